Source: an optimization exercise on an open RTL-to-GDS flow (aim: small area and a short achievable clock period). Production flows keep margins and buffers that such runs may drop.
Where RTL was checked, it was by simulation tests only, not by an equivalence proof against the original.
Order is by start time. A run may have started before the one above it ended, and the first run may already hold edits.
The series may have gaps, and a smaller design here may also do less where the tests do not look.
No functional check of the RTL was part of runs 7 to 9, 15, 16, 21, 22 and 30.
The clock cells of runs 9 to 35 come from the design's own scripts or RTL, not from TritonCTS.
The clock input has no modelled driver; a real chip could not lean on it and would need a root buffer or a full tree.

===== flow/config.mk =====
export PLATFORM = sky130hd
export DESIGN_NAME = SPI_Wrapper
export DESIGN_NICKNAME = SPI_Wrapper
export VERILOG_FILES = /design/flow/design.v
export SDC_FILE = /design/flow/constraint.sdc
export NUM_CORES = 4
export LEC_CHECK = 0
export CAP_MARGIN = 40
export CORE_MARGIN = 2
export CORE_UTILIZATION = 40
export SETUP_SLACK_MARGIN = 0.4
export SLEW_MARGIN = 40

===== flow/constraint.sdc =====
create_clock -name core_clock -period 4.0 [get_ports {CLK}]
set_input_delay 0.8000 -clock core_clock [delete_from_list [all_inputs] [get_ports {CLK}]]
set_output_delay 0.8000 -clock core_clock [all_outputs]
set_load 0.01 [all_outputs]

===== flow/design.v =====
module SPI_SLAVE
#(
    parameter  in_RAM_width  = 10, 
    parameter  out_RAM_width = 8 
) 
(
    input  wire                     CLK,
    input  wire                     rst_n,
    input  wire                     MOSI,
    input  wire                     SS_n,
    input  wire [out_RAM_width-1:0] tx_data,
    input  wire                     tx_valid,
    output reg                      MISO,
    output reg  [in_RAM_width-1:0]  rx_data,
    output wire                     rx_valid
);
    localparam IDLE      = 3'b000;
    localparam CHK_CMD   = 3'b001;
    localparam WRITE     = 3'b010;
    localparam READ_ADDR = 3'b011;
    localparam READ_DATA = 3'b100;
    reg       read_flag;
    reg rx_rec_en;
    reg tx_ser_en;
    reg [3:0] ser_cnt;
    reg [2:0] CS;
    reg [2:0] NS;
    always @(posedge CLK , negedge rst_n) begin
        if (!rst_n) begin
            CS <= IDLE;
        end
        else begin
            CS <= NS;
        end
    end
    always @(*) begin
        case (CS)
        IDLE : begin
            if (!SS_n) begin
                NS = CHK_CMD;
            end
            else begin               
                NS = IDLE;
            end
        end
        CHK_CMD : begin
            if (!SS_n && !MOSI) begin
                NS = WRITE;
            end
            else if (!SS_n && MOSI && read_flag) begin                
                NS = READ_DATA;
            end
            else if (!SS_n && MOSI && !read_flag) begin
                NS = READ_ADDR;
            end
            else begin                
                NS = IDLE;
            end
        end
        WRITE : begin
            if(!SS_n) begin
                NS = WRITE;
            end
            else begin
                NS = IDLE;
            end
        end
        READ_ADDR : begin
            if (!SS_n) begin
                NS = READ_ADDR;
            end
            else begin               
                NS = IDLE;
            end
        end
        READ_DATA : begin
            if (!SS_n) begin
                NS = READ_DATA;
            end
            else begin               
                NS = IDLE;
            end
        end
        default : NS = IDLE;
        endcase
    end
    always @(posedge CLK,negedge rst_n) begin
        if (!rst_n) begin 
            read_flag     <= 1'b0;
        end
        else if (CS == READ_ADDR) begin   
            read_flag     <= 1'b1;
        end
        else if (CS == READ_DATA) begin
            read_flag     <= 1'b0;
        end
    end
    always @(*) begin
        rx_rec_en  = 1'b0;
        tx_ser_en  = 1'b0;
        if ((CS == WRITE || CS == READ_ADDR) || (CS == READ_DATA && !tx_valid)) begin
            rx_rec_en = 1'b1;
        end
        else if (CS == READ_DATA && tx_valid) begin
            tx_ser_en = 1'b1;
        end
        else begin 
            rx_rec_en  = 1'b0;
            tx_ser_en  = 1'b0;
        end
    end
    always @(posedge CLK , negedge rst_n) begin
        if (!rst_n) begin
            rx_data       <= 10'b0;
            ser_cnt       <= 4'b0;
            MISO          <= 1'b0;
        end
        else if (rx_rec_en && ser_cnt != 10) begin
            rx_data       <= {rx_data[8:0],MOSI};
            ser_cnt       <= ser_cnt + 1'b1;
        end
        else if (tx_ser_en && ser_cnt != 4'd8) begin
            MISO          <= tx_data[7-ser_cnt];
            ser_cnt       <= ser_cnt + 1'b1;
        end
        else begin
            ser_cnt       <= 4'b0;
        end
    end
    assign rx_valid = (ser_cnt == 4'd10)? 1'b1:1'b0;
endmodule
module RAM
#(
    parameter IN_WIDTH  = 10,
    parameter OUT_WIDTH = 8,
    parameter MEM_DEPTH = 256,
    parameter ADDR_SIZE = 8
) 
(
    input  wire                CLK,
    input  wire                rst_n,
    input  wire [IN_WIDTH-1:0] din,
    input  wire                rx_valid,
    output reg                 tx_valid,
    output reg [OUT_WIDTH-1:0] dout
);
integer i;
reg [ADDR_SIZE-1:0] RAM [MEM_DEPTH-1:0];
reg [ADDR_SIZE-1:0] address;
always @(posedge CLK , negedge rst_n) begin
    if (!rst_n) begin 
        address  <= 8'b0;
        dout     <= 8'b0;
        tx_valid <= 0;
    end
    else if (rx_valid) begin
        case (din[9:8]) 
            2'b00: begin address      <= din[7:0];     tx_valid <= 0; end
            2'b01: begin RAM[address] <= din[7:0];     tx_valid <= 0; end
            2'b10: begin address      <= din[7:0];     tx_valid <= 0; end
            2'b11: begin dout         <= RAM[address]; tx_valid <= 1; end
        endcase
    end
end
endmodule
module SPI_Wrapper 
#(
    parameter  in_RAM_width  = 10, 
    parameter  out_RAM_width = 8 
) 
(
    input  wire CLK,
    input  wire rst_n,
    input  wire SS_n,
    input  wire MOSI,
    output wire MISO
);
    wire [in_RAM_width-1:0]  rx_data;
    wire [out_RAM_width-1:0] tx_data;
    wire                     rx_valid;
    wire                     tx_valid;
    SPI_SLAVE SLAVE (
        .CLK(CLK),
        .rst_n(rst_n),
        .SS_n(SS_n),
        .MOSI(MOSI),
        .MISO(MISO),
        .rx_data(rx_data),
        .tx_data(tx_data),
        .rx_valid(rx_valid),
        .tx_valid(tx_valid)
    );
    RAM RAM (
        .CLK(CLK),
        .rst_n(rst_n),
        .din(rx_data),
        .dout(tx_data),
        .rx_valid(rx_valid),
        .tx_valid(tx_valid)
    );
endmodule

===== flow/run.sh =====
#!/bin/bash
# synth_recipe.tcl (not shown) runs the flow's synth.tcl, then flattens the netlist and writes it again
# the make line also repeats each setting of config.mk as NAME=value (left out here)
make -C /OpenROAD-flow-scripts/flow DESIGN_CONFIG=/design/flow/config.mk WORK_HOME=/design/flow/orfs CLKGATE_MAP_FILE= SYNTH_SCRIPT=/design/flow/synth_recipe.tcl finish

==> impl_metrics.yaml, run 1 <==
outcome:
  status: "complete, no violations"
global_route:
  grtUsageTotal: 0.429
  grt_use_met2: 0.596
  grt_start_max_net_pins: 135
  use_met3: 0.170
  grt_pass1_wl_um: 562000
  antenna_found_initial: 52
  busiest_layer: "met2"
  use_met1: 0.544
  grt_pass1_vias: 54300
  grt_overflow_total: 0
sta:
  worstMarginPinSlew_ns: 1.04
  finalSetupViolCount: 0
  finalCriticalPeriod_ns: 3.71
  whs_ns: 0.472
  setup_tns_ns: 0
  finClkSkew_ns: 0.0643
  rsz0062_at_grt: "true"
  timing.final.hold_violations: 0
  slew_viol_final: 0
  fmax_mhz: 269
  fin_crit_sh: 0.928
  max_slew_margin: 0.305
worst_setup_path:
  end_kind: "flip-flop"
  arrival_ns: 4.48
  crit_chain: "buf_6 > and4b_4 > buf_12 > nand3_1 > nand4_1 > or4_4 > or4_4 > nor3_2 > a21oi_1"
  slowest_delay_ns: 0.68
  r2r_slack_ns: 0.29
  cp_top_family: "simple AND/OR/NAND/NOR gates"
  critPathSlowestCell: "or4_4"
  cp_max_fo: 18
  r2r_start: "RAM.address[7]"
  reg2reg_to: "RAM.dout[5]"
  reg2reg_depth: 9
  crit_path_frequent_cell: "or4_4"
  crit_buf_inv: 2
  path_class: "reg2reg"
  worstPathRequired_ns: 4.76
  critPathLaunchType: "flip-flop"
synth:
  synthAdderAreaFrac: 0.000473
  synthFlopType: "edfxtp_1"
  synth_compound_area_frac: 0.0922
  synth_nets: 4979
  ys_ff_latch: 2084
  ys_seq_area_frac: 0.787
  yosys.area_share.simple: 0.0958
  syn_area_per_cell_um2: 16.0
  yosys.area.top_type: "edfxtp_1"
  async_flop_share: 0.0173
  synth_warnings: 3
  syn_area_um2: 79300
  synth_edf_count: 2048
  synthMuxAreaShare: 0.00339
  ys_types: 57
  synth_top_family_by_area: "simple AND/OR/NAND/NOR gates"
  synth_xor_area_frac: 0.000221
  synthCells: 4972
  yosys-top-cells-count: "edfxtp_1, nand3_1, a22oi_1, nor2_1, clkbuf_1"
  synth_top_area_frac: 0.775
  yosysMostFrequentCell: "edfxtp_1"
  synthTopCellsByArea: "edfxtp_1, a22oi_1, nand3_1"
clock_network:
  numClockSinks: 2084
  cts.clk_slew.worst_paths_ns: 0.06
  htree_num_levels: 4
  root_buffer: "clkbuf_16"
  cts_tree: "built"
  clk_latency_ns: 0.92
  cts_inserted_buffers: 218
  max-clock-path-buffers: 3
routing:
  initialDrtViolationCount: 11900
  antenna_left: 0
  routed_wl_um: 441000
  firstDrtPassIters: 8
  drc: 0
  vias: 60000
  avgViaCountPerCell: 6.98
  avgRoutedWirePerCell_um: 51.3
floorplanning:
  io_pins: 5
  die_y_um: 449
  std_cell_rows: 163
  die_w_um: 449
  dieArea_um2: 202000
  fp.coreArea_um2: 197000
  start_util: 0.402
finish:
  finalNonFillerCells: 8600
  area_growth_pct: 23.6
  drive_gt1_frac: 0.246
  fin_nets: 5734
worst_hold_path:
  hp-class: "in2async"
placed_design:
  io_buffers: 4
  gp_congestion: 1.04
  hpwl_um: 310000
  placed_cells: 8111
run:
  cap_violations: 0
## placed cells by master (no fill, tap or decap), types with 18 or more instances in the layout
cell type and instances:
nand3_1 597, buf_4 806, mux2_2 19, a32oi_1 102
clkinvlp_4 18, o22ai_1 139, clkinv_2 48, or4_1 20
dfrtp_1 23, nand2_1 99, nor2_1 252, nor3_1 76
diode_2 40, nor3_2 41, edfxtp_1 2048, a22o_1 29
clkinv_1 40, nand4_1 172, a22oi_1 496, bufinv_16 30
a21oi_1 124, clkbuf_1 36, nor4_1 54, buf_12 116
clkbuf_16 219
## worst max-delay path by stage
stage	from	end	slack, ns	depth (start not counted)
floorplan	RAM.address[7]	RAM.RAM[45][0]	0.92	7
CTS	RAM.address[3]	RAM.dout[1]	0.38	11
finish	RAM.address[7]	RAM.dout[5]	0.29	9
global route	RAM.address[3]	RAM.dout[0]	0.35	11
detailed placement	RAM.address[3]	RAM.dout[0]	-0.15	11
global placement	RAM.address[3]	RAM.dout[0]	-0.57	11
## worst min-delay path, cell delays in order
cell	delay, ns
dlygate4sd3_1	0.53
buf_2	0.17
buf_4	0.26
## area by class of cell
cell class / instances / area, µm²
fillers: 16800 / 99100
flip-flops and latches: 2084 / 62400
multi-input cells: 2480 / 16200
repair buffers: 939 / 8570
clock buffers: 256 / 5620
well taps: 2640 / 3300
clock inverters: 157 / 1830
diodes: 40 / 100
inverters: 4 / 15.0
## per-layer routing
layer	wire [µm]	up-vias
met2	181000	5887
met1	155000	30700
met4	39300	32
met5	218	-
li1	-	22000
met3	65400	1396
## per-stage QoR
stage	worst slack (ns)	instance area [µm²]	util
finish	0.289	98100	0.497
global route	0.353	98000	0.497
CTS	0.380	97500	0.495
detailed placement	-0.154	89800	0.456
global placement	-0.568	89700	0.455
floorplan	0.918	79300	-
## kinds of logic (layout without fill, tap and decap cells)
logic type / after synthesis / in the layout
flops: 2084 / 2084
compound gates: 1004 / 1004
simple gates: 1449 / 1449
fa+ha+maj: 3 / 3
other cells: 0 / 40
buf+inv: 408 / 1356
mux: 22 / 22
xor+xnor: 2 / 2
## flip-flops by register name, indices dropped and copies added (netlist names)
register	count
SLAVE.CS	3
SLAVE.read_flag	1
RAM.RAM	2048
RAM.dout	8
SLAVE.ser_cnt	4
RAM.address	8
SLAVE.rx_data	10
SLAVE.MISO	1
RAM.tx_valid	1
## timing repair
item / CTS / global route
endpoints found under the hold margin: 15 / 0
setup buffers: 9 / 23
endpoints found under the setup margin: 8 / 7
pin swaps: 6 / 13
gates resized for setup: 28 / 38
hold buffers: 1 / 0
Power of run 1 is not shown: the default activity estimate is doubtful for this run.
==> run 2, diff against run 1 <==
==> flow/design.v (replaced) <==
module SPI_SLAVE (
    input  wire       CLK,
    input  wire       rst_n,
    input  wire       MOSI,
    input  wire       SS_n,
    input  wire       tx_valid,
    input  wire       tx_bit,      
    output wire [2:0] tx_idx,
    output reg        MISO,
    output reg  [9:0] rx_data,
    output wire       rx_valid
);
    localparam IDLE      = 3'b000;
    localparam CHK_CMD   = 3'b001;
    localparam WRITE     = 3'b010;
    localparam READ_ADDR = 3'b011;
    localparam READ_DATA = 3'b100;
    reg       read_flag;
    reg [3:0] ser_cnt;
    reg [2:0] CS;
    reg [2:0] NS;
    always @(posedge CLK, negedge rst_n) begin
        if (!rst_n) CS <= IDLE;
        else        CS <= NS;
    end
    always @(*) begin
        case (CS)
        IDLE      : NS = SS_n ? IDLE : CHK_CMD;
        CHK_CMD   : NS = SS_n ? IDLE : (!MOSI ? WRITE : (read_flag ? READ_DATA : READ_ADDR));
        WRITE     : NS = SS_n ? IDLE : WRITE;
        READ_ADDR : NS = SS_n ? IDLE : READ_ADDR;
        READ_DATA : NS = SS_n ? IDLE : READ_DATA;
        default   : NS = IDLE;
        endcase
    end
    always @(posedge CLK, negedge rst_n) begin
        if (!rst_n)                read_flag <= 1'b0;
        else if (CS == READ_ADDR)  read_flag <= 1'b1;
        else if (CS == READ_DATA)  read_flag <= 1'b0;
    end
    wire rx_rec_en = (CS == WRITE) || (CS == READ_ADDR) || (CS == READ_DATA && !tx_valid);
    wire tx_ser_en = (CS == READ_DATA) && tx_valid;
    always @(posedge CLK)
        rx_data <= {rx_data[8:0], MOSI};
    always @(posedge CLK, negedge rst_n) begin
        if (!rst_n) begin
            ser_cnt <= 4'b0;
            MISO    <= 1'b0;
        end
        else if (rx_rec_en && ser_cnt != 4'd10) begin
            ser_cnt <= ser_cnt + 1'b1;
        end
        else if (tx_ser_en && ser_cnt != 4'd8) begin
            MISO    <= tx_bit;
            ser_cnt <= ser_cnt + 1'b1;
        end
        else begin
            ser_cnt <= 4'b0;
        end
    end
    assign tx_idx   = ~ser_cnt[2:0];
    assign rx_valid = (ser_cnt == 4'd10);
endmodule
module RAM (
    input  wire       CLK,
    input  wire       rst_n,
    input  wire [9:0] din,
    input  wire       rx_valid,
    input  wire [2:0] tx_idx,
    output reg        tx_valid,
    output wire       tx_bit
);
    integer r, p;
    reg [2:0] ph;
    always @(posedge CLK)
        case (ph)
        3'd0: ph <= 3'd1;
        3'd1: ph <= 3'd2;
        3'd2: ph <= 3'd3;
        3'd3: ph <= 3'd4;
        3'd4: ph <= 3'd5;
        3'd5: ph <= 3'd6;
        3'd6: ph <= 3'd7;
        3'd7: ph <= 3'd0;
        default: ph <= 3'd0;
        endcase
    reg [7:0] address;
    reg       zflag;
    always @(posedge CLK)
        if (rx_valid && !din[8]) address <= din[7:0];
    always @(posedge CLK, negedge rst_n) begin
        if (!rst_n) begin
            zflag    <= 1'b1;
            tx_valid <= 1'b0;
        end
        else if (rx_valid) begin
            if (!din[8]) zflag <= 1'b0;
            tx_valid <= din[9] & din[8];
        end
    end
    wire [7:0] raddr = zflag ? 8'd0 : address;
    reg [7:0] wdata;
    reg       wact;
    reg [2:0] wcnt;
    reg       wz;
    wire      wload = rx_valid && din[9:8] == 2'b01;
    always @(posedge CLK) begin
        if (wload) begin
            wdata <= din[7:0];
            wact  <= 1'b1;
            wcnt  <= 3'd0;
            wz    <= zflag;
        end
        else begin
            if (wcnt == 3'd7) wact <= 1'b0;
            wcnt <= wcnt + 1'b1;
        end
    end
    wire [7:0] waddr = wz ? 8'd0 : address;
    wire       wbit  = wdata[~ph];
    reg [2047:0] mem;
    always @(posedge CLK)
        for (r = 0; r < 256; r = r + 1) begin
            for (p = 1; p < 8; p = p + 1)
                mem[8*r+p] <= mem[8*r+p-1];
            mem[8*r] <= (wact && waddr == r) ? wbit : mem[8*r+7];
        end
    reg [15:0] m1;
    always @(posedge CLK)
        for (r = 0; r < 16; r = r + 1)
            m1[r] <= mem[8*(16*r + raddr[3:0])];
    reg [7:0] S;
    always @(posedge CLK)
        S <= {S[6:2], m1[raddr[7:4]], S[0], S[7]};
    assign tx_bit = S[ph + tx_idx];
endmodule
module SPI_Wrapper (
    input  wire CLK,
    input  wire rst_n,
    input  wire SS_n,
    input  wire MOSI,
    output wire MISO
);
    wire [9:0] rx_data;
    wire [2:0] tx_idx;
    wire       rx_valid;
    wire       tx_valid;
    wire       tx_bit;
    SPI_SLAVE SLAVE (
        .CLK(CLK),
        .rst_n(rst_n),
        .SS_n(SS_n),
        .MOSI(MOSI),
        .tx_valid(tx_valid),
        .tx_bit(tx_bit),
        .tx_idx(tx_idx),
        .MISO(MISO),
        .rx_data(rx_data),
        .rx_valid(rx_valid)
    );
    RAM RAM (
        .CLK(CLK),
        .rst_n(rst_n),
        .din(rx_data),
        .rx_valid(rx_valid),
        .tx_idx(tx_idx),
        .tx_valid(tx_valid),
        .tx_bit(tx_bit)
    );
endmodule
==> run 2 against run 1 <==
  * Sequential cell count increased by 33
  * Cell count decreased by 41%
  * First-iteration DRC count decreased by 88%
  * Clock-buffer cell count increased by 11
  * Critical endpoint is now RAM.m1[14]
==> impl_metrics.yaml, run 2 <==
routing:
  avgViaCountPerCell: 4.47
  routed_wl_um: 87000
  avgRoutedWirePerCell_um: 17.2
  vias: 22600
  firstDrtPassIters: 7
  antenna_left: 0
  initialDrtViolationCount: 1385
  drc: 0
global_route:
  grtUsageTotal: 0.138
  grt_overflow_total: 0
  grt_pass1_wl_um: 133000
  grt_start_max_net_pins: 73
  grt_pass1_vias: 21700
  antenna_found_initial: 1
finish:
  drive_gt1_frac: 0.134
  diodes: 0
  largestRegisters: "RAM.mem (2048), RAM.m1 (16), SLAVE.rx_data (10)"
  nFillCells: 10500
  layout.cells.most_common: "dfxtp_1"
  largest_register_ffs: 2048
  mostFrequentLayoutCells: "dfxtp_1, a21oi_1, a31oi_1"
  area_growth_pct: 17.3
  top_register: "RAM.mem"
  fin_nets: 3298
worst_setup_path:
  end_kind: "flip-flop"
  worstPathRequired_ns: 4.59
  path_class: "reg2reg"
  arrival_ns: 3.61
  cp_max_fo: 28
  critPathLaunchType: "flip-flop"
synth:
  yosys-top-cells-count: "dfxtp_1, a21oi_1, a31oi_1, clkbuf_1, buf_2"
  syn_area_um2: 49500
  synthTopCellsByArea: "dfxtp_1, a31oi_1, a21oi_1"
  ys_seq_area_frac: 0.861
  synthAdderAreaFrac: 0.00293
  synthCells: 3199
  synth_nets: 3214
  synthFlopType: "dfxtp_1"
  synth_top_area_frac: 0.845
  synthMuxAreaShare: 0.0291
  synth_top_family_by_area: "compound AO/OA/AOI/OAI gates"
  synth_xor_area_frac: 0.000708
  ys_types: 51
  yosys.area.top_type: "dfxtp_1"
  async_flop_share: 0.00520
  syn_area_per_cell_um2: 15.5
  synth_edf_count: 17
  synth_warnings: 2
  yosys.area_share.simple: 0.0160
  synth_compound_area_frac: 0.0753
  ys_ff_latch: 2117
  yosysMostFrequentCell: "dfxtp_1"
clock_network:
  numClockSinks: 2117
  max-clock-path-buffers: 3
  htree_num_levels: 4
  cts.clk_slew.worst_paths_ns: 0.06
  cts_resized: 0
  clk_latency_ns: 0.76
  root_buffer: "clkbuf_16"
  cts_setup_buffers: 0
  cts_inserted_buffers: 188
  postCtsHoldBufs: 0
  cts_tree: "built"
sta:
  finalSetupViolCount: 0
  worstMarginPinSlew_ns: 0.853
  fin_crit_sh: 0.755
  finClkSkew_ns: 0.0378
  fmax_mhz: 331
  max_slew_margin: 0.432
  slew_viol_final: 0
  setup_tns_ns: 0
  timing.final.hold_violations: 0
  rsz0062_at_grt: "false"
  finalCriticalPeriod_ns: 3.02
floorplanning:
  die_w_um: 356
  std_cell_rows: 129
  io_pins: 5
  die_y_um: 356
  dieArea_um2: 127000
  start_util: 0.401
  fp.coreArea_um2: 123000
worst_hold_path:
  hp-class: "reg2reg"
placed_design:
  gp_congestion: 0.758
  hpwl_um: 50100
  io_buffers: 4
run:
  cap_violations: 0
outcome:
  status: "complete, no violations"
[run 2: layer usage]
metal  vias to the layer above  global-route usage  wire length (µm)  part of all wire
li1                      11100                   -                 -                 -
met1                     11000               0.202             43700              0.50
met2                       466               0.204             37100              0.43
met3                       163              0.0288              4170             0.048
met4                         0              0.0476              2080             0.024
met5                         -                   0                 0                 0
[run 2: cells by family after synthesis]
| group | after synthesis |
|---|---|
| AND/OR/NAND/NOR | 135 |
| flip-flops | 2117 |
| multiplexers | 111 |
| adder cells (fa/ha/maj) | 11 |
| buffers and inverters | 177 |
| XOR/XNOR | 4 |
| AO/OA/AOI/OAI | 644 |
[run 2: stage by stage]
step                      worst slack, ns  hold WS, ns  instances  cell area (µm²)  utilization
after floorplan                      1.86        0.310       3199            49500            -
after global placement               1.01        0.310       4728            51500        0.418
after detailed placement            0.954        0.312       4729            51500        0.418
after CTS                           0.936        0.291       5067            58000        0.471
after global routing                0.935        0.305       5068            58100        0.471
final                               0.980        0.294       5068            58100        0.471
[run 2: final cells by class]
| class | count | area, µm² | share of cell area |
|---|---|---|---|
| inverters | 10 | 37.5 | 0.000646 |
| clock inverters | 71 | 987 | 0.0170 |
| flip-flops and latches | 2117 | 42600 | 0.734 |
| multi-input cells | 905 | 6310 | 0.109 |
| clock buffers | 267 | 5520 | 0.0950 |
| well taps | 1637 | 2050 | 0.0353 |
| repair buffers | 61 | 571 | 0.00982 |
[run 2: final timing paths]
kind                                    start         endpoint  slack (ns)  cells past startpoint
worst max-delay path                RAM.zflag       RAM.m1[14]        0.98                      4
worst min-delay path            RAM.mem[1877]    RAM.mem[1878]        0.29                      0
worst max register to register      RAM.zflag       RAM.m1[14]        0.98                      4
worst min register to register  RAM.mem[1877]    RAM.mem[1878]        0.29                      0
max in group asynchronous               rst_n  SLAVE.read_flag        3.17                      1
min in group asynchronous               rst_n      SLAVE.CS[0]        0.43                      1
[run 2: critical path, cell delays in order, from the launching register on]
cell and delay (ns):
dfstp_2 0.95, nand2b_2 0.67, mux2_2 0.41, o21ai_0 0.62, a31oi_1 0.18
Power of run 2 is not shown: the default activity estimate is doubtful for this run.
==> run 3, diff against run 2 <==
--- a/flow/config.mk
+++ b/flow/config.mk
@@ -8,5 +8,5 @@
 export CAP_MARGIN = 40
 export CORE_MARGIN = 2
 export CORE_UTILIZATION = 40
-export SETUP_SLACK_MARGIN = 0.4
+export SETUP_SLACK_MARGIN = 2.0
 export SLEW_MARGIN = 40
==> run 3 against run 2 <==
  * Still clean on timing, DRC and antenna
  * Critical path depth grew 2
  * First-iteration DRC count grew 19%
  * Non-clock buffer count grew 113
  * Global-route usage grew 0.96 points
  * Highest routed layer unchanged
  * Sequential cell count is the same
  * Wire length grew 14%
  * Via count grew 4.5%
  * Cell area grew 3.6%
  * Register-to-register slack gained 0.93 ns
  * Synthesized area is the same
  * Synthesized cell count is the same
  * Utilization grew 1.7 points
==> impl_metrics.yaml, run 3 <==
outcome:
  status: "complete, no violations"
clock_network:
  cts_inserted_buffers: 184
  max-clock-path-buffers: 3
  cts_tree: "built"
  root_buffer: "clkbuf_16"
  postCtsHoldBufs: 0
  clk_latency_ns: 0.78
  cts.clk_slew.worst_paths_ns: 0.07
  htree_num_levels: 4
  numClockSinks: 2117
sta:
  fin_crit_sh: 0.522
  finalSetupViolCount: 0
  finalCriticalPeriod_ns: 2.09
  timing.final.hold_violations: 0
  max_slew_margin: 0.564
  setup_tns_ns: 0
  worstMarginPinSlew_ns: 0.654
  slew_viol_final: 0
  rsz0062_at_grt: "true"
  fmax_mhz: 479
  finClkSkew_ns: 0.0335
global_route:
  grt_start_max_net_pins: 39
  grt_pass1_vias: 22300
  grt_overflow_total: 0
  grtUsageTotal: 0.148
  antenna_found_initial: 1
  grt_pass1_wl_um: 140000
synth:
  ys_seq_area_frac: 0.861
  synthFlopType: "dfxtp_1"
  yosysMostFrequentCell: "dfxtp_1"
  yosys-top-cells-count: "dfxtp_1, a21oi_1, a31oi_1, clkbuf_1, buf_2"
  synthCells: 3199
  synthTopCellsByArea: "dfxtp_1, a31oi_1, a21oi_1"
  syn_area_um2: 49500
  ys_types: 51
  async_flop_share: 0.00520
  ys_ff_latch: 2117
  synth_nets: 3214
  yosys.area.top_type: "dfxtp_1"
  synth_warnings: 2
  synth_top_area_frac: 0.845
  synth_edf_count: 17
  syn_area_per_cell_um2: 15.5
floorplanning:
  dieArea_um2: 127000
  std_cell_rows: 129
  fp.coreArea_um2: 123000
  die_y_um: 356
  die_w_um: 356
  io_pins: 5
  start_util: 0.401
finish:
  layout.cells.most_common: "dfxtp_1"
  largest_register_ffs: 2048
  fin_nets: 3410
  largestRegisters: "RAM.mem (2048), RAM.m1 (16), SLAVE.rx_data (10)"
  finalNonFillerCells: 5189
  area_growth_pct: 21.6
  mostFrequentLayoutCells: "dfxtp_1, a21oi_1, a31oi_1"
  top_register: "RAM.mem"
  nFillCells: 10300
  fin_util: 0.488
  drive_gt1_frac: 0.177
placed_design:
  gp_congestion: 0.747
  hpwl_um: 48500
  io_buffers: 4
  placed_cells: 4726
worst_setup_path:
  worstPathRequired_ns: 4.62
  cp_max_fo: 6
  path_class: "reg2reg"
  critPathLaunchType: "flip-flop"
  end_kind: "flip-flop"
  arrival_ns: 2.71
routing:
  firstDrtPassIters: 7
  antenna_left: 0
  initialDrtViolationCount: 1650
  avgViaCountPerCell: 4.56
  avgRoutedWirePerCell_um: 19.1
  vias: 23700
  routed_wl_um: 99000
  drc: 0
run:
  cap_violations: 0
worst_hold_path:
  hp-class: "reg2reg"
[run 3: cell counts after synthesis]
No cell type changed its count.
[run 3: critical path, cell delays in order (launching register included)]
cell and delay (ns):
dfstp_2 0.57, and2b_4 0.23, buf_12 0.15, buf_12 0.12, mux4_2 0.45, a221oi_4 0.35, a31oi_1 0.07
[run 3: through the flow]
| step | instance area [µm²] | hold slack [ns] | worst slack, ns |
|---|---|---|---|
| global route | 60200 | 0.307 | 1.84 |
| floorplan | 49500 | 0.310 | 2.10 |
| global placement | 51500 | 0.309 | 0.879 |
| finish | 60200 | 0.303 | 1.91 |
| detailed placement | 51500 | 0.312 | 1.08 |
| CTS | 59300 | 0.304 | 1.85 |
[run 3: metal layers]
| layer | vias to the layer above | track usage | wire, µm |
|---|---|---|---|
| met1 | 11600 | 0.212 | 48100 |
| met3 | 176 | 0.0322 | 5140 |
| li1 | 11400 | - | - |
| met5 | - | 0 | 0 |
| met2 | 579 | 0.221 | 43000 |
| met4 | 0 | 0.0527 | 2720 |
[run 3: kinds of logic after synthesis]
logic type,share of synthesized area
xor+xnor,0.000708
mux,0.0291
compound gates,0.0753
buf+inv,0.0153
simple gates,0.0160
fa+ha+maj,0.00293
flops,0.861
[run 3: path summary, 6_finish.rpt]
path | startpoint | to | slack, ns | cells after the start
max reg2reg | RAM.zflag | RAM.m1[9] | 1.91 | 6
min reg2reg | RAM.mem[1570] | RAM.mem[1571] | 0.30 | 0
min | RAM.mem[1570] | RAM.mem[1571] | 0.30 | 0
max | RAM.zflag | RAM.m1[9] | 1.91 | 6
min in group asynchronous | rst_n | SLAVE.MISO | 0.40 | 1
max in group asynchronous | rst_n | RAM.zflag | 3.22 | 1
[run 3: area by class of cell]
type	count	area, µm²	area share
repair buffers	174	2410	0.0400
inverters	10	37.5	0.000624
flip-flops and latches	2117	42600	0.708
clock buffers	262	5430	0.0901
multi-input cells	908	6730	0.112
well taps	1637	2050	0.0340
diodes	2	5.00	0.0000831
clock inverters	79	935	0.0155
[run 3: timing repair]
action                                  4_1_cts  5_1_grt
cloned                                       16       16
endpoints found under the setup margin      283      225
pin swaps                                    18       19
gates resized for setup                     102       64
setup buffers                                66       22
Power of run 3 is not shown: the default activity estimate is doubtful for this run.
==> run 4, diff against run 3 <==
--- a/flow/config.mk
+++ b/flow/config.mk
@@ -8,5 +8,8 @@
 export CAP_MARGIN = 40
 export CORE_MARGIN = 2
 export CORE_UTILIZATION = 40
-export SETUP_SLACK_MARGIN = 2.0
+export CTS_BUF_LIST = sky130_fd_sc_hd__clkbuf_8
+export CTS_CLUSTER_DIAMETER = 60
+export CTS_CLUSTER_SIZE = 20
+export SETUP_SLACK_MARGIN = 0.4
 export SLEW_MARGIN = 40
==> run 4 against run 3 <==
  * Non-clock buffer count shrank 113
  * Critical path depth shrank 2
  * Critical endpoint is now RAM.m1[14]
  * Highest routed layer unchanged
  * Sequential share of layout area grew 8.8 points
  * Largest cell class unchanged
  * Clock-buffer cell count shrank 140
  * First-iteration DRC count shrank 18%
  * Cell area shrank 11%
==> impl_metrics.yaml, run 4 <==
floorplanning:
  die_w_um: 356
  dieArea_um2: 127000
  die_y_um: 356
  start_util: 0.401
  fp.coreArea_um2: 123000
  std_cell_rows: 129
  io_pins: 5
synth:
  synth_xor_area_frac: 0.000708
  synth_compound_area_frac: 0.0753
  syn_area_um2: 49500
  syn_area_per_cell_um2: 15.5
  synthAdderAreaFrac: 0.00293
  synthCells: 3199
  yosys.area_share.simple: 0.0160
  synthFlopType: "dfxtp_1"
  yosysMostFrequentCell: "dfxtp_1"
  yosys.area.top_type: "dfxtp_1"
  ys_ff_latch: 2117
  ys_types: 51
  synth_top_area_frac: 0.845
  yosys-top-cells-count: "dfxtp_1, a21oi_1, a31oi_1, clkbuf_1, buf_2"
  synth_warnings: 2
  synth_edf_count: 17
  synthMuxAreaShare: 0.0291
  async_flop_share: 0.00520
  synth_top_family_by_area: "compound AO/OA/AOI/OAI gates"
  synthTopCellsByArea: "dfxtp_1, a31oi_1, a21oi_1"
  synth_nets: 3214
  ys_seq_area_frac: 0.861
routing:
  avgRoutedWirePerCell_um: 17.3
  avgViaCountPerCell: 4.48
  vias: 21800
  routed_wl_um: 84400
  antenna_left: 0
  initialDrtViolationCount: 1353
  drc: 0
  firstDrtPassIters: 5
placed_design:
  placed_cells: 4729
  hpwl_um: 50100
  dp_slack_ns: 0.954
  gp_congestion: 0.758
  io_buffers: 4
sta:
  fin_crit_sh: 0.757
  finalCriticalPeriod_ns: 3.03
  rsz0062_at_grt: "false"
  fmax_mhz: 330
  finClkSkew_ns: 0.0371
  timing.final.hold_violations: 0
  worstMarginPinSlew_ns: 0.845
  setup_ws_ns: 0.972
  finalSetupViolCount: 0
  whs_ns: 0.310
  setup_tns_ns: 0
  max_slew_margin: 0.437
  slew_viol_final: 0
worst_hold_path:
  min_to: "RAM.mem[1700]"
  holdPathStages: 0
  hp-class: "reg2reg"
  min_from: "RAM.mem[1699]"
worst_setup_path:
  critPathLaunchType: "flip-flop"
  crit_start: "RAM.zflag"
  crit_chain: "nand2b_2 > mux2_2 > o21ai_0 > a31oi_1"
  reg2reg_depth: 4
  r2r_start: "RAM.zflag"
  arrival_ns: 3.69
  slowest_delay_ns: 0.99
  critPathSlowestCell: "dfstp_2"
  cp_top_family: "flip-flops"
  r2r_slack_ns: 0.97
  cp_max_fo: 28
  path_class: "reg2reg"
  reg2reg_to: "RAM.m1[14]"
  end_kind: "flip-flop"
  crit_buf_inv: 0
  worstPathRequired_ns: 4.66
clock_network:
  clk_latency_ns: 0.82
  htree_num_levels: 3
  postCtsHoldBufs: 0
  cts.clk_slew.worst_paths_ns: 0.12
  cts_setup_buffers: 0
  root_buffer: "clkbuf_8"
  cts_resized: 0
  numClockSinks: 2117
  cts_tree: "built"
  cts_inserted_buffers: 120
  max-clock-path-buffers: 3
finish:
  top_register: "RAM.mem"
  drive_gt1_frac: 0.0923
  finalNonFillerCells: 4877
  largest_register_ffs: 2048
  largestRegisters: "RAM.mem (2048), RAM.m1 (16), SLAVE.rx_data (10)"
  area_growth_pct: 8.08
  mostFrequentLayoutCells: "dfxtp_1, a21oi_1, a31oi_1"
  layout.cells.most_common: "dfxtp_1"
  fin_nets: 3230
global_route:
  grt_start_max_net_pins: 73
  grt_overflow_total: 0
  antenna_found_initial: 1
  grt_pass1_vias: 20700
  grtUsageTotal: 0.133
  grt_pass1_wl_um: 128000
outcome:
  status: "complete, no violations"
run:
  cap_violations: 0
[run 4: cell counts after synthesis]
No cell type changed its count.
[run 4: through the flow]
stage / utilization / area, µm²
4_1_cts: 0.434 / 53500
5_1_grt: 0.434 / 53500
3_3_place_gp: 0.418 / 51500
3_5_place_dp: 0.418 / 51500
2_1_floorplan: - / 49500
6_report: 0.434 / 53500
[run 4: cells by family after synthesis]
group / Yosys count
AND/OR/NAND/NOR: 135
XOR/XNOR: 4
multiplexers: 111
buffers and inverters: 177
flip-flops: 2117
AO/OA/AOI/OAI: 644
adder cells (fa/ha/maj): 11
[run 4: final cells by class]
type | count | area (µm²)
Antenna cell | 1 | 2.50
Clock buffer | 122 | 1680
Clock inverter | 24 | 253
Fill cell | 11000 | 69800
Inverter | 10 | 37.5
Multi-Input combinational cell | 905 | 6310
Sequential cell | 2117 | 42600
Tap cell | 1637 | 2050
Timing Repair Buffer | 61 | 571
[run 4: how the worst max path moves through the flow]
stage	cells after the start	end	slack (ns)
3_3_place_gp	4	RAM.m1[7]	1.01
3_5_place_dp	4	RAM.m1[14]	0.95
6_report	4	RAM.m1[14]	0.97
2_1_floorplan	4	RAM.wdata[0]	1.86
4_1_cts	4	RAM.m1[14]	0.93
5_1_grt	4	RAM.m1[14]	0.90
[run 4: layer usage]
layer  GRT usage  part of all wire  up-vias
met5           0                 0        -
met4      0.0408             0.024        0
met3      0.0220             0.039      143
met2       0.198              0.42      386
met1       0.199              0.51    10500
li1            -                 -    10800
[run 4: worst register-to-register path, delay by kind of cell, from the launching register on]
family             cells  cell delay [ns]
AOI/OAI and AO/OA      2             0.80
muxes                  1             0.42
and+or+nand+nor        1             0.69
DFF                    1             0.99
Power of run 4 is not shown: the default activity estimate is doubtful for this run.
==> run 5, diff against run 4 <==
--- a/flow/config.mk
+++ b/flow/config.mk
@@ -8,8 +8,8 @@
 export CAP_MARGIN = 40
 export CORE_MARGIN = 2
 export CORE_UTILIZATION = 40
-export CTS_BUF_LIST = sky130_fd_sc_hd__clkbuf_8
-export CTS_CLUSTER_DIAMETER = 60
-export CTS_CLUSTER_SIZE = 20
+export CTS_BUF_LIST = sky130_fd_sc_hd__clkbuf_16
+export CTS_CLUSTER_DIAMETER = 80
+export CTS_CLUSTER_SIZE = 30
 export SETUP_SLACK_MARGIN = 0.4
 export SLEW_MARGIN = 40
==> run 5 against run 4 <==
  * Still clean on timing, DRC and antenna
  * Critical path depth did not move
  * Sequential share of layout area fell by 0.43 points
  * Clock-buffer cell count fell by 39
  * Critical path type unchanged
==> impl_metrics.yaml, run 5 <==
global_route:
  grt_overflow_total: 0
  grt_pass1_wl_um: 127000
  grtUsageTotal: 0.133
  grt_pass1_vias: 20400
  antenna_found_initial: 1
  grt_start_max_net_pins: 73
routing:
  avgViaCountPerCell: 4.48
  drc: 0
  initialDrtViolationCount: 1473
  firstDrtPassIters: 5
  routed_wl_um: 83800
  antenna_left: 0
  avgRoutedWirePerCell_um: 17.3
  vias: 21700
sta:
  slew_viol_final: 0
  setup_tns_ns: 0
  fmax_mhz: 331
  rsz0062_at_grt: "false"
  worstMarginPinSlew_ns: 0.851
  fin_crit_sh: 0.755
  finalSetupViolCount: 0
  timing.final.hold_violations: 0
  finalCriticalPeriod_ns: 3.02
  finClkSkew_ns: 0.0298
  max_slew_margin: 0.433
worst_hold_path:
  min_from: "RAM.mem[893]"
  holdPathStages: 0
  hp-class: "reg2reg"
  min_to: "RAM.mem[894]"
clock_network:
  numClockSinks: 2117
  postCtsHoldBufs: 0
  max-clock-path-buffers: 3
  root_buffer: "clkbuf_16"
  cts_resized: 0
  htree_num_levels: 3
  cts_tree: "built"
  cts.clk_slew.worst_paths_ns: 0.11
  cts_inserted_buffers: 81
  clk_latency_ns: 0.70
  cts_setup_buffers: 0
worst_setup_path:
  crit_chain: "nand2b_2 > mux2_2 > o21ai_0 > a31oi_1"
  cp_max_fo: 28
  path_class: "reg2reg"
  reg2reg_to: "RAM.m1[14]"
  end_kind: "flip-flop"
  r2r_slack_ns: 0.98
  slowest_delay_ns: 0.99
  r2r_start: "RAM.zflag"
  critPathLaunchType: "flip-flop"
  reg2reg_depth: 4
  cp_top_family: "flip-flops"
  crit_buf_inv: 0
  critPathSlowestCell: "dfstp_2"
  worstPathRequired_ns: 4.53
  arrival_ns: 3.55
synth:
  synthAdderAreaFrac: 0.00293
  synth_compound_area_frac: 0.0753
  synth_xor_area_frac: 0.000708
  synth_top_area_frac: 0.845
  ys_seq_area_frac: 0.861
  syn_area_um2: 49500
  syn_area_per_cell_um2: 15.5
  synth_edf_count: 17
  synthTopCellsByArea: "dfxtp_1, a31oi_1, a21oi_1"
  ys_types: 51
  yosys-top-cells-count: "dfxtp_1, a21oi_1, a31oi_1, clkbuf_1, buf_2"
  synth_warnings: 2
  synthCells: 3199
  yosys.area.top_type: "dfxtp_1"
  synthFlopType: "dfxtp_1"
  synth_nets: 3214
  async_flop_share: 0.00520
  yosysMostFrequentCell: "dfxtp_1"
  synthMuxAreaShare: 0.0291
  synth_top_family_by_area: "compound AO/OA/AOI/OAI gates"
  yosys.area_share.simple: 0.0160
  ys_ff_latch: 2117
finish:
  multi_input_area_um2: 6310
  fin_nets: 3191
  layout.cells.most_common: "dfxtp_1"
  largest_register_ffs: 2048
  nFillCells: 10900
  regArea_um2: 42600
  largestRegisters: "RAM.mem (2048), RAM.m1 (16), SLAVE.rx_data (10)"
  top_register: "RAM.mem"
  diodes: 0
  area_growth_pct: 8.67
  drive_gt1_frac: 0.0783
  mostFrequentLayoutCells: "dfxtp_1, a21oi_1, a31oi_1"
floorplanning:
  dieArea_um2: 127000
  die_w_um: 356
  fp.coreArea_um2: 123000
  io_pins: 5
  die_y_um: 356
  start_util: 0.401
  std_cell_rows: 129
placed_design:
  gp_congestion: 0.758
  hpwl_um: 50100
  io_buffers: 4
run:
  cap_violations: 0
outcome:
  status: "complete, no violations"
==> run 5: cell types whose count changed in the layout (fill, tap and decap cells not counted), moves of 2 or more <==
cell | before | now
clkbuf_8 | 122 | 0
clkinvlp_4 | 3 | 1
clkinv_8 | 3 | 5
inv_6 | 4 | 1
clkinv_2 | 3 | 1
bufinv_16 | 2 | 0
clkbuf_16 | 0 | 83
inv_8 | 3 | 1
==> run 5: final cells by class <==
type,instances,share of cell area
sequential,2117,0.792
multi-input combinational,905,0.117
clock buffer,83,0.0386
tap,1637,0.0381
timing repair buffer,61,0.0106
clock inverter,16,0.00279
inverter,10,0.000698
==> run 5: worst max-delay path by stage <==
stage / endpoint / slack, ns / cells past startpoint / start
after global placement: RAM.m1[7] / 1.01 / 4 / RAM.zflag
after detailed placement: RAM.m1[14] / 0.95 / 4 / RAM.zflag
after CTS: RAM.m1[14] / 0.93 / 4 / RAM.zflag
final: RAM.m1[14] / 0.98 / 4 / RAM.zflag
after global routing: RAM.m1[14] / 0.93 / 4 / RAM.zflag
after floorplan: RAM.wdata[0] / 1.86 / 4 / SLAVE.ser_cnt[0]
==> run 5: kinds of logic (layout without fill, tap and decap cells) <==
family	Yosys count	count (layout)
fa+ha+maj	11	11
buf+inv	177	170
flops	2117	2117
xor+xnor	4	4
mux	111	111
simple gates	135	135
compound gates	644	644
==> run 5: through the flow <==
stage	instance area [µm²]	hold WS, ns	utilization	std cells	setup WS, ns
2_1_floorplan	49500	0.310	-	3199	1.86
3_3_place_gp	51500	0.310	0.418	4728	1.01
3_5_place_dp	51500	0.312	0.418	4729	0.954
4_1_cts	53800	0.310	0.436	4828	0.934
5_1_grt	53800	0.319	0.436	4829	0.935
6_report	53800	0.307	0.436	4829	0.981
==> run 5: per-layer routing <==
| layer | global-route usage | part of all wire | up-vias |
|---|---|---|---|
| met5 | 0 | 0.00011 | - |
| met4 | 0.0455 | 0.029 | 2 |
| met3 | 0.0205 | 0.041 | 131 |
| met2 | 0.194 | 0.42 | 382 |
| met1 | 0.199 | 0.51 | 10400 |
| li1 | - | - | 10700 |
Power of run 5 is not shown: the default activity estimate is doubtful for this run.
==> run 6, diff against run 5 <==
--- a/flow/config.mk
+++ b/flow/config.mk
@@ -11,5 +11,5 @@
 export CTS_BUF_LIST = sky130_fd_sc_hd__clkbuf_16
 export CTS_CLUSTER_DIAMETER = 80
 export CTS_CLUSTER_SIZE = 30
-export SETUP_SLACK_MARGIN = 0.4
+export SETUP_SLACK_MARGIN = 2.0
 export SLEW_MARGIN = 40
==> run 6 against run 5 <==
  * Cell area is 3.5% higher
  * Synthesized area stayed put
  * Utilization is 1.5 points higher
  * Register-to-register slack better by 0.92 ns
  * Via count is 3.1% higher
  * Wire length is 10% higher
  * Critical path depth is 1 higher
  * Sequential share of layout area is 2.7 points lower
  * Worst setup slack better by 0.92 ns
  * Die area stayed put
  * Critical endpoint is now RAM.m1[11]
  * Highest routed layer unchanged
==> impl_metrics.yaml, run 6 <==
routing:
  routed_wl_um: 92500
  vias: 22300
  avgViaCountPerCell: 4.54
  firstDrtPassIters: 5
  initialDrtViolationCount: 1606
  avgRoutedWirePerCell_um: 18.8
  drc: 0
  antenna_left: 0
finish:
  drive_gt1_frac: 0.119
  fin_nets: 3280
  diodes: 0
  largestRegisters: "RAM.mem (2048), RAM.m1 (16), SLAVE.rx_data (10)"
  layout.cells.most_common: "dfxtp_1"
  largest_register_ffs: 2048
  area_growth_pct: 12.5
  mostFrequentLayoutCells: "dfxtp_1, a31oi_1, a21oi_1"
  top_register: "RAM.mem"
synth:
  synth_edf_count: 17
  synth_nets: 3214
  ys_ff_latch: 2117
  yosys-top-cells-count: "dfxtp_1, a21oi_1, a31oi_1, clkbuf_1, buf_2"
  synth_top_area_frac: 0.845
  yosys.area.top_type: "dfxtp_1"
  yosysMostFrequentCell: "dfxtp_1"
  synthCells: 3199
  synthFlopType: "dfxtp_1"
  syn_area_per_cell_um2: 15.5
  synthTopCellsByArea: "dfxtp_1, a31oi_1, a21oi_1"
  ys_seq_area_frac: 0.861
  syn_area_um2: 49500
  async_flop_share: 0.00520
  synth_warnings: 2
  ys_types: 51
clock_network:
  numClockSinks: 2117
  htree_num_levels: 3
  cts_inserted_buffers: 81
  clk_latency_ns: 0.68
  max-clock-path-buffers: 3
  cts.clk_slew.worst_paths_ns: 0.11
  cts_tree: "built"
  postCtsHoldBufs: 0
  root_buffer: "clkbuf_16"
global_route:
  grt_overflow_total: 0
  antenna_found_initial: 2
  grtUsageTotal: 0.140
  busiest_layer: "met2"
  grt_start_max_net_pins: 40
  use_met1: 0.203
  use_met3: 0.0262
  grt_pass1_vias: 20900
  grt_pass1_wl_um: 133000
  grt_use_met2: 0.211
sta:
  rsz0062_at_grt: "true"
  finClkSkew_ns: 0.0258
  fin_crit_sh: 0.524
  setup_tns_ns: 0
  finalCriticalPeriod_ns: 2.10
  whs_ns: 0.324
  finalSetupViolCount: 0
  slew_viol_final: 0
  max_slew_margin: 0.560
  worstMarginPinSlew_ns: 0.660
  fmax_mhz: 477
  timing.final.hold_violations: 0
placed_design:
  hpwl_um: 48500
  gp_congestion: 0.747
  io_buffers: 4
worst_setup_path:
  reg2reg_to: "RAM.m1[11]"
  r2r_slack_ns: 1.90
  cp_max_fo: 6
  worstPathRequired_ns: 4.52
  r2r_start: "RAM.zflag"
  critPathLaunchType: "flip-flop"
  reg2reg_depth: 5
  arrival_ns: 2.61
  path_class: "reg2reg"
  end_kind: "flip-flop"
run:
  cap_violations: 0
outcome:
  status: "complete, no violations"
floorplanning:
  io_pins: 5
  fp.coreArea_um2: 123000
  std_cell_rows: 129
  die_y_um: 356
  start_util: 0.401
  die_w_um: 356
  dieArea_um2: 127000
worst_hold_path:
  hp-class: "reg2reg"
  min_from: "RAM.mem[261]"
  min_to: "RAM.mem[262]"
  holdPathStages: 0
run 6: metal layers:
layer | share of wire | wire length [µm]
met1 | 0.50 | 45800
met2 | 0.43 | 39400
met3 | 0.047 | 4380
met4 | 0.031 | 2910
met5 | 0.00015 | 14
run 6: critical path, cell delays in order (launching register included):
cell	delay (ns)
dfstp_2	0.59
and2b_4	0.23
buf_12	0.15
mux4_2	0.47
a221oi_4	0.40
a31oi_1	0.09
run 6: repair_timing:
item / 4_1_cts / 5_1_grt
cloned: 13 / 8
setup buffers: 61 / 11
endpoints found under the hold margin: 0 / 0
endpoints found under the setup margin: 283 / 226
gates resized for setup: 95 / 74
pin swaps: 22 / 14
run 6: kinds of logic (layout without fill, tap and decap cells):
logic type / Yosys count / in the layout / share of synthesized area
compound gates: 644 / 644 / 0.0753
xor+xnor: 4 / 4 / 0.000708
fa+ha+maj: 11 / 11 / 0.00293
buf+inv: 177 / 256 / 0.0153
flops: 2117 / 2117 / 0.861
mux: 111 / 111 / 0.0291
simple gates: 135 / 137 / 0.0160
run 6: worst max path at each step:
stage	from	end	depth (start not counted)
2_1_floorplan	RAM.zflag	RAM.m1[12]	6
3_3_place_gp	RAM.zflag	RAM.m1[7]	5
3_5_place_dp	RAM.zflag	RAM.m1[1]	6
4_1_cts	RAM.zflag	RAM.m1[9]	6
5_1_grt	RAM.zflag	RAM.m1[9]	6
6_report	RAM.zflag	RAM.m1[11]	5
run 6: cell type report:
type | count | area [µm²]
fill | 10800 | 67600
sequential | 2117 | 42600
multi-input combinational | 907 | 6680
clock buffer | 85 | 2130
timing repair buffer | 148 | 2070
tap | 1637 | 2050
clock inverter | 13 | 100
inverter | 10 | 37.5
run 6: through the flow:
| stage | cell area, µm² | instances | worst slack, ns | util |
|---|---|---|---|---|
| floorplan | 49500 | 3199 | 2.10 | - |
| global placement | 51500 | 4723 | 0.879 | 0.417 |
| detailed placement | 51500 | 4726 | 1.08 | 0.418 |
| CTS | 55100 | 4898 | 1.92 | 0.446 |
| global route | 55700 | 4917 | 1.86 | 0.451 |
| finish | 55700 | 4917 | 1.90 | 0.451 |
Power of run 6 is not shown: the default activity estimate is doubtful for this run.
==> run 7, diff against run 6 <==
--- a/flow/design.v
+++ b/flow/design.v
@@ -85,39 +85,36 @@
         default: ph <= 3'd0;
         endcase
     reg [7:0] address;
-    reg       zflag;
-    always @(posedge CLK)
-        if (rx_valid && !din[8]) address <= din[7:0];
     always @(posedge CLK, negedge rst_n) begin
         if (!rst_n) begin
-            zflag    <= 1'b1;
+            address  <= 8'b0;
             tx_valid <= 1'b0;
         end
         else if (rx_valid) begin
-            if (!din[8]) zflag <= 1'b0;
+            if (!din[8]) address <= din[7:0];
             tx_valid <= din[9] & din[8];
         end
     end
-    wire [7:0] raddr = zflag ? 8'd0 : address;
     reg [7:0] wdata;
+    reg [7:0] waddr;
     reg       wact;
     reg [2:0] wcnt;
-    reg       wz;
+    reg       wbit;
     wire      wload = rx_valid && din[9:8] == 2'b01;
     always @(posedge CLK) begin
         if (wload) begin
             wdata <= din[7:0];
+            waddr <= address;
             wact  <= 1'b1;
             wcnt  <= 3'd0;
-            wz    <= zflag;
         end
         else begin
             if (wcnt == 3'd7) wact <= 1'b0;
             wcnt <= wcnt + 1'b1;
         end
     end
-    wire [7:0] waddr = wz ? 8'd0 : address;
-    wire       wbit  = wdata[~ph];
+    always @(posedge CLK)
+        wbit <= wload ? din[~(ph + 3'd1)] : wdata[~(ph + 3'd1)];
     reg [2047:0] mem;
     always @(posedge CLK)
         for (r = 0; r < 256; r = r + 1) begin
@@ -128,10 +125,10 @@
     reg [15:0] m1;
     always @(posedge CLK)
         for (r = 0; r < 16; r = r + 1)
-            m1[r] <= mem[8*(16*r + raddr[3:0])];
+            m1[r] <= mem[8*(16*r + address[3:0])];
     reg [7:0] S;
     always @(posedge CLK)
-        S <= {S[6:2], m1[raddr[7:4]], S[0], S[7]};
+        S <= {S[6:2], m1[address[7:4]], S[0], S[7]};
     assign tx_bit = S[ph + tx_idx];
 endmodule
 module SPI_Wrapper (
==> run 7 against run 6 <==
  * Still clean
  * Global-route usage shrank 1.6 points
  * Cell area shrank 0.34%
  * Clock skew is 0.0098 ns higher
  * First-iteration DRC count down 26%
  * Worst setup slack improved by 0.024 ns
  * Hold slack got worse by 0.27 ns
==> impl_metrics.yaml, run 7 <==
outcome:
  status: "complete, no violations"
synth:
  yosysMostFrequentCell: "dfxtp_1"
  ys_types: 45
  yosys-top-cells-count: "dfxtp_1, mux2_2, nor2_1, mux4_2, nand2_1"
  synth_nets: 2979
  synth_warnings: 2
  ys_seq_area_frac: 0.854
  ys_ff_latch: 2124
  yosys.area.top_type: "dfxtp_1"
  synthTopCellsByArea: "dfxtp_1, mux2_2, mux4_2"
  synth_edf_count: 16
  syn_area_um2: 50100
  syn_area_per_cell_um2: 16.9
  synthCells: 2964
  synthFlopType: "dfxtp_1"
  async_flop_share: 0.00847
  synth_top_area_frac: 0.836
routing:
  initialDrtViolationCount: 1188
  drc: 0
  vias: 19600
  firstDrtPassIters: 4
  routed_wl_um: 80100
  antenna_left: 0
  avgRoutedWirePerCell_um: 17.1
  avgViaCountPerCell: 4.17
sta:
  finClkSkew_ns: 0.0356
  finalCriticalPeriod_ns: 2.07
  fmax_mhz: 483
  setup_tns_ns: 0
  finalSetupViolCount: 0
  max_slew_margin: 0.539
  timing.final.hold_violations: 0
  rsz0062_at_grt: "true"
  worstMarginPinSlew_ns: 0.691
  whs_ns: 0.0504
  fin_crit_sh: 0.518
  slew_viol_final: 0
global_route:
  antenna_found_initial: 1
  grt_use_met2: 0.186
  grt_start_max_net_pins: 84
  use_met1: 0.187
  grt_pass1_wl_um: 120000
  grt_overflow_total: 0
  use_met3: 0.0205
  grtUsageTotal: 0.125
  grt_pass1_vias: 18800
  busiest_layer: "met1"
floorplanning:
  die_y_um: 358
  std_cell_rows: 129
  dieArea_um2: 128000
  io_pins: 5
  fp.coreArea_um2: 124000
  start_util: 0.404
  die_w_um: 358
clock_network:
  numClockSinks: 2124
  root_buffer: "clkbuf_16"
  postCtsHoldBufs: 0
  cts.clk_slew.worst_paths_ns: 0.11
  cts_tree: "built"
  htree_num_levels: 3
  cts_inserted_buffers: 82
  max-clock-path-buffers: 3
  clk_latency_ns: 0.69
placed_design:
  gp_congestion: 0.716
  dpl_cell_area_um2: 52000
  io_buffers: 4
  hpwl_um: 46000
finish:
  mostFrequentLayoutCells: "dfxtp_1, mux2_2, nor2_1"
  drive_gt1_frac: 0.194
  area_growth_pct: 10.8
  fin_nets: 3054
  nFillCells: 10700
  largestRegisters: "RAM.mem (2048), RAM.m1 (16), SLAVE.rx_data (10)"
  regArea_um2: 42800
  multi_input_area_um2: 7270
  top_register: "RAM.mem"
  layout.cells.most_common: "dfxtp_1"
  largest_register_ffs: 2048
  design_area_um2: 55500
worst_setup_path:
  reg2reg_depth: 4
  cp_max_fo: 5
  r2r_slack_ns: 1.93
  critPathLaunchType: "flip-flop"
  path_class: "reg2reg"
  worstPathRequired_ns: 4.54
  arrival_ns: 2.62
  end_kind: "flip-flop"
  endpoint: "RAM.m1[5]"
  crit_start: "RAM.address[0]"
  r2r_start: "RAM.address[0]"
  reg2reg_to: "RAM.m1[5]"
worst_hold_path:
  hp-class: "in2async"
run:
  cap_violations: 0
-- run 7: cell count changes after synthesis, sizes merged, moves of 18 or more --
cell,previous run,this run
a21oi,291,2
mux2,34,265
o21ai,35,3
mux2i,54,8
mux4,23,90
a31oi,289,1
clkbuf,91,53
nand3b,20,2
nand2,20,88
buf,76,36
nand2b,25,5
nor2,35,216
-- run 7: stage by stage --
step,utilization,instances,setup WS [ns]
2_1_floorplan,-,2964,1.76
3_3_place_gp,0.419,4534,1.29
3_5_place_dp,0.420,4536,1.41
4_1_cts,0.444,4679,1.90
5_1_grt,0.448,4696,1.89
6_report,0.448,4697,1.93
-- run 7: how the worst min path moves through the flow --
stage                              from               end  slack [ns]  depth (start not counted)
after floorplan           RAM.mem[1001]     RAM.mem[1002]        0.31                          0
after global placement    RAM.mem[1346]     RAM.mem[1347]        0.31                          0
after detailed placement  RAM.mem[1746]     RAM.mem[1747]        0.31                          0
after CTS                         rst_n    RAM.address[1]        0.02                          1
after global routing              rst_n  SLAVE.ser_cnt[2]        0.05                          1
final                             rst_n    RAM.address[6]        0.05                          1
-- run 7: timing repair --
action                     4_1_cts  5_1_grt
cloned                           2        4
resized for setup               66       39
pin swaps                        6        6
setup endpoints to repair      283      210
setup buffers                   37       13
-- run 7: cell families (layout without fill, tap and decap cells) --
group,Yosys count,in the layout,synth area share
compound gates,12,12,0.00157
xor+xnor,5,5,0.000875
fa+ha+maj,11,11,0.00290
buf+inv,98,193,0.00875
flops,2124,2124,0.854
mux,363,363,0.102
other cells,0,1,0
simple gates,351,351,0.0297
-- run 7: final cells by class --
cell class / count / share of cell area
Antenna cell: 1 / 0.0000451
Clock buffer: 89 / 0.0401
Clock inverter: 15 / 0.00246
Inverter: 9 / 0.000609
Multi-Input combinational cell: 742 / 0.131
Sequential cell: 2124 / 0.771
Tap cell: 1637 / 0.0369
Timing Repair Buffer: 80 / 0.0176
-- run 7: critical path: stages (launching register included) --
cell and delay (ns):
dfrtp_4 0.53, buf_12 0.16, buf_12 0.13, mux4_2 0.59
mux4_2 0.51
-- run 7: per-layer routing --
layer	wire (µm)	vias up
li1	-	9687
met1	41200	9592
met2	34200	202
met3	2970	105
met4	1710	0
met5	0	-
Power of run 7 is not shown: the default activity estimate is doubtful for this run.
==> run 8, diff against run 7 <==
--- a/flow/design.v
+++ b/flow/design.v
@@ -4,8 +4,9 @@
     input  wire       MOSI,
     input  wire       SS_n,
     input  wire       tx_valid,
+    input  wire [2:0] ph,          
     input  wire       tx_bit,      
-    output wire [2:0] tx_idx,
+    output reg  [2:0] tx_pos,
     output reg        MISO,
     output reg  [9:0] rx_data,
     output wire       rx_valid
@@ -40,6 +41,9 @@
     end
     wire rx_rec_en = (CS == WRITE) || (CS == READ_ADDR) || (CS == READ_DATA && !tx_valid);
     wire tx_ser_en = (CS == READ_DATA) && tx_valid;
+    wire tx_shift  = tx_ser_en && ser_cnt != 4'd8;
+    wire cnt_inc   = (rx_rec_en && ser_cnt != 4'd10) || tx_shift;
+    wire [3:0] cnt_next = cnt_inc ? ser_cnt + 1'b1 : 4'd0;
     always @(posedge CLK)
         rx_data <= {rx_data[8:0], MOSI};
     always @(posedge CLK, negedge rst_n) begin
@@ -47,18 +51,13 @@
             ser_cnt <= 4'b0;
             MISO    <= 1'b0;
         end
-        else if (rx_rec_en && ser_cnt != 4'd10) begin
-            ser_cnt <= ser_cnt + 1'b1;
-        end
-        else if (tx_ser_en && ser_cnt != 4'd8) begin
-            MISO    <= tx_bit;
-            ser_cnt <= ser_cnt + 1'b1;
-        end
         else begin
-            ser_cnt <= 4'b0;
+            ser_cnt <= cnt_next;
+            if (tx_shift) MISO <= tx_bit;
         end
     end
-    assign tx_idx   = ~ser_cnt[2:0];
+    always @(posedge CLK)
+        tx_pos <= ph + 3'd1 + ~cnt_next[2:0];
     assign rx_valid = (ser_cnt == 4'd10);
 endmodule
 module RAM (
@@ -66,12 +65,12 @@
     input  wire       rst_n,
     input  wire [9:0] din,
     input  wire       rx_valid,
-    input  wire [2:0] tx_idx,
+    input  wire [2:0] tx_pos,
+    output reg  [2:0] ph,
     output reg        tx_valid,
     output wire       tx_bit
 );
-    integer r, p;
-    reg [2:0] ph;
+    integer r, p, j;
     always @(posedge CLK)
         case (ph)
         3'd0: ph <= 3'd1;
@@ -84,32 +83,37 @@
         3'd7: ph <= 3'd0;
         default: ph <= 3'd0;
         endcase
-    reg [7:0] address;
+    reg [7:0]  address;
+    reg [15:0] asel;
     always @(posedge CLK, negedge rst_n) begin
         if (!rst_n) begin
             address  <= 8'b0;
+            asel     <= 16'b1;
             tx_valid <= 1'b0;
         end
         else if (rx_valid) begin
-            if (!din[8]) address <= din[7:0];
+            if (!din[8]) begin
+                address <= din[7:0];
+                asel    <= 16'b1 << din[3:0];
+            end
             tx_valid <= din[9] & din[8];
         end
     end
-    reg [7:0] wdata;
-    reg [7:0] waddr;
-    reg       wact;
-    reg [2:0] wcnt;
-    reg       wbit;
-    wire      wload = rx_valid && din[9:8] == 2'b01;
+    reg [7:0]  wdata;
+    reg [15:0] whi;
+    reg [3:0]  wlo;
+    reg [2:0]  wcnt;
+    reg        wbit;
+    wire       wload = rx_valid && din[9:8] == 2'b01;
     always @(posedge CLK) begin
         if (wload) begin
             wdata <= din[7:0];
-            waddr <= address;
-            wact  <= 1'b1;
+            whi   <= 16'b1 << address[7:4];
+            wlo   <= address[3:0];
             wcnt  <= 3'd0;
         end
         else begin
-            if (wcnt == 3'd7) wact <= 1'b0;
+            if (wcnt == 3'd7) whi <= 16'b0;
             wcnt <= wcnt + 1'b1;
         end
     end
@@ -120,16 +124,25 @@
         for (r = 0; r < 256; r = r + 1) begin
             for (p = 1; p < 8; p = p + 1)
                 mem[8*r+p] <= mem[8*r+p-1];
-            mem[8*r] <= (wact && waddr == r) ? wbit : mem[8*r+7];
+            mem[8*r] <= (whi[r/16] && wlo == r%16) ? wbit : mem[8*r+7];
         end
     reg [15:0] m1;
-    always @(posedge CLK)
-        for (r = 0; r < 16; r = r + 1)
-            m1[r] <= mem[8*(16*r + address[3:0])];
+    reg [3:0]  m2;
+    reg        b;
+    always @(posedge CLK) begin
+        for (r = 0; r < 16; r = r + 1) begin
+            b = 1'b0;
+            for (j = 0; j < 16; j = j + 1)
+                b = b | (asel[j] & mem[8*(16*r + j)]);
+            m1[r] <= b;
+        end
+        for (r = 0; r < 4; r = r + 1)
+            m2[r] <= m1[4*r + address[5:4]];
+    end
     reg [7:0] S;
     always @(posedge CLK)
-        S <= {S[6:2], m1[address[7:4]], S[0], S[7]};
-    assign tx_bit = S[ph + tx_idx];
+        S <= {S[6:3], m2[address[7:6]], S[1:0], S[7]};
+    assign tx_bit = S[tx_pos];
 endmodule
 module SPI_Wrapper (
     input  wire CLK,
@@ -139,7 +152,8 @@
     output wire MISO
 );
     wire [9:0] rx_data;
-    wire [2:0] tx_idx;
+    wire [2:0] tx_pos;
+    wire [2:0] ph;
     wire       rx_valid;
     wire       tx_valid;
     wire       tx_bit;
@@ -149,8 +163,9 @@
         .SS_n(SS_n),
         .MOSI(MOSI),
         .tx_valid(tx_valid),
+        .ph(ph),
         .tx_bit(tx_bit),
-        .tx_idx(tx_idx),
+        .tx_pos(tx_pos),
         .MISO(MISO),
         .rx_data(rx_data),
         .rx_valid(rx_valid)
@@ -160,7 +175,8 @@
         .rst_n(rst_n),
         .din(rx_data),
         .rx_valid(rx_valid),
-        .tx_idx(tx_idx),
+        .tx_pos(tx_pos),
+        .ph(ph),
         .tx_valid(tx_valid),
         .tx_bit(tx_bit)
     );
--- a/flow/config.mk
+++ b/flow/config.mk
@@ -11,5 +11,5 @@
 export CTS_BUF_LIST = sky130_fd_sc_hd__clkbuf_16
 export CTS_CLUSTER_DIAMETER = 80
 export CTS_CLUSTER_SIZE = 30
-export SETUP_SLACK_MARGIN = 2.0
+export SETUP_SLACK_MARGIN = 2.3
 export SLEW_MARGIN = 40
==> run 8 against run 7 <==
  * Sequential share of layout area fell by 4.7 points
  * Synthesized cell count rose by 5.4%
  * First-iteration DRC count rose by 7.5%
  * Cell count rose by 6.0%
  * Worst setup slack got worse by 0.21 ns
  * Global-route usage rose by 2.3 points
  * Die area rose by 1.7%
  * Clock skew rose by 0.0016 ns
  * Cell area rose by 8.8%
  * Maximum frequency fell by 9.4%
  * Largest cell class unchanged
==> impl_metrics.yaml, run 8 <==
outcome:
  status: "complete, no violations"
clock_network:
  cts.clk_slew.worst_paths_ns: 0.11
  cts_tree: "built"
  cts_inserted_buffers: 82
  htree_num_levels: 3
  root_buffer: "clkbuf_16"
  numClockSinks: 2158
  max-clock-path-buffers: 3
  clk_latency_ns: 0.69
worst_setup_path:
  end_kind: "flip-flop"
  endpoint: "SLAVE.tx_pos[2]"
  critPathLaunchType: "flip-flop"
  path_class: "reg2reg"
  worstPathRequired_ns: 4.58
  cp_max_fo: 2
  r2r_start: "SLAVE.ser_cnt[0]"
  arrival_ns: 2.87
  reg2reg_to: "SLAVE.tx_pos[2]"
  reg2reg_depth: 11
  r2r_slack_ns: 1.71
  crit_start: "SLAVE.ser_cnt[0]"
synth:
  yosys-top-cells-count: "dfxtp_1, nand2_1, mux2_2, clkbuf_1"
  synth_xor_area_frac: 0.000860
  synthMuxAreaShare: 0.0656
  synth_compound_area_frac: 0.0270
  synthAdderAreaFrac: 0.00236
  yosys.area_share.simple: 0.0347
  synthCells: 3123
  synth_top_family_by_area: "multiplexers"
  yosysMostFrequentCell: "dfxtp_1"
  ys_ff_latch: 2158
  syn_area_um2: 50900
  syn_area_per_cell_um2: 16.3
  synth_edf_count: 28
  synthTopCellsByArea: "dfxtp_1, mux2_2, nand2_1"
  yosys.area.top_type: "dfxtp_1"
  synth_warnings: 2
  synth_nets: 3136
  ys_types: 53
  ys_seq_area_frac: 0.857
  async_flop_share: 0.0158
  synth_top_area_frac: 0.824
  synthFlopType: "dfxtp_1"
finish:
  fin_util: 0.480
  fin_nets: 3325
  top_register: "RAM.mem"
  nFillCells: 10600
  drive_gt1_frac: 0.274
  finalNonFillerCells: 4979
  mostFrequentLayoutCells: "dfxtp_1, nand2_4, mux2_4"
  largest_register_ffs: 2048
  area_growth_pct: 18.6
  layout.cells.most_common: "dfxtp_1"
routing:
  initialDrtViolationCount: 1277
  vias: 22100
  avgViaCountPerCell: 4.43
  routed_wl_um: 99600
  avgRoutedWirePerCell_um: 20.0
  firstDrtPassIters: 5
  drc: 0
  antenna_left: 0
floorplanning:
  dieArea_um2: 130000
  io_pins: 5
  die_y_um: 361
  std_cell_rows: 130
  die_w_um: 361
  start_util: 0.404
  fp.coreArea_um2: 126000
global_route:
  antenna_found_initial: 2
  grt_pass1_vias: 21200
  grt_overflow_total: 0
  grt_start_max_net_pins: 87
  grt_pass1_wl_um: 142000
  grtUsageTotal: 0.147
run:
  cap_violations: 0
placed_design:
  placed_cells: 4700
  io_buffers: 4
  gp_congestion: 0.723
  hpwl_um: 54500
worst_hold_path:
  holdPathStages: 0
  hp-class: "reg2reg"
sta:
  finClkSkew_ns: 0.0371
  slew_viol_final: 0
  setup_tns_ns: 0
  fmax_mhz: 437
  fin_crit_sh: 0.572
  finalCriticalPeriod_ns: 2.29
  worstMarginPinSlew_ns: 0.861
  rsz0062_at_grt: "true"
  timing.final.hold_violations: 0
  max_slew_margin: 0.426
  finalSetupViolCount: 0
run 8: cell count changes in the layout (fill, tap and decap cells not counted), sizes merged, moves of 64 or more:
cell,before,now
a221oi,0,64
a22o,0,64
buf,74,217
mux4,90,7
nand2,88,285
nor2,216,28
run 8: how the worst min path moves through the flow:
| stage | from | end |
|---|---|---|
| floorplan | RAM.mem[1001] | RAM.mem[1002] |
| global placement | RAM.mem[1260] | RAM.mem[1261] |
| detailed placement | RAM.mem[1526] | RAM.mem[1527] |
| CTS | RAM.mem[942] | RAM.mem[943] |
| global route | RAM.mem[900] | RAM.mem[901] |
| finish | RAM.mem[942] | RAM.mem[943] |
run 8: critical path: stages (launching register included):
cell and delay [ns]:
dfrtp_1 0.41, inv_2 0.09, ha_2 0.18, mux2i_1 0.07, o311ai_1 0.26, o21a_1 0.21, or2_4 0.15, ha_4 0.12
inv_2 0.03, fa_2 0.34, xor2_1 0.17, xnor2_1 0.15
run 8: cell type report:
| cell class | count | area, µm² | area share |
|---|---|---|---|
| clock inverters | 16 | 103 | 0.00170 |
| inverters | 11 | 45.0 | 0.000746 |
| clock buffers | 84 | 2100 | 0.0348 |
| multi-input cells | 833 | 9220 | 0.153 |
| flip-flops and latches | 2158 | 43700 | 0.724 |
| well taps | 1650 | 2060 | 0.0342 |
| repair buffers | 226 | 3140 | 0.0521 |
| diodes | 1 | 2.50 | 0.0000414 |
run 8: kinds of logic (layout without fill, tap and decap cells):
logic type | Yosys count | count (layout)
other | 0 | 1
XOR/XNOR | 5 | 5
AND/OR/NAND/NOR | 377 | 378
flip-flops | 2158 | 2158
multiplexers | 277 | 277
adder cells (fa/ha/maj) | 9 | 9
AO/OA/AOI/OAI | 164 | 164
buffers and inverters | 133 | 337
run 8: repair_timing:
item / in CTS / in global routing
cloned: 9 / 7
hold buffers: 0 / 0
pin swaps: 49 / 129
resized for setup: 322 / 434
buffers inserted: 119 / 34
setup endpoints to repair: 346 / 333
run 8: layer usage:
layer / wire length, µm / vias to the layer above / global-route usage
met4: 2250 / 0 / 0.0398
li1: - / 10500 / -
met5: 0 / - / 0
met1: 49000 / 11000 / 0.217
met3: 3520 / 135 / 0.0194
met2: 44800 / 355 / 0.228
run 8: through the flow:
stage	instance area [µm²]	hold slack, ns	worst slack, ns
2_1_floorplan	51200	0.310	1.80
3_3_place_gp	52900	0.309	1.44
3_5_place_dp	53200	0.312	1.46
4_1_cts	58000	0.309	1.69
5_1_grt	60400	0.321	1.62
6_report	60400	0.312	1.71
Power of run 8 is not shown: the default activity estimate is doubtful for this run.
==> run 9, diff against run 8 <==
==> flow/flow/run.sh (new file) <==
#!/bin/bash
# The standard layout, with the clock tree built by flow/cts_hook.tcl.
set -euo pipefail
W=$(pwd)
bash standard.sh PRE_CTS_TCL="$W/flow/cts_hook.tcl" finish > "$W/orfs_make.log" 2>&1
==> flow/flow/cts_hook.tcl (new file) <==
# Runs before ORFS's CTS step: builds a two-level clock tree (the clock port
# drives 4 clkbuf_16, each driving a quarter of the leaf buffers, each leaf
# driving a compact cluster of flip-flops), then stands in for
# clock_tree_synthesis so the rest of cts.tcl (legalisation, repair) runs as usual.
source [file join [file dirname [info script]] mytree.tcl]
set ::mytree_leafn 30
set ::mytree_nmid 4
set ::mytree_leaf_cell sky130_fd_sc_hd__clkbuf_16
mytree_build
proc clock_tree_synthesis {args} {
  puts "clock_tree_synthesis: tree built by cts_hook.tcl"
  set_propagated_clock [all_clocks]
}
==> flow/flow/mytree.tcl (new file) <==
# Two-level clock tree: the clock port drives NMID mid buffers, each driving
# leaf buffers; each leaf buffer drives a compact cluster of about LEAFN flops.
proc mytree_build {} {
  set block [ord::get_db_block]
  set db [ord::get_db]
  set lib_master [$db findMaster sky130_fd_sc_hd__clkbuf_16]
  set leaf_master [$db findMaster $::mytree_leaf_cell]
  set clknet [$block findNet CLK]
  set pts {}
  foreach it [$clknet getITerms] {
    set inst [$it getInst]
    set bb [$inst getBBox]
    set x [expr {([$bb xMin] + [$bb xMax]) / 2}]
    set y [expr {([$bb yMin] + [$bb yMax]) / 2}]
    lappend pts [list $x $y $it]
  }
  set n [llength $pts]
  set k [expr {int(ceil(double($n) / $::mytree_leafn))}]
  set bands [expr {max(1, int(round(sqrt($k))))}]
  set pts [lsort -integer -index 1 $pts]
  # split into bands with a whole number of clusters each
  set clusters {}
  set start 0
  for {set b 0} {$b < $bands} {incr b} {
    set kb [expr {($k * ($b + 1)) / $bands - ($k * $b) / $bands}]
    set cnt [expr {(($n * (($k * ($b + 1)) / $bands)) / $k) - $start}]
    if {$b == $bands - 1} { set cnt [expr {$n - $start}] }
    set band [lsort -integer -index 0 [lrange $pts $start [expr {$start + $cnt - 1}]]]
    set start [expr {$start + $cnt}]
    set bn [llength $band]
    set s 0
    for {set c 0} {$c < $kb} {incr c} {
      set e [expr {($bn * ($c + 1)) / $kb}]
      lappend clusters [lrange $band $s [expr {$e - 1}]]
      set s $e
    }
  }
  # leaf buffers
  set leaves {}
  set i 0
  foreach cl $clusters {
    set sx 0; set sy 0
    foreach p $cl { set sx [expr {$sx + [lindex $p 0]}]; set sy [expr {$sy + [lindex $p 1]}] }
    set cx [expr {$sx / [llength $cl]}]; set cy [expr {$sy / [llength $cl]}]
    set inst [odb::dbInst_create $block $leaf_master "ctsleaf_$i"]
    $inst setLocation $cx $cy
    $inst setPlacementStatus PLACED
    set net [odb::dbNet_create $block "clknet_leaf_$i"]
    $net setSigType CLOCK
    [$inst findITerm X] connect $net
    foreach p $cl {
      set it [lindex $p 2]
      $it disconnect
      $it connect $net
    }
    lappend leaves [list $cx $cy $inst]
    incr i
  }
  # mid buffers: split leaves into NMID groups (by x halves then y halves)
  set groups [list $leaves]
  set axis 0
  while {[llength $groups] < $::mytree_nmid} {
    set ng {}
    foreach g $groups {
      set g [lsort -integer -index $axis $g]
      set h [expr {[llength $g] / 2}]
      lappend ng [lrange $g 0 [expr {$h - 1}]] [lrange $g $h end]
    }
    set groups $ng
    set axis [expr {1 - $axis}]
  }
  set j 0
  foreach g $groups {
    set sx 0; set sy 0
    foreach p $g { set sx [expr {$sx + [lindex $p 0]}]; set sy [expr {$sy + [lindex $p 1]}] }
    set cx [expr {$sx / [llength $g]}]; set cy [expr {$sy / [llength $g]}]
    set inst [odb::dbInst_create $block $lib_master "ctsmid_$j"]
    $inst setLocation $cx $cy
    $inst setPlacementStatus PLACED
    set net [odb::dbNet_create $block "clknet_mid_$j"]
    $net setSigType CLOCK
    [$inst findITerm X] connect $net
    foreach p $g { [[lindex $p 2] findITerm A] connect $net }
    [$inst findITerm A] connect $clknet
    incr j
  }
  $clknet setSigType CLOCK
  puts "mytree: $n sinks, [llength $clusters] leaves, $j mids"
}
==> flow/standard.sh (new file) <==
#!/bin/bash
# synth_recipe.tcl (not shown) runs the flow's synth.tcl, then flattens the netlist and writes it again
# the make line also repeats each setting of config.mk as NAME=value (left out here)
make -C /OpenROAD-flow-scripts/flow DESIGN_CONFIG=/design/flow/config.mk WORK_HOME=/design/flow/orfs CLKGATE_MAP_FILE= SYNTH_SCRIPT=/design/flow/synth_recipe.tcl "${@:-finish}"
--- a/flow/config.mk
+++ b/flow/config.mk
@@ -8,8 +8,5 @@
 export CAP_MARGIN = 40
 export CORE_MARGIN = 2
 export CORE_UTILIZATION = 40
-export CTS_BUF_LIST = sky130_fd_sc_hd__clkbuf_16
-export CTS_CLUSTER_DIAMETER = 80
-export CTS_CLUSTER_SIZE = 30
 export SETUP_SLACK_MARGIN = 2.3
 export SLEW_MARGIN = 40
removed: flow/run.sh
==> run 9 against run 8 <==
  * Sequential cell count unchanged
  * Critical endpoint unchanged
  * Die area unchanged
  * Global-route usage decreased by 0.77 points
  * Register-to-register slack about the same
  * Cell count decreased by 0.10%
  * Highest routed layer unchanged
  * Worst setup slack improved by 0.0098 ns
==> impl_metrics.yaml, run 9 <==
outcome:
  status: "complete, no violations"
global_route:
  grt_start_max_net_pins: 87
  grt_overflow_total: 0
  grt_pass1_vias: 20600
  antenna_found_initial: 3
  grt_pass1_wl_um: 136000
  grtUsageTotal: 0.140
placed_design:
  gp_congestion: 0.723
  io_buffers: 4
  hpwl_um: 54500
sta:
  finClkSkew_ns: 0.0286
  max_slew_margin: 0.443
  finalSetupViolCount: 0
  finalCriticalPeriod_ns: 2.28
  rsz0062_at_grt: "true"
  worstMarginPinSlew_ns: 0.836
  timing.final.hold_violations: 0
  setup_tns_ns: 0
  slew_viol_final: 0
  fmax_mhz: 439
  whs_ns: 0.320
  fin_crit_sh: 0.569
finish:
  top_register: "RAM.mem"
  layout.cells.most_common: "dfxtp_1"
  fin_util: 0.473
  fin_nets: 3338
  drive_gt1_frac: 0.258
  area_growth_pct: 16.9
  largest_register_ffs: 2048
  mostFrequentLayoutCells: "dfxtp_1, mux2_4, nand2_4"
worst_hold_path:
  holdPathStages: 0
  min_to: "RAM.mem[846]"
  min_from: "RAM.mem[845]"
  hp-class: "reg2reg"
worst_setup_path:
  r2r_start: "SLAVE.ser_cnt[0]"
  reg2reg_depth: 11
  critPathSlowestCell: "dfrtp_1"
  crit_chain: "inv_2 > ha_2 > mux2i_1 > o311ai_1 > o21a_1 > or2_4 > ha_4 > inv_2 > fa_2 > xor2_1 > xnor2_1"
  arrival_ns: 2.70
  cp_max_fo: 2
  end_kind: "flip-flop"
  worstPathRequired_ns: 4.42
  slowest_delay_ns: 0.41
  r2r_slack_ns: 1.72
  crit_path_frequent_cell: "inv_2"
  reg2reg_to: "SLAVE.tx_pos[2]"
  path_class: "reg2reg"
  critPathLaunchType: "flip-flop"
routing:
  antenna_left: 0
  initialDrtViolationCount: 1344
  avgRoutedWirePerCell_um: 19.6
  firstDrtPassIters: 5
  drc: 0
  vias: 21800
  routed_wl_um: 97700
  avgViaCountPerCell: 4.39
synth:
  yosys-top-cells-count: "dfxtp_1, nand2_1, mux2_2, clkbuf_1"
  synthMuxAreaShare: 0.0656
  syn_area_um2: 50900
  synth_nets: 3136
  ys_seq_area_frac: 0.857
  ys_types: 53
  synthCells: 3123
  syn_area_per_cell_um2: 16.3
  synthAdderAreaFrac: 0.00236
  synth_xor_area_frac: 0.000860
  synth_compound_area_frac: 0.0270
  synth_edf_count: 28
  yosysMostFrequentCell: "dfxtp_1"
  synth_warnings: 2
  yosys.area_share.simple: 0.0347
  async_flop_share: 0.0158
  synth_top_area_frac: 0.824
  synthFlopType: "dfxtp_1"
  synthTopCellsByArea: "dfxtp_1, mux2_2, nand2_1"
  ys_ff_latch: 2158
  synth_top_family_by_area: "multiplexers"
  yosys.area.top_type: "dfxtp_1"
clock_network:
  clk_latency_ns: 0.54
  postCtsHoldBufs: 0
  cts.clk_slew.worst_paths_ns: 0.11
floorplanning:
  std_cell_rows: 130
  dieArea_um2: 130000
  io_pins: 5
  die_w_um: 361
  start_util: 0.404
  die_y_um: 361
  fp.coreArea_um2: 126000
run:
  cap_violations: 0
[run 9: cell types whose count changed in the layout (fill, tap and decap cells not counted), sizes merged]
cell    previous run  this run
clkinv             4         0
clkbuf            90        84
inv               22        10
buf              217       234
[run 9: what timing repair did]
item | CTS | global route
gates cloned | 3 | 13
endpoints found under the setup margin | 346 | 285
endpoints found under the hold margin | 0 | 0
resized for setup | 138 | 443
buffers inserted | 93 | 87
pin swaps | 22 | 114
[run 9: final cells by class]
cell class,instances,area (µm²)
sequential,2158,43700
tap,1650,2060
inverter,11,45.0
antenna,1,2.50
timing repair buffer,245,3220
fill,10600,66400
multi-input combinational,833,8590
buffer,76,1900
[run 9: cell families after synthesis]
| family | count (synthesis) |
|---|---|
| xor gates and xnor gates | 5 |
| adders and majority gates | 9 |
| AOI/OAI and AO/OA | 164 |
| DFF | 2158 |
| and+or+nand+nor | 377 |
| buffers and inverters | 133 |
| muxes | 277 |
[run 9: worst max path at each step]
stage                                start              end  slack (ns)  cells past startpoint
after floorplan           SLAVE.ser_cnt[0]  SLAVE.tx_pos[2]        1.80                     11
after global placement          RAM.wlo[0]    RAM.mem[1168]        1.44                      5
after detailed placement        RAM.wlo[1]    RAM.mem[1800]        1.46                      5
after CTS                 SLAVE.ser_cnt[1]  SLAVE.tx_pos[2]        1.71                     11
after global routing      SLAVE.ser_cnt[0]  SLAVE.tx_pos[2]        1.63                     11
final                     SLAVE.ser_cnt[0]  SLAVE.tx_pos[2]        1.72                     11
[run 9: critical path: cells and delay by family, from the launching register on]
kind | cells | cell delay [ns]
AND/OR/NAND/NOR | 1 | 0.15
AO/OA/AOI/OAI | 2 | 0.47
flip-flops | 1 | 0.41
XOR/XNOR | 2 | 0.32
multiplexers | 1 | 0.07
adder cells (fa/ha/maj) | 3 | 0.64
buffers and inverters | 2 | 0.12
[run 9: metal layers]
metal | up-vias | track usage | part of all wire
met4 | 0 | 0.0336 | 0.029
met2 | 351 | 0.216 | 0.44
met5 | - | 0 | 0
met1 | 10800 | 0.208 | 0.50
met3 | 146 | 0.0175 | 0.036
li1 | 10500 | - | -
[run 9: metrics by stage]
step	area [µm²]	std cells	setup WS, ns
after floorplan	51200	3123	1.80
after global placement	52900	4687	1.44
after detailed placement	53200	4700	1.46
after CTS	56600	4872	1.71
after global routing	59500	4973	1.63
final	59500	4974	1.72
Power of run 9 is not shown: the default activity estimate is doubtful for this run.
==> run 10, diff against run 9 <==
--- a/flow/design.v
+++ b/flow/design.v
@@ -9,7 +9,7 @@
     output reg  [2:0] tx_pos,
     output reg        MISO,
     output reg  [9:0] rx_data,
-    output wire       rx_valid
+    output reg        rx_valid
 );
     localparam IDLE      = 3'b000;
     localparam CHK_CMD   = 3'b001;
@@ -48,17 +48,18 @@
         rx_data <= {rx_data[8:0], MOSI};
     always @(posedge CLK, negedge rst_n) begin
         if (!rst_n) begin
-            ser_cnt <= 4'b0;
-            MISO    <= 1'b0;
+            ser_cnt  <= 4'b0;
+            rx_valid <= 1'b0;
+            MISO     <= 1'b0;
         end
         else begin
-            ser_cnt <= cnt_next;
+            ser_cnt  <= cnt_next;
+            rx_valid <= cnt_inc && ser_cnt == 4'd9;
             if (tx_shift) MISO <= tx_bit;
         end
     end
     always @(posedge CLK)
-        tx_pos <= ph + 3'd1 + ~cnt_next[2:0];
-    assign rx_valid = (ser_cnt == 4'd10);
+        tx_pos <= cnt_inc ? tx_pos : ph;
 endmodule
 module RAM (
     input  wire       CLK,
@@ -101,15 +102,16 @@
     end
     reg [7:0]  wdata;
     reg [15:0] whi;
-    reg [3:0]  wlo;
+    reg [15:0] wlo;
     reg [2:0]  wcnt;
+    reg [2:0]  wpos;
     reg        wbit;
     wire       wload = rx_valid && din[9:8] == 2'b01;
     always @(posedge CLK) begin
         if (wload) begin
             wdata <= din[7:0];
             whi   <= 16'b1 << address[7:4];
-            wlo   <= address[3:0];
+            wlo   <= asel;
             wcnt  <= 3'd0;
         end
         else begin
@@ -117,14 +119,16 @@
             wcnt <= wcnt + 1'b1;
         end
     end
-    always @(posedge CLK)
-        wbit <= wload ? din[~(ph + 3'd1)] : wdata[~(ph + 3'd1)];
+    always @(posedge CLK) begin
+        wpos <= ~(ph + 3'd2);
+        wbit <= wload ? din[wpos] : wdata[wpos];
+    end
     reg [2047:0] mem;
     always @(posedge CLK)
         for (r = 0; r < 256; r = r + 1) begin
             for (p = 1; p < 8; p = p + 1)
                 mem[8*r+p] <= mem[8*r+p-1];
-            mem[8*r] <= (whi[r/16] && wlo == r%16) ? wbit : mem[8*r+7];
+            mem[8*r] <= (whi[r/16] && wlo[r%16]) ? wbit : mem[8*r+7];
         end
     reg [15:0] m1;
     reg [3:0]  m2;
--- a/flow/config.mk
+++ b/flow/config.mk
@@ -8,5 +8,5 @@
 export CAP_MARGIN = 40
 export CORE_MARGIN = 2
 export CORE_UTILIZATION = 40
-export SETUP_SLACK_MARGIN = 2.3
+export SETUP_SLACK_MARGIN = 2.6
 export SLEW_MARGIN = 40
==> run 10 against run 9 <==
  * Still clean on timing, DRC and antenna
  * Wire length fell by 5.8%
  * Critical path depth fell by 10
  * Synthesized cell count down 0.86%
  * Largest cell class unchanged
  * Highest routed layer unchanged
==> impl_metrics.yaml, run 10 <==
synth:
  synth_top_area_frac: 0.827
  yosys-top-cells-count: "dfxtp_1, nand2_1, mux2_2, clkbuf_1, a22o_1"
  syn_area_um2: 50700
  synth_warnings: 2
  synth_edf_count: 43
  ys_types: 46
  ys_ff_latch: 2169
  yosysMostFrequentCell: "dfxtp_1"
  synthCells: 3096
  synthTopCellsByArea: "dfxtp_1, mux2_2, edfxtp_1"
  syn_area_per_cell_um2: 16.4
  synthFlopType: "dfxtp_1"
  yosys.area.top_type: "dfxtp_1"
  ys_seq_area_frac: 0.868
  async_flop_share: 0.0143
  synth_nets: 3108
global_route:
  grt_pass1_vias: 20100
  antenna_found_initial: 2
  grt_overflow_total: 0
  grt_pass1_wl_um: 134000
  grt_start_max_net_pins: 157
  grtUsageTotal: 0.137
worst_hold_path:
  hp-class: "in2async"
sta:
  setup_tns_ns: 0
  finClkSkew_ns: 0.0405
  rsz0062_at_grt: "true"
  fin_crit_sh: 0.474
  max_slew_margin: 0.564
  timing.final.hold_violations: 0
  fmax_mhz: 528
  finalSetupViolCount: 0
  worstMarginPinSlew_ns: 0.654
  finalCriticalPeriod_ns: 1.89
  slew_viol_final: 0
floorplanning:
  die_w_um: 360
  fp.coreArea_um2: 126000
  dieArea_um2: 130000
  die_y_um: 360
  io_pins: 5
  start_util: 0.403
  std_cell_rows: 130
worst_setup_path:
  cp_top_family: "flip-flops"
  worstPathRequired_ns: 3.20
  end_kind: "output port"
  crit_chain: "buf_2"
  critPathLaunchType: "flip-flop"
  crit_buf_inv: 1
  arrival_ns: 1.09
  path_class: "reg2out"
  critPathSlowestCell: "dfrtp_1"
  slowest_delay_ns: 0.41
  cp_max_fo: 2
routing:
  drc: 0
  vias: 20800
  routed_wl_um: 92000
  avgRoutedWirePerCell_um: 19.0
  antenna_left: 0
  initialDrtViolationCount: 1404
  firstDrtPassIters: 5
  avgViaCountPerCell: 4.31
placed_design:
  gp_congestion: 0.734
  hpwl_um: 52100
  dpl_cell_area_um2: 52600
  io_buffers: 4
clock_network:
  clk_latency_ns: 0.54
  postCtsHoldBufs: 0
  cts.clk_slew.worst_paths_ns: 0.11
run:
  cap_violations: 0
finish:
  design_area_um2: 56400
  nFillCells: 10900
  fin_nets: 3195
  largest_register_ffs: 2048
  drive_gt1_frac: 0.177
  area_growth_pct: 11.1
  layout.cells.most_common: "dfxtp_1"
  mostFrequentLayoutCells: "dfxtp_1, nand2_1, mux2_2"
  top_register: "RAM.mem"
outcome:
  status: "complete, no violations"
[run 10: changes by cell type after synthesis, moves of 11 or more]
cell,before,now
mux2_2,194,240
mux2_4,40,0
buf_2,12,48
edfxtp_1,28,43
buf_4,15,1
a22o_1,64,75
[run 10: worst paths after layout]
check                            startpoint  depth (start not counted)         endpoint  slack [ns]
setup reg to reg           SLAVE.ser_cnt[1]                          5  SLAVE.tx_pos[1]        2.45
hold / removal                        rst_n                          1     RAM.asel[13]        0.20
min in group core_clock        RAM.mem[484]                          0     RAM.mem[485]        0.31
setup / recovery                 SLAVE.MISO                          1             MISO        2.11
max in group asynchronous             rst_n                          1     RAM.asel[14]        3.45
hold reg to reg                RAM.mem[484]                          0     RAM.mem[485]        0.31
[run 10: metal layers]
metal / share of wire / vias to the layer above / routed length (µm) / track usage
met2: 0.45 / 254 / 41300 / 0.221
li1: - / 10200 / - / -
met3: 0.031 / 110 / 2860 / 0.0116
met4: 0.020 / 0 / 1810 / 0.0238
met1: 0.50 / 10300 / 46100 / 0.204
met5: 0 / - / 0 / 0
[run 10: what timing repair did]
| item | CTS | global route |
|---|---|---|
| endpoints found under the hold margin | 0 | 0 |
| gates cloned | 2 | 1 |
| endpoints found under the setup margin | 297 | 128 |
| setup buffers | 92 | 8 |
| gates resized for setup | 110 | 37 |
| pin swaps | 20 | 13 |
[run 10: cells by family (layout without fill, tap and decap cells)]
family,Yosys count,count (layout),synth area share
AOI/OAI and AO/OA,156,156,0.0267
DFF,2169,2169,0.868
muxes,277,277,0.0634
other,0,1,0
adders and majority gates,8,8,0.00197
xor gates and xnor gates,3,3,0.000518
buffers and inverters,142,227,0.0119
and+or+nand+nor,341,341,0.0279
[run 10: worst register-to-register path: stages, from the launching register on]
cell	delay, ns
dfrtp_1	0.44
inv_2	0.09
ha_4	0.12
mux2i_1	0.06
o311ai_1	0.23
o21a_2	0.30
[run 10: cell type report]
cell class                 instances  area (µm²)  share of cell area
timing repair inverter             1        7.51            0.000133
antenna                            1        2.50           0.0000444
sequential                      2169       44100               0.781
inverter                           9        37.5            0.000666
buffer                            77        1930              0.0342
multi-input combinational        785        6550               0.116
timing repair buffer             140        1730              0.0306
tap                             1650        2060              0.0366
[run 10: through the flow]
step | setup slack [ns] | instances | hold slack, ns | util
6_report | 2.11 | 4832 | 0.196 | 0.448
5_1_grt | 2.05 | 4831 | 0.210 | 0.448
4_1_cts | 2.07 | 4822 | 0.311 | 0.446
3_5_place_dp | 1.85 | 4651 | 0.312 | 0.418
3_3_place_gp | 1.91 | 4646 | 0.310 | 0.418
2_1_floorplan | 2.38 | 3096 | 0.310 | -
Power of run 10 is not shown: the default activity estimate is doubtful for this run.
==> run 11, diff against run 10 <==
--- a/flow/config.mk
+++ b/flow/config.mk
@@ -5,8 +5,9 @@
 export SDC_FILE = /design/flow/constraint.sdc
 export NUM_CORES = 4
 export LEC_CHECK = 0
+export ABC_AREA = 1
 export CAP_MARGIN = 40
 export CORE_MARGIN = 2
 export CORE_UTILIZATION = 40
-export SETUP_SLACK_MARGIN = 2.6
+export SETUP_SLACK_MARGIN = 2.3
 export SLEW_MARGIN = 40
==> run 11 against run 10 <==
  * First-iteration DRC count increased by 32%
  * Cell count rose by 4.2%
  * Register-to-register slack worse by 0.08 ns
  * Wire length fell by 2.3%
  * Global-route usage decreased by 0.20 points
  * Die area is 1.0% lower
  * Cell area shrank 3.8%
  * Sequential cell count unchanged
  * Sequential share of layout area is 3.0 points higher
  * Clock skew down 0.017 ns
  * Synthesized cell count is 9.9% higher
  * Via count grew 9.1%
==> impl_metrics.yaml, run 11 <==
global_route:
  grt_use_met2: 0.203
  use_met1: 0.212
  antenna_found_initial: 0
  grt_start_max_net_pins: 123
  grt_pass1_wl_um: 132000
  busiest_layer: "met1"
  use_met3: 0.0140
  grt_pass1_vias: 20700
  grt_overflow_total: 0
  grtUsageTotal: 0.135
placed_design:
  hpwl_um: 53800
  io_buffers: 4
  gp_congestion: 0.795
  dp_slack_ns: 2.11
  placed_cells: 4940
  dpl_cell_area_um2: 52100
synth:
  ys_types: 37
  ys_seq_area_frac: 0.877
  synth_top_area_frac: 0.836
  synthCells: 3403
  synth_warnings: 2
  syn_area_um2: 50200
  yosys-top-cells-count: "dfxtp_1, nand2_1, a21oi_1, a31oi_1, clkbuf_1"
  syn_area_per_cell_um2: 14.7
  async_flop_share: 0.0143
  synth_edf_count: 43
  yosys.area.top_type: "dfxtp_1"
  synthFlopType: "dfxtp_1"
  ys_ff_latch: 2169
  yosysMostFrequentCell: "dfxtp_1"
  synth_nets: 3415
  synthTopCellsByArea: "dfxtp_1, a31oi_1, a21oi_1"
worst_setup_path:
  critPathSlowestCell: "dfrtp_1"
  cp_top_family: "flip-flops"
  cp_max_fo: 2
  r2r_start: "RAM.asel[14]"
  reg2reg_to: "RAM.m1[7]"
  end_kind: "output port"
  slowest_delay_ns: 0.40
  path_class: "reg2out"
  crit_chain: "buf_2"
  worstPathRequired_ns: 3.20
  critPathLaunchType: "flip-flop"
  reg2reg_depth: 4
  cp.depth: 1
  r2r_slack_ns: 2.37
  arrival_ns: 1.07
  crit_buf_inv: 1
sta:
  fin_crit_sh: 0.468
  rsz0062_at_grt: "true"
  finClkSkew_ns: 0.0239
  timing.final.hold_violations: 0
  worstMarginPinSlew_ns: 0.786
  setup_tns_ns: 0
  finalCriticalPeriod_ns: 1.87
  setup_ws_ns: 2.13
  finalSetupViolCount: 0
  fmax_mhz: 534
  max_slew_margin: 0.476
  slew_viol_final: 0
floorplanning:
  std_cell_rows: 129
  dieArea_um2: 128000
  die_y_um: 358
  io_pins: 5
  die_w_um: 358
  start_util: 0.404
  fp.coreArea_um2: 124000
worst_hold_path:
  holdPathStages: 0
  hp-class: "reg2reg"
  min_to: "RAM.mem[843]"
  min_from: "RAM.mem[842]"
finish:
  layout.cells.most_common: "dfxtp_1"
  top_register: "RAM.mem"
  mostFrequentLayoutCells: "dfxtp_1, nand2_1, a21oi_1"
  design_area_um2: 54200
  drive_gt1_frac: 0.0509
  largest_register_ffs: 2048
  area_growth_pct: 8.01
  finalNonFillerCells: 5033
  diodes: 0
  fin_nets: 3410
routing:
  vias: 22700
  avgRoutedWirePerCell_um: 17.9
  firstDrtPassIters: 5
  initialDrtViolationCount: 1850
  drc: 0
  avgViaCountPerCell: 4.52
  antenna_left: 0
  routed_wl_um: 89900
clock_network:
  clk_latency_ns: 0.53
  cts.clk_slew.worst_paths_ns: 0.10
outcome:
  status: "complete, no violations"
run:
  cap_violations: 0
==> run 11: cell count changes after synthesis, moves of 20 or more <==
cell / before / now
inv_1: 9 / 38
mux2_1: 20 / 0
nand4_1: 17 / 41
a22o_1: 75 / 16
a221oi_1: 64 / 8
a31oi_1: 0 / 257
mux2_2: 240 / 0
nand3_1: 4 / 52
clkbuf_1: 83 / 112
a21oi_1: 2 / 264
o21ai_0: 6 / 27
==> run 11: through the flow <==
stage | util | hold slack, ns
after floorplan | - | 0.310
after global placement | 0.419 | 0.310
after detailed placement | 0.420 | 0.312
after CTS | 0.436 | 0.317
after global routing | 0.437 | 0.325
final | 0.437 | 0.315
==> run 11: worst max-delay path by stage <==
stage                   startpoint          to  slack (ns)
floorplan           SLAVE.rx_valid  RAM.whi[0]        2.49
global placement    SLAVE.rx_valid  RAM.whi[9]        2.15
detailed placement  SLAVE.rx_valid  RAM.whi[9]        2.11
CTS                     SLAVE.MISO        MISO        2.09
global route            SLAVE.MISO        MISO        2.07
finish                  SLAVE.MISO        MISO        2.13
==> run 11: final cells by class <==
type,instances,area (µm²)
Tap cell,1637,2050
Timing Repair inverter,1,8.76
Multi-Input combinational cell,1034,5390
Timing Repair Buffer,75,638
Sequential cell,2169,44000
Buffer,77,1930
Fill cell,11000,69900
Inverter,40,176
==> run 11: metal layers <==
layer / vias up / wire length [µm]
met5: - / 0
met4: 0 / 1950
met3: 119 / 4570
met2: 487 / 37600
met1: 10900 / 45800
li1: 11200 / -
==> run 11: logic make-up after synthesis <==
group / after synthesis / synth area share
compound gates: 583 / 0.0668
xor+xnor: 3 / 0.000524
fa+ha+maj: 8 / 0.00199
buf+inv: 201 / 0.0164
flops: 2169 / 0.877
mux: 1 / 0.000199
simple gates: 438 / 0.0373
==> run 11: repair_timing <==
action                     in CTS  in global routing
cloned                          1                  1
setup endpoints to repair     185                147
resized for setup              12                  4
hold buffers                    0                  0
pin swaps                       1                  1
buffers inserted                3                 11
Power of run 11 is not shown: the default activity estimate is doubtful for this run.
==> run 12, diff against run 11 <==
--- a/flow/config.mk
+++ b/flow/config.mk
@@ -5,7 +5,6 @@
 export SDC_FILE = /design/flow/constraint.sdc
 export NUM_CORES = 4
 export LEC_CHECK = 0
-export ABC_AREA = 1
 export CAP_MARGIN = 40
 export CORE_MARGIN = 2
 export CORE_UTILIZATION = 40
==> run 12 against run 11 <==
  * Via count decreased by 9.9%
  * Worst setup slack gained 0.023 ns
  * Synthesized area rose by 1.1%
  * Hold slack improved by 0.0011 ns
  * Critical endpoint unchanged
==> impl_metrics.yaml, run 12 <==
worst_setup_path:
  critPathLaunchType: "flip-flop"
  crit_chain: "buf_6"
  r2r_start: "RAM.whi[6]"
  crit_buf_inv: 1
  end_kind: "output port"
  slowest_delay_ns: 0.40
  cp_top_family: "flip-flops"
  cp_max_fo: 2
  critPathSlowestCell: "dfrtp_1"
  arrival_ns: 1.05
  reg2reg_to: "RAM.mem[816]"
  r2r_slack_ns: 2.31
  path_class: "reg2out"
  worstPathRequired_ns: 3.20
  reg2reg_depth: 2
finish:
  top_register: "RAM.mem"
  finalNonFillerCells: 4751
  diodes: 0
  drive_gt1_frac: 0.135
  layout.cells.most_common: "dfxtp_1"
  mostFrequentLayoutCells: "dfxtp_1, nand2_1, mux2_2"
  area_growth_pct: 7.99
  fin_nets: 3115
  largest_register_ffs: 2048
sta:
  whs_ns: 0.316
  timing.final.hold_violations: 0
  rsz0062_at_grt: "true"
  fmax_mhz: 540
  finClkSkew_ns: 0.0322
  worstMarginPinSlew_ns: 0.980
  finalCriticalPeriod_ns: 1.85
  fin_crit_sh: 0.463
  finalSetupViolCount: 0
  setup_tns_ns: 0
  max_slew_margin: 0.347
  slew_viol_final: 0
floorplanning:
  dieArea_um2: 130000
  fp.coreArea_um2: 126000
  die_w_um: 360
  die_y_um: 360
  std_cell_rows: 130
  start_util: 0.403
  io_pins: 5
global_route:
  grt_overflow_total: 0
  grtUsageTotal: 0.133
  grt_start_max_net_pins: 161
  busiest_layer: "met2"
  use_met1: 0.201
  grt_use_met2: 0.207
  use_met3: 0.0154
  grt_pass1_vias: 19900
  antenna_found_initial: 2
  grt_pass1_wl_um: 131000
placed_design:
  placed_cells: 4650
  io_buffers: 4
  hpwl_um: 51700
  gp_congestion: 0.740
worst_hold_path:
  min_from: "RAM.mem[630]"
  holdPathStages: 0
  hp-class: "reg2reg"
  min_to: "RAM.mem[631]"
routing:
  drc: 0
  firstDrtPassIters: 5
  avgViaCountPerCell: 4.31
  vias: 20500
  initialDrtViolationCount: 1429
  routed_wl_um: 88500
  avgRoutedWirePerCell_um: 18.6
  antenna_left: 0
synth:
  synthFlopType: "dfxtp_1"
  syn_area_per_cell_um2: 16.4
  synth_top_area_frac: 0.827
  yosys-top-cells-count: "dfxtp_1, nand2_1, mux2_2, clkbuf_1, a22o_1"
  synth_nets: 3108
  synth_warnings: 2
  synthCells: 3096
  yosysMostFrequentCell: "dfxtp_1"
  ys_seq_area_frac: 0.868
  synthTopCellsByArea: "dfxtp_1, mux2_2, edfxtp_1"
  ys_ff_latch: 2169
  async_flop_share: 0.0143
  yosys.area.top_type: "dfxtp_1"
  synth_edf_count: 43
  ys_types: 46
  syn_area_um2: 50700
clock_network:
  postCtsHoldBufs: 0
  cts.clk_slew.worst_paths_ns: 0.10
  clk_latency_ns: 0.53
run:
  cap_violations: 0
outcome:
  status: "complete, no violations"
==> run 12: per-layer routing <==
metal / vias up / part of all wire
li1: 10000 / -
met1: 10100 / 0.51
met2: 251 / 0.43
met3: 113 / 0.033
met4: 0 / 0.022
met5: - / 0
==> run 12: through the flow <==
step	utilization	setup WS [ns]	instance area (µm²)
after floorplan	-	2.32	50700
after global placement	0.418	1.94	52500
after detailed placement	0.418	1.88	52600
after CTS	0.435	2.11	54700
after global routing	0.436	2.09	54800
final	0.436	2.15	54800
==> run 12: cells by family (layout without fill, tap and decap cells) <==
group,after synthesis,in the layout,share of synthesized area
mux,277,277,0.0634
compound gates,156,156,0.0267
fa+ha+maj,8,8,0.00197
xor+xnor,3,3,0.000518
flops,2169,2169,0.868
buf+inv,142,147,0.0119
simple gates,341,341,0.0279
==> run 12: cell type report <==
| type | instances | area, µm² |
|---|---|---|
| fill | 11000 | 71000 |
| sequential | 2169 | 44100 |
| multi-input combinational | 785 | 6180 |
| tap | 1650 | 2060 |
| buffer | 77 | 1930 |
| timing repair buffer | 60 | 513 |
| inverter | 9 | 37.5 |
| timing repair inverter | 1 | 7.51 |
==> run 12: how the worst max path moves through the flow <==
stage,from,to,cells past startpoint
final,SLAVE.MISO,MISO,1
after global routing,SLAVE.MISO,MISO,1
after CTS,SLAVE.MISO,MISO,1
after detailed placement,SLAVE.rx_valid,RAM.wbit,4
after global placement,SLAVE.rx_valid,RAM.wbit,4
after floorplan,SLAVE.rx_valid,RAM.wbit,5
==> run 12: what timing repair did <==
item	in CTS	in global routing
cloned	1	0
pin swaps	0	3
resized for setup	20	15
buffers inserted	18	5
setup endpoints to repair	137	14
Power of run 12 is not shown: the default activity estimate is doubtful for this run.
==> run 13, diff against run 12 <==
--- a/flow/flow/cts_hook.tcl
+++ b/flow/flow/cts_hook.tcl
@@ -5,7 +5,7 @@
 source [file join [file dirname [info script]] mytree.tcl]
 set ::mytree_leafn 30
 set ::mytree_nmid 4
-set ::mytree_leaf_cell sky130_fd_sc_hd__clkbuf_16
+set ::mytree_leaf_cell sky130_fd_sc_hd__buf_16
 mytree_build
 proc clock_tree_synthesis {args} {
   puts "clock_tree_synthesis: tree built by cts_hook.tcl"
--- a/flow/flow/mytree.tcl
+++ b/flow/flow/mytree.tcl
@@ -3,7 +3,7 @@
 proc mytree_build {} {
   set block [ord::get_db_block]
   set db [ord::get_db]
-  set lib_master [$db findMaster sky130_fd_sc_hd__clkbuf_16]
+  set lib_master [$db findMaster $::mytree_leaf_cell]
   set leaf_master [$db findMaster $::mytree_leaf_cell]
   set clknet [$block findNet CLK]
   set pts {}
==> run 13 against run 12 <==
  * Clock skew rose by 0.00065 ns
  * Global-route usage barely moved
  * Die area unchanged
  * Utilization is 0.17 points higher
  * Sequential cell count unchanged
  * Wire length hardly changed
  * Cell count about the same
==> impl_metrics.yaml, run 13 <==
finish:
  top_register: "RAM.mem"
  diodes: 0
  area_growth_pct: 8.41
  fin_nets: 3116
  largest_register_ffs: 2048
  mostFrequentLayoutCells: "dfxtp_1, nand2_1, mux2_2"
  drive_gt1_frac: 0.135
  layout.cells.most_common: "dfxtp_1"
worst_hold_path:
  min_from: "RAM.mem[630]"
  hp-class: "reg2reg"
worst_setup_path:
  r2r_start: "RAM.asel[2]"
  end_kind: "output port"
  cp_top_family: "flip-flops"
  path_class: "reg2out"
  arrival_ns: 1.08
  crit_chain: "buf_6"
  crit_start: "SLAVE.MISO"
  worstPathRequired_ns: 3.20
  crit_buf_inv: 1
  cp_max_fo: 2
  slowest_delay_ns: 0.40
  critPathSlowestCell: "dfrtp_1"
  critPathLaunchType: "flip-flop"
clock_network:
  clk_latency_ns: 0.56
  cts.clk_slew.worst_paths_ns: 0.11
floorplanning:
  dieArea_um2: 130000
  die_w_um: 360
  std_cell_rows: 130
  fp.coreArea_um2: 126000
  start_util: 0.403
  die_y_um: 360
  io_pins: 5
synth:
  synthCells: 3096
  syn_area_um2: 50700
  synth_warnings: 2
  ys_seq_area_frac: 0.868
  synth_nets: 3108
  yosysMostFrequentCell: "dfxtp_1"
  syn_area_per_cell_um2: 16.4
  synthFlopType: "dfxtp_1"
  synthTopCellsByArea: "dfxtp_1, mux2_2, edfxtp_1"
  async_flop_share: 0.0143
  yosys-top-cells-count: "dfxtp_1, nand2_1, mux2_2, clkbuf_1, a22o_1"
  ys_ff_latch: 2169
  ys_types: 46
  synth_top_area_frac: 0.827
  yosys.area.top_type: "dfxtp_1"
  synth_edf_count: 43
sta:
  setup_tns_ns: 0
  max_slew_margin: 0.362
  worstMarginPinSlew_ns: 0.957
  rsz0062_at_grt: "true"
  finalCriticalPeriod_ns: 1.88
  slew_viol_final: 0
  fin_crit_sh: 0.469
  fmax_mhz: 533
  timing.final.hold_violations: 0
  finClkSkew_ns: 0.0329
  finalSetupViolCount: 0
routing:
  drc: 0
  firstDrtPassIters: 5
  avgRoutedWirePerCell_um: 18.6
  antenna_left: 0
  routed_wl_um: 88500
  avgViaCountPerCell: 4.32
  initialDrtViolationCount: 1333
  vias: 20500
outcome:
  status: "complete, no violations"
global_route:
  grt_start_max_net_pins: 161
  grt_pass1_vias: 19900
  grt_overflow_total: 0
  antenna_found_initial: 2
  grtUsageTotal: 0.133
  grt_pass1_wl_um: 131000
placed_design:
  io_buffers: 4
  hpwl_um: 51700
  gp_congestion: 0.740
run:
  cap_violations: 0
[run 13: cell counts after synthesis]
No cell type changed its count.
[run 13: logic make-up after synthesis]
| family | count (synthesis) | share of synthesized area |
|---|---|---|
| and+or+nand+nor | 341 | 0.0279 |
| muxes | 277 | 0.0634 |
| buffers and inverters | 142 | 0.0119 |
| DFF | 2169 | 0.868 |
| adders and majority gates | 8 | 0.00197 |
| xor gates and xnor gates | 3 | 0.000518 |
| AOI/OAI and AO/OA | 156 | 0.0267 |
[run 13: area by class of cell]
type | instances | area (µm²)
sequential | 2169 | 44100
buffer | 77 | 2120
inverter | 9 | 37.5
multi-input combinational | 785 | 6180
fill | 11000 | 70700
tap | 1650 | 2060
timing repair buffer | 61 | 533
timing repair inverter | 1 | 7.51
[run 13: path summary, 6_finish.rpt]
kind | end | slack, ns | depth (start not counted)
max in group asynchronous | RAM.asel[7] | 3.01 | 2
max reg2reg | RAM.m1[0] | 2.35 | 3
min reg2reg | RAM.mem[631] | 0.31 | 0
min in group asynchronous | SLAVE.read_flag | 0.64 | 2
min | RAM.mem[631] | 0.31 | 0
max | MISO | 2.12 | 1
[run 13: what timing repair did]
| action | 4_1_cts | 5_1_grt |
|---|---|---|
| cloned | 1 | 0 |
| setup endpoints to repair | 138 | 21 |
| resized for setup | 20 | 14 |
| hold buffers | 0 | 0 |
| buffers inserted | 18 | 6 |
| pin swaps | 0 | 3 |
[run 13: worst register-to-register path: stages (launching register included)]
cell	delay [ns]
dfrtp_2	0.62
buf_4	0.34
a221oi_1	0.42
nand4_1	0.13
[run 13: per-stage QoR]
step	instance area, µm²	hold slack [ns]	setup slack (ns)	utilization	cells
after floorplan	50700	0.310	2.32	-	3096
after detailed placement	52600	0.312	1.88	0.418	4650
final	55000	0.310	2.12	0.437	4752
after global placement	52500	0.310	1.94	0.418	4645
after global routing	55000	0.325	2.07	0.437	4752
after CTS	54900	0.314	2.09	0.436	4746
[run 13: per-layer routing]
metal | track usage | vias up | routed length (µm)
li1 | - | 10100 | -
met3 | 0.0140 | 121 | 3170
met1 | 0.202 | 10100 | 45200
met4 | 0.0271 | 0 | 2000
met2 | 0.206 | 282 | 38200
met5 | 0 | - | 0
Power of run 13 is not shown: the default activity estimate is doubtful for this run.
==> run 14, diff against run 13 <==
--- a/flow/flow/cts_hook.tcl
+++ b/flow/flow/cts_hook.tcl
@@ -5,7 +5,7 @@
 source [file join [file dirname [info script]] mytree.tcl]
 set ::mytree_leafn 30
 set ::mytree_nmid 4
-set ::mytree_leaf_cell sky130_fd_sc_hd__buf_16
+set ::mytree_leaf_cell sky130_fd_sc_hd__clkbuf_16
 mytree_build
 proc clock_tree_synthesis {args} {
   puts "clock_tree_synthesis: tree built by cts_hook.tcl"
--- a/flow/flow/mytree.tcl
+++ b/flow/flow/mytree.tcl
@@ -3,7 +3,7 @@
 proc mytree_build {} {
   set block [ord::get_db_block]
   set db [ord::get_db]
-  set lib_master [$db findMaster $::mytree_leaf_cell]
+  set lib_master [$db findMaster sky130_fd_sc_hd__clkbuf_16]
   set leaf_master [$db findMaster $::mytree_leaf_cell]
   set clknet [$block findNet CLK]
   set pts {}
--- a/flow/config.mk
+++ b/flow/config.mk
@@ -5,8 +5,9 @@
 export SDC_FILE = /design/flow/constraint.sdc
 export NUM_CORES = 4
 export LEC_CHECK = 0
+export ABC_AREA = 1
 export CAP_MARGIN = 40
 export CORE_MARGIN = 2
 export CORE_UTILIZATION = 40
-export SETUP_SLACK_MARGIN = 2.3
+export SETUP_SLACK_MARGIN = 2.15
 export SLEW_MARGIN = 40
==> run 14 against run 13 <==
  * Synthesized cell count up 9.9%
  * Synthesized area is 1.1% lower
  * Utilization down 0.18 points
  * Critical path depth unchanged
  * Clock skew is 0.0035 ns lower
  * Die area shrank 1.0%
  * Cell count up 5.6%
  * Worst setup slack improved by 0.00094 ns
  * Hold slack better by 0.0035 ns
  * Sequential cell count unchanged
  * Via count rose by 9.9%
  * Sequential share of layout area up 1.3 points
  * Largest cell class unchanged
==> impl_metrics.yaml, run 14 <==
outcome:
  status: "complete, no violations"
synth:
  syn_area_per_cell_um2: 14.7
  yosysMostFrequentCell: "dfxtp_1"
  synthTopCellsByArea: "dfxtp_1, a31oi_1, a21oi_1"
  synth_compound_area_frac: 0.0668
  async_flop_share: 0.0143
  synthMuxAreaShare: 0.000199
  synth_nets: 3415
  synthFlopType: "dfxtp_1"
  yosys.area_share.simple: 0.0373
  synth_xor_area_frac: 0.000523
  ys_types: 37
  yosys-top-cells-count: "dfxtp_1, nand2_1, a21oi_1, a31oi_1, clkbuf_1"
  ys_seq_area_frac: 0.877
  synthAdderAreaFrac: 0.00199
  synth_top_area_frac: 0.836
  yosys.area.top_type: "dfxtp_1"
  syn_area_um2: 50200
  synthCells: 3403
  synth_top_family_by_area: "compound AO/OA/AOI/OAI gates"
  synth_edf_count: 43
  synth_warnings: 2
  ys_ff_latch: 2169
worst_setup_path:
  cp_top_family: "flip-flops"
  worstPathRequired_ns: 3.20
  slowest_delay_ns: 0.40
  arrival_ns: 1.07
  end_kind: "output port"
  crit_buf_inv: 1
  critPathSlowestCell: "dfrtp_1"
  crit_chain: "buf_2"
  critPathLaunchType: "flip-flop"
  path_class: "reg2out"
  cp_max_fo: 2
  r2r_slack_ns: 2.22
sta:
  finClkSkew_ns: 0.0294
  max_slew_margin: 0.426
  slew_viol_final: 0
  setup_ws_ns: 2.13
  fmax_mhz: 534
  rsz0062_at_grt: "true"
  timing.final.hold_violations: 0
  setup_tns_ns: 0
  fin_crit_sh: 0.469
  finalCriticalPeriod_ns: 1.87
  finalSetupViolCount: 0
  worstMarginPinSlew_ns: 0.862
global_route:
  grt_pass1_wl_um: 132000
  grt_start_max_net_pins: 123
  antenna_found_initial: 1
  grt_overflow_total: 0
  grtUsageTotal: 0.135
  grt_pass1_vias: 20700
routing:
  routed_wl_um: 89000
  initialDrtViolationCount: 1920
  avgRoutedWirePerCell_um: 17.7
  antenna_left: 0
  drc: 0
  avgViaCountPerCell: 4.49
  vias: 22600
  firstDrtPassIters: 5
finish:
  nFillCells: 11000
  multi_input_area_um2: 5380
  regArea_um2: 44000
  area_growth_pct: 7.70
  mostFrequentLayoutCells: "dfxtp_1, nand2_1, a21oi_1"
  fin_nets: 3396
  top_register: "RAM.mem"
  finalNonFillerCells: 5020
  layout.cells.most_common: "dfxtp_1"
  largest_register_ffs: 2048
  drive_gt1_frac: 0.0455
clock_network:
  cts.clk_slew.worst_paths_ns: 0.10
  clk_latency_ns: 0.53
floorplanning:
  start_util: 0.404
  die_w_um: 358
  io_pins: 5
  fp.coreArea_um2: 124000
  die_y_um: 358
  dieArea_um2: 128000
  std_cell_rows: 129
worst_hold_path:
  hp-class: "reg2reg"
placed_design:
  dp_slack_ns: 2.11
  placed_cells: 4940
  gp_congestion: 0.795
  io_buffers: 4
  hpwl_um: 53800
run:
  cap_violations: 0
run 14: cell count changes after synthesis, moves of 20 or more:
| cell | delta |
|---|---|
| a21oi_1 | +262 |
| nand3_1 | +48 |
| o21ai_0 | +21 |
| a22o_1 | -59 |
| inv_1 | +29 |
| nand4_1 | +24 |
| mux2_2 | -240 |
| a221oi_1 | -56 |
| clkbuf_1 | +29 |
| a31oi_1 | +257 |
| mux2_1 | -20 |
run 14: kinds of logic after synthesis:
kind of cell               after synthesis
xor gates and xnor gates                 3
buffers and inverters                  201
adders and majority gates                8
DFF                                   2169
and+or+nand+nor                        438
AOI/OAI and AO/OA                      583
muxes                                    1
run 14: final timing paths:
kind,start,endpoint,cells past startpoint
setup / recovery,SLAVE.MISO,MISO,1
hold / removal,RAM.mem[842],RAM.mem[843],0
setup reg to reg,RAM.asel[1],RAM.m1[13],3
hold reg to reg,RAM.mem[842],RAM.mem[843],0
max in group asynchronous,rst_n,RAM.asel[13],2
min in group asynchronous,rst_n,SLAVE.CS[1],2
run 14: cell type report:
class / count / area share
buffer: 77 / 0.0356
multi-input combinational: 1034 / 0.0994
inverter: 40 / 0.00301
antenna: 1 / 0.0000463
timing repair buffer: 62 / 0.00970
tap: 1637 / 0.0379
sequential: 2169 / 0.814
run 14: metrics by stage:
step | area [µm²] | hold slack (ns) | utilization
2_1_floorplan | 50200 | 0.310 | -
3_3_place_gp | 52000 | 0.310 | 0.419
3_5_place_dp | 52100 | 0.312 | 0.420
4_1_cts | 54000 | 0.317 | 0.435
5_1_grt | 54100 | 0.325 | 0.435
6_report | 54100 | 0.314 | 0.436
run 14: timing repair:
item | 4_1_cts | 5_1_grt
endpoints found under the setup margin | 23 | 18
buffers inserted | 0 | 1
pin swaps | 1 | 0
resized for setup | 5 | 1
hold buffers | 0 | 0
cloned | 1 | 0
run 14: per-layer routing:
layer | track usage | share of wire | vias to the layer above
met5 | 0 | 0 | -
met4 | 0.0261 | 0.022 | 0
met3 | 0.0144 | 0.048 | 121
met2 | 0.203 | 0.42 | 500
met1 | 0.211 | 0.51 | 10800
li1 | - | - | 11200
Power of run 14 is not shown: the default activity estimate is doubtful for this run.
==> run 15, diff against run 14 <==
--- a/flow/design.v
+++ b/flow/design.v
@@ -84,41 +84,38 @@
         3'd7: ph <= 3'd0;
         default: ph <= 3'd0;
         endcase
-    reg [7:0]  address;
-    reg [15:0] asel;
+    reg [7:0] address;
     always @(posedge CLK, negedge rst_n) begin
         if (!rst_n) begin
             address  <= 8'b0;
-            asel     <= 16'b1;
             tx_valid <= 1'b0;
         end
         else if (rx_valid) begin
-            if (!din[8]) begin
-                address <= din[7:0];
-                asel    <= 16'b1 << din[3:0];
-            end
+            if (!din[8]) address <= din[7:0];
             tx_valid <= din[9] & din[8];
         end
     end
-    reg [7:0]  wdata;
-    reg [15:0] whi;
-    reg [15:0] wlo;
-    reg [2:0]  wcnt;
-    reg [2:0]  wpos;
-    reg        wbit;
-    wire       wload = rx_valid && din[9:8] == 2'b01;
+    reg [7:0] wdata;
+    reg [7:0] waddr;
+    reg       wact;
+    reg [2:0] wcnt;
+    reg [2:0] wpos;
+    reg       wbit;
+    wire      wload = rx_valid && din[9:8] == 2'b01;
     always @(posedge CLK) begin
         if (wload) begin
             wdata <= din[7:0];
-            whi   <= 16'b1 << address[7:4];
-            wlo   <= asel;
+            waddr <= address;
+            wact  <= 1'b1;
             wcnt  <= 3'd0;
         end
         else begin
-            if (wcnt == 3'd7) whi <= 16'b0;
+            if (wcnt == 3'd7) wact <= 1'b0;
             wcnt <= wcnt + 1'b1;
         end
     end
+    wire [15:0] whi = wact ? 16'b1 << waddr[7:4] : 16'b0;
+    wire [15:0] wlo = 16'b1 << waddr[3:0];
     always @(posedge CLK) begin
         wpos <= ~(ph + 3'd2);
         wbit <= wload ? din[wpos] : wdata[wpos];
@@ -130,22 +127,19 @@
                 mem[8*r+p] <= mem[8*r+p-1];
             mem[8*r] <= (whi[r/16] && wlo[r%16]) ? wbit : mem[8*r+7];
         end
-    reg [15:0] m1;
-    reg [3:0]  m2;
-    reg        b;
-    always @(posedge CLK) begin
+    wire [15:0] asel = 16'b1 << address[3:0];
+    reg  [15:0] m1;
+    reg         b;
+    always @(posedge CLK)
         for (r = 0; r < 16; r = r + 1) begin
             b = 1'b0;
             for (j = 0; j < 16; j = j + 1)
                 b = b | (asel[j] & mem[8*(16*r + j)]);
             m1[r] <= b;
         end
-        for (r = 0; r < 4; r = r + 1)
-            m2[r] <= m1[4*r + address[5:4]];
-    end
     reg [7:0] S;
     always @(posedge CLK)
-        S <= {S[6:3], m2[address[7:6]], S[1:0], S[7]};
+        S <= {S[6:2], m1[address[7:4]], S[0], S[7]};
     assign tx_bit = S[tx_pos];
 endmodule
 module SPI_Wrapper (
==> run 15 against run 14 <==
  * Still clean on timing, DRC and antenna
  * Critical path depth unchanged
  * Wire length increased by 3.1%
  * Register-to-register slack got worse by 0.05 ns
  * Clock skew is 0.0097 ns lower
  * Global-route usage grew 0.25 points
  * Critical path type unchanged
  * Critical endpoint unchanged
  * Largest cell class unchanged
==> impl_metrics.yaml, run 15 <==
routing:
  drc: 0
  avgRoutedWirePerCell_um: 17.8
  vias: 23800
  antenna_left: 0
  routed_wl_um: 91700
  initialDrtViolationCount: 1771
  firstDrtPassIters: 5
  avgViaCountPerCell: 4.61
worst_setup_path:
  crit_chain: "buf_2"
  r2r_start: "RAM.address[0]"
  reg2reg_to: "RAM.m1[5]"
  reg2reg_depth: 9
  arrival_ns: 1.06
  path_class: "reg2out"
  crit_buf_inv: 1
  critPathSlowestCell: "dfrtp_1"
  end_kind: "output port"
  critPathLaunchType: "flip-flop"
  slowest_delay_ns: 0.41
  cp_max_fo: 2
  r2r_slack_ns: 2.17
  worstPathRequired_ns: 3.20
  cp_top_family: "flip-flops"
synth:
  yosys.area.top_type: "dfxtp_1"
  ys_seq_area_frac: 0.860
  syn_area_per_cell_um2: 14.2
  synth_edf_count: 19
  synth_top_area_frac: 0.839
  synth_nets: 3521
  syn_area_um2: 50000
  ys_types: 29
  yosys-top-cells-count: "dfxtp_1, a21oi_1, a31oi_1, nand4_1, nand2_1"
  synthFlopType: "dfxtp_1"
  synth_warnings: 2
  yosysMostFrequentCell: "dfxtp_1"
  ys_ff_latch: 2131
  async_flop_share: 0.00892
  synthCells: 3507
  synthTopCellsByArea: "dfxtp_1, a31oi_1, a21oi_1"
outcome:
  status: "complete, no violations"
sta:
  finalSetupViolCount: 0
  fin_crit_sh: 0.464
  setup_tns_ns: 0
  slew_viol_final: 0
  timing.final.hold_violations: 0
  finalCriticalPeriod_ns: 1.86
  max_slew_margin: 0.354
  worstMarginPinSlew_ns: 0.969
  rsz0062_at_grt: "true"
  finClkSkew_ns: 0.0197
  fmax_mhz: 539
floorplanning:
  die_w_um: 357
  io_pins: 5
  die_y_um: 357
  start_util: 0.404
  std_cell_rows: 129
  fp.coreArea_um2: 124000
  dieArea_um2: 128000
finish:
  diodes: 0
  regArea_um2: 43000
  fin_util: 0.444
  layout.cells.most_common: "dfxtp_1"
  nFillCells: 10900
  largestRegisters: "RAM.mem (2048), RAM.m1 (16), SLAVE.rx_data (10)"
  drive_gt1_frac: 0.0755
  multi_input_area_um2: 6170
  fin_nets: 3538
  largest_register_ffs: 2048
  mostFrequentLayoutCells: "dfxtp_1, a21oi_1, a31oi_1"
  area_growth_pct: 10.1
  top_register: "RAM.mem"
placed_design:
  hpwl_um: 53500
  gp_congestion: 0.765
  io_buffers: 4
global_route:
  grtUsageTotal: 0.138
  grt_pass1_wl_um: 137000
  grt_pass1_vias: 22400
  antenna_found_initial: 1
  grt_start_max_net_pins: 148
  grt_overflow_total: 0
clock_network:
  clk_latency_ns: 0.52
  postCtsHoldBufs: 0
  cts.clk_slew.worst_paths_ns: 0.11
worst_hold_path:
  hp-class: "in2async"
run:
  cap_violations: 0
[run 15: cell count changes in the layout (fill, tap and decap cells not counted), sizes merged, moves of 16 or more]
| cell | previous run | this run |
|---|---|---|
| nand4 | 41 | 185 |
| nor3 | 24 | 3 |
| nand2 | 274 | 152 |
| buf | 59 | 108 |
| inv | 40 | 90 |
| a22o | 16 | 0 |
| nor2 | 44 | 126 |
| edfxtp | 43 | 19 |
[run 15: worst max-delay path by stage]
stage                         startpoint   endpoint  slack [ns]  cells after the start
after global placement    RAM.address[3]  RAM.m1[0]        1.28                      7
after global routing          SLAVE.MISO       MISO        2.11                      1
after detailed placement  RAM.address[3]  RAM.m1[0]        1.24                      7
after CTS                 RAM.address[2]  RAM.m1[0]        2.11                      9
final                         SLAVE.MISO       MISO        2.14                      1
after floorplan           SLAVE.rx_valid   RAM.wbit        2.28                      8
[run 15: final cells by class]
class / instances / share of cell area
sequential: 2131 / 0.781
multi-input combinational: 1106 / 0.112
inverter: 93 / 0.00739
buffer: 76 / 0.0346
timing repair buffer: 116 / 0.0276
tap: 1637 / 0.0372
[run 15: kinds of logic after synthesis]
logic type,synth area share
flip-flops,0.860
AND/OR/NAND/NOR,0.0516
AO/OA/AOI/OAI,0.0632
buffers and inverters,0.0225
XOR/XNOR,0.000526
adder cells (fa/ha/maj),0.00250
[run 15: stage by stage]
| step | hold WS [ns] | setup WS (ns) | instance area, µm² | cells |
|---|---|---|---|---|
| floorplan | 0.310 | 2.28 | 50000 | 3507 |
| global placement | 0.309 | 1.28 | 51700 | 5001 |
| detailed placement | 0.312 | 1.24 | 52000 | 5016 |
| CTS | 0.235 | 2.11 | 54600 | 5140 |
| global route | 0.239 | 2.11 | 55000 | 5159 |
| finish | 0.241 | 2.14 | 55000 | 5159 |
[run 15: layer usage]
metal	track usage	wire length, µm	share of wire
met1	0.213	46600	0.51
met2	0.207	38700	0.42
met3	0.0170	4670	0.051
met4	0.0263	1700	0.019
met5	0	0	0
[run 15: what timing repair did]
item                       in CTS  in global routing
gates cloned                    3                  6
setup endpoints to repair     155                121
pin swaps                      17                 12
setup buffers                  45                 13
gates resized for setup        51                 51
Power of run 15 is not shown: the default activity estimate is doubtful for this run.
==> run 16, diff against run 15 <==
--- a/flow/config.mk
+++ b/flow/config.mk
@@ -5,7 +5,6 @@
 export SDC_FILE = /design/flow/constraint.sdc
 export NUM_CORES = 4
 export LEC_CHECK = 0
-export ABC_AREA = 1
 export CAP_MARGIN = 40
 export CORE_MARGIN = 2
 export CORE_UTILIZATION = 40
==> run 16 against run 15 <==
  * Worst setup slack lost 0.13 ns
  * Still clean on timing, DRC and antenna
  * Via count down 6.0%
  * Critical path depth grew 6
  * Global-route usage grew 0.26 points
  * Hold slack got worse by 0.017 ns
  * Cell area increased by 5.5%
  * Cell count fell by 2.8%
  * Maximum frequency down 6.6%
  * Wire length rose by 6.3%
  * Register-to-register slack worse by 0.16 ns
  * Die area increased by 1.4%
==> impl_metrics.yaml, run 16 <==
global_route:
  grtUsageTotal: 0.140
  grt_start_max_net_pins: 97
  grt_pass1_vias: 21100
  grt_pass1_wl_um: 138000
  antenna_found_initial: 2
  grt_overflow_total: 0
worst_setup_path:
  worstPathRequired_ns: 4.41
  arrival_ns: 2.40
  crit_start: "RAM.waddr[7]"
  cp_max_fo: 8
  end_kind: "flip-flop"
  critPathLaunchType: "flip-flop"
  path_class: "reg2reg"
  r2r_start: "RAM.waddr[7]"
sta:
  finalCriticalPeriod_ns: 1.99
  rsz0062_at_grt: "true"
  finalSetupViolCount: 0
  worstMarginPinSlew_ns: 0.759
  finClkSkew_ns: 0.0237
  max_slew_margin: 0.493
  fmax_mhz: 503
  whs_ns: 0.223
  setup_tns_ns: 0
  timing.final.hold_violations: 0
  slew_viol_final: 0
  fin_crit_sh: 0.497
routing:
  initialDrtViolationCount: 1653
  avgViaCountPerCell: 4.46
  firstDrtPassIters: 5
  antenna_left: 0
  drc: 0
  routed_wl_um: 97400
  vias: 22400
  avgRoutedWirePerCell_um: 19.4
synth:
  ys_types: 66
  syn_area_um2: 50600
  synth_warnings: 2
  synthCells: 3195
  synth_nets: 3209
  ys_ff_latch: 2131
  ys_seq_area_frac: 0.848
  yosys-top-cells-count: "dfxtp_1, mux2_2, nor2_1, nand2_1, clkbuf_1"
  yosys.area.top_type: "dfxtp_1"
  syn_area_per_cell_um2: 15.9
  synth_top_area_frac: 0.827
  yosysMostFrequentCell: "dfxtp_1"
  synthFlopType: "dfxtp_1"
  synth_edf_count: 19
  async_flop_share: 0.00892
  synthTopCellsByArea: "dfxtp_1, mux2_2, nor2_1"
placed_design:
  hpwl_um: 56000
  io_buffers: 4
  gp_congestion: 0.778
outcome:
  status: "complete, no violations"
finish:
  drive_gt1_frac: 0.234
  largest_register_ffs: 2048
  top_register: "RAM.mem"
  nFillCells: 10700
  mostFrequentLayoutCells: "dfxtp_1, mux2_2, nand2_1"
  fin_nets: 3381
  largestRegisters: "RAM.mem (2048), RAM.m1 (16), SLAVE.rx_data (10)"
  layout.cells.most_common: "dfxtp_1"
  area_growth_pct: 14.6
run:
  cap_violations: 0
floorplanning:
  dieArea_um2: 129000
  die_w_um: 360
  std_cell_rows: 130
  fp.coreArea_um2: 126000
  start_util: 0.403
  die_y_um: 360
  io_pins: 5
clock_network:
  cts.clk_slew.worst_paths_ns: 0.11
  clk_latency_ns: 0.53
  postCtsHoldBufs: 0
worst_hold_path:
  hp-class: "in2async"
-- run 16: layout make-up --
| type | instances | area [µm²] | share of cell area |
|---|---|---|---|
| antenna | 1 | 2.50 | 0.0000431 |
| timing repair buffer | 190 | 2250 | 0.0387 |
| sequential | 2131 | 43000 | 0.740 |
| tap | 1650 | 2060 | 0.0356 |
| inverter | 16 | 77.6 | 0.00134 |
| multi-input combinational | 952 | 8780 | 0.151 |
| buffer | 76 | 1900 | 0.0328 |
-- run 16: path summary, 6_finish.rpt --
check / end / slack (ns) / cells past startpoint
max reg2reg: RAM.mem[560] / 2.01 / 7
max in group asynchronous: RAM.address[2] / 3.41 / 1
min: SLAVE.MISO / 0.22 / 1
min in group core_clock: RAM.mem[1213] / 0.32 / 0
max: RAM.mem[560] / 2.01 / 7
min reg2reg: RAM.mem[1213] / 0.32 / 0
-- run 16: worst max-delay path: stages, from the launching register on --
cell	delay, ns
edfxtp_1	0.48
or3b_4	0.43
buf_12	0.15
nor2b_4	0.13
buf_12	0.14
buf_12	0.15
nand2_1	0.07
mux2_1	0.30
-- run 16: repair_timing --
action	4_1_cts	5_1_grt
gates resized for setup	204	234
setup endpoints to repair	275	293
pin swaps	21	66
setup buffers	101	46
gates cloned	6	10
-- run 16: through the flow --
| step | area, µm² | setup slack, ns | utilization | instances |
|---|---|---|---|---|
| after detailed placement | 52700 | 1.21 | 0.419 | 4776 |
| final | 58000 | 2.01 | 0.462 | 5016 |
| after global routing | 58000 | 1.95 | 0.462 | 5015 |
| after floorplan | 50600 | 2.17 | - | 3195 |
| after global placement | 52500 | 1.20 | 0.418 | 4769 |
| after CTS | 56500 | 2.01 | 0.450 | 4959 |
-- run 16: cell families (layout without fill, tap and decap cells) --
family,Yosys count,in the layout,share of synthesized area
simple gates,459,466,0.0411
flops,2131,2131,0.848
buf+inv,119,282,0.0103
other cells,0,1,0
xor+xnor,3,3,0.000519
mux,326,326,0.0754
compound gates,147,147,0.0222
fa+ha+maj,10,10,0.00247
-- run 16: layer usage --
metal / share of wire / up-vias / track usage / wire length [µm]
li1: - / 10700 / - / -
met1: 0.49 / 10900 / 0.211 / 47400
met2: 0.43 / 527 / 0.219 / 42100
met3: 0.053 / 170 / 0.0150 / 5180
met4: 0.028 / 4 / 0.0292 / 2750
met5: 0.00023 / - / 0 / 22
Power of run 16 is not shown: the default activity estimate is doubtful for this run.
==> run 17, diff against run 16 <==
==> flow/design.v: back to that of run 10 <==
--- a/flow/config.mk
+++ b/flow/config.mk
@@ -5,8 +5,10 @@
 export SDC_FILE = /design/flow/constraint.sdc
 export NUM_CORES = 4
 export LEC_CHECK = 0
+export ABC_AREA = 1
 export CAP_MARGIN = 40
 export CORE_MARGIN = 2
-export CORE_UTILIZATION = 40
-export SETUP_SLACK_MARGIN = 2.15
+export CORE_UTILIZATION = 65
+export PLACE_DENSITY = 0.75
+export SETUP_SLACK_MARGIN = 2.2
 export SLEW_MARGIN = 40
==> run 17 against run 16 <==
  * Sequential share of layout area is 8.5 points higher
  * Cell count is 12% lower
  * Critical path depth is 6 lower
  * Wire length is 3.1% lower
  * Maximum frequency is 6.5% higher
  * Cell area is 8.1% lower
  * Critical endpoint is now MISO
  * Global-route usage is 9.3 points higher
  * Worst setup slack better by 0.12 ns
  * Sequential cell count is 38 higher
  * Register-to-register slack better by 0.19 ns
  * Still clean on timing, DRC and antenna
==> impl_metrics.yaml, run 17 <==
placed_design:
  gp_congestion: 0.820
  io_buffers: 4
  dpl_cell_area_um2: 51400
  dp_slack_ns: 2.15
  hpwl_um: 57100
sta:
  finalSetupViolCount: 0
  setup_tns_ns: 0
  setup_ws_ns: 2.13
  slew_viol_final: 0
  finalCriticalPeriod_ns: 1.87
  timing.final.hold_violations: 0
  finClkSkew_ns: 0.0331
  rsz0062_at_grt: "true"
  fmax_mhz: 536
  max_slew_margin: 0.383
  worstMarginPinSlew_ns: 0.926
  fin_crit_sh: 0.466
  whs_ns: 0.310
floorplanning:
  die_w_um: 282
  start_util: 0.659
  dieArea_um2: 79500
  fp.coreArea_um2: 76200
  std_cell_rows: 101
  die_y_um: 282
  io_pins: 5
synth:
  synth_top_area_frac: 0.836
  synth_nets: 3415
  ys_types: 37
  synthTopCellsByArea: "dfxtp_1, a31oi_1, a21oi_1"
  synthFlopType: "dfxtp_1"
  synth_warnings: 2
  syn_area_um2: 50200
  yosys.area.top_type: "dfxtp_1"
  synth_edf_count: 43
  async_flop_share: 0.0143
  yosys-top-cells-count: "dfxtp_1, nand2_1, a21oi_1, a31oi_1, clkbuf_1"
  yosysMostFrequentCell: "dfxtp_1"
  ys_seq_area_frac: 0.877
  synthCells: 3403
  ys_ff_latch: 2169
  syn_area_per_cell_um2: 14.7
global_route:
  grt_use_met2: 0.374
  antenna_found_initial: 1
  busiest_layer: "met2"
  grt_start_max_net_pins: 153
  grt_pass1_vias: 23300
  use_met1: 0.343
  grt_pass1_wl_um: 140000
  use_met3: 0.0205
  grtUsageTotal: 0.234
  grt_overflow_total: 0
worst_setup_path:
  reg2reg_to: "RAM.mem[1632]"
  crit_chain: "buf_2"
  arrival_ns: 1.07
  r2r_start: "RAM.wlo[12]"
  reg2reg_depth: 3
  slowest_delay_ns: 0.40
  path_class: "reg2out"
  end_kind: "output port"
  r2r_slack_ns: 2.20
  worstPathRequired_ns: 3.20
  critPathSlowestCell: "dfrtp_1"
  cp_top_family: "flip-flops"
  cp_max_fo: 2
  critPathLaunchType: "flip-flop"
  crit_buf_inv: 1
routing:
  avgViaCountPerCell: 5.39
  routed_wl_um: 94400
  avgRoutedWirePerCell_um: 21.4
  initialDrtViolationCount: 2168
  drc: 0
  vias: 23800
  firstDrtPassIters: 6
  antenna_left: 0
run:
  cap_violations: 0
clock_network:
  postCtsHoldBufs: 0
  clk_latency_ns: 0.52
  cts.clk_slew.worst_paths_ns: 0.11
finish:
  diodes: 0
  fin_nets: 3397
  area_growth_pct: 6.21
  top_register: "RAM.mem"
  mostFrequentLayoutCells: "dfxtp_1, nand2_1, a21oi_1"
  drive_gt1_frac: 0.0449
  layout.cells.most_common: "dfxtp_1"
  design_area_um2: 53300
  largest_register_ffs: 2048
worst_hold_path:
  holdPathStages: 0
  min_to: "RAM.mem[1715]"
  hp-class: "reg2reg"
  min_from: "RAM.mem[1714]"
outcome:
  status: "complete, no violations"
run 17: cell types whose count changed after synthesis, moves of 17 or more:
| cell | before | now |
|---|---|---|
| mux2i_1 | 33 | 1 |
| mux2_2 | 262 | 0 |
| a31oi_1 | 4 | 257 |
| a21oi_1 | 15 | 264 |
| mux4_2 | 17 | 0 |
| clkbuf_1 | 52 | 112 |
| nand4_1 | 5 | 41 |
| nand2_1 | 151 | 272 |
| inv_1 | 16 | 38 |
| nor2_1 | 177 | 40 |
| nand3_1 | 22 | 52 |
| nor2b_1 | 18 | 0 |
| edfxtp_1 | 19 | 43 |
run 17: area by class of cell:
class / instances / area (µm²)
plain buffers: 77 / 1930
fillers: 4823 / 22900
inverters: 40 / 176
multi-input cells: 1033 / 5370
flip-flops and latches: 2169 / 44000
well taps: 1030 / 1290
repair buffers: 63 / 531
repair inverters: 1 / 8.76
run 17: metrics by stage:
step           utilization  instances
2_1_floorplan            -       3403
3_3_place_gp         0.672       4324
3_5_place_dp         0.674       4334
4_1_cts              0.699       4412
5_1_grt              0.700       4413
6_report             0.700       4413
run 17: per-layer routing:
layer	routed length, µm	share of wire	vias up
li1	-	-	11200
met1	42600	0.45	11700
met2	43300	0.46	788
met3	5370	0.057	176
met4	3180	0.034	0
met5	0	0	-
run 17: kinds of logic after synthesis:
logic type | synth area share
multiplexers | 0.000199
buffers and inverters | 0.0164
AO/OA/AOI/OAI | 0.0668
XOR/XNOR | 0.000524
flip-flops | 0.877
AND/OR/NAND/NOR | 0.0373
adder cells (fa/ha/maj) | 0.00199
run 17: repair_timing:
action / CTS / global route
pin swaps: 1 / 0
gates resized for setup: 5 / 1
gates cloned: 0 / 1
endpoints found under the setup margin: 18 / 4
setup buffers: 1 / 0
run 17: how the worst max path moves through the flow:
| stage | from | to | slack [ns] | cells after the start |
|---|---|---|---|---|
| final | SLAVE.MISO | MISO | 2.13 | 1 |
| after global routing | SLAVE.MISO | MISO | 2.09 | 1 |
| after CTS | SLAVE.MISO | MISO | 2.11 | 1 |
| after detailed placement | RAM.asel[1] | RAM.m1[6] | 2.15 | 4 |
| after global placement | SLAVE.rx_valid | RAM.whi[12] | 1.88 | 3 |
| after floorplan | SLAVE.rx_valid | RAM.whi[0] | 2.49 | 4 |
run 17: worst reg2reg max path: stages, from the launching register on:
cell	delay [ns]
edfxtp_1	0.86
buf_4	0.53
a21oi_1	0.18
a31oi_1	0.16
Power of run 17 is not shown: the default activity estimate is doubtful for this run.
==> run 18, diff against run 17 <==
--- a/flow/config.mk
+++ b/flow/config.mk
@@ -5,7 +5,6 @@
 export SDC_FILE = /design/flow/constraint.sdc
 export NUM_CORES = 4
 export LEC_CHECK = 0
-export ABC_AREA = 1
 export CAP_MARGIN = 40
 export CORE_MARGIN = 2
 export CORE_UTILIZATION = 65
==> run 18 against run 17 <==
  * Highest routed layer is now met5
  * Maximum frequency is 0.38% higher
  * Critical endpoint unchanged
  * Clock skew is 0.0070 ns lower
  * Sequential share of layout area is 0.62 points lower
  * Global-route usage is 1.4 points lower
  * First-iteration DRC count is 32% lower
  * Via count is 12% lower
==> impl_metrics.yaml, run 18 <==
clock_network:
  clk_latency_ns: 0.53
  cts.clk_slew.worst_paths_ns: 0.10
finish:
  layout.cells.most_common: "dfxtp_1"
  finalNonFillerCells: 4117
  nFillCells: 5003
  design_area_um2: 53700
  area_growth_pct: 5.95
  drive_gt1_frac: 0.126
  diodes: 0
  fin_nets: 3091
  top_register: "RAM.mem"
  mostFrequentLayoutCells: "dfxtp_1, nand2_1, mux2_2"
  largest_register_ffs: 2048
worst_hold_path:
  holdPathStages: 0
  min_from: "RAM.mem[481]"
  hp-class: "reg2reg"
  min_to: "RAM.mem[482]"
sta:
  max_slew_margin: 0.374
  fmax_mhz: 538
  timing.final.hold_violations: 0
  fin_crit_sh: 0.465
  rsz0062_at_grt: "true"
  setup_tns_ns: 0
  finClkSkew_ns: 0.0261
  worstMarginPinSlew_ns: 0.939
  whs_ns: 0.317
  finalSetupViolCount: 0
  finalCriticalPeriod_ns: 1.86
  slew_viol_final: 0
worst_setup_path:
  cp_top_family: "flip-flops"
  critPathSlowestCell: "dfrtp_1"
  r2r_slack_ns: 2.22
  reg2reg_to: "RAM.m1[13]"
  worstPathRequired_ns: 3.20
  arrival_ns: 1.06
  end_kind: "output port"
  crit_buf_inv: 1
  path_class: "reg2out"
  reg2reg_depth: 3
  crit_chain: "buf_2"
  cp_max_fo: 2
  critPathLaunchType: "flip-flop"
  cp.depth: 1
  r2r_start: "RAM.asel[14]"
  slowest_delay_ns: 0.39
floorplanning:
  fp.coreArea_um2: 77300
  die_y_um: 283
  start_util: 0.656
  io_pins: 5
  die_w_um: 283
  dieArea_um2: 80300
  std_cell_rows: 102
synth:
  synth_warnings: 2
  ys_seq_area_frac: 0.868
  yosys-top-cells-count: "dfxtp_1, nand2_1, mux2_2, clkbuf_1, a22o_1"
  syn_area_per_cell_um2: 16.4
  synthFlopType: "dfxtp_1"
  synth_top_area_frac: 0.827
  yosys.area.top_type: "dfxtp_1"
  async_flop_share: 0.0143
  syn_area_um2: 50700
  synth_nets: 3108
  ys_types: 46
  synthCells: 3096
  ys_ff_latch: 2169
  yosysMostFrequentCell: "dfxtp_1"
  synthTopCellsByArea: "dfxtp_1, mux2_2, edfxtp_1"
  synth_edf_count: 43
routing:
  antenna_left: 0
  routed_wl_um: 90400
  firstDrtPassIters: 5
  drc: 0
  avgRoutedWirePerCell_um: 22.0
  avgViaCountPerCell: 5.10
  vias: 21000
  initialDrtViolationCount: 1479
global_route:
  antenna_found_initial: 1
  grt_start_max_net_pins: 109
  grt_pass1_wl_um: 133000
  grt_overflow_total: 0
  grt_pass1_vias: 21200
  grtUsageTotal: 0.220
outcome:
  status: "complete, no violations"
placed_design:
  gp_congestion: 0.791
  io_buffers: 4
  dpl_cell_area_um2: 51800
  hpwl_um: 52000
  placed_cells: 4037
run:
  cap_violations: 0
[run 18: worst max-delay path by stage]
stage                startpoint  slack (ns)          end
2_1_floorplan  SLAVE.rx_data[9]        2.23   RAM.whi[3]
3_3_place_gp   SLAVE.rx_data[9]        1.87   RAM.whi[3]
3_5_place_dp               MOSI        2.00  SLAVE.CS[2]
4_1_cts              SLAVE.MISO        2.11         MISO
5_1_grt              SLAVE.MISO        2.09         MISO
6_report             SLAVE.MISO        2.14         MISO
[run 18: cell families (layout without fill, tap and decap cells)]
group / count (synthesis) / after routing / synth area share
muxes: 277 / 277 / 0.0634
and+or+nand+nor: 341 / 341 / 0.0279
DFF: 2169 / 2169 / 0.868
AOI/OAI and AO/OA: 156 / 156 / 0.0267
xor gates and xnor gates: 3 / 3 / 0.000518
adders and majority gates: 8 / 8 / 0.00197
buffers and inverters: 142 / 123 / 0.0119
[run 18: what timing repair did]
action | CTS | global route
setup buffers | 2 | 0
resized for setup | 9 | 3
hold buffers | 0 | 0
setup endpoints to repair | 28 | 22
[run 18: area by class of cell]
cell class	instances	area, µm²	area share
plain buffers	77	1930	0.0359
inverters	9	38.8	0.000722
multi-input cells	785	6120	0.114
flip-flops and latches	2169	44000	0.819
well taps	1040	1300	0.0242
repair buffers	37	322	0.00598
[run 18: stage by stage]
stage | worst slack (ns) | util
floorplan | 2.23 | -
global placement | 1.87 | 0.669
detailed placement | 2.00 | 0.670
CTS | 2.11 | 0.695
global route | 2.09 | 0.695
finish | 2.14 | 0.695
[run 18: metal layers]
layer	share of wire	global-route usage
met5	0.00014	0
met1	0.47	0.321
met4	0.033	0.0586
met3	0.046	0.0213
met2	0.45	0.356
Power of run 18 is not shown: the default activity estimate is doubtful for this run.
==> run 19, diff against run 18 <==
--- a/flow/flow/cts_hook.tcl
+++ b/flow/flow/cts_hook.tcl
@@ -3,9 +3,9 @@
 # driving a compact cluster of flip-flops), then stands in for
 # clock_tree_synthesis so the rest of cts.tcl (legalisation, repair) runs as usual.
 source [file join [file dirname [info script]] mytree.tcl]
-set ::mytree_leafn 30
+set ::mytree_leafn 16
 set ::mytree_nmid 4
-set ::mytree_leaf_cell sky130_fd_sc_hd__clkbuf_16
+set ::mytree_leaf_cell sky130_fd_sc_hd__clkbuf_8
 mytree_build
 proc clock_tree_synthesis {args} {
   puts "clock_tree_synthesis: tree built by cts_hook.tcl"
--- a/flow/config.mk
+++ b/flow/config.mk
@@ -5,6 +5,7 @@
 export SDC_FILE = /design/flow/constraint.sdc
 export NUM_CORES = 4
 export LEC_CHECK = 0
+export ABC_AREA = 1
 export CAP_MARGIN = 40
 export CORE_MARGIN = 2
 export CORE_UTILIZATION = 65
==> run 19 against run 18 <==
  * Cell count is 8.8% higher
  * Via count is 14% higher
  * Hold slack worse by 0.020 ns
  * Highest routed layer is now met4
  * Cell area fell by 0.72%
  * Sequential cell count unchanged
  * Sequential share of layout area is 0.54 points higher
  * Synthesized area down 1.1%
  * Critical path depth is the same
  * Still clean
==> impl_metrics.yaml, run 19 <==
outcome:
  status: "complete, no violations"
clock_network:
  cts.clk_slew.worst_paths_ns: 0.10
  clk_latency_ns: 0.56
synth:
  ys_ff_latch: 2169
  synth_edf_count: 43
  synthCells: 3403
  yosysMostFrequentCell: "dfxtp_1"
  async_flop_share: 0.0143
  ys_types: 37
  yosys.area.top_type: "dfxtp_1"
  synth_warnings: 2
  synthFlopType: "dfxtp_1"
  syn_area_um2: 50200
  syn_area_per_cell_um2: 14.7
  yosys-top-cells-count: "dfxtp_1, nand2_1, a21oi_1, a31oi_1, clkbuf_1"
  ys_seq_area_frac: 0.877
  synthTopCellsByArea: "dfxtp_1, a31oi_1, a21oi_1"
  synth_nets: 3415
  synth_top_area_frac: 0.836
sta:
  finalCriticalPeriod_ns: 1.90
  max_slew_margin: 0.454
  slew_viol_final: 0
  setup_tns_ns: 0
  finalSetupViolCount: 0
  worstMarginPinSlew_ns: 0.818
  rsz0062_at_grt: "true"
  finClkSkew_ns: 0.0448
  fin_crit_sh: 0.476
  timing.final.hold_violations: 0
  fmax_mhz: 525
placed_design:
  io_buffers: 4
  hpwl_um: 57100
  dpl_cell_area_um2: 51400
  gp_congestion: 0.820
worst_hold_path:
  hp-class: "reg2reg"
worst_setup_path:
  cp_max_fo: 2
  crit_chain: "buf_2"
  arrival_ns: 1.10
  critPathLaunchType: "flip-flop"
  end_kind: "output port"
  crit_buf_inv: 1
  cp_top_family: "flip-flops"
  r2r_slack_ns: 2.24
  slowest_delay_ns: 0.40
  critPathSlowestCell: "dfrtp_1"
  path_class: "reg2out"
  worstPathRequired_ns: 3.20
floorplanning:
  fp.coreArea_um2: 76200
  die_w_um: 282
  std_cell_rows: 101
  die_y_um: 282
  dieArea_um2: 79500
  io_pins: 5
  start_util: 0.659
finish:
  design_area_um2: 53400
  top_register: "RAM.mem"
  diodes: 0
  fin_nets: 3462
  area_growth_pct: 6.31
  fin_util: 0.700
  largest_register_ffs: 2048
  drive_gt1_frac: 0.0632
  layout.cells.most_common: "dfxtp_1"
  mostFrequentLayoutCells: "dfxtp_1, nand2_1, a21oi_1"
routing:
  avgRoutedWirePerCell_um: 20.6
  initialDrtViolationCount: 2036
  drc: 0
  routed_wl_um: 92400
  antenna_left: 0
  vias: 23900
  avgViaCountPerCell: 5.33
  firstDrtPassIters: 5
global_route:
  grt_overflow_total: 0
  grt_start_max_net_pins: 153
  grtUsageTotal: 0.233
  grt_pass1_vias: 23800
  antenna_found_initial: 0
  grt_pass1_wl_um: 140000
run:
  cap_violations: 0
==> run 19: cell count changes after synthesis, moves of 21 or more <==
cell and delta:
clkbuf_1 +29, mux2_2 -240, a31oi_1 +257, o21ai_0 +21, a221oi_1 -56, a22o_1 -59, nand3_1 +48, nand4_1 +24
a21oi_1 +262, inv_1 +29
==> run 19: path summary, 6_finish.rpt <==
kind                              startpoint           end  cells after the start
worst max-delay path              SLAVE.MISO          MISO                      1
worst min-delay path            RAM.mem[326]  RAM.mem[327]                      0
worst max register to register  RAM.asel[10]    RAM.m1[14]                      5
worst min register to register  RAM.mem[326]  RAM.mem[327]                      0
max in group asynchronous              rst_n   RAM.asel[0]                      2
min in group asynchronous              rst_n   SLAVE.CS[1]                      2
==> run 19: cells by family (layout without fill, tap and decap cells) <==
kind of cell	after synthesis	after routing	share of synthesized area
AO/OA/AOI/OAI	583	583	0.0668
flip-flops	2169	2169	0.877
XOR/XNOR	3	3	0.000524
adder cells (fa/ha/maj)	8	8	0.00199
multiplexers	1	1	0.000199
buffers and inverters	201	246	0.0164
AND/OR/NAND/NOR	438	438	0.0373
==> run 19: worst reg2reg max path, stage by stage, from the launching register on <==
cell	delay, ns
dfrtp_1	0.57
buf_4	0.33
nand2_1	0.09
nand4_1	0.07
nor2_1	0.41
nand3_1	0.13
==> run 19: final cells by class <==
class                   instances  area (µm²)
repair buffers                 66         557
fillers                      4865       22800
well taps                    1030        1290
plain buffers                 140        1970
inverters                      40         163
flip-flops and latches       2169       44000
multi-input cells            1033        5370
==> run 19: routing by layer <==
layer,wire (µm),vias up,global-route usage,part of all wire
met1,41700,11600,0.340,0.45
li1,-,11300,-,-
met4,3000,0,0.0768,0.032
met5,0,-,0,0
met3,5990,193,0.0260,0.065
met2,41600,838,0.367,0.45
==> run 19: stage by stage <==
stage	setup slack [ns]	hold WS, ns	instances
2_1_floorplan	2.49	0.310	3403
3_3_place_gp	1.88	0.310	4324
3_5_place_dp	2.15	0.312	4334
4_1_cts	2.07	0.308	4475
5_1_grt	2.05	0.316	4478
6_report	2.10	0.297	4478
==> run 19: what timing repair did <==
action / 4_1_cts / 5_1_grt
pin swaps: 1 / 0
hold endpoints to repair: 0 / 0
hold buffers: 0 / 0
setup endpoints to repair: 18 / 5
gates resized for setup: 5 / 1
buffers inserted: 1 / 2
Power of run 19 is not shown: the default activity estimate is doubtful for this run.
==> run 20, diff against run 19 <==
--- a/flow/flow/cts_hook.tcl
+++ b/flow/flow/cts_hook.tcl
@@ -3,9 +3,9 @@
 # driving a compact cluster of flip-flops), then stands in for
 # clock_tree_synthesis so the rest of cts.tcl (legalisation, repair) runs as usual.
 source [file join [file dirname [info script]] mytree.tcl]
-set ::mytree_leafn 16
+set ::mytree_leafn 24
 set ::mytree_nmid 4
-set ::mytree_leaf_cell sky130_fd_sc_hd__clkbuf_8
+set ::mytree_leaf_cell sky130_fd_sc_hd__clkbuf_16
 mytree_build
 proc clock_tree_synthesis {args} {
   puts "clock_tree_synthesis: tree built by cts_hook.tcl"
==> run 20 against run 19 <==
  * Global-route usage up 0.13 points
  * Worst setup slack better by 0.020 ns
  * First-iteration DRC count shrank 8.1%
  * Sequential cell count unchanged
  * Hold slack improved by 0.022 ns
  * Cell count down 1.0%
  * Synthesized area unchanged
  * Largest cell class unchanged
==> impl_metrics.yaml, run 20 <==
synth:
  ys_types: 37
  synthMuxAreaShare: 0.000199
  synth_top_area_frac: 0.836
  synth_edf_count: 43
  synthAdderAreaFrac: 0.00199
  yosysMostFrequentCell: "dfxtp_1"
  synth_compound_area_frac: 0.0668
  synth_top_family_by_area: "compound AO/OA/AOI/OAI gates"
  synth_nets: 3415
  async_flop_share: 0.0143
  synthFlopType: "dfxtp_1"
  synthCells: 3403
  syn_area_per_cell_um2: 14.7
  ys_ff_latch: 2169
  synth_xor_area_frac: 0.000523
  ys_seq_area_frac: 0.877
  yosys.area_share.simple: 0.0373
  yosys.area.top_type: "dfxtp_1"
  syn_area_um2: 50200
  synth_warnings: 2
  synthTopCellsByArea: "dfxtp_1, a31oi_1, a21oi_1"
  yosys-top-cells-count: "dfxtp_1, nand2_1, a21oi_1, a31oi_1, clkbuf_1"
floorplanning:
  dieArea_um2: 79500
  fp.coreArea_um2: 76200
  start_util: 0.659
  std_cell_rows: 101
  io_pins: 5
  die_y_um: 282
  die_w_um: 282
sta:
  finalCriticalPeriod_ns: 1.88
  setup_tns_ns: 0
  finClkSkew_ns: 0.0155
  timing.final.hold_violations: 0
  fin_crit_sh: 0.471
  fmax_mhz: 531
  finalSetupViolCount: 0
  max_slew_margin: 0.449
  rsz0062_at_grt: "true"
  slew_viol_final: 0
  worstMarginPinSlew_ns: 0.826
worst_setup_path:
  worstPathRequired_ns: 3.20
  end_kind: "output port"
  path_class: "reg2out"
  critPathLaunchType: "flip-flop"
  cp_max_fo: 2
  cp_top_family: "flip-flops"
  r2r_slack_ns: 2.27
  r2r_start: "RAM.wlo[1]"
  crit_buf_inv: 1
  crit_chain: "buf_2"
  arrival_ns: 1.08
  slowest_delay_ns: 0.40
  critPathSlowestCell: "dfrtp_1"
  crit_start: "SLAVE.MISO"
global_route:
  grt_overflow_total: 0
  grt_pass1_wl_um: 141000
  grt_start_max_net_pins: 153
  grtUsageTotal: 0.234
  grt_pass1_vias: 23400
  antenna_found_initial: 1
routing:
  vias: 23800
  avgViaCountPerCell: 5.37
  routed_wl_um: 93400
  drc: 0
  initialDrtViolationCount: 1871
  avgRoutedWirePerCell_um: 21.1
  antenna_left: 0
  firstDrtPassIters: 5
finish:
  fin_nets: 3417
  layout.cells.most_common: "dfxtp_1"
  diodes: 0
  largest_register_ffs: 2048
  area_growth_pct: 7.11
  mostFrequentLayoutCells: "dfxtp_1, nand2_1, a21oi_1"
  top_register: "RAM.mem"
  drive_gt1_frac: 0.0505
  nFillCells: 4782
clock_network:
  postCtsHoldBufs: 0
  clk_latency_ns: 0.55
  cts.clk_slew.worst_paths_ns: 0.09
placed_design:
  hpwl_um: 57100
  io_buffers: 4
  gp_congestion: 0.820
worst_hold_path:
  hp-class: "reg2reg"
  min_from: "RAM.mem[1814]"
run:
  cap_violations: 0
outcome:
  status: "complete, no violations"
## run 20: cells by family (layout without fill, tap and decap cells)
group	after synthesis	in the layout
flip-flops	2169	2169
AO/OA/AOI/OAI	583	583
AND/OR/NAND/NOR	438	438
buffers and inverters	201	201
adder cells (fa/ha/maj)	8	8
XOR/XNOR	3	3
multiplexers	1	1
## run 20: timing repair
item	in CTS	in global routing
gates resized for setup	5	0
pin swaps	1	0
endpoints found under the setup margin	11	3
buffers inserted	1	2
## run 20: final cells by class
type	count	area (µm²)	area share
multi-input combinational	1033	5370	0.0998
sequential	2169	44000	0.819
tap	1030	1290	0.0240
buffer	95	2380	0.0442
inverter	40	163	0.00303
timing repair buffer	66	557	0.0104
## run 20: metal layers
metal,GRT usage,vias up,wire length [µm]
met3,0.0269,187,5560
met5,0,-,0
met1,0.342,11700,42300
met2,0.367,775,42100
li1,-,11200,-
met4,0.0792,0,3490
## run 20: per-stage QoR
stage	utilization	instances	hold WS (ns)	setup slack [ns]	instance area, µm²
floorplan	-	3403	0.310	2.49	50200
global placement	0.672	4324	0.310	1.88	51200
detailed placement	0.674	4334	0.312	2.15	51400
CTS	0.705	4430	0.316	2.09	53700
global route	0.706	4433	0.321	2.06	53800
finish	0.706	4433	0.318	2.12	53800
## run 20: final timing paths
kind | end | cells after the start
worst max-delay path | MISO | 1
worst min-delay path | RAM.mem[1815] | 0
worst max register to register | RAM.mem[776] | 3
worst min register to register | RAM.mem[1815] | 0
max in group asynchronous | RAM.asel[1] | 2
min in group asynchronous | SLAVE.ser_cnt[0] | 2
Power of run 20 is not shown: the default activity estimate is doubtful for this run.
==> run 21, diff against run 20 <==
--- a/flow/design.v
+++ b/flow/design.v
@@ -84,25 +84,29 @@
         3'd7: ph <= 3'd0;
         default: ph <= 3'd0;
         endcase
-    reg [7:0]  address;
+    reg [7:4]  address;
     reg [15:0] asel;
+    reg        zflag;
+    always @(posedge CLK)
+        if (rx_valid && !din[8]) begin
+            address <= din[7:4];
+            asel    <= 16'b1 << din[3:0];
+        end
     always @(posedge CLK, negedge rst_n) begin
         if (!rst_n) begin
-            address  <= 8'b0;
-            asel     <= 16'b1;
+            zflag    <= 1'b1;
             tx_valid <= 1'b0;
         end
         else if (rx_valid) begin
-            if (!din[8]) begin
-                address <= din[7:0];
-                asel    <= 16'b1 << din[3:0];
-            end
+            if (!din[8]) zflag <= 1'b0;
             tx_valid <= din[9] & din[8];
         end
     end
+    wire [15:0] rsel = zflag ? 16'b1 : asel;
+    wire [7:4]  rhi  = zflag ? 4'b0 : address;
     reg [7:0]  wdata;
     reg [15:0] whi;
-    reg [15:0] wlo;
+    reg        wz;
     reg [2:0]  wcnt;
     reg [2:0]  wpos;
     reg        wbit;
@@ -110,8 +114,8 @@
     always @(posedge CLK) begin
         if (wload) begin
             wdata <= din[7:0];
-            whi   <= 16'b1 << address[7:4];
-            wlo   <= asel;
+            whi   <= 16'b1 << rhi;
+            wz    <= zflag;
             wcnt  <= 3'd0;
         end
         else begin
@@ -119,6 +123,7 @@
             wcnt <= wcnt + 1'b1;
         end
     end
+    wire [15:0] wlo = wz ? 16'b1 : asel;
     always @(posedge CLK) begin
         wpos <= ~(ph + 3'd2);
         wbit <= wload ? din[wpos] : wdata[wpos];
@@ -137,15 +142,15 @@
         for (r = 0; r < 16; r = r + 1) begin
             b = 1'b0;
             for (j = 0; j < 16; j = j + 1)
-                b = b | (asel[j] & mem[8*(16*r + j)]);
+                b = b | (rsel[j] & mem[8*(16*r + j)]);
             m1[r] <= b;
         end
         for (r = 0; r < 4; r = r + 1)
-            m2[r] <= m1[4*r + address[5:4]];
+            m2[r] <= m1[4*r + rhi[5:4]];
     end
     reg [7:0] S;
     always @(posedge CLK)
-        S <= {S[6:3], m2[address[7:6]], S[1:0], S[7]};
+        S <= {S[6:3], m2[rhi[7:6]], S[1:0], S[7]};
     assign tx_bit = S[tx_pos];
 endmodule
 module SPI_Wrapper (
--- a/flow/flow/cts_hook.tcl
+++ b/flow/flow/cts_hook.tcl
@@ -3,7 +3,7 @@
 # driving a compact cluster of flip-flops), then stands in for
 # clock_tree_synthesis so the rest of cts.tcl (legalisation, repair) runs as usual.
 source [file join [file dirname [info script]] mytree.tcl]
-set ::mytree_leafn 24
+set ::mytree_leafn 30
 set ::mytree_nmid 4
 set ::mytree_leaf_cell sky130_fd_sc_hd__clkbuf_16
 mytree_build
==> flow/config.mk (replaced) <==
export PLATFORM = sky130hd
export DESIGN_NAME = SPI_Wrapper
export DESIGN_NICKNAME = SPI_Wrapper
export VERILOG_FILES = /design/flow/design.v
export SDC_FILE = /design/flow/constraint.sdc
export NUM_CORES = 4
export LEC_CHECK = 0
export CAP_MARGIN = 40
export CORE_MARGIN = 2
export CORE_UTILIZATION = 40
export SETUP_SLACK_MARGIN = 2.3
export SLEW_MARGIN = 40
==> run 21 against run 20 <==
  * Still clean on timing, DRC and antenna
  * Critical path depth is the same
  * Wire length decreased by 1.9%
  * Maximum frequency increased by 1.5%
  * Sequential cell count down 14
  * First-iteration DRC count decreased by 19%
  * Hold slack better by 0.0062 ns
  * Clock skew grew 0.012 ns
  * Sequential share of layout area down 3.2 points
  * Register-to-register slack worse by 0.08 ns
  * Critical path type unchanged
==> impl_metrics.yaml, run 21 <==
worst_setup_path:
  worstPathRequired_ns: 3.20
  cp_max_fo: 2
  crit_buf_inv: 1
  r2r_start: "RAM.wz"
  crit_chain: "buf_2"
  arrival_ns: 1.06
  slowest_delay_ns: 0.40
  reg2reg_depth: 6
  end_kind: "output port"
  critPathSlowestCell: "dfrtp_1"
  path_class: "reg2out"
  reg2reg_to: "RAM.mem[1488]"
  critPathLaunchType: "flip-flop"
  cp_top_family: "flip-flops"
  r2r_slack_ns: 2.19
global_route:
  grt_overflow_total: 0
  use_met1: 0.198
  grt_pass1_vias: 20000
  grt_use_met2: 0.211
  grtUsageTotal: 0.132
  busiest_layer: "met2"
  use_met3: 0.0111
  grt_start_max_net_pins: 96
  grt_pass1_wl_um: 130000
  antenna_found_initial: 3
worst_hold_path:
  min_to: "RAM.mem[78]"
  holdPathStages: 0
  min_from: "RAM.mem[77]"
  hp-class: "reg2reg"
finish:
  fin_nets: 3227
  diodes: 0
  top_register: "RAM.mem"
  mostFrequentLayoutCells: "dfxtp_1, nand2_1, mux2_2"
  layout.cells.most_common: "dfxtp_1"
  nFillCells: 11000
  drive_gt1_frac: 0.144
  finalNonFillerCells: 4863
  fin_util: 0.443
  largest_register_ffs: 2048
  area_growth_pct: 9.77
floorplanning:
  die_y_um: 360
  die_w_um: 360
  dieArea_um2: 129000
  fp.coreArea_um2: 126000
  io_pins: 5
  start_util: 0.403
  std_cell_rows: 130
sta:
  finClkSkew_ns: 0.0271
  fmax_mhz: 539
  worstMarginPinSlew_ns: 0.937
  finalSetupViolCount: 0
  rsz0062_at_grt: "true"
  fin_crit_sh: 0.464
  setup_tns_ns: 0
  max_slew_margin: 0.376
  slew_viol_final: 0
  timing.final.hold_violations: 0
  finalCriticalPeriod_ns: 1.86
  whs_ns: 0.325
clock_network:
  postCtsHoldBufs: 0
  clk_latency_ns: 0.53
  cts.clk_slew.worst_paths_ns: 0.11
synth:
  ys_seq_area_frac: 0.863
  yosys.area.top_type: "dfxtp_1"
  synthFlopType: "dfxtp_1"
  async_flop_share: 0.00557
  synth_nets: 3160
  syn_area_per_cell_um2: 16.1
  synth_edf_count: 48
  synthTopCellsByArea: "dfxtp_1, mux2_2, edfxtp_1"
  ys_ff_latch: 2155
  synthCells: 3148
  ys_types: 46
  synth_top_area_frac: 0.829
  synth_warnings: 2
  yosys-top-cells-count: "dfxtp_1, nand2_1, mux2_2, a22oi_1, clkbuf_1"
  yosysMostFrequentCell: "dfxtp_1"
  syn_area_um2: 50600
routing:
  routed_wl_um: 91600
  initialDrtViolationCount: 1523
  antenna_left: 0
  vias: 21300
  drc: 0
  avgViaCountPerCell: 4.37
  firstDrtPassIters: 5
  avgRoutedWirePerCell_um: 18.8
run:
  cap_violations: 0
placed_design:
  hpwl_um: 54800
  placed_cells: 4723
  gp_congestion: 0.775
  io_buffers: 4
outcome:
  status: "complete, no violations"
## run 21: metal layers
layer,part of all wire,vias up,routed length [µm]
li1,-,10300,-
met1,0.49,10500,45200
met2,0.44,389,40700
met3,0.042,113,3850
met4,0.021,4,1910
met5,0.00027,-,25
## run 21: worst max path at each step
stage	depth (start not counted)	slack, ns	to	from
floorplan	6	2.48	RAM.mem[0]	RAM.wz
global placement	3	1.58	RAM.mem[680]	RAM.wz
detailed placement	4	1.60	RAM.mem[160]	RAM.wz
CTS	1	2.10	MISO	SLAVE.MISO
global route	1	2.09	MISO	SLAVE.MISO
finish	1	2.14	MISO	SLAVE.MISO
## run 21: timing repair
action                                  CTS  global route
pin swaps                                 5            15
setup buffers                            36            21
gates resized for setup                  51            70
endpoints found under the setup margin  288           101
cloned                                    0             7
## run 21: cell families after synthesis
family,share of synthesized area
AO/OA/AOI/OAI,0.0215
adder cells (fa/ha/maj),0.00198
XOR/XNOR,0.000519
buffers and inverters,0.0151
flip-flops,0.863
multiplexers,0.0628
AND/OR/NAND/NOR,0.0351
## run 21: per-stage QoR
step	area, µm²	setup WS (ns)
3_3_place_gp	52300	1.58
2_1_floorplan	50600	2.48
5_1_grt	55600	2.09
3_5_place_dp	52500	1.60
4_1_cts	55000	2.10
6_report	55600	2.14
## run 21: cell type report
cell class,count,area (µm²),share of cell area
Buffer,76,1900,0.0342
Inverter,10,37.5,0.000675
Multi-Input combinational cell,855,6430,0.116
Sequential cell,2155,43700,0.786
Tap cell,1650,2060,0.0372
Timing Repair Buffer,117,1450,0.0261
Power of run 21 is not shown: the default activity estimate is doubtful for this run.
==> run 22, diff against run 21 <==
--- a/flow/config.mk
+++ b/flow/config.mk
@@ -5,8 +5,10 @@
 export SDC_FILE = /design/flow/constraint.sdc
 export NUM_CORES = 4
 export LEC_CHECK = 0
+export ABC_AREA = 1
 export CAP_MARGIN = 40
 export CORE_MARGIN = 2
-export CORE_UTILIZATION = 40
-export SETUP_SLACK_MARGIN = 2.3
+export CORE_UTILIZATION = 65
+export PLACE_DENSITY = 0.75
+export SETUP_SLACK_MARGIN = 2.2
 export SLEW_MARGIN = 40
==> run 22 against run 21 <==
  * Via count up 12%
  * Clock skew up 0.0084 ns
  * Wire length down 0.67%
  * Die area down 39%
  * Utilization up 27 points
  * Cell area down 2.5%
  * Hold slack worse by 0.0026 ns
==> impl_metrics.yaml, run 22 <==
worst_hold_path:
  min_from: "RAM.mem[1794]"
  hp-class: "reg2reg"
  min_to: "RAM.mem[1795]"
  holdPathStages: 0
synth:
  async_flop_share: 0.00557
  synth_warnings: 2
  yosysMostFrequentCell: "dfxtp_1"
  yosys-top-cells-count: "dfxtp_1, nand2_1, o21ai_0, nor2_1, clkbuf_1"
  ys_ff_latch: 2155
  syn_area_um2: 50300
  synthCells: 3635
  synthTopCellsByArea: "dfxtp_1, nand2_1, edfxtp_1"
  synth_edf_count: 48
  synth_top_area_frac: 0.834
  synth_nets: 3647
  synthFlopType: "dfxtp_1"
  ys_seq_area_frac: 0.869
  ys_types: 36
  yosys.area.top_type: "dfxtp_1"
  syn_area_per_cell_um2: 13.8
finish:
  fin_nets: 3707
  mostFrequentLayoutCells: "dfxtp_1, nand2_1, o21ai_0"
  design_area_um2: 54200
  regArea_um2: 43700
  finalNonFillerCells: 4723
  multi_input_area_um2: 6010
  largest_register_ffs: 2048
  drive_gt1_frac: 0.0585
  diodes: 0
  area_growth_pct: 7.81
  nFillCells: 4821
  layout.cells.most_common: "dfxtp_1"
  top_register: "RAM.mem"
worst_setup_path:
  cp_max_fo: 5
  crit_chain: "buf_12 > nor2_4 > buf_12 > nand2_2 > nand4_1 > nor2_2 > nand2_1"
  end_kind: "flip-flop"
  critPathSlowestCell: "dfstp_4"
  worstPathRequired_ns: 4.40
  critPathLaunchType: "flip-flop"
  arrival_ns: 2.29
  reg2reg_to: "RAM.m1[14]"
  slowest_delay_ns: 0.67
  crit_path_frequent_cell: "buf_12"
  r2r_start: "RAM.zflag"
  cp_top_family: "simple AND/OR/NAND/NOR gates"
  crit_buf_inv: 2
  r2r_slack_ns: 2.12
  path_class: "reg2reg"
  reg2reg_depth: 7
floorplanning:
  start_util: 0.660
  fp.coreArea_um2: 76200
  io_pins: 5
  dieArea_um2: 79600
  die_w_um: 282
  std_cell_rows: 101
  die_y_um: 282
routing:
  routed_wl_um: 91000
  initialDrtViolationCount: 2318
  vias: 23800
  antenna_left: 0
  firstDrtPassIters: 6
  avgViaCountPerCell: 5.04
  drc: 0
  avgRoutedWirePerCell_um: 19.3
sta:
  setup_tns_ns: 0
  timing.final.hold_violations: 0
  finalSetupViolCount: 0
  max_slew_margin: 0.418
  fmax_mhz: 531
  worstMarginPinSlew_ns: 0.872
  finalCriticalPeriod_ns: 1.88
  slew_viol_final: 0
  setup_ws_ns: 2.12
  fin_crit_sh: 0.471
  rsz0062_at_grt: "true"
  finClkSkew_ns: 0.0355
placed_design:
  dpl_cell_area_um2: 51500
  hpwl_um: 54900
  dp_slack_ns: 1.51
  placed_cells: 4602
  gp_congestion: 0.827
  io_buffers: 4
global_route:
  grtUsageTotal: 0.227
  grt_pass1_wl_um: 136000
  grt_overflow_total: 0
  grt_pass1_vias: 22700
  antenna_found_initial: 0
  grt_start_max_net_pins: 93
clock_network:
  clk_latency_ns: 0.53
  postCtsHoldBufs: 0
  cts.clk_slew.worst_paths_ns: 0.12
outcome:
  status: "complete, no violations"
run:
  cap_violations: 0
[run 22: what timing repair did]
action / CTS / global route
pin swaps: 18 / 31
cloned: 1 / 3
resized for setup: 36 / 38
setup endpoints to repair: 207 / 35
setup buffers: 36 / 3
[run 22: per-layer routing]
| layer | part of all wire | track usage |
|---|---|---|
| met2 | 0.44 | 0.352 |
| met1 | 0.47 | 0.346 |
| met3 | 0.059 | 0.0239 |
| met4 | 0.029 | 0.0565 |
| met5 | 0 | 0 |
[run 22: worst max path at each step]
stage / start / end / slack (ns) / cells past startpoint
after floorplan: SLAVE.rx_valid / RAM.address[4] / 2.31 / 2
after global placement: RAM.zflag / RAM.m1[14] / 1.62 / 7
after detailed placement: RAM.zflag / RAM.m1[6] / 1.51 / 7
after CTS: SLAVE.MISO / MISO / 2.11 / 1
after global routing: SLAVE.MISO / MISO / 2.09 / 1
final: RAM.zflag / RAM.m1[14] / 2.12 / 7
[run 22: logic make-up after synthesis]
group	after synthesis	synth area share
buf+inv	162	0.0144
xor+xnor	3	0.000523
simple gates	1011	0.0837
compound gates	296	0.0304
fa+ha+maj	8	0.00199
flops	2155	0.869
[run 22: final cells by class]
cell class,instances,share of cell area
Timing Repair Buffer,80,0.0194
Multi-Input combinational cell,1319,0.111
Sequential cell,2155,0.806
Tap cell,1030,0.0238
Buffer,76,0.0351
Inverter,63,0.00478
[run 22: per-stage QoR]
step                      hold WS, ns   util
after detailed placement        0.312  0.675
after floorplan                 0.310      -
final                           0.322  0.711
after CTS                       0.328  0.708
after global placement          0.309  0.672
after global routing            0.334  0.711
Power of run 22 is not shown: the default activity estimate is doubtful for this run.
==> run 23, diff against run 22 <==
--- a/flow/design.v
+++ b/flow/design.v
@@ -84,29 +84,25 @@
         3'd7: ph <= 3'd0;
         default: ph <= 3'd0;
         endcase
-    reg [7:4]  address;
+    reg [7:0]  address;
     reg [15:0] asel;
-    reg        zflag;
-    always @(posedge CLK)
-        if (rx_valid && !din[8]) begin
-            address <= din[7:4];
-            asel    <= 16'b1 << din[3:0];
-        end
     always @(posedge CLK, negedge rst_n) begin
         if (!rst_n) begin
-            zflag    <= 1'b1;
+            address  <= 8'b0;
+            asel     <= 16'b1;
             tx_valid <= 1'b0;
         end
         else if (rx_valid) begin
-            if (!din[8]) zflag <= 1'b0;
+            if (!din[8]) begin
+                address <= din[7:0];
+                asel    <= 16'b1 << din[3:0];
+            end
             tx_valid <= din[9] & din[8];
         end
     end
-    wire [15:0] rsel = zflag ? 16'b1 : asel;
-    wire [7:4]  rhi  = zflag ? 4'b0 : address;
     reg [7:0]  wdata;
     reg [15:0] whi;
-    reg        wz;
+    reg [15:0] wlo;
     reg [2:0]  wcnt;
     reg [2:0]  wpos;
     reg        wbit;
@@ -114,8 +110,8 @@
     always @(posedge CLK) begin
         if (wload) begin
             wdata <= din[7:0];
-            whi   <= 16'b1 << rhi;
-            wz    <= zflag;
+            whi   <= 16'b1 << address[7:4];
+            wlo   <= asel;
             wcnt  <= 3'd0;
         end
         else begin
@@ -123,7 +119,6 @@
             wcnt <= wcnt + 1'b1;
         end
     end
-    wire [15:0] wlo = wz ? 16'b1 : asel;
     always @(posedge CLK) begin
         wpos <= ~(ph + 3'd2);
         wbit <= wload ? din[wpos] : wdata[wpos];
@@ -142,15 +137,15 @@
         for (r = 0; r < 16; r = r + 1) begin
             b = 1'b0;
             for (j = 0; j < 16; j = j + 1)
-                b = b | (rsel[j] & mem[8*(16*r + j)]);
+                b = b | (asel[j] & mem[8*(16*r + j)]);
             m1[r] <= b;
         end
         for (r = 0; r < 4; r = r + 1)
-            m2[r] <= m1[4*r + rhi[5:4]];
+            m2[r] <= m1[4*r + address[5:4]];
     end
     reg [7:0] S;
     always @(posedge CLK)
-        S <= {S[6:3], m2[rhi[7:6]], S[1:0], S[7]};
+        S <= {S[6:3], m2[address[7:6]], S[1:0], S[7]};
     assign tx_bit = S[tx_pos];
 endmodule
 module SPI_Wrapper (
--- a/flow/config.mk
+++ b/flow/config.mk
@@ -10,5 +10,5 @@
 export CORE_MARGIN = 2
 export CORE_UTILIZATION = 65
 export PLACE_DENSITY = 0.75
-export SETUP_SLACK_MARGIN = 2.2
+export SETUP_SLACK_MARGIN = 2.0
 export SLEW_MARGIN = 40
==> run 23 against run 22 <==
  * Synthesized area fell by 0.14%
  * Register-to-register slack improved by 0.02 ns
  * Maximum frequency increased by 1.2%
  * Sequential cell count is 14 higher
  * Via count is 0.24% lower
  * Cell count shrank 6.6%
  * Synthesized cell count is 6.4% lower
  * Utilization down 1.2 points
==> impl_metrics.yaml, run 23 <==
synth:
  synth_nets: 3415
  syn_area_per_cell_um2: 14.7
  synthFlopType: "dfxtp_1"
  async_flop_share: 0.0143
  yosys.area.top_type: "dfxtp_1"
  synthCells: 3403
  ys_seq_area_frac: 0.877
  yosysMostFrequentCell: "dfxtp_1"
  synth_top_area_frac: 0.836
  ys_ff_latch: 2169
  synth_edf_count: 43
  synthTopCellsByArea: "dfxtp_1, a31oi_1, a21oi_1"
  yosys-top-cells-count: "dfxtp_1, nand2_1, a21oi_1, a31oi_1, clkbuf_1"
  synth_warnings: 2
  ys_types: 37
  syn_area_um2: 50200
routing:
  avgViaCountPerCell: 5.39
  avgRoutedWirePerCell_um: 21.2
  vias: 23800
  antenna_left: 0
  drc: 0
  routed_wl_um: 93600
  firstDrtPassIters: 5
  initialDrtViolationCount: 2081
finish:
  largest_register_ffs: 2048
  top_register: "RAM.mem"
  drive_gt1_frac: 0.0441
  regArea_um2: 44000
  mostFrequentLayoutCells: "dfxtp_1, nand2_1, a21oi_1"
  diodes: 0
  fin_nets: 3395
  multi_input_area_um2: 5360
  area_growth_pct: 6.14
  nFillCells: 4826
  layout.cells.most_common: "dfxtp_1"
floorplanning:
  start_util: 0.659
  std_cell_rows: 101
  die_w_um: 282
  fp.coreArea_um2: 76200
  io_pins: 5
  die_y_um: 282
  dieArea_um2: 79500
placed_design:
  hpwl_um: 57100
  io_buffers: 4
  dp_slack_ns: 2.15
  gp_congestion: 0.820
sta:
  fmax_mhz: 537
  max_slew_margin: 0.413
  finalSetupViolCount: 0
  finClkSkew_ns: 0.0304
  timing.final.hold_violations: 0
  slew_viol_final: 0
  rsz0062_at_grt: "false"
  finalCriticalPeriod_ns: 1.86
  setup_tns_ns: 0
  worstMarginPinSlew_ns: 0.880
  setup_ws_ns: 2.14
  fin_crit_sh: 0.466
worst_setup_path:
  crit_path_frequent_cell: "nand2_1"
  critPathLaunchType: "flip-flop"
  arrival_ns: 2.22
  crit_chain: "nand2_1 > nand2_1 > a221oi_1 > nand3_1"
  r2r_start: "RAM.asel[1]"
  slowest_delay_ns: 0.71
  cp_max_fo: 18
  end_kind: "flip-flop"
  path_class: "reg2reg"
  critPathSlowestCell: "dfrtp_2"
  worstPathRequired_ns: 4.36
  crit_buf_inv: 0
  crit_start: "RAM.asel[1]"
  cp_top_family: "flip-flops"
clock_network:
  clk_latency_ns: 0.52
  cts.clk_slew.worst_paths_ns: 0.11
  cts_setup_buffers: 0
  cts_resized: 2
  postCtsHoldBufs: 0
global_route:
  antenna_found_initial: 1
  grt_pass1_wl_um: 140000
  grtUsageTotal: 0.234
  grt_pass1_vias: 23200
  grt_overflow_total: 0
  grt_start_max_net_pins: 153
outcome:
  status: "complete, no violations"
worst_hold_path:
  min_from: "RAM.mem[1714]"
  hp-class: "reg2reg"
run:
  cap_violations: 0
run 23: worst paths after layout:
kind | cells after the start | slack [ns] | to
setup / recovery | 4 | 2.14 | RAM.m1[6]
hold / removal | 0 | 0.31 | RAM.mem[1715]
setup reg to reg | 4 | 2.14 | RAM.m1[6]
hold reg to reg | 0 | 0.31 | RAM.mem[1715]
max in group asynchronous | 2 | 2.98 | RAM.asel[0]
min in group asynchronous | 2 | 0.67 | SLAVE.read_flag
run 23: final cells by class:
| class | instances | area share |
|---|---|---|
| plain buffers | 77 | 0.0362 |
| inverters | 40 | 0.00305 |
| multi-input cells | 1033 | 0.101 |
| flip-flops and latches | 2169 | 0.826 |
| well taps | 1030 | 0.0242 |
| repair buffers | 62 | 0.00982 |
run 23: kinds of logic (layout without fill, tap and decap cells):
| kind of cell | after synthesis | count (layout) | synth area share |
|---|---|---|---|
| AOI/OAI and AO/OA | 583 | 583 | 0.0668 |
| buffers and inverters | 201 | 179 | 0.0164 |
| adders and majority gates | 8 | 8 | 0.00199 |
| and+or+nand+nor | 438 | 438 | 0.0373 |
| DFF | 2169 | 2169 | 0.877 |
| muxes | 1 | 1 | 0.000199 |
| xor gates and xnor gates | 3 | 3 | 0.000524 |
run 23: metrics by stage:
stage          hold slack, ns  instances  utilization  cell area (µm²)
2_1_floorplan           0.310       3403            -            50200
3_3_place_gp            0.310       4324        0.672            51200
3_5_place_dp            0.312       4334        0.674            51400
4_1_cts                 0.314       4411        0.699            53300
5_1_grt                 0.332       4411        0.699            53300
6_report                0.309       4411        0.699            53300
run 23: routing by layer:
layer  share of wire  GRT usage  vias up
li1                -          -    11200
met1            0.45      0.343    11700
met2            0.46      0.374      766
met3           0.057     0.0205      179
met4           0.034     0.0719        0
met5               0          0        -
Power of run 23 is not shown: the default activity estimate is doubtful for this run.
==> run 24, diff against run 23 <==
==> flow/flow/cts_hook.tcl (replaced) <==
# Runs before ORFS's CTS step: builds a two-level clock tree (the clock port
# drives 4 buf_16, each driving a quarter of the leaf buffers, each leaf
# buffer a buf_12 driving a compact cluster of flip-flops), then stands in for
# clock_tree_synthesis so the rest of cts.tcl (legalisation, repair) runs as usual.
source [file join [file dirname [info script]] mytree.tcl]
set ::mytree_leafn 30
set ::mytree_nmid 4
set ::mytree_leaf_cell sky130_fd_sc_hd__buf_12
set ::mytree_mid_cell sky130_fd_sc_hd__buf_16
mytree_build
proc clock_tree_synthesis {args} {
  puts "clock_tree_synthesis: tree built by cts_hook.tcl"
  set_propagated_clock [all_clocks]
}
--- a/flow/flow/mytree.tcl
+++ b/flow/flow/mytree.tcl
@@ -3,7 +3,7 @@
 proc mytree_build {} {
   set block [ord::get_db_block]
   set db [ord::get_db]
-  set lib_master [$db findMaster sky130_fd_sc_hd__clkbuf_16]
+  set lib_master [$db findMaster $::mytree_mid_cell]
   set leaf_master [$db findMaster $::mytree_leaf_cell]
   set clknet [$block findNet CLK]
   set pts {}
--- a/flow/config.mk
+++ b/flow/config.mk
@@ -10,5 +10,5 @@
 export CORE_MARGIN = 2
 export CORE_UTILIZATION = 65
 export PLACE_DENSITY = 0.75
-export SETUP_SLACK_MARGIN = 2.0
+export SETUP_SLACK_MARGIN = 2.2
 export SLEW_MARGIN = 40
==> run 24 against run 23 <==
  * Still clean
  * Synthesized area unchanged
  * Die area stayed put
  * Register-to-register slack improved by 0.07 ns
  * Worst setup slack improved by 0.038 ns
  * Wire length down 0.16%
  * Cell area is 0.62% lower
  * Clock skew decreased by 0.0046 ns
  * Utilization down 0.43 points
==> impl_metrics.yaml, run 24 <==
outcome:
  status: "complete, no violations"
sta:
  finalSetupViolCount: 0
  rsz0062_at_grt: "true"
  max_slew_margin: 0.452
  fmax_mhz: 548
  fin_crit_sh: 0.456
  timing.final.hold_violations: 0
  finalCriticalPeriod_ns: 1.82
  finClkSkew_ns: 0.0258
  setup_tns_ns: 0
  slew_viol_final: 0
  worstMarginPinSlew_ns: 0.822
worst_setup_path:
  critPathSlowestCell: "dfrtp_1"
  arrival_ns: 1.02
  crit_buf_inv: 1
  cp_top_family: "flip-flops"
  crit_chain: "buf_2"
  end_kind: "output port"
  path_class: "reg2out"
  worstPathRequired_ns: 3.20
  slowest_delay_ns: 0.41
  critPathLaunchType: "flip-flop"
  cp_max_fo: 2
finish:
  area_growth_pct: 5.48
  finalNonFillerCells: 4413
  nFillCells: 4896
  drive_gt1_frac: 0.0449
  diodes: 0
  mostFrequentLayoutCells: "dfxtp_1, nand2_1, a21oi_1"
  largest_register_ffs: 2048
  top_register: "RAM.mem"
  layout.cells.most_common: "dfxtp_1"
  fin_nets: 3397
synth:
  ys_seq_area_frac: 0.877
  synthTopCellsByArea: "dfxtp_1, a31oi_1, a21oi_1"
  async_flop_share: 0.0143
  syn_area_per_cell_um2: 14.7
  ys_ff_latch: 2169
  synth_edf_count: 43
  yosysMostFrequentCell: "dfxtp_1"
  synthFlopType: "dfxtp_1"
  synth_warnings: 2
  synth_nets: 3415
  yosys.area.top_type: "dfxtp_1"
  synthCells: 3403
  yosys-top-cells-count: "dfxtp_1, nand2_1, a21oi_1, a31oi_1, clkbuf_1"
  ys_types: 37
  synth_top_area_frac: 0.836
  syn_area_um2: 50200
placed_design:
  hpwl_um: 57100
  placed_cells: 4334
  gp_congestion: 0.820
  io_buffers: 4
routing:
  avgViaCountPerCell: 5.38
  firstDrtPassIters: 5
  drc: 0
  vias: 23700
  antenna_left: 0
  avgRoutedWirePerCell_um: 21.2
  routed_wl_um: 93500
  initialDrtViolationCount: 2103
floorplanning:
  dieArea_um2: 79500
  std_cell_rows: 101
  die_y_um: 282
  die_w_um: 282
  fp.coreArea_um2: 76200
  start_util: 0.659
  io_pins: 5
global_route:
  grt_start_max_net_pins: 153
  busiest_layer: "met2"
  antenna_found_initial: 0
  grt_pass1_vias: 23100
  grtUsageTotal: 0.234
  grt_use_met2: 0.372
  use_met3: 0.0252
  grt_overflow_total: 0
  grt_pass1_wl_um: 140000
  use_met1: 0.341
worst_hold_path:
  hp-class: "reg2reg"
clock_network:
  clk_latency_ns: 0.48
  cts.clk_slew.worst_paths_ns: 0.11
run:
  cap_violations: 0
## run 24: area by class of cell
| type | instances | area, µm² | share of cell area |
|---|---|---|---|
| plain buffers | 77 | 1570 | 0.0297 |
| inverters | 40 | 163 | 0.00307 |
| multi-input cells | 1033 | 5370 | 0.101 |
| flip-flops and latches | 2169 | 44000 | 0.831 |
| well taps | 1030 | 1290 | 0.0243 |
| repair buffers | 64 | 542 | 0.0102 |
## run 24: cells by family (layout without fill, tap and decap cells)
family | Yosys count | in the layout | share of synthesized area
flip-flops | 2169 | 2169 | 0.877
adder cells (fa/ha/maj) | 8 | 8 | 0.00199
buffers and inverters | 201 | 181 | 0.0164
AND/OR/NAND/NOR | 438 | 438 | 0.0373
AO/OA/AOI/OAI | 583 | 583 | 0.0668
multiplexers | 1 | 1 | 0.000199
XOR/XNOR | 3 | 3 | 0.000524
## run 24: repair_timing
item                                    4_1_cts  5_1_grt
endpoints found under the setup margin       18        1
setup buffers                                 1        0
pin swaps                                     1        0
gates cloned                                  0        0
hold buffers                                  0        0
resized for setup                             5        0
hold endpoints to repair                      0        0
## run 24: path summary, 6_finish.rpt
check                              startpoint            end  slack, ns  cells after the start
max in group asynchronous               rst_n    RAM.asel[0]       2.93                      2
min in group asynchronous               rst_n    SLAVE.CS[1]       0.72                      2
worst min register to register  RAM.mem[1714]  RAM.mem[1715]       0.32                      0
worst max register to register    RAM.wlo[12]  RAM.mem[1632]       2.21                      3
worst min-delay path            RAM.mem[1714]  RAM.mem[1715]       0.32                      0
worst max-delay path               SLAVE.MISO           MISO       2.18                      1
## run 24: metal layers
metal / vias up / wire (µm)
met5: - / 0
met4: 0 / 3170
met3: 186 / 5650
met2: 782 / 42600
met1: 11600 / 42100
li1: 11200 / -
## run 24: stage by stage
step / utilization / area (µm²) / setup WS (ns) / hold slack [ns]
after global placement: 0.672 / 51200 / 1.88 / 0.310
after global routing: 0.695 / 52900 / 2.13 / 0.337
after floorplan: - / 50200 / 2.49 / 0.310
after CTS: 0.695 / 52900 / 2.15 / 0.321
final: 0.695 / 52900 / 2.18 / 0.319
after detailed placement: 0.674 / 51400 / 2.15 / 0.312
Power of run 24 is not shown: the default activity estimate is doubtful for this run.
==> run 25, diff against run 24 <==
==> flow/config.mk (replaced) <==
export PLATFORM = sky130hd
export DESIGN_NAME = SPI_Wrapper
export DESIGN_NICKNAME = SPI_Wrapper
export VERILOG_FILES = /design/flow/design.v
export SDC_FILE = /design/flow/constraint.sdc
export NUM_CORES = 4
export LEC_CHECK = 0
export CAP_MARGIN = 40
export CORE_MARGIN = 2
export CORE_UTILIZATION = 40
export SETUP_SLACK_MARGIN = 2.3
export SLEW_MARGIN = 40
==> run 25 against run 24 <==
  * Synthesized area rose by 1.1%
  * Register-to-register slack improved by 0.15 ns
  * Worst setup slack better by 0.017 ns
  * Critical path type unchanged
  * Largest cell class unchanged
==> impl_metrics.yaml, run 25 <==
outcome:
  status: "complete, no violations"
sta:
  finClkSkew_ns: 0.0210
  finalCriticalPeriod_ns: 1.81
  fmax_mhz: 553
  rsz0062_at_grt: "true"
  max_slew_margin: 0.377
  timing.final.hold_violations: 0
  fin_crit_sh: 0.452
  worstMarginPinSlew_ns: 0.935
  finalSetupViolCount: 0
  slew_viol_final: 0
  setup_tns_ns: 0
global_route:
  grt_start_max_net_pins: 161
  antenna_found_initial: 2
  grt_pass1_wl_um: 131000
  grt_pass1_vias: 20000
  grtUsageTotal: 0.133
  grt_overflow_total: 0
clock_network:
  postCtsHoldBufs: 0
  clk_latency_ns: 0.49
  cts.clk_slew.worst_paths_ns: 0.11
worst_setup_path:
  end_kind: "output port"
  arrival_ns: 1.01
  cp_top_family: "flip-flops"
  crit_chain: "buf_6"
  critPathSlowestCell: "dfrtp_1"
  crit_buf_inv: 1
  path_class: "reg2out"
  slowest_delay_ns: 0.40
  cp_max_fo: 2
  worstPathRequired_ns: 3.20
  critPathLaunchType: "flip-flop"
floorplanning:
  io_pins: 5
  std_cell_rows: 130
  die_w_um: 360
  dieArea_um2: 130000
  fp.coreArea_um2: 126000
  start_util: 0.403
  die_y_um: 360
finish:
  regArea_um2: 44100
  nFillCells: 11100
  fin_nets: 3117
  mostFrequentLayoutCells: "dfxtp_1, nand2_1, mux2_2"
  multi_input_area_um2: 6190
  diodes: 0
  top_register: "RAM.mem"
  layout.cells.most_common: "dfxtp_1"
  area_growth_pct: 7.36
  drive_gt1_frac: 0.136
  largest_register_ffs: 2048
synth:
  syn_area_per_cell_um2: 16.4
  yosys-top-cells-count: "dfxtp_1, nand2_1, mux2_2, clkbuf_1, a22o_1"
  synthTopCellsByArea: "dfxtp_1, mux2_2, edfxtp_1"
  yosys.area.top_type: "dfxtp_1"
  async_flop_share: 0.0143
  synth_nets: 3108
  synthCells: 3096
  ys_ff_latch: 2169
  synth_edf_count: 43
  synth_top_area_frac: 0.827
  syn_area_um2: 50700
  ys_types: 46
  yosysMostFrequentCell: "dfxtp_1"
  synthFlopType: "dfxtp_1"
  synth_warnings: 2
  ys_seq_area_frac: 0.868
routing:
  initialDrtViolationCount: 1381
  firstDrtPassIters: 5
  antenna_left: 0
  avgRoutedWirePerCell_um: 18.7
  routed_wl_um: 88700
  vias: 20500
  drc: 0
  avgViaCountPerCell: 4.31
placed_design:
  io_buffers: 4
  hpwl_um: 51700
  gp_congestion: 0.740
worst_hold_path:
  hp-class: "reg2reg"
run:
  cap_violations: 0
==> run 25: changes by cell type after synthesis, sizes merged, moves of 31 or more <==
cell | before | now
a21oi | 265 | 2
a221oi | 8 | 64
a22o | 16 | 75
a31oi | 257 | 0
inv | 40 | 9
mux2 | 0 | 260
nand3 | 52 | 4
==> run 25: metal layers <==
layer | wire, µm | global-route usage | up-vias
met4 | 2030 | 0.0275 | 0
met5 | 0 | 0 | -
met2 | 38400 | 0.207 | 249
li1 | - | - | 10000
met3 | 3010 | 0.0151 | 114
met1 | 45300 | 0.201 | 10100
==> run 25: cell families after synthesis <==
kind of cell,after synthesis,share of synthesized area
flip-flops,2169,0.868
AND/OR/NAND/NOR,341,0.0279
multiplexers,277,0.0634
AO/OA/AOI/OAI,156,0.0267
buffers and inverters,142,0.0119
adder cells (fa/ha/maj),8,0.00197
XOR/XNOR,3,0.000518
==> run 25: repair_timing <==
item,CTS,global route
endpoints found under the setup margin,137,42
gates resized for setup,18,19
gates cloned,1,0
buffers inserted,18,7
pin swaps,0,3
==> run 25: worst paths after layout <==
| kind | startpoint | endpoint | slack (ns) | cells after the start |
|---|---|---|---|---|
| worst max-delay path | SLAVE.MISO | MISO | 2.19 | 1 |
| worst min-delay path | RAM.mem[910] | RAM.mem[911] | 0.32 | 0 |
| worst max register to register | RAM.asel[14] | RAM.m1[12] | 2.36 | 4 |
| worst min register to register | RAM.mem[910] | RAM.mem[911] | 0.32 | 0 |
| max in group asynchronous | rst_n | RAM.asel[7] | 2.94 | 2 |
| min in group asynchronous | rst_n | SLAVE.read_flag | 0.71 | 2 |
==> run 25: layout make-up <==
type,count,area share
buffer,77,0.0289
inverter,9,0.000689
timing repair inverter,1,0.000138
tap,1650,0.0379
timing repair buffer,62,0.00992
sequential,2169,0.809
multi-input combinational,785,0.114
==> run 25: metrics by stage <==
stage,hold slack [ns],utilization,cell area [µm²],std cells,setup WS (ns)
2_1_floorplan,0.310,-,50700,3096,2.32
5_1_grt,0.329,0.433,54500,4753,2.13
4_1_cts,0.324,0.432,54300,4746,2.14
3_3_place_gp,0.310,0.418,52500,4645,1.94
6_report,0.324,0.433,54500,4753,2.19
3_5_place_dp,0.312,0.418,52600,4650,1.88
Power of run 25 is not shown: the default activity estimate is doubtful for this run.
==> run 26, diff against run 25 <==
--- a/flow/design.v
+++ b/flow/design.v
@@ -104,7 +104,6 @@
     reg [15:0] whi;
     reg [15:0] wlo;
     reg [2:0]  wcnt;
-    reg [2:0]  wpos;
     reg        wbit;
     wire       wload = rx_valid && din[9:8] == 2'b01;
     always @(posedge CLK) begin
@@ -119,10 +118,9 @@
             wcnt <= wcnt + 1'b1;
         end
     end
-    always @(posedge CLK) begin
-        wpos <= ~(ph + 3'd2);
+    wire [2:0] wpos = ~(ph + 3'd1);
+    always @(posedge CLK)
         wbit <= wload ? din[wpos] : wdata[wpos];
-    end
     reg [2047:0] mem;
     always @(posedge CLK)
         for (r = 0; r < 256; r = r + 1) begin
@@ -131,21 +129,17 @@
             mem[8*r] <= (whi[r/16] && wlo[r%16]) ? wbit : mem[8*r+7];
         end
     reg [15:0] m1;
-    reg [3:0]  m2;
     reg        b;
-    always @(posedge CLK) begin
+    always @(posedge CLK)
         for (r = 0; r < 16; r = r + 1) begin
             b = 1'b0;
             for (j = 0; j < 16; j = j + 1)
                 b = b | (asel[j] & mem[8*(16*r + j)]);
             m1[r] <= b;
         end
-        for (r = 0; r < 4; r = r + 1)
-            m2[r] <= m1[4*r + address[5:4]];
-    end
     reg [7:0] S;
     always @(posedge CLK)
-        S <= {S[6:3], m2[address[7:6]], S[1:0], S[7]};
+        S <= {S[6:2], m1[address[7:4]], S[0], S[7]};
     assign tx_bit = S[tx_pos];
 endmodule
 module SPI_Wrapper (
==> run 26 against run 25 <==
  * Still clean on timing, DRC and antenna
  * Hold slack worse by 0.018 ns
  * Via count increased by 0.12%
  * Synthesized cell count decreased by 0.39%
  * First-iteration DRC count is 2.4% lower
==> impl_metrics.yaml, run 26 <==
outcome:
  status: "complete, no violations"
floorplanning:
  dieArea_um2: 129000
  io_pins: 5
  std_cell_rows: 130
  die_y_um: 359
  die_w_um: 359
  start_util: 0.403
  fp.coreArea_um2: 125000
global_route:
  antenna_found_initial: 5
  grtUsageTotal: 0.132
  grt_pass1_vias: 19700
  grt_overflow_total: 0
  grt_start_max_net_pins: 97
  grt_pass1_wl_um: 129000
finish:
  nFillCells: 11000
  fin_nets: 3122
  finalNonFillerCells: 4758
  area_growth_pct: 7.81
  largest_register_ffs: 2048
  diodes: 0
  multi_input_area_um2: 6110
  top_register: "RAM.mem"
  layout.cells.most_common: "dfxtp_1"
  drive_gt1_frac: 0.145
  mostFrequentLayoutCells: "dfxtp_1, nand2_1, mux2_2"
  regArea_um2: 43900
synth:
  synth_warnings: 2
  syn_area_um2: 50500
  synthTopCellsByArea: "dfxtp_1, mux2_2, edfxtp_1"
  yosys-top-cells-count: "dfxtp_1, nand2_1, mux2_2, clkbuf_1, a22o_1"
  synthFlopType: "dfxtp_1"
  synth_nets: 3096
  synth_top_area_frac: 0.828
  ys_ff_latch: 2163
  ys_seq_area_frac: 0.869
  ys_types: 42
  syn_area_per_cell_um2: 16.4
  async_flop_share: 0.0143
  synth_edf_count: 43
  synthCells: 3084
  yosys.area.top_type: "dfxtp_1"
  yosysMostFrequentCell: "dfxtp_1"
sta:
  fin_crit_sh: 0.476
  timing.final.hold_violations: 0
  fmax_mhz: 525
  setup_tns_ns: 0
  worstMarginPinSlew_ns: 0.851
  max_slew_margin: 0.433
  finalSetupViolCount: 0
  finClkSkew_ns: 0.0374
  finalCriticalPeriod_ns: 1.91
  rsz0062_at_grt: "true"
  slew_viol_final: 0
  setup_ws_ns: 2.09
routing:
  vias: 20500
  avgRoutedWirePerCell_um: 18.4
  routed_wl_um: 87400
  top_layer: "met5"
  drc: 0
  route.met3.wl_um: 2930
  initialDrtViolationCount: 1348
  firstDrtPassIters: 5
  wl_met1_um: 44600
  avgViaCountPerCell: 4.31
  antenna_left: 0
  routed-wl-met2_um: 37500
placed_design:
  io_buffers: 4
  gp_congestion: 0.743
  hpwl_um: 49900
  placed_cells: 4636
  dp_slack_ns: 1.85
worst_setup_path:
  path_class: "reg2out"
  slowest_delay_ns: 0.39
  cp_max_fo: 2
  critPathSlowestCell: "dfrtp_1"
  critPathLaunchType: "flip-flop"
  crit_chain: "clkdlybuf4s15_1"
  crit_buf_inv: 1
  cp_top_family: "flip-flops"
  arrival_ns: 1.11
  end_kind: "output port"
  worstPathRequired_ns: 3.20
worst_hold_path:
  hp-class: "reg2reg"
clock_network:
  cts.clk_slew.worst_paths_ns: 0.11
  clk_latency_ns: 0.49
run:
  cap_violations: 0
-- run 26: changes by cell type after synthesis, moves of 6 or more --
| cell | delta |
|---|---|
| mux2_2 | +20 |
| clkbuf_1 | +43 |
| buf_2 | -46 |
| mux2_1 | -20 |
| dfxtp_1 | -6 |
-- run 26: worst reg2reg max path: stages, from the launching register on --
cell      delay [ns]
dfrtp_4         0.56
buf_4           0.26
a22o_1          0.25
a221oi_1        0.32
nand4_1         0.14
-- run 26: layout make-up --
cell class / count / area share
Buffer: 77 / 0.0289
Multi-Input combinational cell: 778 / 0.112
Tap cell: 1650 / 0.0379
Timing Repair inverter: 1 / 0.000138
Timing Repair Buffer: 78 / 0.0126
Sequential cell: 2163 / 0.807
Inverter: 11 / 0.000828
-- run 26: metrics by stage --
step	cell area [µm²]	hold WS [ns]	util
after global routing	54400	0.320	0.434
after detailed placement	52400	0.312	0.418
after global placement	52300	0.310	0.417
after CTS	54200	0.320	0.432
final	54400	0.306	0.434
after floorplan	50500	0.310	-
-- run 26: worst paths after layout --
check,from,endpoint,slack [ns],cells past startpoint
max in group asynchronous,rst_n,RAM.asel[4],2.94,2
min in group asynchronous,rst_n,SLAVE.CS[1],0.69,2
worst max-delay path,SLAVE.MISO,MISO,2.09,1
worst max register to register,RAM.asel[7],RAM.m1[13],2.34,4
worst min-delay path,RAM.mem[1309],RAM.mem[1310],0.31,0
worst min register to register,RAM.mem[1309],RAM.mem[1310],0.31,0
-- run 26: metal layers --
layer  GRT usage  up-vias
met5           0        -
met4      0.0317        2
met3      0.0138      129
met2       0.204      254
met1       0.198    10100
li1            -    10000
-- run 26: logic make-up after synthesis --
| family | share of synthesized area |
|---|---|
| compound gates | 0.0262 |
| buf+inv | 0.0108 |
| flops | 0.869 |
| mux | 0.0640 |
| simple gates | 0.0270 |
| fa+ha+maj | 0.00198 |
| xor+xnor | 0.000521 |
-- run 26: what timing repair did --
item / 4_1_cts / 5_1_grt
gates cloned: 1 / 0
gates resized for setup: 17 / 11
endpoints found under the setup margin: 264 / 63
pin swaps: 0 / 1
hold buffers: 0 / 0
setup buffers: 19 / 24
Power of run 26 is not shown: the default activity estimate is doubtful for this run.
==> run 27, diff against run 26 <==
--- a/flow/flow/cts_hook.tcl
+++ b/flow/flow/cts_hook.tcl
@@ -8,6 +8,19 @@
 set ::mytree_leaf_cell sky130_fd_sc_hd__buf_12
 set ::mytree_mid_cell sky130_fd_sc_hd__buf_16
 mytree_build
+
+# The MISO port buffer: a plain buf_4, kept from later resizing (the resizer
+# otherwise may pick one of the slow delay buffers of the same footprint).
+set block [ord::get_db_block]
+foreach it [[[$block findBTerm MISO] getNet] getITerms] {
+  if {[$it isOutputSignal]} {
+    set drv [$it getInst]
+    replace_cell [$drv getName] sky130_fd_sc_hd__buf_4
+    set_dont_touch [get_cells [$drv getName]]
+    puts "MISO port buffer [$drv getName] set to buf_4"
+  }
+}
+
 proc clock_tree_synthesis {args} {
   puts "clock_tree_synthesis: tree built by cts_hook.tcl"
   set_propagated_clock [all_clocks]
--- a/flow/config.mk
+++ b/flow/config.mk
@@ -5,8 +5,10 @@
 export SDC_FILE = /design/flow/constraint.sdc
 export NUM_CORES = 4
 export LEC_CHECK = 0
+export ABC_AREA = 1
 export CAP_MARGIN = 40
 export CORE_MARGIN = 2
-export CORE_UTILIZATION = 40
-export SETUP_SLACK_MARGIN = 2.3
+export CORE_UTILIZATION = 65
+export PLACE_DENSITY = 0.75
+export SETUP_SLACK_MARGIN = 2.2
 export SLEW_MARGIN = 40
==> run 27 against run 26 <==
  * Sequential cell count is the same
  * Utilization grew 26 points
  * Cell area shrank 2.8%
  * Global-route usage increased by 9.5 points
==> impl_metrics.yaml, run 27 <==
outcome:
  status: "complete, no violations"
synth:
  async_flop_share: 0.0143
  synth_edf_count: 43
  synth_warnings: 2
  syn_area_per_cell_um2: 14.6
  ys_seq_area_frac: 0.876
  yosys-top-cells-count: "dfxtp_1, nand2_1, a21oi_1, a31oi_1, clkbuf_1"
  synthTopCellsByArea: "dfxtp_1, a31oi_1, a21oi_1"
  synthFlopType: "dfxtp_1"
  synthCells: 3421
  yosys.area.top_type: "dfxtp_1"
  synth_nets: 3433
  ys_ff_latch: 2163
  ys_types: 32
  synth_top_area_frac: 0.835
  yosysMostFrequentCell: "dfxtp_1"
  syn_area_um2: 50100
sta:
  worstMarginPinSlew_ns: 0.850
  finalSetupViolCount: 0
  rsz0062_at_grt: "true"
  timing.final.hold_violations: 0
  slew_viol_final: 0
  whs_ns: 0.321
  setup_tns_ns: 0
  max_slew_margin: 0.433
  fmax_mhz: 549
  finalCriticalPeriod_ns: 1.82
  finClkSkew_ns: 0.0225
  setup_ws_ns: 2.18
  fin_crit_sh: 0.455
worst_setup_path:
  worstPathRequired_ns: 3.20
  end_kind: "output port"
  crit_chain: "buf_4"
  arrival_ns: 1.02
  cp_top_family: "flip-flops"
  slowest_delay_ns: 0.40
  cp_max_fo: 2
  critPathSlowestCell: "dfrtp_1"
  critPathLaunchType: "flip-flop"
  path_class: "reg2out"
  crit_buf_inv: 1
finish:
  fin_nets: 3418
  diodes: 0
  largest_register_ffs: 2048
  top_register: "RAM.mem"
  multi_input_area_um2: 5380
  area_growth_pct: 5.59
  regArea_um2: 43900
  layout.cells.most_common: "dfxtp_1"
  finalNonFillerCells: 4434
  nFillCells: 4995
  drive_gt1_frac: 0.0458
  mostFrequentLayoutCells: "dfxtp_1, nand2_1, a21oi_1"
routing:
  avgViaCountPerCell: 5.29
  vias: 23400
  routed_wl_um: 90600
  antenna_left: 0
  initialDrtViolationCount: 1877
  avgRoutedWirePerCell_um: 20.4
  firstDrtPassIters: 6
  drc: 0
run:
  cap_violations: 0
floorplanning:
  io_pins: 5
  start_util: 0.659
  die_y_um: 282
  std_cell_rows: 101
  die_w_um: 282
  dieArea_um2: 79300
  fp.coreArea_um2: 76100
placed_design:
  hpwl_um: 55400
  io_buffers: 4
  gp_congestion: 0.852
  placed_cells: 4352
  dp_slack_ns: 2.10
clock_network:
  cts.clk_slew.worst_paths_ns: 0.11
  postCtsHoldBufs: 0
  clk_latency_ns: 0.48
worst_hold_path:
  hp-class: "reg2reg"
global_route:
  antenna_found_initial: 2
  grt_overflow_total: 0
  grt_pass1_vias: 23200
  grtUsageTotal: 0.227
  grt_start_max_net_pins: 114
  grt_pass1_wl_um: 137000
run 27: cells by family after synthesis:
| family | after synthesis | share of synthesized area |
|---|---|---|
| xor+xnor | 3 | 0.000524 |
| compound gates | 565 | 0.0641 |
| fa+ha+maj | 8 | 0.00200 |
| buf+inv | 209 | 0.0170 |
| flops | 2163 | 0.876 |
| simple gates | 473 | 0.0405 |
run 27: worst register-to-register path, stage by stage (launching register included):
cell and delay, ns:
edfxtp_1 0.91, buf_4 0.47, a21oi_1 0.13, a31oi_1 0.19
run 27: routing by layer:
metal,global-route usage,up-vias,wire length (µm)
met5,0,-,0
met4,0.0730,0,3420
met3,0.0278,206,5630
met2,0.361,715,40600
met1,0.329,11300,41000
li1,-,11200,-
run 27: layout make-up:
class / instances / area share
buffer: 77 / 0.0297
inverter: 48 / 0.00364
multi-input combinational: 1050 / 0.102
sequential: 2163 / 0.830
tap: 1030 / 0.0244
timing repair buffer: 66 / 0.0110
run 27: path summary, 6_finish.rpt:
kind | from | to | cells after the start | slack, ns
setup / recovery | SLAVE.MISO | MISO | 1 | 2.18
hold / removal | RAM.mem[190] | RAM.mem[191] | 0 | 0.32
setup reg to reg | RAM.wlo[2] | RAM.mem[1040] | 3 | 2.21
hold reg to reg | RAM.mem[190] | RAM.mem[191] | 0 | 0.32
max in group asynchronous | rst_n | RAM.asel[0] | 2 | 2.91
min in group asynchronous | rst_n | SLAVE.CS[2] | 2 | 0.72
run 27: repair_timing:
item	CTS	global route
setup buffers	0	3
gates cloned	1	0
pin swaps	1	0
gates resized for setup	4	2
endpoints found under the setup margin	84	50
run 27: stage by stage:
step | util | area, µm²
2_1_floorplan | - | 50100
3_3_place_gp | 0.672 | 51100
3_5_place_dp | 0.674 | 51300
4_1_cts | 0.695 | 52900
5_1_grt | 0.695 | 52900
6_report | 0.695 | 52900
Power of run 27 is not shown: the default activity estimate is doubtful for this run.
==> run 28, diff against run 27 <==
==> flow/config.mk (replaced) <==
export PLATFORM = sky130hd
export DESIGN_NAME = SPI_Wrapper
export DESIGN_NICKNAME = SPI_Wrapper
export VERILOG_FILES = /design/flow/design.v
export SDC_FILE = /design/flow/constraint.sdc
export NUM_CORES = 4
export LEC_CHECK = 0
export CAP_MARGIN = 40
export CORE_MARGIN = 2
export CORE_UTILIZATION = 40
export SETUP_SLACK_MARGIN = 2.3
export SLEW_MARGIN = 40
==> run 28 against run 27 <==
  * Wire length decreased by 3.5%
  * Hold slack worse by 0.016 ns
  * Cell count is 7.3% higher
  * Synthesized area rose by 0.75%
  * Register-to-register slack gained 0.13 ns
  * Critical path type unchanged
  * Highest routed layer is now met5
==> impl_metrics.yaml, run 28 <==
synth:
  yosys.area.top_type: "dfxtp_1"
  synthCells: 3084
  yosysMostFrequentCell: "dfxtp_1"
  yosys.area_share.simple: 0.0270
  synth_nets: 3096
  synth_top_family_by_area: "multiplexers"
  ys_seq_area_frac: 0.869
  yosys-top-cells-count: "dfxtp_1, nand2_1, mux2_2, clkbuf_1, a22o_1"
  async_flop_share: 0.0143
  synth_warnings: 2
  synthAdderAreaFrac: 0.00198
  synth_compound_area_frac: 0.0262
  ys_types: 42
  syn_area_per_cell_um2: 16.4
  ys_ff_latch: 2163
  synth_top_area_frac: 0.828
  synthTopCellsByArea: "dfxtp_1, mux2_2, edfxtp_1"
  synthMuxAreaShare: 0.0640
  synth_edf_count: 43
  syn_area_um2: 50500
  synth_xor_area_frac: 0.000520
  synthFlopType: "dfxtp_1"
sta:
  max_slew_margin: 0.433
  slew_viol_final: 0
  finClkSkew_ns: 0.0369
  setup_tns_ns: 0
  worstMarginPinSlew_ns: 0.851
  fin_crit_sh: 0.454
  timing.final.hold_violations: 0
  finalCriticalPeriod_ns: 1.82
  fmax_mhz: 550
  finalSetupViolCount: 0
  rsz0062_at_grt: "true"
routing:
  avgViaCountPerCell: 4.31
  routed_wl_um: 87400
  initialDrtViolationCount: 1367
  avgRoutedWirePerCell_um: 18.4
  antenna_left: 0
  vias: 20500
  drc: 0
  firstDrtPassIters: 5
finish:
  largest_register_ffs: 2048
  area_growth_pct: 7.80
  layout.cells.most_common: "dfxtp_1"
  mostFrequentLayoutCells: "dfxtp_1, nand2_1, mux2_2"
  fin_nets: 3122
  nFillCells: 11000
  drive_gt1_frac: 0.145
  top_register: "RAM.mem"
  diodes: 0
clock_network:
  postCtsHoldBufs: 0
  cts.clk_slew.worst_paths_ns: 0.11
  clk_latency_ns: 0.49
worst_setup_path:
  crit_chain: "buf_4"
  path_class: "reg2out"
  end_kind: "output port"
  worstPathRequired_ns: 3.20
  crit_buf_inv: 1
  cp_top_family: "flip-flops"
  critPathSlowestCell: "dfrtp_1"
  slowest_delay_ns: 0.39
  cp_max_fo: 2
  critPathLaunchType: "flip-flop"
  arrival_ns: 1.02
outcome:
  status: "complete, no violations"
placed_design:
  gp_congestion: 0.743
  hpwl_um: 49900
  io_buffers: 4
floorplanning:
  std_cell_rows: 130
  start_util: 0.403
  dieArea_um2: 129000
  fp.coreArea_um2: 125000
  die_y_um: 359
  die_w_um: 359
  io_pins: 5
global_route:
  grtUsageTotal: 0.132
  grt_start_max_net_pins: 97
  grt_pass1_vias: 19700
  grt_pass1_wl_um: 129000
  antenna_found_initial: 5
  grt_overflow_total: 0
worst_hold_path:
  hp-class: "reg2reg"
run:
  cap_violations: 0
[run 28: changes by cell type after synthesis, sizes merged, moves of 12 or more]
cell    delta
a21oi    -259
a221oi    +60
a22o      +63
a31oi    -257
buf       -41
clkbuf    +12
inv       -37
mux2     +260
nand2     -36
nand3     -31
nand4     -40
nor2      -26
nor3      -14
o21ai     -24
[run 28: logic make-up after synthesis]
| kind of cell | Yosys count |
|---|---|
| AO/OA/AOI/OAI | 155 |
| XOR/XNOR | 3 |
| adder cells (fa/ha/maj) | 8 |
| buffers and inverters | 143 |
| flip-flops | 2163 |
| multiplexers | 276 |
| AND/OR/NAND/NOR | 336 |
[run 28: path summary, 6_finish.rpt]
kind / start / end / slack, ns / cells past startpoint
min reg2reg: RAM.mem[1309] / RAM.mem[1310] / 0.30 / 0
min in group asynchronous: rst_n / SLAVE.CS[1] / 0.70 / 2
max: SLAVE.MISO / MISO / 2.18 / 1
max in group asynchronous: rst_n / RAM.asel[14] / 2.94 / 2
max reg2reg: RAM.asel[4] / RAM.m1[8] / 2.34 / 4
min: RAM.mem[1309] / RAM.mem[1310] / 0.30 / 0
[run 28: layout make-up]
cell class / instances / area [µm²] / share of cell area
Buffer: 77 / 1570 / 0.0289
Inverter: 11 / 45.0 / 0.000828
Multi-Input combinational cell: 778 / 6110 / 0.112
Sequential cell: 2163 / 43900 / 0.807
Tap cell: 1650 / 2060 / 0.0379
Timing Repair Buffer: 78 / 683 / 0.0126
Timing Repair inverter: 1 / 7.51 / 0.000138
[run 28: metal layers]
layer  up-vias  track usage  wire length, µm  part of all wire
met3       128       0.0138             2820             0.032
met4         2       0.0317             2370             0.027
li1      10000            -                -                 -
met1     10100        0.198            44800              0.51
met2       245        0.204            37500              0.43
met5         -            0               10           0.00011
[run 28: through the flow]
| step | cell area [µm²] | setup WS (ns) | instances | hold slack, ns | util |
|---|---|---|---|---|---|
| after floorplan | 50500 | 2.28 | 3084 | 0.310 | - |
| after global placement | 52300 | 1.87 | 4633 | 0.310 | 0.417 |
| after detailed placement | 52400 | 1.85 | 4636 | 0.312 | 0.418 |
| after CTS | 54200 | 2.15 | 4733 | 0.320 | 0.432 |
| after global routing | 54400 | 2.13 | 4758 | 0.320 | 0.434 |
| final | 54400 | 2.18 | 4758 | 0.305 | 0.434 |
[run 28: repair_timing]
action                                  4_1_cts  5_1_grt
pin swaps                                     0        1
gates resized for setup                      16       10
buffers inserted                             19       24
cloned                                        1        0
endpoints found under the setup margin      264       63
Power of run 28 is not shown: the default activity estimate is doubtful for this run.
==> run 29, diff against run 28 <==
==> flow/flow/cts_hook.tcl (replaced) <==
# Runs before ORFS's CTS step: builds a two-level clock tree (the clock port
# drives 4 buf_16, each driving a quarter of the leaf buffers, each leaf
# buffer a buf_12 driving a compact cluster of flip-flops), then stands in for
# clock_tree_synthesis so the rest of cts.tcl (legalisation, repair) runs as usual.
source [file join [file dirname [info script]] mytree.tcl]
set ::mytree_leafn 30
set ::mytree_nmid 4
set ::mytree_leaf_cell sky130_fd_sc_hd__buf_12
set ::mytree_mid_cell sky130_fd_sc_hd__buf_16
mytree_build
proc clock_tree_synthesis {args} {
  puts "clock_tree_synthesis: tree built by cts_hook.tcl"
  set_propagated_clock [all_clocks]
}
--- a/flow/config.mk
+++ b/flow/config.mk
@@ -5,8 +5,10 @@
 export SDC_FILE = /design/flow/constraint.sdc
 export NUM_CORES = 4
 export LEC_CHECK = 0
+export ABC_AREA = 1
 export CAP_MARGIN = 40
 export CORE_MARGIN = 2
-export CORE_UTILIZATION = 40
-export SETUP_SLACK_MARGIN = 2.3
+export CORE_UTILIZATION = 65
+export PLACE_DENSITY = 0.75
+export SETUP_SLACK_MARGIN = 2.2
 export SLEW_MARGIN = 40
==> run 29 against run 28 <==
  * Still clean on timing, DRC and antenna
  * Synthesized cell count rose by 11%
  * Die area is 39% lower
  * Global-route usage up 9.5 points
  * Hold slack better by 0.017 ns
  * Critical path depth stayed put
  * Register-to-register slack worse by 0.11 ns
  * Clock skew down 0.0090 ns
  * First-iteration DRC count rose by 35%
  * Utilization up 26 points
  * Cell area is 2.8% lower
  * Synthesized area down 0.75%
  * Cell count is 6.8% lower
  * Critical path type unchanged
==> impl_metrics.yaml, run 29 <==
worst_setup_path:
  crit_buf_inv: 1
  r2r_start: "RAM.asel[4]"
  path_class: "reg2out"
  slowest_delay_ns: 0.41
  cp_max_fo: 2
  critPathSlowestCell: "dfrtp_1"
  reg2reg_depth: 5
  r2r_slack_ns: 2.23
  arrival_ns: 1.01
  cp_top_family: "flip-flops"
  reg2reg_to: "RAM.m1[3]"
  end_kind: "output port"
  worstPathRequired_ns: 3.20
  critPathLaunchType: "flip-flop"
  crit_chain: "buf_6"
clock_network:
  postCtsHoldBufs: 0
  cts.clk_slew.worst_paths_ns: 0.11
  clk_latency_ns: 0.48
sta:
  rsz0062_at_grt: "true"
  finalSetupViolCount: 0
  timing.final.hold_violations: 0
  max_slew_margin: 0.422
  slew_viol_final: 0
  fin_crit_sh: 0.453
  worstMarginPinSlew_ns: 0.866
  finClkSkew_ns: 0.0279
  finalCriticalPeriod_ns: 1.81
  setup_tns_ns: 0
  fmax_mhz: 552
floorplanning:
  start_util: 0.659
  die_w_um: 282
  fp.coreArea_um2: 76100
  dieArea_um2: 79300
  die_y_um: 282
  std_cell_rows: 101
  io_pins: 5
synth:
  async_flop_share: 0.0143
  ys_ff_latch: 2163
  yosys-top-cells-count: "dfxtp_1, nand2_1, a21oi_1, a31oi_1, clkbuf_1"
  syn_area_per_cell_um2: 14.6
  yosys.area.top_type: "dfxtp_1"
  synthFlopType: "dfxtp_1"
  synth_top_area_frac: 0.835
  synth_edf_count: 43
  synth_nets: 3433
  syn_area_um2: 50100
  synth_warnings: 2
  ys_seq_area_frac: 0.876
  synthCells: 3421
  ys_types: 32
  yosysMostFrequentCell: "dfxtp_1"
  synthTopCellsByArea: "dfxtp_1, a31oi_1, a21oi_1"
finish:
  top_register: "RAM.mem"
  drive_gt1_frac: 0.0458
  largest_register_ffs: 2048
  layout.cells.most_common: "dfxtp_1"
  finalNonFillerCells: 4434
  diodes: 0
  mostFrequentLayoutCells: "dfxtp_1, nand2_1, a21oi_1"
  fin_nets: 3418
  fin_util: 0.696
  design_area_um2: 52900
  area_growth_pct: 5.60
routing:
  routed_wl_um: 90800
  top_layer: "met4"
  route.met3.wl_um: 5920
  vias: 23500
  routed-wl-met2_um: 40700
  initialDrtViolationCount: 1840
  firstDrtPassIters: 8
  avgViaCountPerCell: 5.30
  wl_met1_um: 40900
  antenna_left: 0
  drc: 0
  avgRoutedWirePerCell_um: 20.5
worst_hold_path:
  hp-class: "reg2reg"
  min_to: "RAM.mem[283]"
  min_from: "RAM.mem[282]"
  holdPathStages: 0
placed_design:
  dpl_cell_area_um2: 51300
  hpwl_um: 55400
  placed_cells: 4352
  gp_congestion: 0.852
  io_buffers: 4
global_route:
  grt_pass1_vias: 23200
  antenna_found_initial: 2
  grtUsageTotal: 0.227
  grt_overflow_total: 0
  grt_start_max_net_pins: 114
  grt_pass1_wl_um: 137000
run:
  cap_violations: 0
outcome:
  status: "complete, no violations"
[run 29: cell types whose count changed in the layout (fill, tap and decap cells not counted), moves of 37 or more]
| cell | before | now |
|---|---|---|
| a31oi_1 | 0 | 257 |
| nand4_1 | 17 | 57 |
| inv_1 | 10 | 47 |
| mux2_2 | 260 | 0 |
| a21oi_1 | 4 | 262 |
| a221oi_1 | 56 | 4 |
| a22o_1 | 73 | 10 |
[run 29: layer usage]
metal,vias to the layer above,global-route usage
li1,11200,-
met1,11400,0.329
met2,752,0.361
met3,199,0.0278
met4,0,0.0730
met5,-,0
[run 29: logic make-up after synthesis]
kind of cell             synth area share
adder cells (fa/ha/maj)           0.00200
AO/OA/AOI/OAI                      0.0641
AND/OR/NAND/NOR                    0.0405
buffers and inverters              0.0170
XOR/XNOR                         0.000524
flip-flops                          0.876
[run 29: worst max path at each step]
stage | endpoint | cells after the start | start
after floorplan | RAM.whi[0] | 4 | SLAVE.rx_valid
after global placement | RAM.m1[3] | 5 | RAM.asel[4]
after detailed placement | RAM.m1[3] | 5 | RAM.asel[4]
after CTS | MISO | 1 | SLAVE.MISO
after global routing | MISO | 1 | SLAVE.MISO
final | MISO | 1 | SLAVE.MISO
[run 29: what timing repair did]
action                                  in CTS  in global routing
gates cloned                                 1                  0
endpoints found under the setup margin      84                 50
pin swaps                                    1                  0
resized for setup                            8                  3
setup buffers                                0                  3
[run 29: per-stage QoR]
stage | setup slack [ns] | hold slack [ns]
2_1_floorplan | 2.51 | 0.310
3_3_place_gp | 2.10 | 0.309
3_5_place_dp | 2.10 | 0.312
4_1_cts | 2.17 | 0.326
5_1_grt | 2.16 | 0.335
6_report | 2.19 | 0.322
[run 29: area by class of cell]
type	count	area (µm²)
Fill cell	4995	23200
Sequential cell	2163	43900
Timing Repair Buffer	66	587
Buffer	77	1570
Inverter	48	193
Multi-Input combinational cell	1050	5380
Tap cell	1030	1290
Power of run 29 is not shown: the default activity estimate is doubtful for this run.
==> run 30, diff against run 29 <==
--- a/flow/design.v
+++ b/flow/design.v
@@ -101,7 +101,8 @@
         end
     end
     reg [7:0]  wdata;
-    reg [15:0] whi;
+    reg [7:4]  wa;
+    reg        wact;
     reg [15:0] wlo;
     reg [2:0]  wcnt;
     reg        wbit;
@@ -109,15 +110,17 @@
     always @(posedge CLK) begin
         if (wload) begin
             wdata <= din[7:0];
-            whi   <= 16'b1 << address[7:4];
+            wa    <= address[7:4];
+            wact  <= 1'b1;
             wlo   <= asel;
             wcnt  <= 3'd0;
         end
         else begin
-            if (wcnt == 3'd7) whi <= 16'b0;
+            if (wcnt == 3'd7) wact <= 1'b0;
             wcnt <= wcnt + 1'b1;
         end
     end
+    wire [15:0] whi = wact ? 16'b1 << wa : 16'b0;
     wire [2:0] wpos = ~(ph + 3'd1);
     always @(posedge CLK)
         wbit <= wload ? din[wpos] : wdata[wpos];
==> run 30 against run 29 <==
  * Global-route usage barely moved
  * Worst setup slack improved by 0.0020 ns
  * Sequential share of layout area fell by 1.0 points
  * Sequential cell count fell by 11
  * Largest cell class unchanged
  * Synthesized area fell by 0.46%
  * Wire length rose by 0.23%
  * Critical path type unchanged
  * Still clean
  * Register-to-register slack got worse by 0.03 ns
  * Clock skew fell by 0.0083 ns
  * Cell area rose by 0.48%
  * Cell count rose by 3.3%
  * Utilization rose by 0.45 points
==> impl_metrics.yaml, run 30 <==
outcome:
  status: "complete, no violations"
worst_setup_path:
  end_kind: "output port"
  critPathSlowestCell: "dfrtp_1"
  crit_buf_inv: 1
  slowest_delay_ns: 0.41
  worstPathRequired_ns: 3.20
  path_class: "reg2out"
  critPathLaunchType: "flip-flop"
  r2r_start: "SLAVE.rx_valid"
  cp_top_family: "flip-flops"
  cp_max_fo: 2
  arrival_ns: 1.01
  crit_chain: "clkbuf_2"
  crit_start: "SLAVE.MISO"
finish:
  drive_gt1_frac: 0.0541
  nFillCells: 4933
  mostFrequentLayoutCells: "dfxtp_1, nand2_1, o21ai_0"
  largest_register_ffs: 2048
  top_register: "RAM.mem"
  area_growth_pct: 6.60
  diodes: 0
  design_area_um2: 53200
  layout.cells.most_common: "dfxtp_1"
  finalNonFillerCells: 4582
  fin_nets: 3568
  multi_input_area_um2: 5740
  regArea_um2: 43600
sta:
  fin_crit_sh: 0.453
  rsz0062_at_grt: "true"
  fmax_mhz: 552
  worstMarginPinSlew_ns: 0.771
  slew_viol_final: 0
  finalCriticalPeriod_ns: 1.81
  timing.final.hold_violations: 0
  setup_ws_ns: 2.19
  finalSetupViolCount: 0
  finClkSkew_ns: 0.0196
  max_slew_margin: 0.486
  setup_tns_ns: 0
floorplanning:
  std_cell_rows: 101
  dieArea_um2: 79000
  die_w_um: 281
  fp.coreArea_um2: 75900
  start_util: 0.657
  die_y_um: 281
  io_pins: 5
routing:
  routed_wl_um: 91000
  vias: 23700
  avgRoutedWirePerCell_um: 19.9
  avgViaCountPerCell: 5.17
  antenna_left: 0
  initialDrtViolationCount: 1885
  firstDrtPassIters: 6
  drc: 0
worst_hold_path:
  hp-class: "reg2reg"
  min_from: "RAM.mem[886]"
synth:
  ys_seq_area_frac: 0.873
  yosys.area.top_type: "dfxtp_1"
  synth_warnings: 2
  syn_area_per_cell_um2: 14.2
  syn_area_um2: 49900
  synthFlopType: "dfxtp_1"
  synth_edf_count: 31
  ys_ff_latch: 2152
  ys_types: 28
  yosysMostFrequentCell: "dfxtp_1"
  yosys-top-cells-count: "dfxtp_1, nand2_1, o21ai_0, a21oi_1, clkbuf_1"
  synthTopCellsByArea: "dfxtp_1, nand2_1, edfxtp_1"
  synth_nets: 3534
  async_flop_share: 0.0144
  synth_top_area_frac: 0.839
  synthCells: 3520
clock_network:
  clk_latency_ns: 0.48
  cts.clk_slew.worst_paths_ns: 0.12
  postCtsHoldBufs: 0
global_route:
  grt_pass1_wl_um: 136000
  grtUsageTotal: 0.227
  antenna_found_initial: 0
  grt_pass1_vias: 22900
  grt_overflow_total: 0
  grt_start_max_net_pins: 140
placed_design:
  io_buffers: 4
  hpwl_um: 55700
  gp_congestion: 0.815
  dpl_cell_area_um2: 51100
  placed_cells: 4477
  dp_slack_ns: 1.85
run:
  cap_violations: 0
run 30: cell count changes after synthesis, sizes merged, moves of 7 or more:
cell	before	now
nand3	34	80
nand2	304	582
edfxtp	43	31
a21oi	263	111
buf	47	26
nor3	23	4
o21ai	28	193
a221oi	4	19
nand4	57	21
nor2	50	43
a31oi	257	98
clkbuf	114	101
run 30: worst reg2reg max path: stages, from the launching register on:
cell	delay, ns
dfrtp_1	0.38
inv_1	0.07
nor2_1	0.36
nand2_1	0.33
o21ai_0	0.50
run 30: stage by stage:
stage	utilization	hold slack, ns
finish	0.700	0.323
global route	0.700	0.331
CTS	0.698	0.326
detailed placement	0.673	0.312
global placement	0.672	0.310
floorplan	-	0.310
run 30: per-layer routing:
metal / up-vias / global-route usage / part of all wire
met5: - / 0 / 0
met4: 0 / 0.0698 / 0.037
li1: 11300 / - / -
met2: 725 / 0.356 / 0.44
met3: 175 / 0.0206 / 0.059
met1: 11500 / 0.339 / 0.46
run 30: repair_timing:
action                                 CTS  global route
setup buffers                           16            10
gates cloned                             2             1
resized for setup                       17            15
setup endpoints to repair              188           122
pin swaps                               12             5
endpoints found under the hold margin    0             0
run 30: kinds of logic (layout without fill, tap and decap cells):
family | count (synthesis) | count (layout) | synth area share
flip-flops | 2152 | 2152 | 0.873
AND/OR/NAND/NOR | 731 | 733 | 0.0595
AO/OA/AOI/OAI | 444 | 444 | 0.0499
buffers and inverters | 180 | 210 | 0.0143
adder cells (fa/ha/maj) | 10 | 10 | 0.00251
XOR/XNOR | 3 | 3 | 0.000527
run 30: cell type report:
cell class,count,area share
well taps,1030,0.0242
repair inverters,1,0.000165
flip-flops and latches,2152,0.819
multi-input cells,1190,0.108
plain buffers,76,0.0292
repair buffers,80,0.0150
inverters,53,0.00424
run 30: worst paths after layout:
path | to | slack, ns | cells past startpoint
worst max-delay path | MISO | 2.19 | 1
worst min-delay path | RAM.mem[887] | 0.32 | 0
worst max register to register | RAM.asel[7] | 2.20 | 4
worst min register to register | RAM.mem[887] | 0.32 | 0
max in group asynchronous | RAM.asel[0] | 2.91 | 2
min in group asynchronous | RAM.address[4] | 0.73 | 2
Power of run 30 is not shown: the default activity estimate is doubtful for this run.
==> run 31, diff against run 30 <==
--- a/flow/design.v
+++ b/flow/design.v
@@ -101,8 +101,7 @@
         end
     end
     reg [7:0]  wdata;
-    reg [7:4]  wa;
-    reg        wact;
+    reg [15:0] whi;
     reg [15:0] wlo;
     reg [2:0]  wcnt;
     reg        wbit;
@@ -110,17 +109,15 @@
     always @(posedge CLK) begin
         if (wload) begin
             wdata <= din[7:0];
-            wa    <= address[7:4];
-            wact  <= 1'b1;
+            whi   <= 16'b1 << address[7:4];
             wlo   <= asel;
             wcnt  <= 3'd0;
         end
         else begin
-            if (wcnt == 3'd7) wact <= 1'b0;
+            if (wcnt == 3'd7) whi <= 16'b0;
             wcnt <= wcnt + 1'b1;
         end
     end
-    wire [15:0] whi = wact ? 16'b1 << wa : 16'b0;
     wire [2:0] wpos = ~(ph + 3'd1);
     always @(posedge CLK)
         wbit <= wload ? din[wpos] : wdata[wpos];
--- a/flow/flow/cts_hook.tcl
+++ b/flow/flow/cts_hook.tcl
@@ -8,6 +8,19 @@
 set ::mytree_leaf_cell sky130_fd_sc_hd__buf_12
 set ::mytree_mid_cell sky130_fd_sc_hd__buf_16
 mytree_build
+
+# The MISO port buffer: a plain buf_4, kept from later resizing (the resizer
+# otherwise may pick one of the slow delay buffers of the same footprint).
+set block [ord::get_db_block]
+foreach it [[[$block findBTerm MISO] getNet] getITerms] {
+  if {[$it isOutputSignal]} {
+    set drv [$it getInst]
+    replace_cell [$drv getName] sky130_fd_sc_hd__buf_4
+    set_dont_touch [get_cells [$drv getName]]
+    puts "MISO port buffer [$drv getName] set to buf_4"
+  }
+}
+
 proc clock_tree_synthesis {args} {
   puts "clock_tree_synthesis: tree built by cts_hook.tcl"
   set_propagated_clock [all_clocks]
--- a/flow/config.mk
+++ b/flow/config.mk
@@ -10,5 +10,5 @@
 export CORE_MARGIN = 2
 export CORE_UTILIZATION = 65
 export PLACE_DENSITY = 0.75
-export SETUP_SLACK_MARGIN = 2.2
+export SETUP_SLACK_MARGIN = 2.25
 export SLEW_MARGIN = 40
==> run 31 against run 30 <==
  * First-iteration DRC count is 0.16% higher
  * Register-to-register slack better by 0.07 ns
  * Critical path type unchanged
  * Still clean on timing, DRC and antenna
  * Highest routed layer unchanged
  * Hold slack worse by 0.0027 ns
==> impl_metrics.yaml, run 31 <==
outcome:
  status: "complete, no violations"
sta:
  finClkSkew_ns: 0.0253
  finalCriticalPeriod_ns: 1.82
  max_slew_margin: 0.423
  fmax_mhz: 550
  finalSetupViolCount: 0
  fin_crit_sh: 0.455
  worstMarginPinSlew_ns: 0.865
  setup_tns_ns: 0
  timing.final.hold_violations: 0
  slew_viol_final: 0
  rsz0062_at_grt: "true"
worst_setup_path:
  crit_buf_inv: 1
  slowest_delay_ns: 0.40
  worstPathRequired_ns: 3.20
  critPathSlowestCell: "dfrtp_1"
  crit_chain: "buf_4"
  arrival_ns: 1.02
  path_class: "reg2out"
  cp_top_family: "flip-flops"
  end_kind: "output port"
  cp_max_fo: 2
  critPathLaunchType: "flip-flop"
routing:
  antenna_left: 0
  routed_wl_um: 91700
  initialDrtViolationCount: 1888
  avgViaCountPerCell: 5.32
  avgRoutedWirePerCell_um: 20.7
  drc: 0
  vias: 23600
  firstDrtPassIters: 6
global_route:
  grt_overflow_total: 0
  grt_pass1_wl_um: 137000
  busiest_layer: "met2"
  grt_use_met2: 0.361
  grt_start_max_net_pins: 114
  antenna_found_initial: 2
  grt_pass1_vias: 23200
  use_met1: 0.329
  grtUsageTotal: 0.227
  use_met3: 0.0278
finish:
  largest_register_ffs: 2048
  mostFrequentLayoutCells: "dfxtp_1, nand2_1, a21oi_1"
  area_growth_pct: 5.75
  top_register: "RAM.mem"
  fin_nets: 3422
  nFillCells: 4991
  layout.cells.most_common: "dfxtp_1"
  drive_gt1_frac: 0.0481
  diodes: 0
  regArea_um2: 43900
  multi_input_area_um2: 5400
synth:
  async_flop_share: 0.0143
  synthCells: 3421
  synthTopCellsByArea: "dfxtp_1, a31oi_1, a21oi_1"
  ys_ff_latch: 2163
  syn_area_per_cell_um2: 14.6
  yosys.area.top_type: "dfxtp_1"
  synth_warnings: 2
  yosys-top-cells-count: "dfxtp_1, nand2_1, a21oi_1, a31oi_1, clkbuf_1"
  synthFlopType: "dfxtp_1"
  synth_nets: 3433
  ys_types: 32
  yosysMostFrequentCell: "dfxtp_1"
  synth_top_area_frac: 0.835
  syn_area_um2: 50100
  ys_seq_area_frac: 0.876
  synth_edf_count: 43
floorplanning:
  std_cell_rows: 101
  start_util: 0.659
  die_y_um: 282
  dieArea_um2: 79300
  die_w_um: 282
  fp.coreArea_um2: 76100
  io_pins: 5
clock_network:
  postCtsHoldBufs: 0
  clk_latency_ns: 0.48
  cts.clk_slew.worst_paths_ns: 0.11
placed_design:
  gp_congestion: 0.852
  io_buffers: 4
  hpwl_um: 55400
run:
  cap_violations: 0
worst_hold_path:
  hp-class: "reg2reg"
run 31: changes by cell type after synthesis, sizes merged, moves of 7 or more:
cell | previous run | this run
a21oi | 111 | 263
a221oi | 19 | 4
a31oi | 98 | 257
buf | 26 | 47
clkbuf | 101 | 114
edfxtp | 31 | 43
nand2 | 582 | 304
nand3 | 80 | 34
nand4 | 21 | 57
nor2 | 43 | 50
nor3 | 4 | 23
o21ai | 193 | 28
run 31: cell type report:
cell class | instances | area share
buffer | 77 | 0.0297
inverter | 48 | 0.00390
multi-input combinational | 1050 | 0.102
sequential | 2163 | 0.828
tap | 1030 | 0.0243
timing repair buffer | 69 | 0.0117
timing repair inverter | 1 | 0.000165
run 31: kinds of logic (layout without fill, tap and decap cells):
group	count (synthesis)	count (layout)	share of synthesized area
AND/OR/NAND/NOR	473	474	0.0405
XOR/XNOR	3	3	0.000524
flip-flops	2163	2163	0.876
AO/OA/AOI/OAI	565	565	0.0641
adder cells (fa/ha/maj)	8	8	0.00200
buffers and inverters	209	195	0.0170
run 31: metal layers:
metal / share of wire / vias up / wire (µm)
met5: 0 / - / 0
met4: 0.039 / 0 / 3540
met3: 0.061 / 211 / 5600
met2: 0.45 / 756 / 41100
met1: 0.45 / 11400 / 41400
li1: - / 11200 / -
run 31: what timing repair did:
action / in CTS / in global routing
endpoints found under the setup margin: 165 / 95
gates resized for setup: 4 / 10
hold endpoints to repair: 0 / 0
gates cloned: 1 / 2
buffers inserted: 1 / 5
pin swaps: 1 / 0
run 31: path summary, 6_finish.rpt:
kind | from | end | slack [ns] | cells after the start
worst max-delay path | SLAVE.MISO | MISO | 2.18 | 1
worst min-delay path | RAM.mem[190] | RAM.mem[191] | 0.32 | 0
worst max register to register | RAM.asel[2] | RAM.m1[3] | 2.27 | 5
worst min register to register | RAM.mem[190] | RAM.mem[191] | 0.32 | 0
max in group asynchronous | rst_n | RAM.asel[0] | 2.92 | 2
min in group asynchronous | rst_n | SLAVE.CS[2] | 0.72 | 2
run 31: per-stage QoR:
step	area, µm²	cells	util	setup WS, ns	hold WS, ns
2_1_floorplan	50100	3421	-	2.51	0.310
3_3_place_gp	51100	4340	0.672	2.10	0.309
3_5_place_dp	51300	4352	0.674	2.10	0.312
4_1_cts	52900	4431	0.695	2.16	0.326
5_1_grt	53000	4438	0.697	2.14	0.335
6_report	53000	4438	0.697	2.18	0.321
Power of run 31 is not shown: the default activity estimate is doubtful for this run.
==> run 32, diff against run 31 <==
--- a/flow/config.mk
+++ b/flow/config.mk
@@ -10,5 +10,5 @@
 export CORE_MARGIN = 2
 export CORE_UTILIZATION = 65
 export PLACE_DENSITY = 0.75
-export SETUP_SLACK_MARGIN = 2.25
+export SETUP_SLACK_MARGIN = 2.15
 export SLEW_MARGIN = 40
==> run 32 against run 31 <==
  * Sequential share of layout area is 0.17 points higher
  * Register-to-register slack worse by 0.04 ns
  * Wire length is 1.2% lower
  * Hold slack better by 0.00057 ns
  * Global-route usage hardly changed
  * Cell count is 0.16% lower
  * Utilization is 0.15 points lower
  * First-iteration DRC count is 4.2% higher
  * Critical path depth stayed put
==> impl_metrics.yaml, run 32 <==
outcome:
  status: "complete, no violations"
worst_setup_path:
  worstPathRequired_ns: 3.20
  cp_max_fo: 2
  critPathLaunchType: "flip-flop"
  arrival_ns: 1.02
  crit_buf_inv: 1
  crit_chain: "buf_4"
  critPathSlowestCell: "dfrtp_1"
  cp_top_family: "flip-flops"
  path_class: "reg2out"
  cp.depth: 1
  slowest_delay_ns: 0.40
  reg2reg_depth: 5
  end_kind: "output port"
synth:
  ys_seq_area_frac: 0.876
  synth_top_area_frac: 0.835
  yosys.area.top_type: "dfxtp_1"
  synthFlopType: "dfxtp_1"
  synthCells: 3421
  async_flop_share: 0.0143
  ys_ff_latch: 2163
  yosysMostFrequentCell: "dfxtp_1"
  yosys-top-cells-count: "dfxtp_1, nand2_1, a21oi_1, a31oi_1, clkbuf_1"
  ys_types: 32
  syn_area_per_cell_um2: 14.6
  synth_warnings: 2
  synth_edf_count: 43
  syn_area_um2: 50100
  synth_nets: 3433
  synthTopCellsByArea: "dfxtp_1, a31oi_1, a21oi_1"
sta:
  rsz0062_at_grt: "true"
  timing.final.hold_violations: 0
  finClkSkew_ns: 0.0279
  fmax_mhz: 549
  whs_ns: 0.321
  fin_crit_sh: 0.455
  finalCriticalPeriod_ns: 1.82
  setup_tns_ns: 0
  slew_viol_final: 0
  finalSetupViolCount: 0
  max_slew_margin: 0.425
  worstMarginPinSlew_ns: 0.863
routing:
  avgRoutedWirePerCell_um: 20.4
  avgViaCountPerCell: 5.30
  firstDrtPassIters: 5
  drc: 0
  antenna_left: 0
  initialDrtViolationCount: 1967
  vias: 23500
  routed_wl_um: 90600
finish:
  largest_register_ffs: 2048
  fin_nets: 3415
  layout.cells.most_common: "dfxtp_1"
  regArea_um2: 43900
  diodes: 0
  top_register: "RAM.mem"
  area_growth_pct: 5.53
  mostFrequentLayoutCells: "dfxtp_1, nand2_1, a21oi_1"
  multi_input_area_um2: 5380
  drive_gt1_frac: 0.0450
  nFillCells: 4999
global_route:
  grt_pass1_wl_um: 137000
  grt_pass1_vias: 23200
  grt_start_max_net_pins: 114
  grtUsageTotal: 0.227
  antenna_found_initial: 2
  grt_overflow_total: 0
floorplanning:
  fp.coreArea_um2: 76100
  io_pins: 5
  die_y_um: 282
  std_cell_rows: 101
  dieArea_um2: 79300
  die_w_um: 282
  start_util: 0.659
clock_network:
  cts_setup_buffers: 0
  clk_latency_ns: 0.48
  cts.clk_slew.worst_paths_ns: 0.12
  postCtsHoldBufs: 0
placed_design:
  hpwl_um: 55400
  gp_congestion: 0.852
  io_buffers: 4
worst_hold_path:
  hp-class: "reg2reg"
  holdPathStages: 0
run:
  cap_violations: 0
## run 32: changes by cell type in the layout (fill, tap and decap cells not counted), sizes merged
| cell | before | now |
|---|---|---|
| clkbuf | 1 | 0 |
| buf | 142 | 137 |
| bufinv | 1 | 0 |
## run 32: cell families after synthesis
kind of cell / count (synthesis) / synth area share
buf+inv: 209 / 0.0170
compound gates: 565 / 0.0641
xor+xnor: 3 / 0.000524
fa+ha+maj: 8 / 0.00200
flops: 2163 / 0.876
simple gates: 473 / 0.0405
## run 32: layout make-up
| type | instances | share of cell area |
|---|---|---|
| timing repair buffer | 63 | 0.0105 |
| buffer | 77 | 0.0297 |
| sequential | 2163 | 0.830 |
| tap | 1030 | 0.0244 |
| multi-input combinational | 1050 | 0.102 |
| inverter | 48 | 0.00364 |
## run 32: what timing repair did
action,4_1_cts,5_1_grt
pin swaps,1,0
setup endpoints to repair,32,19
resized for setup,3,2
gates cloned,1,0
## run 32: through the flow
step,cells,utilization,instance area [µm²],setup slack [ns]
after floorplan,3421,-,50100,2.51
after global placement,4340,0.672,51100,2.10
after detailed placement,4352,0.674,51300,2.10
after CTS,4430,0.695,52900,2.16
after global routing,4431,0.695,52900,2.14
final,4431,0.695,52900,2.18
## run 32: metal layers
layer | track usage | up-vias | routed length (µm) | part of all wire
met1 | 0.329 | 11300 | 41000 | 0.45
li1 | - | 11200 | - | -
met3 | 0.0278 | 209 | 5570 | 0.061
met2 | 0.361 | 740 | 40700 | 0.45
met5 | 0 | - | 0 | 0
met4 | 0.0730 | 0 | 3380 | 0.037
## run 32: final timing paths
path | slack, ns | from | endpoint
max in group asynchronous | 2.91 | rst_n | RAM.asel[10]
worst min-delay path | 0.32 | RAM.mem[507] | RAM.mem[508]
worst min register to register | 0.32 | RAM.mem[507] | RAM.mem[508]
worst max register to register | 2.23 | RAM.asel[4] | RAM.m1[3]
worst max-delay path | 2.18 | SLAVE.MISO | MISO
min in group asynchronous | 0.72 | rst_n | SLAVE.CS[2]
Power of run 32 is not shown: the default activity estimate is doubtful for this run.
==> run 33, diff against run 32 <==
==> flow/config.mk (replaced) <==
export PLATFORM = sky130hd
export DESIGN_NAME = SPI_Wrapper
export DESIGN_NICKNAME = SPI_Wrapper
export VERILOG_FILES = /design/flow/design.v
export SDC_FILE = /design/flow/constraint.sdc
export NUM_CORES = 4
export LEC_CHECK = 0
export ABC_AREA = 1
export CAP_MARGIN = 20
export CORE_MARGIN = 2
export CORE_UTILIZATION = 50
export PLACE_DENSITY = 0.65
export SETUP_SLACK_MARGIN = 2.2
export SLEW_MARGIN = 20
==> run 33 against run 32 <==
  * Critical path depth is the same
  * Cell area rose by 0.56%
  * Synthesized area stayed put
  * First-iteration DRC count fell by 16%
  * Wire length decreased by 5.6%
  * Register-to-register slack better by 0.03 ns
  * Synthesized cell count stayed put
  * Cell count is 6.0% higher
  * Via count decreased by 3.9%
  * Maximum frequency grew 0.54%
  * Die area increased by 30%
  * Largest cell class unchanged
==> impl_metrics.yaml, run 33 <==
global_route:
  grt_pass1_vias: 20900
  grt_start_max_net_pins: 121
  grt_pass1_wl_um: 128000
  grtUsageTotal: 0.163
  grt_overflow_total: 0
  antenna_found_initial: 3
finish:
  fin_nets: 3411
  drive_gt1_frac: 0.0453
  diodes: 0
  area_growth_pct: 6.12
  nFillCells: 8014
  largest_register_ffs: 2048
  top_register: "RAM.mem"
  layout.cells.most_common: "dfxtp_1"
  multi_input_area_um2: 5380
  regArea_um2: 43900
  mostFrequentLayoutCells: "dfxtp_1, nand2_1, a21oi_1"
synth:
  synth_edf_count: 43
  yosys.area.top_type: "dfxtp_1"
  yosys-top-cells-count: "dfxtp_1, nand2_1, a21oi_1, a31oi_1, clkbuf_1"
  synthFlopType: "dfxtp_1"
  ys_ff_latch: 2163
  synth_nets: 3433
  synth_warnings: 2
  syn_area_um2: 50100
  syn_area_per_cell_um2: 14.6
  yosysMostFrequentCell: "dfxtp_1"
  async_flop_share: 0.0143
  synthCells: 3421
  ys_types: 32
  synth_top_area_frac: 0.835
  synthTopCellsByArea: "dfxtp_1, a31oi_1, a21oi_1"
  ys_seq_area_frac: 0.876
worst_setup_path:
  arrival_ns: 1.01
  critPathSlowestCell: "dfrtp_1"
  slowest_delay_ns: 0.40
  reg2reg_to: "RAM.mem[456]"
  crit_start: "SLAVE.MISO"
  cp_max_fo: 2
  worstPathRequired_ns: 3.20
  critPathLaunchType: "flip-flop"
  r2r_slack_ns: 2.26
  crit_buf_inv: 1
  crit_chain: "buf_4"
  cp_top_family: "flip-flops"
  reg2reg_depth: 3
  path_class: "reg2out"
  end_kind: "output port"
  r2r_start: "RAM.wlo[9]"
outcome:
  status: "complete, no violations"
placed_design:
  gp_congestion: 0.766
  io_buffers: 4
  hpwl_um: 49800
sta:
  fmax_mhz: 552
  worstMarginPinSlew_ns: 1.10
  slew_viol_final: 0
  finalCriticalPeriod_ns: 1.81
  finClkSkew_ns: 0.0184
  rsz0062_at_grt: "true"
  finalSetupViolCount: 0
  timing.final.hold_violations: 0
  fin_crit_sh: 0.453
  setup_tns_ns: 0
  max_slew_margin: 0.267
floorplanning:
  io_pins: 5
  std_cell_rows: 116
  fp.coreArea_um2: 99700
  die_y_um: 321
  dieArea_um2: 103000
  die_w_um: 321
  start_util: 0.503
run:
  cap_violations: 0
routing:
  initialDrtViolationCount: 1643
  antenna_left: 0
  firstDrtPassIters: 6
  drc: 0
  avgViaCountPerCell: 4.81
  routed_wl_um: 85500
  vias: 22600
  avgRoutedWirePerCell_um: 18.2
clock_network:
  postCtsHoldBufs: 0
  cts.clk_slew.worst_paths_ns: 0.11
  clk_latency_ns: 0.48
worst_hold_path:
  hp-class: "in2async"
## run 33: repair_timing
item                       CTS  global route
pin swaps                    1             0
setup endpoints to repair   24            93
buffers inserted             2             5
gates cloned                 1             0
gates resized for setup      0             6
## run 33: layer usage
layer  GRT usage  vias to the layer above  part of all wire
met2       0.248                      420              0.43
met3      0.0149                      133             0.039
li1            -                    11200                 -
met5           0                        -                 0
met4      0.0416                        0             0.028
met1       0.251                    10800              0.50
## run 33: cells by family after synthesis
kind of cell               synth area share
AOI/OAI and AO/OA                    0.0641
xor gates and xnor gates           0.000524
adders and majority gates           0.00200
buffers and inverters                0.0170
DFF                                   0.876
and+or+nand+nor                      0.0405
## run 33: worst max-delay path by stage
| stage | cells past startpoint | slack [ns] | to |
|---|---|---|---|
| floorplan | 4 | 2.51 | RAM.whi[0] |
| global placement | 2 | 1.89 | RAM.asel[3] |
| detailed placement | 2 | 1.85 | RAM.asel[1] |
| CTS | 1 | 2.16 | MISO |
| global route | 1 | 2.13 | MISO |
| finish | 1 | 2.19 | MISO |
## run 33: area by class of cell
type,count,share of cell area
buffer,77,0.0296
inverter,48,0.00388
multi-input combinational,1050,0.101
sequential,2163,0.826
tap,1298,0.0305
timing repair buffer,59,0.00922
## run 33: worst reg2reg max path, cell delays in order, from the launching register on
cell      delay [ns]
edfxtp_1        0.84
buf_4           0.50
a21oi_1         0.14
a31oi_1         0.18
## run 33: stage by stage
step                utilization  setup slack, ns  area [µm²]  cells  hold slack, ns
CTS                       0.532             2.16       53100   4687           0.325
global route              0.533             2.13       53200   4695           0.284
finish                    0.533             2.19       53200   4695           0.273
detailed placement        0.516             1.85       51500   4607           0.312
global placement          0.516             1.89       51400   4605           0.310
floorplan                     -             2.51       50100   3421           0.310
Power of run 33 is not shown: the default activity estimate is doubtful for this run.
==> run 34, diff against run 33 <==
--- a/flow/flow/cts_hook.tcl
+++ b/flow/flow/cts_hook.tcl
@@ -16,6 +16,10 @@
   if {[$it isOutputSignal]} {
     set drv [$it getInst]
     replace_cell [$drv getName] sky130_fd_sc_hd__buf_4
+    # replace_cell leaves the new cell's supply pins unconnected
+    foreach {pin net} {VPWR VDD VPB VDD VGND VSS VNB VSS} {
+      [$drv findITerm $pin] connect [$block findNet $net]
+    }
     set_dont_touch [get_cells [$drv getName]]
     puts "MISO port buffer [$drv getName] set to buf_4"
   }
--- a/flow/config.mk
+++ b/flow/config.mk
@@ -6,9 +6,9 @@
 export NUM_CORES = 4
 export LEC_CHECK = 0
 export ABC_AREA = 1
-export CAP_MARGIN = 20
+export CAP_MARGIN = 40
 export CORE_MARGIN = 2
-export CORE_UTILIZATION = 50
-export PLACE_DENSITY = 0.65
+export CORE_UTILIZATION = 55
+export PLACE_DENSITY = 0.7
 export SETUP_SLACK_MARGIN = 2.2
-export SLEW_MARGIN = 20
+export SLEW_MARGIN = 40
==> run 34 against run 33 <==
  * Cell area is 0.16% lower
  * Global-route usage rose by 1.8 points
  * Sequential share of layout area grew 0.12 points
  * Still clean
  * Largest cell class unchanged
  * Cell count decreased by 2.5%
  * Clock skew rose by 0.0011 ns
  * Synthesized cell count did not move
  * Die area is 9.0% lower
  * Wire length grew 1.1%
  * Hold slack improved by 0.048 ns
  * First-iteration DRC count rose by 27%
==> impl_metrics.yaml, run 34 <==
outcome:
  status: "complete, no violations"
routing:
  firstDrtPassIters: 6
  routed_wl_um: 86500
  vias: 22900
  drc: 0
  initialDrtViolationCount: 2088
  avgViaCountPerCell: 5.00
  antenna_left: 0
  avgRoutedWirePerCell_um: 18.9
run:
  cap_violations: 0
worst_hold_path:
  hp-class: "reg2reg"
  min_from: "RAM.mem[1172]"
global_route:
  grtUsageTotal: 0.181
  grt_start_max_net_pins: 124
  grt_pass1_vias: 21200
  grt_pass1_wl_um: 129000
  grt_overflow_total: 0
  antenna_found_initial: 1
sta:
  finClkSkew_ns: 0.0196
  rsz0062_at_grt: "true"
  slew_viol_final: 0
  finalSetupViolCount: 0
  finalCriticalPeriod_ns: 1.82
  max_slew_margin: 0.437
  fmax_mhz: 548
  timing.final.hold_violations: 0
  setup_tns_ns: 0
  worstMarginPinSlew_ns: 0.845
  fin_crit_sh: 0.456
floorplanning:
  io_pins: 5
  die_w_um: 306
  fp.coreArea_um2: 90100
  dieArea_um2: 93500
  std_cell_rows: 110
  die_y_um: 306
  start_util: 0.556
worst_setup_path:
  crit_chain: "buf_4"
  arrival_ns: 1.02
  path_class: "reg2out"
  cp_max_fo: 2
  critPathSlowestCell: "dfrtp_1"
  critPathLaunchType: "flip-flop"
  slowest_delay_ns: 0.41
  crit_buf_inv: 1
  r2r_start: "RAM.wlo[10]"
  worstPathRequired_ns: 3.20
  cp_top_family: "flip-flops"
  crit_start: "SLAVE.MISO"
  end_kind: "output port"
placed_design:
  gp_congestion: 0.822
  hpwl_um: 54600
  io_buffers: 4
  dpl_cell_area_um2: 51500
finish:
  mostFrequentLayoutCells: "dfxtp_1, nand2_1, a21oi_1"
  fin_nets: 3416
  top_register: "RAM.mem"
  area_growth_pct: 5.95
  layout.cells.most_common: "dfxtp_1"
  fin_util: 0.589
  largest_register_ffs: 2048
  drive_gt1_frac: 0.0453
  design_area_um2: 53100
  diodes: 0
synth:
  syn_area_per_cell_um2: 14.6
  synth_nets: 3433
  synthCells: 3421
  synthTopCellsByArea: "dfxtp_1, a31oi_1, a21oi_1"
  synthFlopType: "dfxtp_1"
  async_flop_share: 0.0143
  ys_types: 32
  yosys.area.top_type: "dfxtp_1"
  yosysMostFrequentCell: "dfxtp_1"
  ys_ff_latch: 2163
  synth_edf_count: 43
  synth_warnings: 2
  ys_seq_area_frac: 0.876
  synth_top_area_frac: 0.835
  yosys-top-cells-count: "dfxtp_1, nand2_1, a21oi_1, a31oi_1, clkbuf_1"
  syn_area_um2: 50100
clock_network:
  cts.clk_slew.worst_paths_ns: 0.11
  postCtsHoldBufs: 0
  cts_setup_buffers: 0
  clk_latency_ns: 0.48
## run 34: what timing repair did
item | 4_1_cts | 5_1_grt
endpoints found under the setup margin | 13 | 17
resized for setup | 2 | 0
pin swaps | 0 | 1
gates cloned | 0 | 1
## run 34: worst paths after layout
check,depth (start not counted),slack [ns],to
max in group asynchronous,2,2.95,RAM.asel[0]
max,1,2.18,MISO
max reg2reg,3,2.28,RAM.mem[1232]
min,0,0.32,RAM.mem[1173]
min reg2reg,0,0.32,RAM.mem[1173]
min in group asynchronous,2,0.71,SLAVE.CS[0]
## run 34: cell families after synthesis
kind of cell / Yosys count / share of synthesized area
AO/OA/AOI/OAI: 565 / 0.0641
flip-flops: 2163 / 0.876
XOR/XNOR: 3 / 0.000524
AND/OR/NAND/NOR: 473 / 0.0405
adder cells (fa/ha/maj): 8 / 0.00200
buffers and inverters: 209 / 0.0170
## run 34: through the flow
step | hold WS (ns) | worst slack [ns] | instances
after detailed placement | 0.312 | 2.10 | 4498
final | 0.322 | 2.18 | 4578
after global placement | 0.309 | 2.16 | 4483
after CTS | 0.325 | 2.17 | 4575
after floorplan | 0.310 | 2.51 | 3421
after global routing | 0.329 | 2.14 | 4578
## run 34: per-layer routing
metal  global-route usage  wire, µm  up-vias
met1                0.281     42300    10900
met2                0.265     36000      652
met3               0.0230      5430      158
met4               0.0514      2810        0
met5                    0         0        -
li1                     -         -    11200
## run 34: final cells by class
class / instances / area (µm²)
flip-flops and latches: 2163 / 43900
fillers: 6709 / 37100
multi-input cells: 1050 / 5380
plain buffers: 77 / 1570
well taps: 1176 / 1470
repair buffers: 64 / 583
inverters: 48 / 193
Power of run 34 is not shown: the default activity estimate is doubtful for this run.
==> run 35, diff against run 34 <==
--- a/flow/config.mk
+++ b/flow/config.mk
@@ -8,7 +8,7 @@
 export ABC_AREA = 1
 export CAP_MARGIN = 40
 export CORE_MARGIN = 2
-export CORE_UTILIZATION = 55
-export PLACE_DENSITY = 0.7
+export CORE_UTILIZATION = 50
+export PLACE_DENSITY = 0.65
 export SETUP_SLACK_MARGIN = 2.2
 export SLEW_MARGIN = 40
==> run 35 against run 34 <==
  * Critical endpoint unchanged
  * Register-to-register slack worse by 0.02 ns
  * Largest cell class unchanged
  * Cell area is 0.30% higher
  * Sequential cell count stayed put
  * Still clean
==> impl_metrics.yaml, run 35 <==
outcome:
  status: "complete, no violations"
sta:
  setup_tns_ns: 0
  rsz0062_at_grt: "true"
  worstMarginPinSlew_ns: 0.919
  finClkSkew_ns: 0.0264
  fmax_mhz: 555
  timing.final.hold_violations: 0
  slew_viol_final: 0
  finalSetupViolCount: 0
  finalCriticalPeriod_ns: 1.80
  max_slew_margin: 0.388
  setup_ws_ns: 2.20
  fin_crit_sh: 0.450
clock_network:
  postCtsHoldBufs: 0
  clk_latency_ns: 0.49
  cts.clk_slew.worst_paths_ns: 0.10
routing:
  drc: 0
  avgViaCountPerCell: 4.82
  antenna_left: 0
  vias: 22600
  firstDrtPassIters: 5
  routed_wl_um: 85400
  avgRoutedWirePerCell_um: 18.2
  initialDrtViolationCount: 1656
worst_setup_path:
  cp_top_family: "flip-flops"
  crit_chain: "buf_4"
  r2r_start: "RAM.asel[5]"
  path_class: "reg2out"
  arrival_ns: 1.00
  crit_start: "SLAVE.MISO"
  slowest_delay_ns: 0.39
  worstPathRequired_ns: 3.20
  crit_buf_inv: 1
  end_kind: "output port"
  critPathSlowestCell: "dfrtp_1"
  critPathLaunchType: "flip-flop"
  cp_max_fo: 2
finish:
  design_area_um2: 53200
  layout.cells.most_common: "dfxtp_1"
  nFillCells: 7968
  drive_gt1_frac: 0.0467
  top_register: "RAM.mem"
  area_growth_pct: 6.27
  finalNonFillerCells: 4701
  mostFrequentLayoutCells: "dfxtp_1, nand2_1, a21oi_1"
  fin_nets: 3417
  diodes: 0
  multi_input_area_um2: 5380
  regArea_um2: 43900
  largest_register_ffs: 2048
synth:
  yosysMostFrequentCell: "dfxtp_1"
  ys_seq_area_frac: 0.876
  synth_edf_count: 43
  syn_area_per_cell_um2: 14.6
  synthFlopType: "dfxtp_1"
  syn_area_um2: 50100
  async_flop_share: 0.0143
  synth_nets: 3433
  yosys-top-cells-count: "dfxtp_1, nand2_1, a21oi_1, a31oi_1, clkbuf_1"
  synth_top_area_frac: 0.835
  synthTopCellsByArea: "dfxtp_1, a31oi_1, a21oi_1"
  yosys.area.top_type: "dfxtp_1"
  ys_ff_latch: 2163
  synthCells: 3421
  ys_types: 32
  synth_warnings: 2
placed_design:
  dpl_cell_area_um2: 51600
  placed_cells: 4620
  io_buffers: 4
  hpwl_um: 50300
  dp_slack_ns: 2.16
  gp_congestion: 0.766
floorplanning:
  io_pins: 5
  die_y_um: 321
  std_cell_rows: 116
  dieArea_um2: 103000
  start_util: 0.503
  die_w_um: 321
  fp.coreArea_um2: 99700
global_route:
  use_met1: 0.249
  grt_start_max_net_pins: 121
  antenna_found_initial: 3
  grt_use_met2: 0.247
  grt_pass1_wl_um: 127000
  grt_pass1_vias: 21000
  grtUsageTotal: 0.162
  grt_overflow_total: 0
  busiest_layer: "met1"
  use_met3: 0.0158
worst_hold_path:
  hp-class: "in2async"
run:
  cap_violations: 0
-- run 35: path summary, 6_finish.rpt --
kind / to / slack, ns / cells past startpoint
hold / removal: SLAVE.CS[1] / 0.28 / 1
hold reg to reg: RAM.mem[1574] / 0.32 / 0
setup / recovery: MISO / 2.20 / 1
max in group asynchronous: RAM.asel[1] / 3.17 / 2
min in group core_clock: RAM.mem[1574] / 0.32 / 0
setup reg to reg: RAM.m1[0] / 2.26 / 5
-- run 35: final cells by class --
class | count | area share
Inverter | 48 | 0.00388
Tap cell | 1298 | 0.0305
Buffer | 77 | 0.0295
Sequential cell | 2163 | 0.824
Timing Repair Buffer | 65 | 0.0107
Multi-Input combinational cell | 1050 | 0.101
-- run 35: per-stage QoR --
stage | utilization | hold slack [ns]
floorplan | - | 0.310
global placement | 0.516 | 0.310
detailed placement | 0.518 | 0.312
CTS | 0.534 | 0.262
global route | 0.534 | 0.276
finish | 0.534 | 0.276
-- run 35: kinds of logic (layout without fill, tap and decap cells) --
logic type | count (synthesis) | count (layout) | synth area share
compound gates | 565 | 565 | 0.0641
flops | 2163 | 2163 | 0.876
fa+ha+maj | 8 | 8 | 0.00200
simple gates | 473 | 474 | 0.0405
xor+xnor | 3 | 3 | 0.000524
buf+inv | 209 | 190 | 0.0170
-- run 35: routing by layer --
metal	vias to the layer above	wire length [µm]
met1	10800	43000
li1	11200	-
met4	2	2420
met5	-	13
met2	506	36300
met3	135	3670
-- run 35: what timing repair did --
| item | in CTS | in global routing |
|---|---|---|
| gates cloned | 1 | 0 |
| gates resized for setup | 0 | 4 |
| buffers inserted | 0 | 3 |
| pin swaps | 1 | 0 |
| setup endpoints to repair | 17 | 74 |
Power of run 35 is not shown: the default activity estimate is doubtful for this run.

-- static timing again, ports no longer ideal --
No port has a modelled driver above. Below, the same layouts with a new extraction and two added sets of constraints.
Step 1 sets driving cells, clkbuf_16 on the clock port and buf_2 on the other inputs (assumed; they add their load-dependent delay and slew).
Step 2 moves the port delays by t, midway between the first and last clock arrival at a register: inputs arrive t later, outputs are due t later. That takes back most of the time a late clock gives input paths.
a / b / c = no drivers / after step 1 / after step 2; a / b = the first two.
| run | shift t [ns] | slack for setup (ns) | worst hold slack (ns) | worst setup path after step 2 | worst slew at a driven data input, ns |
|---|---|---|---|---|---|
| run 1 | 0.976 | 0.289 / 0.289 / -0.039 | 0.472 / 0.404 / 0.490 | input to register | 0.03 |
| run 2 | 0.818 | 0.980 / 0.980 / 0.980 | 0.294 / 0.294 / 0.294 | register to register | 0.03 |
| run 3 | 0.835 | 1.914 / 1.844 / 1.914 | 0.303 / 0.303 / 0.303 | register to register | 0.03 |
| run 4 | 0.869 | 0.972 / 0.972 / 0.972 | 0.310 / 0.310 / 0.310 | register to register | 0.03 |
| run 5 | 0.756 | 0.981 / 0.981 / 0.981 | 0.307 / 0.307 / 0.307 | register to register | 0.03 |
| run 6 | 0.746 | 1.904 / 1.904 / 1.904 | 0.324 / 0.324 / 0.324 | register to register | 0.03 |
| run 7 | 0.739 | 1.928 / 1.925 / 1.928 | 0.050 / 0.005 / 0.313 | register to register | 0.03 |
| run 8 | 0.736 | 1.714 / 1.714 / 1.714 | 0.312 / 0.312 / 0.312 | register to register | 0.03 |
| run 9 | 0.665 | 1.723 / 1.723 / 1.723 | 0.320 / 0.320 / 0.320 | register to register | 0.03 |
| run 10 | 0.661 | 2.106 / 1.960 / 2.223 | 0.196 / 0.160 / 0.309 | input to register | 0.10 |
| run 11 | 0.665 | 2.127 / 1.979 / 2.297 | 0.315 / 0.315 / 0.315 | input to register | 0.03 |
| run 12 | 0.665 | 2.150 / 2.000 / 1.999 | 0.316 / 0.316 / 0.316 | input to register | 0.03 |
| run 13 | 0.702 | 2.125 / 1.961 / 2.002 | 0.310 / 0.310 / 0.310 | input to register | 0.03 |
| run 14 | 0.670 | 2.126 / 1.974 / 2.224 | 0.314 / 0.314 / 0.314 | register to register | 0.03 |
| run 15 | 0.653 | 2.144 / 2.001 / 2.168 | 0.241 / 0.118 / 0.325 | register to register | 0.03 |
| run 16 | 0.654 | 2.013 / 2.012 / 2.013 | 0.223 / 0.105 / 0.322 | register to register | 0.03 |
| run 17 | 0.651 | 2.134 / 1.990 / 2.197 | 0.310 / 0.310 / 0.310 | register to register | 0.03 |
| run 18 | 0.650 | 2.141 / 2.003 / 1.962 | 0.317 / 0.317 / 0.317 | input to register | 0.03 |
| run 19 | 0.680 | 2.096 / 1.955 / 2.243 | 0.297 / 0.297 / 0.297 | register to register | 0.03 |
| run 20 | 0.681 | 2.117 / 1.977 / 2.265 | 0.318 / 0.319 / 0.319 | input to register | 0.03 |
| run 21 | 0.660 | 2.144 / 1.997 / 1.995 | 0.325 / 0.324 / 0.324 | input to register | 0.03 |
| run 22 | 0.651 | 2.115 / 2.005 / 2.115 | 0.322 / 0.322 / 0.322 | register to register | 0.03 |
| run 23 | 0.654 | 2.137 / 1.993 / 2.137 | 0.309 / 0.310 / 0.310 | register to register | 0.03 |
| run 24 | 0.621 | 2.176 / 2.021 / 2.213 | 0.319 / 0.319 / 0.319 | register to register | 0.03 |
| run 25 | 0.638 | 2.193 / 2.031 / 1.993 | 0.324 / 0.324 / 0.324 | input to register | 0.03 |
| run 26 | 0.635 | 2.094 / 1.933 / 2.139 | 0.306 / 0.306 / 0.306 | input to register | 0.03 |
| run 27 | 0.623 | 2.179 / 2.020 / 2.214 | 0.321 / 0.321 / 0.321 | register to register | 0.03 |
| run 28 | 0.635 | 2.183 / 2.021 / 2.133 | 0.305 / 0.305 / 0.305 | input to register | 0.03 |
| run 29 | 0.627 | 2.188 / 2.029 / 2.227 | 0.322 / 0.322 / 0.322 | register to register | 0.03 |
| run 30 | 0.618 | 2.190 / 2.040 / 2.203 | 0.323 / 0.323 / 0.323 | register to register | 0.03 |
| run 31 | 0.630 | 2.181 / 2.018 / 2.272 | 0.321 / 0.321 / 0.321 | register to register | 0.03 |
| run 32 | 0.631 | 2.178 / 2.015 / 2.230 | 0.321 / 0.321 / 0.321 | register to register | 0.03 |
| run 33 | 0.625 | 2.188 / 2.032 / 2.262 | 0.273 / 0.139 / 0.322 | register to register | 0.03 |
| run 34 | 0.627 | 2.176 / 2.018 / 2.275 | 0.322 / 0.322 / 0.322 | register to register | 0.03 |
| run 35 | 0.626 | 2.199 / 2.043 / 2.259 | 0.276 / 0.144 / 0.320 | register to register | 0.03 |
Met with ideal ports but missed after step 2: setup timing in run 1. For run 1, which loses most, drivers alone change the setup slack by 0.000 ns; drivers and shift together by -0.328 ns.
